Context: an optimization exercise on an open-source flow, tuned for small area. The choices shown serve that exercise and are no tape-out recipe.
At most, simulation tests tie the RTL to the original design; equivalence was not proved.
Order is by start time. A run may have started before the one above it ended, and the first run may already hold edits.
Some runs may be left out. An edit can pass the tests and still lose a function that they never use.
The RTL of runs 7 to 10 and 17 was laid out without a check of its function.
The clock cells of runs 13 to 21 come from the design's own scripts or RTL, not from TritonCTS.
The flow treats the clock pin as an ideal source. Dropping or thinning the clock tree relies on that and would not hold on a real chip.
Power figures rest on the tool's default switching activity, not on a simulated workload.

[flow/config.mk]
export PLATFORM = sky130hd
export DESIGN_NAME = top_module_UART
export DESIGN_NICKNAME = top_module_UART
export VERILOG_FILES = /design/flow/design.v
export SDC_FILE = /design/flow/constraint.sdc
export NUM_CORES = 4
export LEC_CHECK = 0
export CAP_MARGIN = 20
export CORE_MARGIN = 2
export CORE_UTILIZATION = 40
export SLEW_MARGIN = 20
[flow/constraint.sdc]
create_clock -name core_clock -period 20.0 [get_ports {clk_10MHz}]
set_input_delay 4.0000 -clock core_clock [delete_from_list [all_inputs] [get_ports {clk_10MHz}]]
set_output_delay 4.0000 -clock core_clock [all_outputs]
set_load 0.01 [all_outputs]
[flow/design.v]
package pkg_UART;    
    typedef struct packed {
        logic [29 : 0]  zero;
        logic           new_rx;
        logic           send;
    } control_UART_r;
    typedef struct packed {
        logic [23 : 0]  zero;
        logic [7  : 0]  data;
    } data_UART_r;
endpackage
module UART_tx #(
    parameter int BAUD_CLK_TICKS = 1041   
) (
    input  logic       clk,
    input  logic       reset,
    input  logic       tx_start,
    output logic       tx_rdy,
    input  logic [7:0] tx_data_in,
    output logic       tx_data_out
);
    typedef enum logic [1:0] {IDLE, START, DATA, STOP} tx_states_t;
    tx_states_t tx_state;
    logic        baud_rate_clk;
    logic [10:0] baud_count;
    logic [2:0]  data_index;
    logic        data_index_reset;
    logic [7:0]  stored_data;
    logic        start_detected;
    logic        start_reset;
    logic        tx_end;
    logic        edge_signal;
    logic [7:0]  reg_data;
    logic        reg_start;
    logic        clean;
    always_ff @(posedge clk) begin
        if (reset) begin
            baud_rate_clk <= 1'b0;
            baud_count    <= 11'(BAUD_CLK_TICKS - 1);
        end else if (baud_count == 0) begin
            baud_rate_clk <= 1'b1;
            baud_count    <= 11'(BAUD_CLK_TICKS - 1);
        end else begin
            baud_rate_clk <= 1'b0;
            baud_count    <= baud_count - 11'd1;
        end
    end
    always_ff @(posedge clk) begin
        if (reset || clean) begin
            reg_data  <= '0;
            reg_start <= 1'b0;
        end else if (tx_start) begin
            reg_start <= 1'b1;
            reg_data  <= tx_data_in;
        end
    end
    always_ff @(posedge clk) begin
        if (reset || start_reset) begin
            start_detected <= 1'b0;
            clean          <= 1'b0;
        end else if (reg_start && !start_detected) begin
            start_detected <= 1'b1;
            stored_data    <= reg_data;
            clean          <= 1'b1;
        end else begin
            clean          <= 1'b0;
        end
    end
    always_ff @(posedge clk) begin
        if (reset || data_index_reset)
            data_index <= '0;
        else if (baud_rate_clk)
            data_index <= data_index + 3'd1;
    end
    always_ff @(posedge clk) begin
        if (reset) begin
            tx_state         <= IDLE;
            data_index_reset <= 1'b1;
            start_reset      <= 1'b1;
            tx_data_out      <= 1'b1;
            tx_end           <= 1'b0;
        end else if (baud_rate_clk) begin
            case (tx_state)
                IDLE: begin
                    tx_end           <= 1'b0;
                    data_index_reset <= 1'b1;
                    start_reset      <= 1'b0;
                    tx_data_out      <= 1'b1;
                    if (start_detected) tx_state <= START;
                end
                START: begin
                    tx_end           <= 1'b0;
                    data_index_reset <= 1'b0;
                    tx_data_out      <= 1'b0;
                    tx_state         <= DATA;
                end
                DATA: begin
                    tx_data_out <= stored_data[data_index];
                    if (data_index == 3'd7) begin
                        data_index_reset <= 1'b1;
                        tx_state         <= STOP;
                    end
                end
                default: begin  
                    tx_data_out <= 1'b1;
                    start_reset <= 1'b1;
                    tx_end      <= 1'b1;
                    tx_state    <= IDLE;
                end
            endcase
        end
    end
    always_ff @(posedge clk) begin
        if (reset) begin
            tx_rdy      <= 1'b0;
            edge_signal <= 1'b0;
        end else begin
            tx_rdy      <= tx_end & ~edge_signal;
            edge_signal <= tx_end;
        end
    end
endmodule
module UART_rx #(
    parameter int BAUD_X16_CLK_TICKS = 65   
) (
    input  logic       clk,
    input  logic       reset,
    input  logic       rx_data_in,
    output logic       rx_data_rdy,
    output logic [7:0] rx_data_out
);
    typedef enum logic [1:0] {IDLE, START, DATA, STOP} rx_states_t;
    rx_states_t rx_state;
    logic       baud_rate_x16_clk;
    logic [6:0] baud_x16_count;
    logic [7:0] rx_stored_data;
    logic       rx_end;
    logic       edge_signal;
    logic [3:0] bit_duration_count;
    logic [2:0] bit_count;
    always_ff @(posedge clk) begin
        if (reset) begin
            baud_rate_x16_clk <= 1'b0;
            baud_x16_count    <= 7'(BAUD_X16_CLK_TICKS - 1);
        end else if (baud_x16_count == 0) begin
            baud_rate_x16_clk <= 1'b1;
            baud_x16_count    <= 7'(BAUD_X16_CLK_TICKS - 1);
        end else begin
            baud_rate_x16_clk <= 1'b0;
            baud_x16_count    <= baud_x16_count - 7'd1;
        end
    end
    always_ff @(posedge clk) begin
        if (reset) begin
            rx_state           <= IDLE;
            rx_stored_data     <= '0;
            rx_data_out        <= '0;
            rx_end             <= 1'b0;
            bit_duration_count <= '0;
            bit_count          <= '0;
        end else if (baud_rate_x16_clk) begin
            case (rx_state)
                IDLE: begin
                    rx_end             <= 1'b0;
                    rx_stored_data     <= '0;
                    bit_duration_count <= '0;
                    bit_count          <= '0;
                    if (rx_data_in == 1'b0) rx_state <= START;
                end
                START: begin
                    rx_end <= 1'b0;
                    if (rx_data_in == 1'b0) begin
                        if (bit_duration_count == 4'd7) begin
                            rx_state           <= DATA;
                            bit_duration_count <= '0;
                        end else begin
                            bit_duration_count <= bit_duration_count + 4'd1;
                        end
                    end else begin
                        rx_state <= IDLE;
                    end
                end
                DATA: begin
                    if (bit_duration_count == 4'd15) begin
                        rx_stored_data[bit_count] <= rx_data_in;
                        bit_duration_count        <= '0;
                        if (bit_count == 3'd7)
                            rx_state <= STOP;
                        else
                            bit_count <= bit_count + 3'd1;
                    end else begin
                        bit_duration_count <= bit_duration_count + 4'd1;
                    end
                end
                default: begin  
                    if (bit_duration_count == 4'd15) begin
                        rx_data_out <= rx_stored_data;
                        rx_end      <= 1'b1;
                        rx_state    <= IDLE;
                    end else begin
                        bit_duration_count <= bit_duration_count + 4'd1;
                    end
                end
            endcase
        end
    end
    always_ff @(posedge clk) begin
        if (reset) begin
            rx_data_rdy <= 1'b0;
            edge_signal <= 1'b0;
        end else begin
            rx_data_rdy <= rx_end & ~edge_signal;
            edge_signal <= rx_end;
        end
    end
endmodule
module UART (
    input  logic       clk,
    input  logic       reset,
    input  logic       tx_start,
    output logic       tx_rdy,
    output logic       rx_data_rdy,
    input  logic [7:0] data_in,
    output logic [7:0] data_out,
    input  logic       rx,
    output logic       tx
);
    UART_tx transmitter (
        .clk         (clk),
        .reset       (reset),
        .tx_start    (tx_start),
        .tx_rdy      (tx_rdy),
        .tx_data_in  (data_in),
        .tx_data_out (tx)
    );
    UART_rx receiver (
        .clk         (clk),
        .reset       (reset),
        .rx_data_in  (rx),
        .rx_data_rdy (rx_data_rdy),
        .rx_data_out (data_out)
    );
endmodule
module module_control_register_uart
#(
    parameter DATA_WIDTH = 32
)(   
    input logic clk_i,
    input logic rst_i,
    input logic send_clear_i,
    input logic new_rx_clear_i,
    input logic wr_1_i,
    input logic wr_2_i,
    input logic wr_3_i,
    input logic [DATA_WIDTH - 1 : 0] data1_cr_i,
    output logic [DATA_WIDTH - 1 : 0] data_control_o
);
    pkg_UART::control_UART_r control;
    always_ff @ (posedge clk_i) begin
        if (!rst_i)
            control <= '0;
        else if (wr_1_i)
            control <= data1_cr_i;
        else if (wr_2_i && send_clear_i)
            control.send <= 0;
        else if (wr_3_i)
            control.new_rx <= new_rx_clear_i; 
        else control <= control;
    end 
    assign data_control_o = control; 
endmodule
module module_data_register_uart
(
    input logic clk_i,
    input logic rst_i,
    input logic addr_i,
    input logic wr_1_i,
    input logic wr_2_i,
    input pkg_UART::data_UART_r data1_i,
    input pkg_UART::data_UART_r data2_i,
    output pkg_UART::data_UART_r data1_o,
    output pkg_UART::data_UART_r data2_o
);
    typedef logic [31 : 0]  register;
    register      [1 : 0]   rf_r;
    always_ff@ (posedge clk_i) begin
        if (!rst_i) begin
            rf_r <= '0;
        end
        else begin
            if (wr_1_i)
                rf_r[0] <= data1_i.data;
            if (wr_2_i)
                rf_r[1] <= data2_i.data;
        end
    end
    assign data1_o.data = rf_r [0];
    assign data2_o.data = rf_r [addr_i];
    always_comb begin
        if (data1_i.zero == '0) 
            data1_o.zero = data1_i.zero;
        else  data1_o.zero = '0;
        if (data2_i.zero == '0) 
            data2_o.zero = data2_i.zero;
        else  data2_o.zero = '0;
    end      
endmodule
module module_dmux_1_2 (
  input logic  wr_i,
  input logic  reg_sel_i,
  output logic wr1_control_o,
  output logic wr1_data_o
);
  always_comb begin 
    case (reg_sel_i) 
      1'b0: begin
        wr1_control_o = wr_i;
        wr1_data_o   = 1'b0;
      end
      1'b1: begin
        wr1_control_o = 1'b0;
        wr1_data_o   = wr_i;
      end
    endcase
  end
endmodule
module module_fsm_rx(
    input logic  clk_i,
    input logic  reset_i,
    input logic  rx_data_rdy,
    output logic new_rx_clear,
    output logic we_control_rx_o
    );
    typedef enum logic [1 : 0] {
        STATE_0,
        STATE_1,
        STATE_2
    } states;
    states actual_state;
    states next_state;
    always_ff @(posedge clk_i) begin
        if (!reset_i) begin
            actual_state <= STATE_0;
        end
        else begin
            actual_state <= next_state;
		end
	end
	always_comb  begin
        case(actual_state)
            STATE_0: begin	
           	    if(rx_data_rdy) 
           	        next_state = STATE_1;
				else 
					next_state = STATE_0; 
            end
            STATE_1: next_state = STATE_2;    
            STATE_2: next_state = STATE_0;
            default: next_state = STATE_0;      
        endcase
    end
    always_comb begin
        new_rx_clear = 0;
        we_control_rx_o = 0;
        case(actual_state)
            STATE_0: begin
                new_rx_clear = 0; 
                we_control_rx_o = 0;
            end
            STATE_1: begin
                new_rx_clear = 1; 
                we_control_rx_o = 1;
            end
            STATE_2: begin
                new_rx_clear = 1;
                we_control_rx_o = 0;
            end
            default: begin
                new_rx_clear = 0;
                we_control_rx_o = 0;
            end
        endcase
    end
endmodule
module module_fsm_tx 
(
    input logic  clk_i,
    input logic  reset_i,
    input logic  tx_rdy,
    input logic  control_tx_i,
    output logic tx_start,
    output logic send_clear_o,
    output logic wr
);
    typedef enum logic [1:0] {
        STATE_0,
        STATE_1,
        STATE_2,
        STATE_3 
    } states;
    states actual_state; 
    states next_state;
    always_ff @ (posedge clk_i) begin
        if (!reset_i) begin
            actual_state <= STATE_0;
        end
        else begin
            actual_state <= next_state;
		end
	end
	always_comb  begin
        case(actual_state)
            STATE_0: begin	
           	    if(control_tx_i == 1)
           	        next_state = STATE_1;
				else 
					next_state = STATE_0; 
            end
            STATE_1: next_state = STATE_2; 
            STATE_2: begin
                if(tx_rdy == 1)
                    next_state = STATE_3;
                else 
					next_state = STATE_2; 
            end
            STATE_3: next_state = STATE_0;
            default: next_state = STATE_0;
        endcase
    end
    always_comb begin
        case(actual_state)
            STATE_1: begin
                tx_start     = 1;
                send_clear_o = 0;
                wr           = 0;
            end
            STATE_3: begin 
                tx_start     = 0;
                send_clear_o = 1;
                wr           = 1;
            end
            default: begin
                tx_start     = 0;
                send_clear_o = 0;
                wr           = 0;
            end
        endcase 
    end    
endmodule
module module_mux_2_1
    (
    input reg_sel_i,
    input pkg_UART::data_UART_r data_1_i,
    input pkg_UART::data_UART_r data_2_i,
    output pkg_UART::data_UART_r data_o
);
    always_comb begin
        case (reg_sel_i) 
            1'b0: data_o = data_1_i;
            1'b1: data_o = data_2_i;
            default: data_o = '0;
        endcase
    end
endmodule
module top_module_UART
    (
    input logic clk_10MHz,
    input logic rst,
    input logic wr_pi, 
    input logic reg_sel_pi,
    input logic addr_pi,
    input logic  [31 : 0] input_pi,
    output logic [31 : 0] output_po, 
    input  logic rx,
    output logic tx  
);
    logic wr_control;
    logic wr_data;
    logic wr_rx_clear;
    logic [31 : 0] data_out_control;
    logic [31 : 0] data_register;
    logic          tx_start;
    logic          tx_rdy;
    logic [31 : 0] data_in_UART;
    logic [31 : 0] data_out_UART;
    logic          rx_data_rdy; 
    logic new_rx_clear;
    logic send_clear;
    logic wr_fsm;
    module_dmux_1_2 DMUX (
        .wr_i           (wr_pi),
        .reg_sel_i      (reg_sel_pi),
        .wr1_control_o  (wr_control),
        .wr1_data_o     (wr_data)
    );
    module_mux_2_1 MUX (
        .reg_sel_i  (reg_sel_pi),
        .data_1_i   (data_out_control),
        .data_2_i   (data_register),
        .data_o     (output_po)
    );
    UART UART( 
        .clk            (clk_10MHz),
        .reset          (~rst),
        .tx_start       (tx_start),
        .tx_rdy         (tx_rdy),
        .data_out       (data_out_UART [7 : 0]),
        .data_in        (data_in_UART  [7 : 0]),
        .rx_data_rdy    (rx_data_rdy),
        .rx             (rx),
        .tx             (tx)
    );
    assign data_out_UART [31 : 8] = '0;
    module_fsm_rx RX (
        .clk_i           (clk_10MHz),
        .reset_i         (rst),
        .rx_data_rdy     (rx_data_rdy),
        .new_rx_clear    (new_rx_clear),
        .we_control_rx_o (wr_rx_clear)
    );
    module_fsm_tx TX (
        .clk_i          (clk_10MHz),
        .reset_i        (rst),
        .tx_rdy         (tx_rdy), 
        .control_tx_i   (data_out_control [0]),
        .tx_start       (tx_start),
        .send_clear_o   (send_clear),
        .wr             (wr_fsm)
    );
    module_control_register_uart CTRL_REG (
        .clk_i          (clk_10MHz),
        .rst_i          (rst),
        .send_clear_i   (send_clear),
        .new_rx_clear_i (new_rx_clear),
        .wr_1_i         (wr_control),
        .wr_2_i         (wr_fsm),
        .wr_3_i         (wr_rx_clear),
        .data1_cr_i     (input_pi),
        .data_control_o (data_out_control)
    );
    module_data_register_uart DATA_REG (
        .clk_i      (clk_10MHz),
        .rst_i      (rst),
        .addr_i     (addr_pi),
        .wr_1_i     (wr_data),
        .wr_2_i     (rx_data_rdy),
        .data1_i    (input_pi),
        .data2_i    (data_out_UART),
        .data1_o    (data_in_UART),
        .data2_o    (data_register)
    );
endmodule
[flow/run.sh]
#!/bin/bash
# synth_recipe.tcl (not shown) runs the flow's synth.tcl, then flattens the netlist and writes it again
# the make line also repeats each setting of config.mk as NAME=value (left out here)
make -C /OpenROAD-flow-scripts/flow DESIGN_CONFIG=/design/flow/config.mk WORK_HOME=/design/flow/orfs CLKGATE_MAP_FILE= SYNTH_SCRIPT=/design/flow/synth_recipe.tcl finish
==> results of run 1 <==
==> per-layer routing <==
| metal | track usage [%] | wire, um |
|---|---|---|
| met5 | 0 | 0 |
| met4 | 6.178 | 80 |
| met3 | 4.354 | 379 |
| met2 | 27.51 | 5733 |
| met1 | 20.69 | 5552 |
==> state kept, by name (all words and copies together), names as in the netlist, 2 cells and up <==
signal and flops:
UART.receiver.bit_count 3, UART.transmitter.reg_data 8, CTRL_REG.control 32, UART.transmitter.baud_count 11, UART.receiver.baud_x16_count 7, RX.actual_state 2
UART.receiver.bit_duration_count 4, UART.receiver.rx_data_out 8, UART.transmitter.data_index 3, UART.receiver.rx_state 2, UART.transmitter.stored_data 8, UART.receiver.rx_stored_data 8
TX.actual_state 2, DATA_REG.rf_r 16, UART.transmitter.tx_state 2
==> cell families after synthesis <==
kind of cell	after synthesis	synth area share, %
AND/OR/NAND/NOR	251	21.25
flip-flops	130	48.31
AO/OA/AOI/OAI	120	13.05
buffers and inverters	57	4.078
multiplexers	35	6.760
adder cells (fa/ha/maj)	20	4.507
XOR/XNOR	13	2.050
==> cell type report <==
type	count	share of cell area (%)
flip-flops and latches	130	38.44
multi-input cells	439	37.92
repair buffers	76	10.69
clock buffers	22	6.652
well taps	180	3.228
clock inverters	10	1.937
inverters	21	1.130
==> where the power goes <==
group	leakage, nW	switching [W]	internal (W)	total, W
clock	0.282	0.000108	0.000202	0.000309
sequential	1.07	0.00000988	0.000274	0.000284
combinational	1.17	0.0000299	0.0000297	0.0000597
==> worst max-delay path by stage <==
stage | start | to | slack, ns | depth (start not counted)
after global placement | reg_sel_pi | output_po[3] | 10.37 | 5
after global routing | reg_sel_pi | output_po[0] | 10.23 | 5
after floorplan | reg_sel_pi | output_po[6] | 11.19 | 4
after detailed placement | reg_sel_pi | output_po[5] | 10.35 | 5
after CTS | reg_sel_pi | output_po[5] | 10.33 | 5
final | reg_sel_pi | output_po[5] | 10.34 | 5
==> cells in the mapped netlist, types with 3 or more instances <==
| library cell | count | area [um2] |
|---|---|---|
| a211oi_1 | 5 | 37.54 |
| a21oi_1 | 67 | 335.3 |
| and2_1 | 4 | 25.02 |
| and3_1 | 3 | 18.77 |
| buf_2 | 4 | 20.02 |
| clkbuf_1 | 29 | 108.9 |
| dfxtp_1 | 122 | 2442 |
| edfxtp_1 | 8 | 240.2 |
| ha_1 | 20 | 250.2 |
| inv_1 | 20 | 75.07 |
| mux2i_1 | 33 | 330.3 |
| nand2_1 | 101 | 379.1 |
| nand2b_1 | 6 | 37.54 |
| nand3_1 | 15 | 75.07 |
| nand3b_1 | 7 | 52.55 |
| nand4_1 | 3 | 18.77 |
| nor2_1 | 57 | 214.0 |
| nor2b_1 | 29 | 181.4 |
| nor3_1 | 13 | 65.06 |
| o211ai_1 | 8 | 60.06 |
| o21ai_0 | 13 | 65.06 |
| o22ai_1 | 3 | 18.77 |
| or4_1 | 3 | 22.52 |
| xnor2_1 | 7 | 61.31 |
| xor2_1 | 6 | 52.55 |
==> worst max-delay path, stage by stage <==
cell	delay, ns
clkdlybuf4s50_1	0.45
buf_4	0.41
nor2_1	0.09
a21oi_1	0.14
clkdlybuf4s50_1	0.55
==> placed cells by master, fill, tap and decap left out, types with 4 or more instances in the layout <==
cell type / synthesis / layout
dfxtp_1: 122 / 122
nand2_1: 101 / 101
clkdlybuf4s50_1: 0 / 70
a21oi_1: 67 / 67
nor2_1: 57 / 57
mux2i_1: 33 / 33
nor2b_1: 29 / 28
inv_1: 20 / 20
ha_1: 20 / 20
clkbuf_16: 0 / 17
nand3_1: 15 / 15
o21ai_0: 13 / 13
nor3_1: 13 / 13
edfxtp_1: 8 / 8
o211ai_1: 8 / 8
xnor2_1: 7 / 7
nand3b_1: 7 / 7
nand2b_1: 6 / 6
xor2_1: 6 / 6
buf_4: 0 / 6
a211oi_1: 5 / 5
and2_1: 4 / 4
clkinvlp_4: 0 / 4
==> through the flow <==
step	total power (W)	cells	util, %
2_1_floorplan	0.0003272	626	-
3_3_place_gp	0.0003463	846	46.49
3_5_place_dp	0.0003491	846	46.49
4_1_cts	0.0006603	878	50.86
5_1_grt	0.0006802	878	50.86
6_report	0.0006525	878	50.86
==> summary.txt, run 1 <==
status: no timing/DRC/antenna violations
Die X: 121.8 um
clock root buffer: clkbuf_16
r2r startpoint: UART.receiver.bit_duration_count[0]
R2R cell count: 5
skew final: 0.006736 ns
I/O Buffers: 70
register area: 2683 um2
share of the yosys chip area belonging to registers: 48.31%
clock tree buffer depth: 2
Setup Buffers After CTS: 0
Final WS setup: 10.34 ns
GRT Residual Overflow: 0
final period utilization: 48.30%
fin nets: 743
RSZ-0062 raised after global routing: no
Cells after Synth: 626
TritonCTS clock tree: built
critical path type: primary input to primary output
minimum clock period: 9.660 ns
drt pass-1 iters: 4
crit path DAT: 5.66 ns
Final Hold Viols: 0
Post-CTS Resized: 0
via-per-instance ratio: 5.043
Post-Place Cell Area: 6379 um2
Peak VDD IR: 0.06151 mV
Rows: 43
Hold Crit Class: flip-flop to flip-flop
CTS Hold Bufs: 0
worst-path fanout max: 51
Setup-failing EPs final: 0
CP endpoint kind: primary output
Reg clk slew, reported paths: 0.05 ns
ys flop type: dfxtp_1
Slew Viols, Final: 0
global-route wire length before repair: 19,470 um
Worst-Margin Slew: 0.6465 ns
fin area: 6978 um2
hold path start: UART.receiver.edge_signal
area occupied by multi-input gates: 2646 um2
worst hold slack: 0.3871 ns
# DRC: 0
Setup Slack @ Placement: 10.35 ns
Max-Cap Viols: 0
CP Data Required Time: 16.00 ns
HPWL after DPL: 8178 um
Core Footprint: 13,720 um2
clk sinks: 130
vias: 4,428
Starting Density: 40.47%
IO Pins: 71
asr flop ratio synth: 0%
Routed Antenna Nets: 0
H-tree levels: 4
R2R Setup Slk: 18.10 ns
largest net degree at the start of global routing: 63
RR Endpoint: UART.receiver.rx_data_out[4]
routed len/inst: 13.38 um
GRT Overall Usage: 16.58%
number of global-route vias before repair: 4,170
Seq cells post-synth: 130
GP Congestion: 0.8185
Cell Area, Synth: 5553 um2
fraction of layout cells with a size suffix above 1: 6.877%
syn nets: 684
Area Overhead vs Synth: 25.66%
Min-Delay Endpoint: UART.receiver.rx_data_rdy
Hold Path Stages: 1
startpoint type of the worst setup path: primary input
CTS buffer count: 17
initial antenna violation count: 0
TNS Setup: 0 ns
EDFF count, synth: 8
antenna cell count: 0
YS warnings: 8
DRT iter0 DRCs: 322
height of the die: 121.8 um
WL final: 11,750 um
Rel. slew slack: 56.90%
Achievable Freq: 0.1035 GHz
Yosys cell types: 56
pwr dens: 93.51 nW/um2
Avg Inst Size Synth: 8.870 um2
clock latency (worst-skew pair): 0.41 ns
FILL cells: 1,294
Lkg Pwr: 2.516 nW
die area: 14,840 um2
==> inputs of run 2 (changes only) <==
==> flow/design.v (replaced) <==
package pkg_UART;    
    typedef struct packed {
        logic [29 : 0]  zero;
        logic           new_rx;
        logic           send;
    } control_UART_r;
    typedef struct packed {
        logic [23 : 0]  zero;
        logic [7  : 0]  data;
    } data_UART_r;
endpackage
module top_module_UART (
    input  logic        clk_10MHz,
    input  logic        rst,
    input  logic        wr_pi,
    input  logic        reg_sel_pi,
    input  logic        addr_pi,
    input  logic [31:0] input_pi,
    output logic [31:0] output_po,
    input  logic        rx,
    output logic        tx
);
    localparam logic [4:0] T_START = 5'b10110, T_SB = 5'b10111,
                           T_B0 = 5'b11000, T_B7 = 5'b11111,
                           T_Q1 = 5'b00101, T_Q2 = 5'b00110, T_Q3 = 5'b00111,
                           N_W0 = 5'b01000, N_W1 = 5'b01001, N_W2 = 5'b01010, N_W3 = 5'b01011,
                           N_R0 = 5'b01100, N_R1 = 5'b01101, N_R2 = 5'b01110, N_R3 = 5'b01111;
    logic [4:0]  ts;
    logic [10:0] tcnt;
    logic        ttick;
    logic [7:0]  tbuf;
    logic [7:0]  pos;
    logic [6:0]  rcnt;
    logic        rtick;
    logic [7:0]  rsh;
    logic [31:0] ctrl;
    logic [7:0]  dr0, dr1;
    localparam int TXT = 1041;   
    localparam int RXT = 65;     
    assign ttick = (tcnt == 11'd0);
    assign rtick = (rcnt == 7'd0);
    always_ff @(posedge clk_10MHz) begin
        if (!rst)       tcnt <= 11'(TXT);
        else if (ttick) tcnt <= 11'(TXT - 1);
        else            tcnt <= tcnt - 11'd1;
    end
    always_ff @(posedge clk_10MHz) begin
        if (!rst)       rcnt <= 7'(RXT);
        else if (rtick) rcnt <= 7'(RXT - 1);
        else            rcnt <= rcnt - 7'd1;
    end
    always_ff @(posedge clk_10MHz) begin
        if (!rst) ts <= N_W0;
        else begin
            if (ts[4]) begin
                if (ttick) ts <= (ts == T_B7) ? T_Q1 : ts + 5'd1;
            end else if (!ts[3]) begin
                ts <= ts + 5'd1;                           
            end else begin
                if (ttick && ts == N_R3) ts <= T_START;
                else begin
                    ts[2] <= ts[2] | ttick;
                    case (ts[1:0])
                        2'd0:    ts[1:0] <= {1'b0, ctrl[0]};
                        2'd1:    ts[1:0] <= 2'd2;
                        default: ts[1:0] <= 2'd3;
                    endcase
                end
            end
        end
    end
    always_ff @(posedge clk_10MHz) begin
        if (ts == N_W1 || ts == N_R1) tbuf <= dr0;
    end
    always_comb begin
        if (ts[4:3] == 2'b11) tx = tbuf[ts[2:0]];
        else                  tx = (ts != T_SB);
    end
    always_ff @(posedge clk_10MHz) begin
        if (!rst) pos <= 8'd255;
        else if (pos == 8'd152 || pos == 8'd153) pos <= pos + 8'd1;
        else if (pos == 8'd154) pos <= 8'd255;
        else if (rtick) begin
            if (pos == 8'd255 || pos < 8'd8) pos <= rx ? 8'd255 : pos + 8'd1;
            else                            pos <= pos + 8'd1;
        end
    end
    always_ff @(posedge clk_10MHz) begin
        if (rtick && pos >= 8'd8 && pos <= 8'd135 && pos[3:0] == 4'd7)
            rsh <= {rx, rsh[7:1]};
    end
    always_ff @(posedge clk_10MHz) begin
        if (!rst) ctrl <= '0;
        else if (wr_pi && !reg_sel_pi) ctrl <= input_pi;
        else if (ts == T_Q3) ctrl[0] <= 1'b0;
        else if (pos == 8'd154) ctrl[1] <= 1'b1;
    end
    always_ff @(posedge clk_10MHz) begin
        if (!rst) dr0 <= '0;
        else if (wr_pi && reg_sel_pi) dr0 <= input_pi[7:0];
    end
    always_ff @(posedge clk_10MHz) begin
        if (!rst) dr1 <= '0;
        else if (pos == 8'd153) dr1 <= rsh;
    end
    assign output_po = reg_sel_pi ? {24'd0, addr_pi ? dr1 : dr0} : ctrl;
endmodule
==> run 2 against run 1 <==
Compared with the run above:
- die area fell by 22%
- synthesized cell count shrank 24%
- utilization is 0.32 points higher
- register-to-register slack got worse by 0.08 ns
- clock power shrank 55%
- area after synthesis fell by 22%
- first-iteration DRC count fell by 21%
- hold slack gained 0.066 ns
- critical path depth down 1
- count of clock-buffer cells in the layout fell by 12
- global-route usage up 1.2 points
- sequential power fell by 24%
- highest routed layer is now met5
==> summary.txt, run 2 <==
Setup Buffers After CTS: 0 (unchanged)
syn nets: 530 (-23%)
mux share of post-synthesis cell area: 4.990% (-1.8 points)
Top Registers: ctrl: 32 flops, tcnt: 11 flops
Top cell by count, worst path: clkdlybuf4s50_1
Cell Area, Synth: 4313 um2 (-22%)
CP max stage cell: clkdlybuf4s50_1
critical path type: primary input to primary output
post-synth top area share: 36.67% (-7.3 points)
Largest register FFs: 32 (unchanged)
Cells after Synth: 478 (-24%)
Max-Cap Viols: 0 (unchanged)
worst hold slack: 0.4535 ns (+0.06638 ns)
IO Pins: 71 (unchanged)
top-count cell post-synth: nand2_1
largest area contributor in the netlist: dfxtp_1
DRT iter0 DRCs: 255 (-21%)
Yosys cell types: 52 (-7.1%)
I/O Buffers: 70 (unchanged)
asr flop ratio synth: 0% (unchanged)
Setup-failing EPs final: 0 (unchanged)
die area: 11,630 um2 (-22%)
Area Overhead vs Synth: 23.61%
Final Hold Viols: 0 (unchanged)
skew final: 0.01869 ns (+0.01195 ns)
clock latency (worst-skew pair): 0.35 ns (-0.06 ns)
Die X: 107.8 um (-11%)
Post-CTS Resized: 0 (unchanged)
Largest Register: ctrl
clk sinks: 95 (-27%)
Achievable Freq: 0.1031 GHz (-0.37%)
antenna cell count: 0 (unchanged)
GRT Residual Overflow: 0 (unchanged)
vias: 3,458 (-22%)
Simple-Gate Fraction of Synth Area: 25.36% (+4.1 points)
Starting Density: 41.41% (+0.93 points)
CP endpoint kind: primary output
largest net degree at the start of global routing: 52 (-17%)
Synth Area in Compound Gates: 11.60% (-1.4 points)
EDFF count, synth: 16 (+8)
ys flop type: dfxtp_1
Routed Antenna Nets: 0 (unchanged)
Rows: 37 (-14%)
Max stage delay on crit path: 0.77 ns (+0.22 ns)
Rel. slew slack: 39.59% (-17 points)
largest family of logic cells by synthesized area: simple AND/OR/NAND/NOR gates
Seq cells post-synth: 95 (-27%)
CTS Hold Bufs: 0 (unchanged)
synth top area cells: dfxtp_1 37%, edfxtp_1 11%, nand2_1 7.5%, a21oi_1 6.6%, ha_1 4.1%
final period utilization: 48.48% (+0.18 points)
FILL cells: 979 (-24%)
number of global-route vias before repair: 3,373 (-19%)
most frequent cells in the layout: 86 x nand2_1, 79 x dfxtp_1, 69 x clkdlybuf4s50_1
global-route wire length before repair: 16,530 um (-15%)
hold path start: ctrl[11]
crit path DAT: 5.70 ns (+0.04 ns)
via-per-instance ratio: 5.078 (+0.69%)
startpoint type of the worst setup path: primary input
# DRC: 0 (unchanged)
clock tree buffer depth: 2 (unchanged)
HPWL after DPL: 6892 um (-16%)
worst-path fanout max: 8 (-84%)
r2r startpoint: rcnt[0]
WL final: 9849 um (-16%)
Crit. Startpoint: addr_pi
share of the yosys chip area belonging to registers: 47.81% (-0.50 points)
Peak VDD IR: 0.04034 mV (-34%)
pwr dens: 77.19 nW/um2 (-17%)
status: no timing/DRC/antenna violations
most common cell after layout, fill and taps aside: nand2_1
Avg Inst Size Synth: 9.023 um2 (+1.7%)
YS warnings: 1 (-7)
GP Congestion: 0.7993 (-2.3%)
RSZ-0062 raised after global routing: no
adder-cell share of the synthesized area: 4.062% (-0.45 points)
clock root buffer: clkbuf_8
GRT Overall Usage: 17.74% (+1.2 points)
Synth Area in XOR/XNOR: 2.843% (+0.79 points)
Reg clk slew, reported paths: 0.08 ns (+0.03 ns)
initial antenna violation count: 1 (+1)
TNS Setup: 0 ns (unchanged)
CTS buffer count: 9 (-8)
CP Data Required Time: 16.00 ns (about the same)
Worst-Margin Slew: 0.9062 ns (+0.2597 ns)
fin nets: 592 (-20%)
H-tree levels: 3 (-1)
fraction of layout cells with a size suffix above 1: 6.972% (+0.096 points)
drt pass-1 iters: 4 (unchanged)
R2R Setup Slk: 18.02 ns (-0.08 ns)
height of the die: 107.8 um (-11%)
crit-path cells: clkdlybuf4s50_1, mux2i_1, a21oi_1, clkdlybuf4s50_1
Core Footprint: 10,420 um2 (-24%)
Commonest cells post-synth: 86 x nand2_1, 79 x dfxtp_1, 57 x a21oi_1
routed len/inst: 14.46 um (+8.1%)
Hold Crit Class: flip-flop to flip-flop
Slew Viols, Final: 0 (unchanged)
minimum clock period: 9.696 ns (+0.03560 ns)
Lkg Pwr: 2.037 nW (-19%)
TritonCTS clock tree: built
==> run 2: cell types whose count changed in the layout (fill, tap and decap cells not counted), moves of 10 or more <==
cell       before  now
a21oi_1        67   57
clkbuf_16      17    0
dfxtp_1       122   79
mux2i_1        33   17
nand2_1       101   86
nor2_1         57   39
==> run 2: stage by stage <==
step	std cells	worst slack, ns	area, um2	utilization (%)	total power [W]
finish	681	10.30	5331	51.18	0.0004115
global route	681	10.19	5331	51.18	0.0004333
CTS	681	10.29	5331	51.18	0.0004163
detailed placement	665	10.31	5112	49.08	0.0002771
global placement	665	10.32	5112	49.08	0.0002757
floorplan	478	11.19	4313	-	0.0002549
==> run 2: worst max-delay path, delay by kind of cell <==
family | cells | cell delay [ns]
mux | 1 | 0.15
buf+inv | 2 | 1.33
compound gates | 1 | 0.21
==> run 2: kinds of logic (layout without fill, tap and decap cells) <==
group	after synthesis	count (layout)
simple gates	216	216
flops	95	95
compound gates	85	85
buf+inv	35	102
mux	19	19
fa+ha+maj	14	14
xor+xnor	14	14
==> run 2: worst paths after layout <==
check	endpoint	cells after the start
hold / removal	ctrl[11]	2
hold reg to reg	ctrl[11]	2
setup / recovery	output_po[0]	4
setup reg to reg	rsh[7]	6
==> run 2: power by group <==
group | total (W) | switching [W] | leakage, nW | internal, W
clock network | 0.000139 | 0.0000676 | 0.111 | 0.0000715
logic | 0.0000570 | 0.0000285 | 1.13 | 0.0000285
registers | 0.000215 | 0.0000103 | 0.792 | 0.000205
==> run 2: routing by layer <==
| layer | part of all wire [%] | track usage [%] |
|---|---|---|
| met3 | 5.1 | 6.053 |
| met1 | 47 | 23.49 |
| met5 | 0.13 | 0 |
| met4 | 1.9 | 4.396 |
| met2 | 46 | 27.76 |
==> run 2: final cells by class <==
cell class | instances | area, um2 | area share [%]
tap | 136 | 170.2 | 3.192
multi-input combinational | 348 | 2110 | 39.57
clock buffer | 10 | 127.6 | 2.394
timing repair buffer | 74 | 725.7 | 13.61
inverter | 12 | 45.04 | 0.8449
sequential | 95 | 2062 | 38.68
clock inverter | 6 | 91.34 | 1.713
==> inputs of run 3 (changes only) <==
==> flow/flow/run.sh (new file) <==
#!/bin/bash
# The standard ORFS layout, with buf_1 port buffers and no CTS dummy loads.
set -euo pipefail
export BUFFER_PORTS_ARGS="-buffer_cell sky130_fd_sc_hd__buf_1"
export CTS_ARGS="-sink_clustering_enable -repair_clock_nets -dont_use_dummy_load"
bash standard.sh > standard_make.log 2>&1
==> flow/standard.sh (new file) <==
#!/bin/bash
# synth_recipe.tcl (not shown) runs the flow's synth.tcl, then flattens the netlist and writes it again
# the make line also repeats each setting of config.mk as NAME=value (left out here)
make -C /OpenROAD-flow-scripts/flow DESIGN_CONFIG=/design/flow/config.mk WORK_HOME=/design/flow/orfs CLKGATE_MAP_FILE= SYNTH_SCRIPT=/design/flow/synth_recipe.tcl "${@:-finish}"
removed: flow/run.sh
==> run 3 against run 2 <==
Compared with the run above:
- still clean
- clock power decreased by 29%
- critical path depth is the same
- global-route usage decreased by 1.1 points
- power fell by 12%
- setup slack better by 0.54 ns
- count of clock-buffer cells in the layout down 1
- die area stayed put
- synthesized cell count unchanged
- final cell count shrank 1.0%
- highest routed layer unchanged
==> summary.txt, run 3 <==
Hold Path Stages: 0 (-2)
crit-path cells: clkbuf_2, nor2_1, a21oi_1, buf_1
final period utilization: 45.77% (-2.7 points)
Peak VDD IR: 0.03911 mV (-3.0%)
TNS Setup: 0 ns (unchanged)
Setup-failing EPs final: 0 (unchanged)
Commonest cells post-synth: 86 x nand2_1, 79 x dfxtp_1, 57 x a21oi_1
ys flop type: dfxtp_1
Starting Density: 41.41% (unchanged)
Setup Buffers After CTS: 0 (unchanged)
fin nets: 592 (unchanged)
startpoint type of the worst setup path: primary input
largest area contributor in the netlist: dfxtp_1
Yosys cell types: 52 (unchanged)
clock latency (worst-skew pair): 0.36 ns (about the same)
P_sw: 0.00009623 W (-9.6%)
post-synth top area share: 36.67% (unchanged)
Rel. slew slack: 36.46% (-3.1 points)
Slew Viols, Final: 0 (unchanged)
CP Data Required Time: 16.00 ns (about the same)
RR Endpoint: pos[1]
Largest Register: ctrl
WL final: 9233 um (-6.3%)
TritonCTS clock tree: built
CTS Hold Bufs: 0 (unchanged)
syn nets: 530 (unchanged)
combinational share of power: 13.6% (-0.3 points)
pwr dens: 75.49 nW/um2 (-2.2%)
share of the yosys chip area belonging to registers: 47.81% (unchanged)
antenna cell count: 0 (unchanged)
via-per-instance ratio: 5.154 (+1.5%)
Largest register FFs: 32 (unchanged)
Worst-Margin Slew: 0.9531 ns (+0.04693 ns)
drt pass-1 iters: 4 (unchanged)
CP max stage cell: clkbuf_2
Routed Antenna Nets: 0 (unchanged)
synth top area cells: dfxtp_1 37%, edfxtp_1 11%, nand2_1 7.5%, a21oi_1 6.6%, ha_1 4.1%
Cells after Synth: 478 (unchanged)
Min-Delay Endpoint: rsh[2]
global-route wire length before repair: 15,300 um (-7.4%)
R2R cell count: 6 (unchanged)
IO Pins: 71 (unchanged)
HPWL after DPL: 6465 um (-6.2%)
most common cell after layout, fill and taps aside: nand2_1
worst-path fanout max: 51 (+43)
Max-Cap Viols: 0 (unchanged)
FILL cells: 1,048 (+7.0%)
critical path type: primary input to primary output
CP endpoint kind: primary output
Cell Area, Synth: 4313 um2 (unchanged)
internal power: 0.0002665 W (-13%)
GRT Overall Usage: 16.61% (-1.1 points)
Post-CTS Resized: 0 (unchanged)
initial antenna violation count: 1 (unchanged)
number of global-route vias before repair: 3,259 (-3.4%)
top-count cell post-synth: nand2_1
hold path start: rsh[3]
GRT Residual Overflow: 0 (unchanged)
YS warnings: 1 (unchanged)
Area Overhead vs Synth: 11.40%
Die X: 107.8 um (unchanged)
crit path DAT: 5.15 ns (-0.55 ns)
Avg Inst Size Synth: 9.023 um2 (unchanged)
height of the die: 107.8 um (unchanged)
RSZ-0062 raised after global routing: no
Hold Crit Class: flip-flop to flip-flop
switching share of power: 26.53% (+0.67 points)
clock tree buffer depth: 2 (unchanged)
Clock power frac: 27.1% (-6.7 points)
Reg clk slew, reported paths: 0.08 ns (about the same)
vias: 3,474 (+0.46%)
Max stage delay on crit path: 0.71 ns (-0.06 ns)
r2r startpoint: pos[0]
status: no timing/DRC/antenna violations
I/O Buffers: 70 (unchanged)
Rows: 37 (unchanged)
routed len/inst: 13.70 um (-5.3%)
CTS buffer count: 9 (unchanged)
Lkg Pwr: 1.815 nW (-11%)
H-tree levels: 3 (unchanged)
Achievable Freq: 0.1092 GHz (+5.9%)
Final Hold Viols: 0 (unchanged)
Seq cells post-synth: 95 (unchanged)
Core Footprint: 10,420 um2 (unchanged)
clock root buffer: clkbuf_8
fin area: 4805 um2 (-9.9%)
minimum clock period: 9.155 ns (-0.5413 ns)
Post-Place Cell Area: 4681 um2 (-8.4%)
GP Congestion: 0.7871 (-1.5%)
DRT iter0 DRCs: 231 (-9.4%)
largest net degree at the start of global routing: 52 (unchanged)
Flop pwr share: 59.4% (+7.1 points)
R2R Setup Slk: 18.03 ns (about the same)
# DRC: 0 (unchanged)
asr flop ratio synth: 0% (unchanged)
most frequent cells in the layout: 86 x nand2_1, 79 x dfxtp_1, 69 x buf_1
EDFF count, synth: 16 (unchanged)
clk sinks: 95 (unchanged)
skew final: 0.01500 ns (-0.003687 ns)
Top Registers: ctrl: 32 flops, tcnt: 11 flops
fraction of layout cells with a size suffix above 1: 5.948% (-1.0 points)
die area: 11,630 um2 (unchanged)
run 3: cell count changes in the layout (fill, tap and decap cells not counted), sizes merged:
| cell | previous run | this run |
|---|---|---|
| clkdlybuf4s50 | 69 | 0 |
| buf | 5 | 73 |
| bufinv | 2 | 0 |
| clkinv | 2 | 0 |
| inv | 14 | 12 |
run 3: kinds of logic (layout without fill, tap and decap cells):
kind of cell | count (synthesis) | in the layout | synth area share (%)
simple gates | 216 | 216 | 25.36
flops | 95 | 95 | 47.81
compound gates | 85 | 85 | 11.60
buf+inv | 35 | 95 | 3.336
mux | 19 | 19 | 4.990
fa+ha+maj | 14 | 14 | 4.062
xor+xnor | 14 | 14 | 2.843
run 3: final cells by class:
type | count | area [um2] | area share (%)
repair buffers | 74 | 294.0 | 6.120
multi-input cells | 348 | 2110 | 43.91
clock buffers | 9 | 123.9 | 2.578
inverters | 12 | 45.04 | 0.9375
well taps | 136 | 170.2 | 3.542
flip-flops and latches | 95 | 2062 | 42.92
run 3: layer usage:
layer	vias up	global-route usage, %	wire (um)
met2	73	25.43	4316
li1	1756	-	-
met3	16	5.085	473
met4	2	6.685	159
met5	-	0	12
met1	1627	21.79	4271
run 3: stage by stage:
step	power [W]	hold slack (ns)	utilization (%)	cells	setup WS, ns
after floorplan	0.0002549	0.4257	-	478	11.19
after global placement	0.0002676	0.4345	44.94	665	10.82
after detailed placement	0.0002691	0.4419	44.94	665	10.82
after CTS	0.0003684	0.4427	46.13	674	10.82
after global routing	0.0003832	0.4690	46.13	674	10.68
final	0.0003627	0.4360	46.13	674	10.85
run 3: power by group through the flow:
stage	Clock, W	Sequential, W	Combinational (W)
finish	0.0000982	0.000215	0.0000492
floorplan	0	0.000217	0.0000375
detailed placement	0	0.000220	0.0000493
CTS	0.000103	0.000215	0.0000496
global placement	0	0.000219	0.0000482
global route	0.000110	0.000217	0.0000559
run 3: critical path, delay by kind of cell:
family / cells / cell delay (ns)
buffers and inverters: 2 / 0.90
AO/OA/AOI/OAI: 1 / 0.18
AND/OR/NAND/NOR: 1 / 0.07
run 3: worst max path at each step:
stage,from,endpoint,slack [ns]
3_5_place_dp,reg_sel_pi,output_po[0],10.82
3_3_place_gp,reg_sel_pi,output_po[0],10.82
6_report,reg_sel_pi,output_po[0],10.85
5_1_grt,reg_sel_pi,output_po[0],10.68
4_1_cts,reg_sel_pi,output_po[0],10.82
2_1_floorplan,reg_sel_pi,output_po[6],11.19
==> inputs of run 4 (changes only) <==
--- a/flow/flow/run.sh
+++ b/flow/flow/run.sh
@@ -4,3 +4,4 @@
 export BUFFER_PORTS_ARGS="-buffer_cell sky130_fd_sc_hd__buf_1"
 export CTS_ARGS="-sink_clustering_enable -repair_clock_nets -dont_use_dummy_load"
+export RECOVER_POWER=100
 bash standard.sh > standard_make.log 2>&1
==> run 4 against run 3 <==
Compared with the run above:
- now fails the layout checks on capacitance limit, slew limit
- critical path depth is the same
- final cell count unchanged
- hold slack is essentially flat
- register-to-register slack got worse by 0.82 ns
- first-iteration DRC count is 16% higher
- combinational power is 1% lower
- utilization is 0.40 points lower
==> summary.txt, run 4 <==
status: complete, but fails checks
violated checks: capacitance limit, slew limit
final std cells w/o fill: 674 (unchanged)
pwr dens: 75.94 nW/um2 (+0.60%)
combinational share of power: 13.4% (-0.2 points)
Cells after DPL: 665 (unchanged)
most common cell after layout, fill and taps aside: nand2_1
Slew Viols, Final: 102 (+102)
fin nets: 592 (unchanged)
Commonest cells post-synth: 86 x nand2_1, 79 x dfxtp_1, 57 x a21oi_1
FILL cells: 1,057 (+0.86%)
largest area contributor in the netlist: dfxtp_1
Lkg Pwr: 1.791 nW (-1.3%)
I/O Buffers: 70 (unchanged)
Cell Area, Synth: 4313 um2 (unchanged)
die area: 11,630 um2 (unchanged)
Max stage delay on crit path: 1.42 ns (+0.71 ns)
# DRC: 0 (unchanged)
Rows: 37 (unchanged)
CP endpoint kind: primary output
Peak VDD IR: 0.03911 mV (about the same)
vias: 3,477 (+0.086%)
Setup-failing EPs final: 0 (unchanged)
Achievable Freq: 0.1010 GHz (-7.6%)
DRT iter0 DRCs: 268 (+16%)
CP max stage cell: clkbuf_1
initial antenna violation count: 1 (unchanged)
number of global-route vias before repair: 3,259 (unchanged)
synth top area cells: dfxtp_1 37%, edfxtp_1 11%, nand2_1 7.5%, a21oi_1 6.6%, ha_1 4.1%
area occupied by multi-input gates: 2081 um2 (-1.4%)
most frequent cells in the layout: 86 x nand2_1, 79 x dfxtp_1, 68 x buf_1
Seq cells post-synth: 95 (unchanged)
clk sinks: 95 (unchanged)
skew final: 0.01465 ns (-0.0003491 ns)
crit path DAT: 5.90 ns (+0.75 ns)
CTS Hold Bufs: 0 (unchanged)
Largest register FFs: 32 (unchanged)
YS warnings: 1 (unchanged)
routed len/inst: 13.76 um (+0.48%)
Max-Cap Viols: 2 (+2)
Clock power frac: 27.2% (about the same)
Area Overhead vs Synth: 10.44%
Yosys cell types: 52 (unchanged)
RSZ-0062 raised after global routing: no
Cells after Synth: 478 (unchanged)
minimum clock period: 9.902 ns (+0.7477 ns)
drt pass-1 iters: 4 (unchanged)
Core Footprint: 10,420 um2 (unchanged)
HPWL after DPL: 6465 um (unchanged)
delay-heaviest family, CP: buffers and inverters
IO Pins: 71 (unchanged)
Die X: 107.8 um (unchanged)
Hold Crit Class: flip-flop to flip-flop
R2R Setup Slk: 17.21 ns (-0.82 ns)
Reg clk slew, reported paths: 0.08 ns (about the same)
clock root buffer: clkbuf_8
largest net degree at the start of global routing: 52 (unchanged)
Top Registers: ctrl: 32 flops, tcnt: 11 flops
Post-CTS Resized: 0 (unchanged)
clock latency (worst-skew pair): 0.36 ns (about the same)
final period utilization: 49.51% (+3.7 points)
Post-Place Cell Area: 4681 um2 (unchanged)
H-tree levels: 3 (unchanged)
clock tree buffer depth: 2 (unchanged)
post-synth top area share: 36.67% (unchanged)
share of the yosys chip area belonging to registers: 47.81% (unchanged)
CP Data Required Time: 16.00 ns (about the same)
top-count cell post-synth: nand2_1
GP Congestion: 0.7871 (unchanged)
fin area: 4763 um2 (-0.86%)
CTS buffer count: 9 (unchanged)
internal power: 0.0002660 W (-0.17%)
antenna cell count: 0 (unchanged)
Starting Density: 41.41% (unchanged)
crit-path cells: clkbuf_1, nor2_1, a21oi_1, buf_1
Routed Antenna Nets: 0 (unchanged)
TritonCTS clock tree: built
switching share of power: 26.46% (-0.073 points)
Rel. slew slack: -47.94% (-84 points)
Largest Register: ctrl
startpoint type of the worst setup path: primary input
height of the die: 107.8 um (unchanged)
WL final: 9277 um (+0.48%)
Worst-Margin Slew: 2.219 ns (+1.266 ns)
worst-path fanout max: 51 (unchanged)
Flop pwr share: 59.4% (about the same)
TNS Setup: 0 ns (unchanged)
asr flop ratio synth: 0% (unchanged)
ys flop type: dfxtp_1
Setup Buffers After CTS: 0 (unchanged)
global-route wire length before repair: 15,300 um (unchanged)
syn nets: 530 (unchanged)
Avg Inst Size Synth: 9.023 um2 (unchanged)
via-per-instance ratio: 5.159 (about the same)
WP buf/inv: 2 (unchanged)
GRT Residual Overflow: 0 (unchanged)
fraction of layout cells with a size suffix above 1: 4.647% (-1.3 points)
EDFF count, synth: 16 (unchanged)
register area: 2062 um2 (unchanged)
Final Hold Viols: 0 (unchanged)
P_sw: 0.00009571 W (-0.54%)
GRT Overall Usage: 16.61% (unchanged)
critical path type: primary input to primary output
==> run 4: routing by layer <==
layer / vias to the layer above / global-route usage [%] / share of wire, %
met5: - / 0 / 0.12
met4: 2 / 6.685 / 1.8
met3: 16 / 5.085 / 5.5
met2: 77 / 25.43 / 46
met1: 1629 / 21.79 / 46
li1: 1753 / - / -
==> run 4: layout make-up <==
type                            instances  share of cell area, %
Sequential cell                        95                  43.29
Multi-Input combinational cell        348                  43.68
Tap cell                              136                  3.572
Inverter                               12                 0.9456
Clock buffer                            9                  2.600
Timing Repair Buffer                   74                  5.910
==> run 4: through the flow <==
stage	worst slack (ns)	hold WS, ns	power, W	utilization [%]
after floorplan	11.19	0.4257	0.0002549	-
after global placement	10.82	0.4345	0.0002676	44.94
after global routing	9.809	0.4690	0.0003820	45.73
after detailed placement	10.82	0.4419	0.0002691	44.94
final	10.10	0.4364	0.0003617	45.73
after CTS	10.82	0.4427	0.0003684	46.13
==> run 4: power by group through the flow <==
| stage | Sequential (W) | Combinational [W] | Clock [W] |
|---|---|---|---|
| 2_1_floorplan | 0.000217 | 0.0000375 | 0 |
| 3_3_place_gp | 0.000219 | 0.0000482 | 0 |
| 3_5_place_dp | 0.000220 | 0.0000493 | 0 |
| 4_1_cts | 0.000215 | 0.0000496 | 0.000103 |
| 5_1_grt | 0.000217 | 0.0000552 | 0.000110 |
| 6_report | 0.000215 | 0.0000485 | 0.0000984 |
==> run 4: cell families after synthesis <==
kind of cell / count (synthesis) / synth area share [%]
DFF: 95 / 47.81
and+or+nand+nor: 216 / 25.36
xor gates and xnor gates: 14 / 2.843
adders and majority gates: 14 / 4.062
muxes: 19 / 4.990
AOI/OAI and AO/OA: 85 / 11.60
buffers and inverters: 35 / 3.336
==> run 4: path summary, 6_finish.rpt <==
path | endpoint | depth (start not counted) | startpoint
setup / recovery | output_po[0] | 4 | reg_sel_pi
hold reg to reg | rsh[2] | 0 | rsh[3]
hold / removal | rsh[2] | 0 | rsh[3]
setup reg to reg | rsh[3] | 6 | rcnt[0]
==> inputs of run 5 (changes only) <==
==> flow/flow/run.sh (replaced) <==
#!/bin/bash
# The standard ORFS layout, with buf_1 port buffers and no CTS dummy loads.
set -euo pipefail
export BUFFER_PORTS_ARGS="-buffer_cell sky130_fd_sc_hd__buf_1"
export CTS_ARGS="-sink_clustering_enable -repair_clock_nets -dont_use_dummy_load -buf_list sky130_fd_sc_hd__clkbuf_8 -root_buf sky130_fd_sc_hd__clkbuf_8 -sink_clustering_size 32 -sink_clustering_max_diameter 200"
bash standard.sh > standard_make.log 2>&1
==> run 5 against run 4 <==
Compared with the run above:
- the run now finishes clean
- first-iteration DRC count fell by 14%
- largest cell class unchanged
- final cell count did not move
- synthesized cell count did not move
- non-clock buffer count did not move
- flip-flop and latch count did not move
- setup slack improved by 0.75 ns
- combinational power rose by 1%
- count of clock-buffer cells in the layout did not move
==> summary.txt, run 5 <==
Peak VDD IR: 0.03911 mV (about the same)
syn nets: 530 (unchanged)
Area Overhead vs Synth: 11.40%
ys flop type: dfxtp_1
number of global-route vias before repair: 3,259 (unchanged)
Top Registers: ctrl: 32 flops, tcnt: 11 flops
Core Footprint: 10,420 um2 (unchanged)
# DRC: 0 (unchanged)
Max-Cap Viols: 0 (-2)
global-route wire length before repair: 15,300 um (unchanged)
height of the die: 107.8 um (unchanged)
Commonest cells post-synth: 86 x nand2_1, 79 x dfxtp_1, 57 x a21oi_1
Largest Register: ctrl
clock root buffer: clkbuf_8
Routed Antenna Nets: 0 (unchanged)
I/O Buffers: 70 (unchanged)
delay-heaviest family, CP: buffers and inverters
antenna cell count: 0 (unchanged)
R2R Setup Slk: 18.03 ns (+0.82 ns)
synth top area cells: dfxtp_1 37%, edfxtp_1 11%, nand2_1 7.5%, a21oi_1 6.6%, ha_1 4.1%
Slew Viols, Final: 0 (-100%)
CP endpoint kind: primary output
clock latency (worst-skew pair): 0.36 ns (about the same)
GRT Residual Overflow: 0 (unchanged)
YS warnings: 1 (unchanged)
HPWL after DPL: 6465 um (unchanged)
Seq cells post-synth: 95 (unchanged)
most frequent cells in the layout: 86 x nand2_1, 79 x dfxtp_1, 69 x buf_1
EDFF count, synth: 16 (unchanged)
Max stage delay on crit path: 0.71 ns (-0.71 ns)
WP buf/inv: 2 (unchanged)
post-synth top area share: 36.67% (unchanged)
CTS buffer count: 9 (unchanged)
pwr dens: 75.49 nW/um2 (-0.59%)
Die X: 107.8 um (unchanged)
vias: 3,474 (-0.086%)
CP Depth: 4 (unchanged)
Cell Area, Synth: 4313 um2 (unchanged)
Worst-Margin Slew: 0.9531 ns (-1.266 ns)
crit path DAT: 5.15 ns (-0.75 ns)
Final Power: 0.0003627 W (+0.27%)
fin util: 46.13% (+0.40 points)
GRT Overall Usage: 16.61% (unchanged)
most common cell after layout, fill and taps aside: nand2_1
clock tree buffer depth: 2 (unchanged)
status: no timing/DRC/antenna violations
Hold Crit Class: flip-flop to flip-flop
Final Hold Viols: 0 (unchanged)
GP Congestion: 0.7871 (unchanged)
Yosys cell types: 52 (unchanged)
drt pass-1 iters: 4 (unchanged)
TritonCTS clock tree: built
Reg clk slew, reported paths: 0.08 ns (about the same)
Starting Density: 41.41% (unchanged)
share of the yosys chip area belonging to registers: 47.81% (unchanged)
top-count cell post-synth: nand2_1
IO Pins: 71 (unchanged)
via-per-instance ratio: 5.154 (about the same)
fin nets: 592 (unchanged)
Min-Delay Endpoint: rsh[2]
Lkg Pwr: 1.815 nW (+1.3%)
fraction of layout cells with a size suffix above 1: 5.948% (+1.3 points)
Rows: 37 (unchanged)
initial antenna violation count: 1 (unchanged)
CP max stage cell: clkbuf_2
Rel. slew slack: 36.46% (+84 points)
asr flop ratio synth: 0% (unchanged)
Avg Inst Size Synth: 9.023 um2 (unchanged)
RR Endpoint: pos[1]
TNS Setup: 0 ns (unchanged)
skew final: 0.01500 ns (+0.0003491 ns)
DRT iter0 DRCs: 231 (-14%)
WL final: 9233 um (-0.47%)
R2R cell count: 6 (unchanged)
hold path start: rsh[3]
crit-path cells: clkbuf_2, nor2_1, a21oi_1, buf_1
die area: 11,630 um2 (unchanged)
largest net degree at the start of global routing: 52 (unchanged)
Hold Path Stages: 0 (unchanged)
CTS Hold Bufs: 0 (unchanged)
r2r startpoint: pos[0]
CP Data Required Time: 16.00 ns (about the same)
Achievable Freq: 0.1092 GHz (+8.2%)
clk sinks: 95 (unchanged)
worst-path fanout max: 51 (unchanged)
Setup Buffers After CTS: 0 (unchanged)
startpoint type of the worst setup path: primary input
minimum clock period: 9.155 ns (-0.7477 ns)
RSZ-0062 raised after global routing: no
final period utilization: 45.77% (-3.7 points)
critical path type: primary input to primary output
Largest register FFs: 32 (unchanged)
Post-CTS Resized: 0 (unchanged)
Setup-failing EPs final: 0 (unchanged)
routed len/inst: 13.70 um (-0.47%)
H-tree levels: 3 (unchanged)
Cells after Synth: 478 (unchanged)
largest area contributor in the netlist: dfxtp_1
[run 5: kinds of logic (layout without fill, tap and decap cells)]
logic type	Yosys count	count (layout)	synth area share, %
AOI/OAI and AO/OA	85	85	11.60
xor gates and xnor gates	14	14	2.843
adders and majority gates	14	14	4.062
buffers and inverters	35	95	3.336
DFF	95	95	47.81
muxes	19	19	4.990
and+or+nand+nor	216	216	25.36
[run 5: worst max path at each step]
stage,startpoint,to,slack [ns]
final,reg_sel_pi,output_po[0],10.85
after global routing,reg_sel_pi,output_po[0],10.68
after CTS,reg_sel_pi,output_po[0],10.82
after detailed placement,reg_sel_pi,output_po[0],10.82
after global placement,reg_sel_pi,output_po[0],10.82
after floorplan,reg_sel_pi,output_po[6],11.19
[run 5: per-stage QoR]
stage / setup WS, ns / cells / area [um2] / hold WS [ns]
final: 10.85 / 674 / 4805 / 0.4360
after global routing: 10.68 / 674 / 4805 / 0.4690
after CTS: 10.82 / 674 / 4805 / 0.4427
after detailed placement: 10.82 / 665 / 4681 / 0.4419
after global placement: 10.82 / 665 / 4681 / 0.4345
after floorplan: 11.19 / 478 / 4313 / 0.4257
[run 5: final cells by class]
type                            instances  area (um2)
Inverter                               12       45.04
Multi-Input combinational cell        348        2110
Tap cell                              136       170.2
Timing Repair Buffer                   74       294.0
Fill cell                            1048        5612
Clock buffer                            9       123.9
Sequential cell                        95        2062
[run 5: where the power goes]
group,internal [W],switching (W),total [W],leakage (nW)
sequential,0.000205,0.0000102,0.000215,0.792
clock,0.0000404,0.0000578,0.0000982,0.0647
combinational,0.0000209,0.0000282,0.0000492,0.958
total,0.000266,0.0000962,0.000363,1.81
[run 5: per-layer routing]
metal	track usage, %	wire length (um)
met5	0	12
met4	6.685	159
met3	5.085	473
met2	25.43	4316
met1	21.79	4271
==> inputs of run 6 (changes only) <==
==> flow/design.v (replaced) <==
package pkg_UART;    
    typedef struct packed {
        logic [29 : 0]  zero;
        logic           new_rx;
        logic           send;
    } control_UART_r;
    typedef struct packed {
        logic [23 : 0]  zero;
        logic [7  : 0]  data;
    } data_UART_r;
endpackage
module top_module_UART (
    input  logic        clk_10MHz,
    input  logic        rst,
    input  logic        wr_pi,
    input  logic        reg_sel_pi,
    input  logic        addr_pi,
    input  logic [31:0] input_pi,
    output logic [31:0] output_po,
    input  logic        rx,
    output logic        tx
);
    localparam int TXT = 1041;   
    localparam int RXT = 65;     
    localparam logic [10:0] T_TERM = 11'b00000000101;   
    localparam logic [6:0]  R_TERM = 7'b0001110;        
    localparam logic [10:0] T_POL  = 11'b01010101010;
    localparam logic [6:0]  R_POL  = 7'b0101010;
    logic [10:0] tq;     
    logic [6:0]  rq;
    logic [10:0] ts_l;
    logic [6:0]  rs_l;
    logic        ttick, rtick;
    assign ts_l  = tq ^ T_POL;
    assign rs_l  = rq ^ R_POL;
    assign ttick = (ts_l == T_TERM);
    assign rtick = (rs_l == R_TERM);
    logic tload, rload;
    assign tload = ~rst | ttick;
    assign rload = ~rst | rtick;
    always_ff @(posedge clk_10MHz) begin
        for (int i = 1; i < 10; i++) tq[i] <= (tload | ts_l[i-1]) ^ T_POL[i];
        tq[10] <= rst & (ttick | ts_l[9]);
        tq[0]  <= (tload | (ts_l[10] ^ ts_l[8])) ^ T_POL[0];
    end
    always_ff @(posedge clk_10MHz) begin
        for (int i = 1; i < 6; i++) rq[i] <= (rload | rs_l[i-1]) ^ R_POL[i];
        rq[6] <= rst & (rtick | rs_l[5]);
        rq[0] <= (rload | (rs_l[6] ^ rs_l[5])) ^ R_POL[0];
    end
    logic [4:0] ts;
    logic [7:0] tbuf;
    logic       sclr;
    assign sclr = (ts[4:3] == 2'b00) & ~ts_l[1];
    always_ff @(posedge clk_10MHz) begin
        if (!rst) ts <= 5'b01000;
        else if (ts[4]) begin
            if (ttick) ts <= ts + 5'd1;
        end else if (!ts[3]) begin
            if (sclr) ts <= 5'b01000;
        end else if (ttick && ts[2:0] == 3'b110) begin
            ts <= 5'b10110;
        end else begin
            ts[2] <= ts[2] | ttick;
            ts[1] <= ts[1] | ts[0];
            ts[0] <= ~ts[1] & (ts[0] | ctrl0);
        end
    end
    always_ff @(posedge clk_10MHz) begin
        if (ts[4:3] == 2'b01 && ts[1:0] == 2'b01) tbuf <= dr0;
    end
    always_comb begin
        if (ts[4:3] == 2'b11) tx = tbuf[ts[2:0]];
        else                  tx = (ts != 5'b10111);
    end
    localparam logic [2:0] R_IDLE = 3'd0, R_START = 3'd1, R_DATA = 3'd2,
                           R_STOP = 3'd3, R_DONE = 3'd4;
    logic [2:0] rst_s;
    logic [3:0] dur;
    logic [7:0] rsh;
    logic       bend, ld1, rxset;
    assign bend  = rtick & (dur == 4'd15);
    assign ld1   = (rst_s == R_DONE) & rs_l[1] & ~rs_l[0];
    assign rxset = (rst_s == R_DONE) & ~rs_l[1];
    always_ff @(posedge clk_10MHz) begin
        if (!rst) rst_s <= R_IDLE;
        else case (rst_s)
            R_IDLE:  if (rtick && !rx) rst_s <= R_START;
            R_START: if (rtick && rx) rst_s <= R_IDLE;
                     else if (bend) rst_s <= R_DATA;
            R_DATA:  if (bend && rsh[0]) rst_s <= R_STOP;
            R_STOP:  if (bend) rst_s <= R_DONE;
            default: if (~rs_l[1]) rst_s <= R_IDLE;
        endcase
    end
    always_ff @(posedge clk_10MHz) begin
        if (rst_s == R_IDLE) dur <= 4'd8;
        else if (rtick)      dur <= dur + 4'd1;
    end
    always_ff @(posedge clk_10MHz) begin
        if (rst_s == R_START && bend)     rsh <= 8'h80;
        else if (rst_s == R_DATA && bend) rsh <= {rx, rsh[7:1]};
    end
    logic [31:0] ctrl;
    logic [7:0]  dr0, dr1;
    logic        ctrl0;
    assign ctrl0 = ctrl[0];
    always_ff @(posedge clk_10MHz) begin
        if (!rst) ctrl <= '0;
        else if (wr_pi && !reg_sel_pi) ctrl <= input_pi;
        else if (sclr) ctrl[0] <= 1'b0;
        else if (rxset) ctrl[1] <= 1'b1;
    end
    always_ff @(posedge clk_10MHz) begin
        if (!rst) dr0 <= '0;
        else if (wr_pi && reg_sel_pi) dr0 <= input_pi[7:0];
    end
    always_ff @(posedge clk_10MHz) begin
        if (!rst) dr1 <= '0;
        else if (ld1) dr1 <= rsh;
    end
    assign output_po = reg_sel_pi ? {24'd0, addr_pi ? dr1 : dr0} : ctrl;
endmodule
==> flow/flow/run.sh (replaced) <==
#!/bin/bash
# The standard ORFS layout with three changes: the technology mapping of the
# combinational logic uses an area-oriented ABC script (flow/area.abc; the
# rest of the synthesis, flip-flop mapping included, is synth_recipe.tcl
# unchanged), the port buffers are buf_1, and CTS inserts no dummy loads.
set -euo pipefail
HERE=$(pwd)
{
  head -n 1 synth_recipe.tcl
  echo "proc abc {args} {"
  echo "  set i [lsearch -exact \$args -script]"
  echo "  if { \$i >= 0 } { lset args [expr { \$i + 1 }] $HERE/flow/area.abc }"
  echo "  yosys abc {*}\$args"
  echo "}"
  tail -n +2 synth_recipe.tcl
} > flow_synth.tcl
export BUFFER_PORTS_ARGS="-buffer_cell sky130_fd_sc_hd__buf_1"
export CTS_ARGS="-sink_clustering_enable -repair_clock_nets -dont_use_dummy_load"
bash standard.sh SYNTH_SCRIPT=$HERE/flow_synth.tcl finish > standard_make.log 2>&1
==> flow/flow/area.abc (new file) <==
strash
dch -f
amap
strash
dch -f
amap
strash
dch -f
amap
strash
dch -f
amap
==> run 6 against run 5 <==
Compared with the run above:
- sequential share of layout area up 5.2 points
- still clean
- routed wire length down 15%
- utilization up 1.1 points
- largest power group unchanged
- clock power down 2.6%
- flip-flop and latch count down 1
- setup slack worse by 0.13 ns
- highest routed layer is now met4
- area after synthesis down 18%
- final cell count down 14%
- die area down 17%
- register-to-register slack worse by 0.91 ns
- count of clock-buffer cells in the layout unchanged
==> summary.txt, run 6 <==
status: no timing/DRC/antenna violations
clk sinks: 94 (-1.1%)
routed len/inst: 13.59 um (-0.80%)
Rows: 34 (-8.1%)
Largest register FFs: 32 (unchanged)
syn nets: 430 (-19%)
top-count cell post-synth: dfxtp_1
pwr dens: 81.96 nW/um2 (+8.6%)
Peak VDD IR: 0.04075 mV (+4.2%)
critical path type: primary input to primary output
antenna cell count: 0 (unchanged)
CP endpoint kind: primary output
area occupied by multi-input gates: 1454 um2 (-31%)
Cells after Synth: 387 (-19%)
WL final: 7841 um (-15%)
crit path DAT: 5.29 ns (+0.14 ns)
IO Pins: 71 (unchanged)
Starting Density: 40.92% (-0.49 points)
fin nets: 514 (-13%)
H-tree levels: 3 (unchanged)
# DRC: 0 (unchanged)
clock latency (worst-skew pair): 0.35 ns (about the same)
RSZ-0062 raised after global routing: no
synth top area cells: dfxtp_1 49%, nor2_1 8.3%, o22ai_1 8.0%, edfxtp_1 6.8%, nor2b_1 4.6%
Final Power: 0.0003344 W (-7.8%)
global-route wire length before repair: 13,440 um (-12%)
FILL cells: 884 (-16%)
Post-Place Cell Area: 3956 um2 (-15%)
R2R cell count: 12 (+6)
CTS buffer count: 9 (unchanged)
Top Registers: ctrl: 32 flops, tq: 11 flops
via-per-instance ratio: 5.232 (+1.5%)
Lkg Pwr: 1.393 nW (-23%)
die area: 9601 um2 (-17%)
Rel. slew slack: 38.69% (+2.2 points)
Achievable Freq: 0.1077 GHz (-1.4%)
Hold Path Stages: 1 (+1)
GRT Overall Usage: 16.99% (+0.39 points)
Post-CTS Resized: 0 (unchanged)
asr flop ratio synth: 0% (unchanged)
Die X: 97.99 um (-9.1%)
fraction of layout cells with a size suffix above 1: 2.772% (-3.2 points)
largest net degree at the start of global routing: 37 (-29%)
register area: 1962 um2 (-4.9%)
Setup Buffers After CTS: 0 (unchanged)
Area Overhead vs Synth: 15.47%
EDFF count, synth: 8 (-8)
skew final: 0.02212 ns (+0.007120 ns)
Core Footprint: 8636 um2 (-17%)
Worst-Margin Slew: 0.9140 ns (-0.03915 ns)
post-synth top area share: 48.73% (+12 points)
fin area: 4080 um2 (-15%)
drt pass-1 iters: 4 (unchanged)
number of global-route vias before repair: 2,930 (-10%)
Yosys cell types: 27 (-48%)
Commonest cells post-synth: 86 x dfxtp_1, 78 x nor2_1, 45 x o22ai_1
YS warnings: 1 (unchanged)
largest area contributor in the netlist: dfxtp_1
GP Congestion: 0.7952 (+1.0%)
height of the die: 97.99 um (-9.1%)
ys flop type: dfxtp_1
most frequent cells in the layout: 86 x dfxtp_1, 77 x nor2_1, 70 x buf_1
Seq cells post-synth: 94 (-1.1%)
worst-path fanout max: 27 (-47%)
TNS Setup: 0 ns (unchanged)
Cell Area, Synth: 3533 um2 (-18%)
GRT Residual Overflow: 0 (unchanged)
vias: 3,019 (-13%)
DRT iter0 DRCs: 84 (-64%)
most common cell after layout, fill and taps aside: dfxtp_1
clock tree buffer depth: 2 (unchanged)
final period utilization: 46.43% (+0.66 points)
HPWL after DPL: 5546 um (-14%)
CTS Hold Bufs: 0 (unchanged)
Routed Antenna Nets: 0 (unchanged)
share of the yosys chip area belonging to registers: 55.52% (+7.7 points)
minimum clock period: 9.286 ns (+0.1318 ns)
Avg Inst Size Synth: 9.130 um2 (+1.2%)
Final Hold Viols: 0 (unchanged)
clock root buffer: clkbuf_8
initial antenna violation count: 0 (-1)
Max-Cap Viols: 0 (unchanged)
Hold Crit Class: flip-flop to flip-flop
TritonCTS clock tree: built
Largest Register: ctrl
I/O Buffers: 70 (unchanged)
Reg clk slew, reported paths: 0.09 ns (about the same)
Setup-failing EPs final: 0 (unchanged)
startpoint type of the worst setup path: primary input
Slew Viols, Final: 0 (unchanged)
CP Data Required Time: 16.00 ns (about the same)
-- run 6: cell count changes after synthesis, sizes merged, moves of 9 or more --
cell    previous run  this run
nand3             25         7
o22ai              1        45
nand2             86        23
mux2i             17         0
nor2              40        78
clkinv             0        32
a22oi              1        18
inv               12         0
a21oi             57         7
ha                14         5
clkbuf            19         0
-- run 6: metrics by stage --
stage          instances  util [%]  hold slack (ns)  worst slack (ns)
5_1_grt              577     47.25           0.4032             10.57
6_report             577     47.25           0.3864             10.71
3_3_place_gp         568     45.81           0.3667             10.71
4_1_cts              577     47.25           0.3876             10.69
2_1_floorplan        387         -           0.3580             11.42
3_5_place_dp         568     45.81           0.3662             10.70
-- run 6: layout make-up --
type                            instances  share of cell area, %
Sequential cell                        94                  48.08
Timing Repair Buffer                   73                  6.992
Tap cell                              108                  3.312
Inverter                               32                  2.944
Clock buffer                            9                  3.036
Multi-Input combinational cell        261                  35.63
-- run 6: per-layer routing --
layer	vias up	global-route usage [%]	part of all wire (%)
li1	1565	-	-
met1	1363	24.50	50
met2	76	24.55	42
met3	15	3.508	5.2
met4	0	7.585	2.2
met5	-	0	0
-- run 6: final timing paths --
path	from	slack, ns	endpoint
max	reg_sel_pi	10.71	output_po[1]
min	rq[3]	0.39	rq[4]
max reg2reg	rq[1]	17.12	rst_s[1]
min reg2reg	rq[3]	0.39	rq[4]
-- run 6: worst max-delay path, stage by stage --
cell and delay, ns:
buf_1 0.06, buf_4 0.28, clkinv_1 0.39, o21ai_0 0.34, buf_1 0.19
-- run 6: cell families (layout without fill, tap and decap cells) --
kind of cell,count (synthesis),after routing,share of synthesized area (%)
fa+ha+maj,5,5,1.771
simple gates,148,148,18.41
flops,94,94,55.52
compound gates,108,108,20.89
buf+inv,32,114,3.400
-- run 6: power breakdown --
part	internal, W	total (W)	switching (W)	leakage (nW)
combinational	0.0000144	0.0000373	0.0000230	0.552
sequential	0.000197	0.000202	0.00000422	0.777
clock	0.0000404	0.0000956	0.0000552	0.0647
==> inputs of run 7 (changes only) <==
--- a/flow/design.v
+++ b/flow/design.v
@@ -102,22 +102,32 @@
         else if (rst_s == R_DATA && bend) rsh <= {rx, rsh[7:1]};
     end
-    logic [31:0] ctrl;
-    logic [7:0]  dr0, dr1;
+    logic [31:0] nctrl;
+    logic [7:0]  ndr0, ndr1, dr0;
     logic        ctrl0;
-    assign ctrl0 = ctrl[0];
+    logic        gc, hc, g0, h0, g1, h1;
+    assign ctrl0 = ~nctrl[0];
+    assign dr0   = ~ndr0;
+    assign gc = rst & wr_pi & ~reg_sel_pi;
+    assign hc = rst & ~(wr_pi & ~reg_sel_pi);
+    assign g0 = rst & wr_pi & reg_sel_pi;
+    assign h0 = rst & ~(wr_pi & reg_sel_pi);
+    assign g1 = rst & ld1;
+    assign h1 = rst & ~ld1;
     always_ff @(posedge clk_10MHz) begin
-        if (!rst) ctrl <= '0;
-        else if (wr_pi && !reg_sel_pi) ctrl <= input_pi;
-        else if (sclr) ctrl[0] <= 1'b0;
-        else if (rxset) ctrl[1] <= 1'b1;
+        nctrl[31:2] <= ~((gc ? input_pi[31:2] : 30'd0) | (hc ? ~nctrl[31:2] : 30'd0));
+        ndr0 <= ~((g0 ? input_pi[7:0] : 8'd0) | (h0 ? ~ndr0 : 8'd0));
+        ndr1 <= ~((g1 ? rsh : 8'd0) | (h1 ? ~ndr1 : 8'd0));
     end
     always_ff @(posedge clk_10MHz) begin
-        if (!rst) dr0 <= '0;
-        else if (wr_pi && reg_sel_pi) dr0 <= input_pi[7:0];
+        if (!rst) nctrl[1:0] <= 2'b11;
+        else if (wr_pi && !reg_sel_pi) nctrl[1:0] <= ~input_pi[1:0];
+        else if (sclr) nctrl[0] <= 1'b1;
+        else if (rxset) nctrl[1] <= 1'b0;
     end
-    always_ff @(posedge clk_10MHz) begin
-        if (!rst) dr1 <= '0;
-        else if (ld1) dr1 <= rsh;
-    end
-    assign output_po = reg_sel_pi ? {24'd0, addr_pi ? dr1 : dr0} : ctrl;
+    logic sc, s0, s1;
+    assign sc = ~reg_sel_pi;
+    assign s0 = reg_sel_pi & ~addr_pi;
+    assign s1 = reg_sel_pi & addr_pi;
+    assign output_po[31:8] = ~(nctrl[31:8] | {24{reg_sel_pi}});
+    assign output_po[7:0]  = ~(({8{sc}} & nctrl[7:0]) | ({8{s0}} & ndr0) | ({8{s1}} & ndr1));
 endmodule
==> flow/flow/area.abc (replaced) <==
strash
dch -f
amap -F 1000 -A 1000
strash
dch -f
amap -F 1000 -A 1000
strash
dch -f
amap -F 1000 -A 1000
strash
dch -f
amap -F 1000 -A 1000
==> run 7 against run 6 <==
Compared with the run above:
- utilization grew 1.0 points
- via count is 0.56% lower
- final area decreased by 2.3%
- non-clock buffer count rose by 1
- critical path depth grew 1
- clock skew grew 0.0074 ns
- synthesized cell count down 2.1%
- hold slack got worse by 0.016 ns
- register-to-register slack better by 0.47 ns
- fmax decreased by 4.2%
- critical endpoint is now output_po[4]
- largest cell class unchanged
==> summary.txt, run 7 <==
Clock power frac: 28.4% (-0.2 points)
pwr dens: 84.99 nW/um2 (+3.7%)
RSZ-0062 raised after global routing: no
critical path type: primary input to primary output
FILL cells: 829 (-6.2%)
Top Registers: nctrl: 32 flops, tq: 11 flops
DRT iter0 DRCs: 238 (+180%)
EDFF count, synth: 8 (unchanged)
HPWL after DPL: 5833 um (+5.2%)
Routed Antenna Nets: 0 (unchanged)
Final WS setup: 10.30 ns (-0.4101 ns)
largest family of logic cells by synthesized area: compound AO/OA/AOI/OAI gates
via-per-instance ratio: 5.295 (+1.2%)
post-synth top area share: 50.13% (+1.4 points)
TNS Setup: 0 ns (unchanged)
I/O Buffers: 70 (unchanged)
Hold Crit Class: flip-flop to flip-flop
Reg clk slew, reported paths: 0.10 ns (about the same)
CTS Hold Bufs: 0 (unchanged)
asr flop ratio synth: 0% (unchanged)
GRT Overall Usage: 17.48% (+0.49 points)
IO Pins: 71 (unchanged)
Post-CTS Resized: 0 (unchanged)
area occupied by multi-input gates: 1346 um2 (-7.4%)
Seq cells post-synth: 94 (unchanged)
internal power: 0.0002515 W (-0.24%)
fin nets: 507 (-1.4%)
Lkg Pwr: 1.372 nW (-1.5%)
worst hold slack: 0.3703 ns (-0.01609 ns)
CTS buffer count: 9 (unchanged)
Rel. slew slack: 34.98% (-3.7 points)
Synth Area in Compound Gates: 20.47% (-0.42 points)
Rows: 33 (-2.9%)
clock tree buffer depth: 2 (unchanged)
GRT Residual Overflow: 0 (unchanged)
CP Data Required Time: 16.00 ns (about the same)
ys flop type: dfxtp_1
syn nets: 422 (-1.9%)
Achievable Freq: 0.1031 GHz (-4.2%)
number of global-route vias before repair: 2,880 (-1.7%)
Largest Register: nctrl
Setup Buffers After CTS: 0 (unchanged)
Peak VDD IR: 0.03697 mV (-9.3%)
combinational share of power: 11.5% (+0.3 points)
YS warnings: 1 (unchanged)
Worst-Margin Slew: 0.9679 ns (+0.05391 ns)
Avg Inst Size Synth: 9.062 um2 (-0.75%)
most frequent cells in the layout: 100 x nor2_1, 86 x dfxtp_1, 70 x buf_1
skew final: 0.02951 ns (+0.007387 ns)
Synth Area in XOR/XNOR: 0% (unchanged)
clk sinks: 94 (unchanged)
mux share of post-synthesis cell area: 0% (unchanged)
die area: 9343 um2 (-2.7%)
TritonCTS clock tree: built
P_sw: 0.00008744 W (+6.2%)
synth top area cells: dfxtp_1 50%, nor2_1 11%, edfxtp_1 7.0%, a31oi_1 5.6%, clkinv_1 3.8%
Yosys cell types: 28 (+3.7%)
largest area contributor in the netlist: dfxtp_1
antenna cell count: 0 (unchanged)
routed len/inst: 14.27 um (+5.0%)
Area Overhead vs Synth: 16.10%
GP Congestion: 0.8084 (+1.7%)
switching share of power: 25.80% (+1.2 points)
largest net degree at the start of global routing: 38 (+2.7%)
Largest register FFs: 32 (unchanged)
status: no timing/DRC/antenna violations
Starting Density: 41.59% (+0.68 points)
Die X: 96.66 um (-1.4%)
H-tree levels: 3 (unchanged)
clock latency (worst-skew pair): 0.35 ns (about the same)
crit path DAT: 5.70 ns (+0.41 ns)
Max-Cap Viols: 0 (unchanged)
Setup-failing EPs final: 0 (unchanged)
minimum clock period: 9.697 ns (+0.4101 ns)
Simple-Gate Fraction of Synth Area: 16.76% (-1.7 points)
initial antenna violation count: 0 (unchanged)
R2R Setup Slk: 17.59 ns (+0.47 ns)
Final Hold Viols: 0 (unchanged)
global-route wire length before repair: 13,470 um (+0.20%)
register area: 1962 um2 (unchanged)
Core Footprint: 8258 um2 (-4.4%)
Commonest cells post-synth: 101 x nor2_1, 86 x dfxtp_1, 35 x clkinv_1
height of the die: 96.66 um (-1.4%)
drt pass-1 iters: 4 (unchanged)
top-count cell post-synth: nor2_1
Cell Area, Synth: 3435 um2 (-2.8%)
Cells after Synth: 379 (-2.1%)
final period utilization: 48.48% (+2.1 points)
share of the yosys chip area belonging to registers: 57.12% (+1.6 points)
vias: 3,002 (-0.56%)
# DRC: 0 (unchanged)
fin util: 48.29% (+1.0 points)
clock root buffer: clkbuf_8
Slew Viols, Final: 0 (unchanged)
fraction of layout cells with a size suffix above 1: 3.247% (+0.47 points)
Flop pwr share: 60.1% (-0.2 points)
worst-path fanout max: 26 (-3.7%)
WL final: 8092 um (+3.2%)
CP endpoint kind: primary output
Setup Slack @ Placement: 10.33 ns (-0.3645 ns)
startpoint type of the worst setup path: primary input
most common cell after layout, fill and taps aside: nor2_1
adder-cell share of the synthesized area: 1.821% (+0.051 points)
[run 7: metrics by stage]
stage,cells,cell area [um2],total power [W]
final,567,3988,0.0003389
after global routing,567,3988,0.0003553
after CTS,567,3985,0.0003423
after floorplan,379,3435,0.0002313
after detailed placement,558,3861,0.0002470
after global placement,558,3861,0.0002457
[run 7: layout make-up]
type | instances | share of cell area, %
Inverter | 35 | 3.295
Timing Repair Buffer | 74 | 7.342
Tap cell | 105 | 3.295
Sequential cell | 94 | 49.20
Clock buffer | 9 | 3.106
Multi-Input combinational cell | 250 | 33.76
[run 7: kinds of logic (layout without fill, tap and decap cells)]
logic type | after synthesis | count (layout)
AOI/OAI and AO/OA | 104 | 104
adders and majority gates | 5 | 5
buffers and inverters | 35 | 118
DFF | 94 | 94
and+or+nand+nor | 141 | 141
[run 7: layer usage]
layer | share of wire (%) | wire, um | GRT usage [%] | vias to the layer above
li1 | - | - | - | 1530
met1 | 45 | 3611 | 21.72 | 1410
met2 | 51 | 4096 | 29.27 | 49
met3 | 2.9 | 238 | 3.251 | 13
met4 | 1.8 | 144 | 8.342 | 0
met5 | 0 | 0 | 0 | -
[run 7: final timing paths]
| kind | from | endpoint | cells after the start |
|---|---|---|---|
| worst max register to register | rq[5] | rsh[3] | 9 |
| worst min register to register | tq[3] | tq[4] | 1 |
| worst max-delay path | reg_sel_pi | output_po[4] | 6 |
| worst min-delay path | tq[3] | tq[4] | 1 |
[run 7: power groups by stage]
stage                     clock network, W  logic (W)  registers (W)
after global placement                   0  0.0000379       0.000208
after floorplan                          0  0.0000250       0.000206
after global routing              0.000107  0.0000437       0.000205
after CTS                        0.0000994  0.0000392       0.000204
after detailed placement                 0  0.0000391       0.000208
final                            0.0000962  0.0000390       0.000204
[run 7: critical path, cell delays in order]
cell,delay [ns]
buf_1,0.07
buf_4,0.27
clkinv_1,0.34
nor2b_1,0.56
a222oi_1,0.27
buf_1,0.17
==> inputs of run 8 (changes only) <==
--- a/flow/flow/run.sh
+++ b/flow/flow/run.sh
@@ -16,4 +16,4 @@
 } > flow_synth.tcl
 export BUFFER_PORTS_ARGS="-buffer_cell sky130_fd_sc_hd__buf_1"
-export CTS_ARGS="-sink_clustering_enable -repair_clock_nets -dont_use_dummy_load"
+export CTS_ARGS="-sink_clustering_enable -repair_clock_nets -dont_use_dummy_load -sink_clustering_size 50 -sink_clustering_max_diameter 300 -sink_buffer_max_cap_derate 1.0 -buf_list sky130_fd_sc_hd__clkbuf_8 -root_buf sky130_fd_sc_hd__clkbuf_8"
 bash standard.sh SYNTH_SCRIPT=$HERE/flow_synth.tcl finish > standard_make.log 2>&1
==> run 8 against run 7 <==
Compared with the run above:
- critical path type unchanged
- highest routed layer unchanged
- final cell count unchanged
- largest power group unchanged
- critical endpoint unchanged
- hold slack unchanged
- non-clock buffer count unchanged
- setup slack is the same
- sequential share of layout area unchanged
- largest cell class unchanged
- register-to-register slack is essentially flat
- sequential power hardly changed
- die area unchanged
- area after synthesis unchanged
==> summary.txt, run 8 <==
clk sinks: 94 (unchanged)
status: no timing/DRC/antenna violations
largest net degree at the start of global routing: 38 (unchanged)
final period utilization: 48.48% (unchanged)
Rel. slew slack: 34.98% (unchanged)
most frequent cells in the layout: 100 x nor2_1, 86 x dfxtp_1, 70 x buf_1
Commonest cells post-synth: 101 x nor2_1, 86 x dfxtp_1, 35 x clkinv_1
Slew Viols, Final: 0 (unchanged)
Yosys cell types: 28 (unchanged)
Cells after DPL: 558 (unchanged)
Routed Antenna Nets: 0 (unchanged)
Core Footprint: 8258 um2 (unchanged)
number of global-route vias before repair: 2,880 (unchanged)
fin nets: 507 (unchanged)
antenna cell count: 0 (unchanged)
height of the die: 96.66 um (unchanged)
Area Overhead vs Synth: 16.10% (unchanged)
post-synth top area share: 50.13% (unchanged)
CTS Hold Bufs: 0 (unchanged)
Largest register FFs: 32 (unchanged)
clock root buffer: clkbuf_8
initial antenna violation count: 0 (unchanged)
top-count cell post-synth: nor2_1
CP max stage cell: nor2b_1
die area: 9343 um2 (unchanged)
Max-Cap Viols: 0 (unchanged)
# DRC: 0 (unchanged)
Cells after Synth: 379 (unchanged)
Setup-failing EPs final: 0 (unchanged)
pwr dens: 84.99 nW/um2 (unchanged)
fraction of layout cells with a size suffix above 1: 3.247% (unchanged)
Starting Density: 41.59% (unchanged)
largest area contributor in the netlist: dfxtp_1
drt pass-1 iters: 4 (unchanged)
Worst-Margin Slew: 0.9679 ns (unchanged)
crit path DAT: 5.70 ns (about the same)
Rows: 33 (unchanged)
RSZ-0062 raised after global routing: no
Avg Inst Size Synth: 9.062 um2 (unchanged)
clock tree buffer depth: 2 (unchanged)
worst-path fanout max: 26 (unchanged)
WP buf/inv: 4 (unchanged)
HPWL after DPL: 5833 um (unchanged)
minimum clock period: 9.697 ns (unchanged)
Largest Register: nctrl
GP Congestion: 0.8084 (unchanged)
CP endpoint kind: primary output
Final Hold Viols: 0 (unchanged)
TritonCTS clock tree: built
global-route wire length before repair: 13,470 um (unchanged)
asr flop ratio synth: 0% (unchanged)
Die X: 96.66 um (unchanged)
ys flop type: dfxtp_1
Peak VDD IR: 0.03697 mV (unchanged)
routed len/inst: 14.27 um (unchanged)
CP Data Required Time: 16.00 ns (about the same)
most common cell after layout, fill and taps aside: nor2_1
skew final: 0.02951 ns (unchanged)
share of the yosys chip area belonging to registers: 57.12% (unchanged)
startpoint type of the worst setup path: primary input
YS warnings: 1 (unchanged)
synth top area cells: dfxtp_1 50%, nor2_1 11%, edfxtp_1 7.0%, a31oi_1 5.6%, clkinv_1 3.8%
Post-CTS Resized: 0 (unchanged)
delay-heaviest family, CP: buffers and inverters
EDFF count, synth: 8 (unchanged)
Cell Area, Synth: 3435 um2 (unchanged)
final std cells w/o fill: 567 (unchanged)
via-per-instance ratio: 5.295 (unchanged)
vias: 3,002 (unchanged)
GRT Residual Overflow: 0 (unchanged)
crit-path cells: buf_1, buf_4, clkinv_1, nor2b_1, a222oi_1, buf_1
DRT iter0 DRCs: 238 (unchanged)
I/O Buffers: 70 (unchanged)
Lkg Pwr: 1.372 nW (unchanged)
Hold Crit Class: flip-flop to flip-flop
H-tree levels: 3 (unchanged)
Top cell by count, worst path: buf_1
Setup Buffers After CTS: 0 (unchanged)
Max stage delay on crit path: 0.56 ns (about the same)
syn nets: 422 (unchanged)
TNS Setup: 0 ns (unchanged)
WL final: 8092 um (unchanged)
Top Registers: nctrl: 32 flops, tq: 11 flops
GRT Overall Usage: 17.48% (unchanged)
clock latency (worst-skew pair): 0.35 ns (about the same)
Seq cells post-synth: 94 (unchanged)
IO Pins: 71 (unchanged)
CTS buffer count: 9 (unchanged)
Reg clk slew, reported paths: 0.10 ns (about the same)
Achievable Freq: 0.1031 GHz (unchanged)
critical path type: primary input to primary output
[run 8: cell counts after synthesis]
Identical to the previous run, type by type.
[run 8: power breakdown]
part / internal [W] / switching [W]
sequential: 0.000197 / 0.00000633
clock: 0.0000404 / 0.0000557
combinational: 0.0000136 / 0.0000254
[run 8: routing by layer]
metal / track usage [%] / wire length [um] / vias to the layer above
li1: - / - / 1530
met4: 8.342 / 144 / 0
met3: 3.251 / 238 / 13
met2: 29.27 / 4096 / 49
met5: 0 / 0 / -
met1: 21.72 / 3611 / 1410
[run 8: worst paths after layout]
kind	slack [ns]	startpoint	depth (start not counted)	to
worst min register to register	0.37	tq[3]	1	tq[4]
worst max register to register	17.59	rq[5]	9	rsh[3]
worst max-delay path	10.30	reg_sel_pi	6	output_po[4]
worst min-delay path	0.37	tq[3]	1	tq[4]
[run 8: logic make-up (layout without fill, tap and decap cells)]
logic type                 count (synthesis)  in the layout  share of synthesized area [%]
adders and majority gates                  5              5                          1.821
buffers and inverters                     35            118                          3.825
DFF                                       94             94                          57.12
AOI/OAI and AO/OA                        104            104                          20.47
and+or+nand+nor                          141            141                          16.76
[run 8: through the flow]
| step | util, % | instance area (um2) | total power [W] | worst slack [ns] | hold WS, ns |
|---|---|---|---|---|---|
| after floorplan | - | 3435 | 0.0002313 | 11.24 | 0.3527 |
| after global placement | 46.76 | 3861 | 0.0002457 | 10.35 | 0.3629 |
| after detailed placement | 46.76 | 3861 | 0.0002470 | 10.33 | 0.3613 |
| after CTS | 48.26 | 3985 | 0.0003423 | 10.31 | 0.3754 |
| after global routing | 48.29 | 3988 | 0.0003553 | 10.08 | 0.3827 |
| final | 48.29 | 3988 | 0.0003389 | 10.30 | 0.3703 |
[run 8: worst reg2reg max path: cells and delay by family (launching register included)]
family	cells	cell delay [ns]
DFF	1	0.38
AOI/OAI and AO/OA	1	0.32
buffers and inverters	3	0.52
and+or+nand+nor	5	1.08
[run 8: cell type report]
type	instances	area, um2
fillers	829	4270
flip-flops and latches	94	1962
multi-input cells	250	1346
repair buffers	74	292.8
inverters	35	131.4
well taps	105	131.4
clock buffers	9	123.9
==> inputs of run 9 (changes only) <==
==> flow/flow/run.sh (replaced) <==
#!/bin/bash
# The standard ORFS layout with three changes: the technology mapping of the
# combinational logic uses an area-oriented ABC script (flow/area.abc; the
# rest of the synthesis, flip-flop mapping included, is synth_recipe.tcl
# unchanged, except that adders are not mapped to adder cells first), the
# port buffers are buf_1, and CTS inserts no dummy loads.
set -euo pipefail
HERE=$(pwd)
{
  head -n 1 synth_recipe.tcl
  echo "proc abc {args} {"
  echo "  set i [lsearch -exact \$args -script]"
  echo "  if { \$i >= 0 } { lset args [expr { \$i + 1 }] $HERE/flow/area.abc }"
  echo "  yosys abc {*}\$args"
  echo "}"
  tail -n +2 synth_recipe.tcl
} > flow_synth.tcl
export BUFFER_PORTS_ARGS="-buffer_cell sky130_fd_sc_hd__buf_1"
export CTS_ARGS="-sink_clustering_enable -repair_clock_nets -dont_use_dummy_load -sink_clustering_size 50 -sink_clustering_max_diameter 500 -buf_list sky130_fd_sc_hd__clkbuf_16 -root_buf sky130_fd_sc_hd__clkbuf_16"
bash standard.sh SYNTH_SCRIPT=$HERE/flow_synth.tcl ADDER_MAP_FILE= finish > standard_make.log 2>&1
==> run 9 against run 8 <==
Compared with the run above:
- critical endpoint is now output_po[0]
- clock power up 44%
- sequential power up 3%
- utilization up 0.78 points
- first-iteration DRC count down 24%
- sequential share of layout area down 0.29 points
- critical path depth unchanged
- clock skew down 0.014 ns
- power up 19%
- non-clock buffer count down 1
- setup slack better by 0.090 ns
- count of clock-buffer cells in the layout unchanged
- via count down 3.0%
==> summary.txt, run 9 <==
status: no timing/DRC/antenna violations
clock tree buffer depth: 2 (unchanged)
startpoint type of the worst setup path: primary input
CP Data Required Time: 16.00 ns (about the same)
Setup-failing EPs final: 0 (unchanged)
clk sinks: 94 (unchanged)
Top cell by count, worst path: buf_1
number of global-route vias before repair: 2,572 (-11%)
CP max stage cell: nor2b_1
antenna cell count: 0 (unchanged)
crit path DAT: 5.61 ns (-0.09 ns)
H-tree levels: 3 (unchanged)
routed len/inst: 13.48 um (-5.5%)
minimum clock period: 9.606 ns (-0.09030 ns)
height of the die: 95.68 um (-1.0%)
Area Overhead vs Synth: 19.32%
GRT Overall Usage: 17.33% (-0.15 points)
skew final: 0.01505 ns (-0.01446 ns)
RSZ-0062 raised after global routing: no
global-route wire length before repair: 12,290 um (-8.8%)
I/O Buffers: 70 (unchanged)
Setup Buffers After CTS: 0 (unchanged)
combinational share of power: 13.5% (+2.0 points)
Hold Crit Class: flip-flop to flip-flop
Max stage delay on crit path: 0.52 ns (-0.04 ns)
Lkg Pwr: 1.409 nW (+2.7%)
CP endpoint kind: primary output
ys flop type: dfxtp_1
Top Registers: nctrl: 32 flops, tq: 11 flops
# DRC: 0 (unchanged)
pwr dens: 100.7 nW/um2 (+19%)
WL final: 7605 um (-6.0%)
most common cell after layout, fill and taps aside: nor2_1
Avg Inst Size Synth: 8.918 um2 (-1.6%)
Slew Viols, Final: 0 (unchanged)
critical path type: primary input to primary output
Max-Cap Viols: 0 (unchanged)
share of the yosys chip area belonging to registers: 58.36% (+1.2 points)
largest area contributor in the netlist: dfxtp_1
top-count cell post-synth: nor2_1
GRT Residual Overflow: 0 (unchanged)
Final WS setup: 10.39 ns (+0.09030 ns)
Cells after Synth: 377 (-0.53%)
synth top area cells: dfxtp_1 51%, nor2_1 11%, edfxtp_1 7.1%, a31oi_1 6.1%, clkinv_1 4.1%
TritonCTS clock tree: built
Final Hold Viols: 0 (unchanged)
most frequent cells in the layout: 99 x nor2_1, 86 x dfxtp_1, 70 x buf_1
die area: 9155 um2 (-2.0%)
post-synth top area share: 51.21% (+1.1 points)
crit-path cells: buf_1, buf_4, clkinv_1, nor2b_1, a222oi_1, buf_1
YS warnings: 1 (unchanged)
Reg clk slew, reported paths: 0.04 ns (-0.06 ns)
DRT iter0 DRCs: 181 (-24%)
syn nets: 415 (-1.7%)
Clock power frac: 34.5% (+6.1 points)
Die X: 95.68 um (-1.0%)
Cell Area, Synth: 3362 um2 (-2.1%)
Setup Slack @ Placement: 10.40 ns (+0.07020 ns)
clock root buffer: clkbuf_16
delay-heaviest family, CP: buffers and inverters
Rel. slew slack: 30.92% (-4.1 points)
largest net degree at the start of global routing: 39 (+2.6%)
clock latency (worst-skew pair): 0.33 ns (-0.02 ns)
Yosys cell types: 25 (-11%)
Rows: 33 (unchanged)
HPWL after DPL: 5331 um (-8.6%)
fraction of layout cells with a size suffix above 1: 3.050% (-0.20 points)
Peak VDD IR: 0.04426 mV (+20%)
switching share of power: 25.62% (-0.18 points)
fin nets: 499 (-1.6%)
GP Congestion: 0.8118 (+0.42%)
asr flop ratio synth: 0% (unchanged)
Post-CTS Resized: 0 (unchanged)
Largest register FFs: 32 (unchanged)
vias: 2,911 (-3.0%)
Flop pwr share: 52.1% (-8.0 points)
CTS Hold Bufs: 0 (unchanged)
via-per-instance ratio: 5.161 (-2.5%)
worst-path fanout max: 26 (unchanged)
Seq cells post-synth: 94 (unchanged)
drt pass-1 iters: 5 (+1)
Largest Register: nctrl
EDFF count, synth: 8 (unchanged)
Starting Density: 41.12% (-0.47 points)
CTS buffer count: 9 (unchanged)
Achievable Freq: 0.1041 GHz (+0.94%)
Core Footprint: 8175 um2 (-1.0%)
IO Pins: 71 (unchanged)
internal power: 0.0003005 W (+20%)
P_sw: 0.0001035 W (+18%)
TNS Setup: 0 ns (unchanged)
fin util: 49.07% (+0.78 points)
initial antenna violation count: 0 (unchanged)
Routed Antenna Nets: 0 (unchanged)
Worst-Margin Slew: 1.034 ns (+0.06572 ns)
Commonest cells post-synth: 100 x nor2_1, 86 x dfxtp_1, 37 x clkinv_1
WP buf/inv: 4 (unchanged)
final period utilization: 48.03% (-0.45 points)
[run 9: changes by cell type in the layout (fill, tap and decap cells not counted), moves of 3 or more]
cell / previous run / this run
a222oi_1: 8 / 11
o21ai_0: 10 / 13
nand2_1: 14 / 26
clkbuf_16: 0 / 9
o22ai_1: 8 / 4
nor3_1: 10 / 7
ha_1: 5 / 0
clkbuf_8: 9 / 0
[run 9: logic make-up after synthesis]
family / Yosys count / synth area share [%]
buffers and inverters: 37 / 4.131
DFF: 94 / 58.35
AOI/OAI and AO/OA: 101 / 20.36
and+or+nand+nor: 145 / 17.16
[run 9: power by group through the flow]
stage	sequential [W]	clock, W	combinational [W]
floorplan	0.000212	0	0.0000381
global placement	0.000214	0	0.0000531
detailed placement	0.000214	0	0.0000541
CTS	0.000210	0.000143	0.0000542
global route	0.000211	0.000152	0.0000620
finish	0.000210	0.000139	0.0000544
[run 9: layer usage]
metal | track usage (%) | share of wire [%] | vias up
met1 | 22.88 | 46 | 1316
li1 | - | - | 1508
met5 | 0 | 0 | -
met3 | 3.715 | 4.7 | 7
met4 | 5.833 | 0.97 | 0
met2 | 28.15 | 48 | 80
[run 9: per-stage QoR]
stage                     instances  hold slack, ns  total power, W  cell area (um2)
after floorplan                 377          0.3527       0.0002500             3362
after global placement          555          0.3592       0.0002670             3781
after detailed placement        555          0.3689       0.0002682             3781
after CTS                       564          0.3758       0.0004076             4006
after global routing            564          0.3891       0.0004253             4011
final                           564          0.3748       0.0004040             4011
[run 9: cell type report]
class | count | area (um2)
timing repair buffer | 73 | 285.3
clock buffer | 9 | 225.2
fill | 812 | 4164
multi-input combinational | 246 | 1269
inverter | 37 | 138.9
sequential | 94 | 1962
tap | 105 | 131.4
[run 9: final timing paths]
kind / start / endpoint / slack, ns / depth (start not counted)
min: rq[3] / rq[4] / 0.37 / 1
max: reg_sel_pi / output_po[0] / 10.39 / 6
min reg2reg: rq[3] / rq[4] / 0.37 / 1
max reg2reg: rq[5] / rsh[2] / 17.29 / 11
==> inputs of run 10 (changes only) <==
--- a/flow/flow/run.sh
+++ b/flow/flow/run.sh
@@ -17,4 +17,4 @@
 } > flow_synth.tcl
 export BUFFER_PORTS_ARGS="-buffer_cell sky130_fd_sc_hd__buf_1"
-export CTS_ARGS="-sink_clustering_enable -repair_clock_nets -dont_use_dummy_load -sink_clustering_size 50 -sink_clustering_max_diameter 500 -buf_list sky130_fd_sc_hd__clkbuf_16 -root_buf sky130_fd_sc_hd__clkbuf_16"
+export CTS_ARGS="-repair_clock_nets -dont_use_dummy_load -buf_list sky130_fd_sc_hd__clkbuf_16 -root_buf sky130_fd_sc_hd__clkbuf_16"
 bash standard.sh SYNTH_SCRIPT=$HERE/flow_synth.tcl ADDER_MAP_FILE= finish > standard_make.log 2>&1
==> run 10 against run 9 <==
Compared with the run above:
- register-to-register slack is essentially flat
- still clean
- setup slack stayed put
- clock skew is the same
- sequential share of layout area unchanged
- area after synthesis is the same
- highest routed layer unchanged
- clock power about the same
- combinational power about the same
- fmax unchanged
- power did not move
- via count stayed put
- global-route usage stayed put
- non-clock buffer count unchanged
==> summary.txt, run 10 <==
status: no timing/DRC/antenna violations
crit path DAT: 5.61 ns (about the same)
Avg Inst Size Synth: 8.918 um2 (unchanged)
startpoint type of the worst setup path: primary input
clock latency (worst-skew pair): 0.33 ns (about the same)
skew final: 0.01505 ns (unchanged)
GRT met3 Usage: 3.715% (unchanged)
CP Data Required Time: 16.00 ns (about the same)
fin nets: 499 (unchanged)
R2R Setup Slk: 17.29 ns (about the same)
Achievable Freq: 0.1041 GHz (unchanged)
met1 Use GR: 22.88% (unchanged)
initial antenna violation count: 0 (unchanged)
Top Registers: nctrl: 32 flops, tq: 11 flops
register area: 1962 um2 (unchanged)
EDFF count, synth: 8 (unchanged)
GP Congestion: 0.8118 (unchanged)
synth top area cells: dfxtp_1 51%, nor2_1 11%, edfxtp_1 7.1%, a31oi_1 6.1%, clkinv_1 4.1%
most common cell after layout, fill and taps aside: nor2_1
r2r startpoint: rq[5]
Reg clk slew, reported paths: 0.04 ns (about the same)
largest net degree at the start of global routing: 39 (unchanged)
IO Pins: 71 (unchanged)
CP endpoint kind: primary output
minimum clock period: 9.606 ns (unchanged)
Yosys cell types: 25 (unchanged)
Area Overhead vs Synth: 19.32% (unchanged)
RSZ-0062 raised after global routing: no
largest area contributor in the netlist: dfxtp_1
hold path start: rq[3]
area occupied by multi-input gates: 1269 um2 (unchanged)
Setup-failing EPs final: 0 (unchanged)
ys flop type: dfxtp_1
HPWL after DPL: 5331 um (unchanged)
critical path type: primary input to primary output
drt pass-1 iters: 5 (unchanged)
final period utilization: 48.03% (unchanged)
number of global-route vias before repair: 2,572 (unchanged)
worst-path fanout max: 26 (unchanged)
Post-CTS Resized: 0 (unchanged)
pwr dens: 100.7 nW/um2 (unchanged)
combinational share of power: 13.5% (about the same)
worst hold slack: 0.3748 ns (unchanged)
vias: 2,911 (unchanged)
YS warnings: 1 (unchanged)
via-per-instance ratio: 5.161 (unchanged)
Cells after Synth: 377 (unchanged)
antenna cell count: 0 (unchanged)
switching share of power: 25.62% (unchanged)
GRT met2 Usage: 28.15% (unchanged)
final std cells w/o fill: 564 (unchanged)
FILL cells: 812 (unchanged)
Commonest cells post-synth: 100 x nor2_1, 86 x dfxtp_1, 37 x clkinv_1
Core Footprint: 8175 um2 (unchanged)
global-route wire length before repair: 12,290 um (unchanged)
fraction of layout cells with a size suffix above 1: 3.050% (unchanged)
die area: 9155 um2 (unchanged)
CTS buffer count: 9 (unchanged)
Final Hold Viols: 0 (unchanged)
syn nets: 415 (unchanged)
Cell Area, Synth: 3362 um2 (unchanged)
Cells after DPL: 555 (unchanged)
TNS Setup: 0 ns (unchanged)
top-count cell post-synth: nor2_1
I/O Buffers: 70 (unchanged)
H-tree levels: 3 (unchanged)
Largest register FFs: 32 (unchanged)
clk sinks: 94 (unchanged)
Crit. Startpoint: reg_sel_pi
share of the yosys chip area belonging to registers: 58.36% (unchanged)
Slew Viols, Final: 0 (unchanged)
# DRC: 0 (unchanged)
Max-Cap Viols: 0 (unchanged)
WL final: 7605 um (unchanged)
Rel. slew slack: 30.92% (unchanged)
clock root buffer: clkbuf_16
GRT Overall Usage: 17.33% (unchanged)
asr flop ratio synth: 0% (unchanged)
Starting Density: 41.12% (unchanged)
Hold Crit Class: flip-flop to flip-flop
Clock power frac: 34.5% (about the same)
height of the die: 95.68 um (unchanged)
most frequent cells in the layout: 99 x nor2_1, 86 x dfxtp_1, 70 x buf_1
RR Endpoint: rsh[2]
Die X: 95.68 um (unchanged)
Peak VDD IR: 0.04426 mV (unchanged)
R2R cell count: 11 (unchanged)
Largest Register: nctrl
Setup Buffers After CTS: 0 (unchanged)
Worst-Margin Slew: 1.034 ns (unchanged)
Flop pwr share: 52.1% (about the same)
TritonCTS clock tree: built
DRT iter0 DRCs: 181 (unchanged)
Lkg Pwr: 1.409 nW (unchanged)
most used routing layer: met2
Hold Path Stages: 1 (unchanged)
GRT Residual Overflow: 0 (unchanged)
Min-Delay Endpoint: rq[4]
CTS Hold Bufs: 0 (unchanged)
Seq cells post-synth: 94 (unchanged)
internal power: 0.0003005 W (unchanged)
P_sw: 0.0001035 W (unchanged)
Routed Antenna Nets: 0 (unchanged)
clock tree buffer depth: 2 (unchanged)
Rows: 33 (unchanged)
routed len/inst: 13.48 um (unchanged)
post-synth top area share: 51.21% (unchanged)
[run 10: worst max-delay path by stage]
stage | slack [ns] | endpoint
after floorplan | 11.24 | output_po[0]
after global routing | 10.25 | output_po[0]
final | 10.39 | output_po[0]
after CTS | 10.40 | output_po[7]
after detailed placement | 10.40 | output_po[7]
after global placement | 10.41 | output_po[0]
[run 10: metal layers]
layer | part of all wire (%) | vias up
li1 | - | 1508
met1 | 46 | 1316
met2 | 48 | 80
met3 | 4.7 | 7
met4 | 0.97 | 0
met5 | 0 | -
[run 10: power groups by stage]
stage | Combinational (W) | Clock, W | Sequential [W]
floorplan | 0.0000381 | 0 | 0.000212
global placement | 0.0000531 | 0 | 0.000214
detailed placement | 0.0000541 | 0 | 0.000214
CTS | 0.0000542 | 0.000143 | 0.000210
global route | 0.0000620 | 0.000152 | 0.000211
finish | 0.0000544 | 0.000139 | 0.000210
[run 10: through the flow]
stage / setup slack, ns / instance area, um2 / total power, W / utilization [%]
after floorplan: 11.24 / 3362 / 0.0002500 / -
after global placement: 10.41 / 3781 / 0.0002670 / 46.25
after detailed placement: 10.40 / 3781 / 0.0002682 / 46.25
after CTS: 10.40 / 4006 / 0.0004076 / 49.01
after global routing: 10.25 / 4011 / 0.0004253 / 49.07
final: 10.39 / 4011 / 0.0004040 / 49.07
[run 10: cell type report]
type / count / share of cell area (%)
clock buffer: 9 / 5.614
inverter: 37 / 3.462
sequential: 94 / 48.91
tap: 105 / 3.275
multi-input combinational: 246 / 31.63
timing repair buffer: 73 / 7.112
[run 10: worst max-delay path, cell delays in order]
cell and delay [ns]:
buf_1 0.07, buf_4 0.27, clkinv_1 0.32, nor2b_1 0.52
a222oi_1 0.24, buf_1 0.17
[run 10: logic make-up (layout without fill, tap and decap cells)]
kind of cell    Yosys count  count (layout)  share of synthesized area, %
flops                    94              94                         58.35
buf+inv                  37             119                         4.131
compound gates          101             101                         20.36
simple gates            145             145                         17.16
==> inputs of run 11 (changes only) <==
--- a/flow/design.v
+++ b/flow/design.v
@@ -74,13 +74,12 @@
         else                  tx = (ts != 5'b10111);
     end
-    localparam logic [2:0] R_IDLE = 3'd0, R_START = 3'd1, R_DATA = 3'd2,
-                           R_STOP = 3'd3, R_DONE = 3'd4;
-    logic [2:0] rst_s;
+    localparam logic [1:0] R_IDLE = 2'd0, R_START = 2'd1, R_DATA = 2'd2, R_STOP = 2'd3;
+    logic [1:0] rst_s;
     logic [3:0] dur;
     logic [7:0] rsh;
     logic       bend, ld1, rxset;
     assign bend  = rtick & (dur == 4'd15);
-    assign ld1   = (rst_s == R_DONE) & rs_l[1] & ~rs_l[0];
-    assign rxset = (rst_s == R_DONE) & ~rs_l[1];
+    assign ld1   = (rst_s == R_IDLE) & (dur == 4'd1);
+    assign rxset = (rst_s == R_IDLE) & (dur == 4'd2);
     always_ff @(posedge clk_10MHz) begin
         if (!rst) rst_s <= R_IDLE;
@@ -90,11 +89,10 @@
                      else if (bend) rst_s <= R_DATA;
             R_DATA:  if (bend && rsh[0]) rst_s <= R_STOP;
-            R_STOP:  if (bend) rst_s <= R_DONE;
-            default: if (~rs_l[1]) rst_s <= R_IDLE;
+            default: if (bend) rst_s <= R_IDLE;
         endcase
     end
     always_ff @(posedge clk_10MHz) begin
-        if (rst_s == R_IDLE) dur <= 4'd8;
-        else if (rtick)      dur <= dur + 4'd1;
+        if (!rst || (rst_s == R_START && rtick && rx)) dur <= 4'd8;
+        else if (rst_s == R_IDLE ? dur != 4'd8 : rtick) dur <= dur + 4'd1;
     end
     always_ff @(posedge clk_10MHz) begin
--- a/flow/flow/run.sh
+++ b/flow/flow/run.sh
@@ -17,4 +17,4 @@
 } > flow_synth.tcl
 export BUFFER_PORTS_ARGS="-buffer_cell sky130_fd_sc_hd__buf_1"
-export CTS_ARGS="-repair_clock_nets -dont_use_dummy_load -buf_list sky130_fd_sc_hd__clkbuf_16 -root_buf sky130_fd_sc_hd__clkbuf_16"
+export CTS_ARGS="-sink_clustering_enable -repair_clock_nets -dont_use_dummy_load"
 bash standard.sh SYNTH_SCRIPT=$HERE/flow_synth.tcl ADDER_MAP_FILE= finish > standard_make.log 2>&1
--- a/flow/config.mk
+++ b/flow/config.mk
@@ -8,4 +8,5 @@
 export CAP_MARGIN = 20
 export CORE_MARGIN = 2
-export CORE_UTILIZATION = 40
+export CORE_UTILIZATION = 70
+export PLACE_DENSITY = 0.75
 export SLEW_MARGIN = 20
==> run 11 against run 10 <==
Compared with the run above:
- clock power shrank 31%
- hold slack gained 0.0091 ns
- setup slack lost 0.063 ns
- power shrank 15%
- fmax shrank 0.65%
- critical path type unchanged
- critical endpoint is now output_po[1]
- largest cell class unchanged
- highest routed layer unchanged
==> summary.txt, run 11 <==
TNS Setup: 0 ns (unchanged)
WL final: 7475 um (-1.7%)
clk sinks: 93 (-1.1%)
final std cells w/o fill: 522 (-7.4%)
Cell Area, Synth: 3372 um2 (+0.30%)
Top cell by count, worst path: buf_1
die area: 5388 um2 (-41%)
CTS buffer count: 9 (unchanged)
TritonCTS clock tree: built
Achievable Freq: 0.1034 GHz (-0.65%)
Starting Density: 71.87% (+31 points)
vias: 3,103 (+6.6%)
Cells after DPL: 513 (-7.6%)
final period utilization: 48.34% (+0.31 points)
GP Congestion: 0.8589 (+5.8%)
Lkg Pwr: 1.361 nW (-3.4%)
pwr dens: 89.25 nW/um2 (-11%)
height of the die: 73.41 um (-23%)
H-tree levels: 3 (unchanged)
startpoint type of the worst setup path: primary input
largest net degree at the start of global routing: 45 (+15%)
HPWL after DPL: 5274 um (-1.1%)
Cells after Synth: 386 (+2.4%)
Max-Cap Viols: 0 (unchanged)
CTS Hold Bufs: 0 (unchanged)
skew final: 0.01207 ns (-0.002975 ns)
Hold Path Stages: 1 (unchanged)
Slew Viols, Final: 0 (unchanged)
most common cell after layout, fill and taps aside: nor2_1
Largest register FFs: 32 (unchanged)
Setup-failing EPs final: 0 (unchanged)
ys flop type: dfxtp_1
YS warnings: 1 (unchanged)
Peak VDD IR: 0.06942 mV (+57%)
CP Data Required Time: 16.00 ns (about the same)
Min-Delay Endpoint: rq[4]
top-count cell post-synth: nor2_1
RSZ-0062 raised after global routing: no
Die X: 73.41 um (-23%)
synth top area cells: dfxtp_1 50%, nor2_1 12%, edfxtp_1 7.1%, a31oi_1 6.7%, clkinv_1 4.6%
worst-path fanout max: 26 (unchanged)
clock root buffer: clkbuf_8
global-route wire length before repair: 12,160 um (-1.0%)
EDFF count, synth: 8 (unchanged)
# DRC: 0 (unchanged)
Avg Inst Size Synth: 8.736 um2 (-2.0%)
crit path DAT: 5.67 ns (+0.06 ns)
Yosys cell types: 24 (-4.0%)
hold path start: rq[3]
fraction of layout cells with a size suffix above 1: 2.778% (-0.27 points)
WP buf/inv: 4 (unchanged)
R2R Setup Slk: 16.81 ns (-0.48 ns)
I/O Buffers: 70 (unchanged)
Routed Antenna Nets: 0 (unchanged)
Max stage delay on crit path: 0.57 ns (+0.05 ns)
minimum clock period: 9.669 ns (+0.06270 ns)
most frequent cells in the layout: 111 x nor2_1, 85 x dfxtp_1, 70 x buf_1
clock tree buffer depth: 2 (unchanged)
RR Endpoint: rsh[7]
asr flop ratio synth: 0% (unchanged)
syn nets: 424 (+2.2%)
number of global-route vias before repair: 2,752 (+7.0%)
CP max stage cell: nor2b_1
clock latency (worst-skew pair): 0.35 ns (+0.02 ns)
delay-heaviest family, CP: buffers and inverters
Area Overhead vs Synth: 14.21%
routed len/inst: 14.32 um (+6.2%)
Top Registers: nctrl: 32 flops, tq: 11 flops
Setup Slack @ Placement: 10.36 ns (-0.03960 ns)
Largest Register: nctrl
GRT Overall Usage: 29.25% (+12 points)
Commonest cells post-synth: 112 x nor2_1, 85 x dfxtp_1, 41 x clkinv_1
Final Hold Viols: 0 (unchanged)
r2r startpoint: rq[5]
drt pass-1 iters: 5 (unchanged)
status: no timing/DRC/antenna violations
crit-path cells: buf_1, buf_4, clkinv_1, nor2b_1, a222oi_1, buf_1
share of the yosys chip area belonging to registers: 57.59% (-0.77 points)
largest area contributor in the netlist: dfxtp_1
Seq cells post-synth: 93 (-1.1%)
Reg clk slew, reported paths: 0.08 ns (+0.04 ns)
R2R cell count: 11 (unchanged)
Rel. slew slack: 27.59% (-3.3 points)
CP endpoint kind: primary output
initial antenna violation count: 0 (unchanged)
antenna cell count: 0 (unchanged)
DRT iter0 DRCs: 242 (+34%)
Setup Buffers After CTS: 0 (unchanged)
Hold Crit Class: flip-flop to flip-flop
Rows: 25 (-24%)
Post-CTS Resized: 0 (unchanged)
critical path type: primary input to primary output
GRT Residual Overflow: 0 (unchanged)
Core Footprint: 4692 um2 (-43%)
IO Pins: 71 (unchanged)
post-synth top area share: 50.46% (-0.75 points)
via-per-instance ratio: 5.944 (+15%)
Final WS setup: 10.33 ns (-0.06270 ns)
Worst-Margin Slew: 1.078 ns (+0.04416 ns)
fin nets: 508 (+1.8%)
[run 11: worst max path at each step]
| stage | startpoint | endpoint | slack [ns] | cells after the start |
|---|---|---|---|---|
| floorplan | reg_sel_pi | output_po[0] | 11.24 | 3 |
| detailed placement | reg_sel_pi | output_po[7] | 10.36 | 6 |
| CTS | reg_sel_pi | output_po[1] | 10.35 | 6 |
| finish | reg_sel_pi | output_po[1] | 10.33 | 6 |
| global placement | reg_sel_pi | output_po[0] | 10.47 | 6 |
| global route | reg_sel_pi | output_po[0] | 10.18 | 6 |
[run 11: cell type report]
| cell class | count | area (um2) |
|---|---|---|
| Sequential cell | 93 | 1942 |
| Tap cell | 54 | 67.56 |
| Multi-Input combinational cell | 252 | 1279 |
| Fill cell | 321 | 840.8 |
| Timing Repair Buffer | 73 | 285.3 |
| Inverter | 41 | 153.9 |
| Clock buffer | 9 | 123.9 |
[run 11: kinds of logic (layout without fill, tap and decap cells)]
family          Yosys count  count (layout)  share of synthesized area (%)
compound gates           93              93                          18.81
simple gates            159             159                          19.04
buf+inv                  41             123                          4.564
flops                    93              93                          57.59
[run 11: per-stage QoR]
| step | power [W] | hold slack (ns) | utilization [%] | instance area (um2) |
|---|---|---|---|---|
| 5_1_grt | 0.0003591 | 0.4021 | 82.08 | 3851 |
| 4_1_cts | 0.0003438 | 0.3866 | 82.08 | 3851 |
| 6_report | 0.0003437 | 0.3840 | 82.08 | 3851 |
| 3_5_place_dp | 0.0002518 | 0.3693 | 79.44 | 3727 |
| 3_3_place_gp | 0.0002499 | 0.3626 | 79.44 | 3727 |
| 2_1_floorplan | 0.0002365 | 0.3529 | - | 3372 |
[run 11: routing by layer]
metal  routed length [um]  up-vias  part of all wire [%]  track usage, %
li1                     -     1541                     -               -
met2                 3650      128                    49           47.25
met3                  474       14                   6.3           4.801
met4                  163        0                   2.2           13.74
met1                 3186     1420                    43           38.51
met5                    0        -                     0               0
[run 11: report_power, final]
group	switching (W)	internal, W	total (W)
Sequential	0.00000755	0.000198	0.000206
Combinational	0.0000276	0.0000149	0.0000426
Clock	0.0000551	0.0000404	0.0000955
[run 11: worst register-to-register path, cell delays in order (launching register included)]
cell      delay (ns)
dfxtp_1         0.37
clkinv_1        0.09
or4_1           0.48
nor3_1          0.25
nand2_1         0.19
nor3_1          0.29
clkinv_1        0.17
nor2_1          0.46
clkinv_1        0.38
nor2_1          0.16
a21oi_1         0.05
or2_0           0.19
==> inputs of run 12 (changes only) <==
--- a/flow/config.mk
+++ b/flow/config.mk
@@ -8,5 +8,4 @@
 export CAP_MARGIN = 20
 export CORE_MARGIN = 2
-export CORE_UTILIZATION = 70
-export PLACE_DENSITY = 0.75
+export CORE_UTILIZATION = 40
 export SLEW_MARGIN = 20
==> run 12 against run 11 <==
Compared with the run above:
- first-iteration DRC count shrank 27%
- power shrank 0.18%
- critical path depth is the same
- area after synthesis is the same
- sequential power is essentially flat
- register-to-register slack gained 0.05 ns
- non-clock buffer count is the same
- clock skew grew 0.027 ns
- largest cell class unchanged
==> summary.txt, run 12 <==
status: no timing/DRC/antenna violations
Final Hold Viols: 0 (unchanged)
GRT Residual Overflow: 0 (unchanged)
adder-cell share of the synthesized area: 0% (unchanged)
final period utilization: 48.36% (about the same)
Commonest cells post-synth: 112 x nor2_1, 85 x dfxtp_1, 41 x clkinv_1
HPWL after DPL: 5321 um (+0.89%)
IO Pins: 71 (unchanged)
Routed Antenna Nets: 0 (unchanged)
I/O Buffers: 70 (unchanged)
Yosys cell types: 24 (unchanged)
asr flop ratio synth: 0% (unchanged)
share of the yosys chip area belonging to registers: 57.59% (unchanged)
Largest Register: nctrl
largest net degree at the start of global routing: 45 (unchanged)
Reg clk slew, reported paths: 0.06 ns (-0.02 ns)
Max stage delay on crit path: 0.56 ns (about the same)
startpoint type of the worst setup path: primary input
top-count cell post-synth: nor2_1
Cell Area, Synth: 3372 um2 (unchanged)
drt pass-1 iters: 5 (unchanged)
DRT iter0 DRCs: 176 (-27%)
Avg Inst Size Synth: 8.736 um2 (unchanged)
hold path start: tq[7]
syn nets: 424 (unchanged)
Seq cells post-synth: 93 (unchanged)
Synth Area in XOR/XNOR: 0% (unchanged)
clock root buffer: clkbuf_8
WP buf/inv: 4 (unchanged)
Peak VDD IR: 0.03792 mV (-45%)
FILL cells: 851 (+170%)
Die X: 95.82 um (+31%)
height of the die: 95.82 um (+31%)
Final WS setup: 10.33 ns (-0.003700 ns)
GP Congestion: 0.8164 (-4.9%)
CP max stage cell: nor2b_1
Setup Slack @ Placement: 10.33 ns (-0.03460 ns)
critical path type: primary input to primary output
Core Footprint: 8175 um2 (+74%)
CP Data Required Time: 16.00 ns (about the same)
crit-path cells: buf_1, buf_4, clkinv_1, nor2b_1, a222oi_1, buf_1
Post-CTS Resized: 0 (unchanged)
synth top area cells: dfxtp_1 50%, nor2_1 12%, edfxtp_1 7.1%, a31oi_1 6.7%, clkinv_1 4.6%
clock latency (worst-skew pair): 0.36 ns (about the same)
TNS Setup: 0 ns (unchanged)
RSZ-0062 raised after global routing: no
YS warnings: 1 (unchanged)
die area: 9181 um2 (+70%)
delay-heaviest family, CP: buffers and inverters
global-route wire length before repair: 12,000 um (-1.4%)
ys flop type: dfxtp_1
largest family of logic cells by synthesized area: simple AND/OR/NAND/NOR gates
RR Endpoint: rsh[7]
Worst-Margin Slew: 1.061 ns (-0.01695 ns)
initial antenna violation count: 0 (unchanged)
largest area contributor in the netlist: dfxtp_1
fin util: 47.90% (-34 points)
Crit. Startpoint: reg_sel_pi
Max-Cap Viols: 0 (unchanged)
Area Overhead vs Synth: 16.14%
number of global-route vias before repair: 2,591 (-5.9%)
Rel. slew slack: 29.11% (+1.5 points)
GRT Overall Usage: 16.83% (-12 points)
skew final: 0.03916 ns (+0.02708 ns)
worst-path fanout max: 26 (unchanged)
Top cell by count, worst path: buf_1
TritonCTS clock tree: built
Achievable Freq: 0.1034 GHz (about the same)
CTS Hold Bufs: 0 (unchanged)
r2r startpoint: rq[5]
Min-Delay Endpoint: tq[8]
Hold Path Stages: 1 (unchanged)
WL final: 7635 um (+2.1%)
clk sinks: 93 (unchanged)
most frequent cells in the layout: 111 x nor2_1, 85 x dfxtp_1, 69 x buf_1
CTS buffer count: 9 (unchanged)
pwr dens: 87.61 nW/um2 (-1.8%)
Setup-failing EPs final: 0 (unchanged)
vias: 2,981 (-3.9%)
post-synth top area share: 50.46% (unchanged)
H-tree levels: 3 (unchanged)
antenna cell count: 0 (unchanged)
Lkg Pwr: 1.364 nW (+0.22%)
Setup Buffers After CTS: 0 (unchanged)
most common cell after layout, fill and taps aside: nor2_1
Starting Density: 41.25% (-31 points)
R2R Setup Slk: 16.86 ns (+0.05 ns)
clock tree buffer depth: 2 (unchanged)
minimum clock period: 9.673 ns (+0.003700 ns)
EDFF count, synth: 8 (unchanged)
Hold Crit Class: flip-flop to flip-flop
Top Registers: nctrl: 32 flops, tq: 11 flops
R2R cell count: 11 (unchanged)
Simple-Gate Fraction of Synth Area: 19.04% (unchanged)
mux share of post-synthesis cell area: 0% (unchanged)
fin nets: 508 (unchanged)
Largest register FFs: 32 (unchanged)
via-per-instance ratio: 5.202 (-12%)
Cells after Synth: 386 (unchanged)
# DRC: 0 (unchanged)
CP endpoint kind: primary output
crit path DAT: 5.67 ns (about the same)
routed len/inst: 13.32 um (-7.0%)
Rows: 33 (+32%)
fraction of layout cells with a size suffix above 1: 2.991% (+0.21 points)
Slew Viols, Final: 0 (unchanged)
Synth Area in Compound Gates: 18.81% (unchanged)
-- run 12: cell counts after synthesis --
Identical to the previous run, type by type.
-- run 12: area by class of cell --
class / count / area (um2) / share of cell area [%]
tap: 105 / 131.4 / 3.355
clock buffer: 9 / 123.9 / 3.163
inverter: 41 / 153.9 / 3.930
multi-input combinational: 252 / 1279 / 32.65
sequential: 93 / 1942 / 49.58
timing repair buffer: 73 / 286.5 / 7.316
-- run 12: how the worst max path moves through the flow --
| stage | end | cells after the start |
|---|---|---|
| CTS | output_po[0] | 6 |
| global route | output_po[3] | 6 |
| detailed placement | output_po[0] | 6 |
| global placement | output_po[0] | 6 |
| finish | output_po[0] | 6 |
| floorplan | output_po[0] | 3 |
-- run 12: kinds of logic after synthesis --
logic type,Yosys count
flip-flops,93
AO/OA/AOI/OAI,93
AND/OR/NAND/NOR,159
buffers and inverters,41
-- run 12: through the flow --
| step | cells | power, W | hold slack [ns] | instance area [um2] |
|---|---|---|---|---|
| 6_report | 573 | 0.0003431 | 0.3802 | 3916 |
| 5_1_grt | 573 | 0.0003623 | 0.3964 | 3916 |
| 4_1_cts | 573 | 0.0003469 | 0.3849 | 3916 |
| 3_5_place_dp | 564 | 0.0002525 | 0.3682 | 3792 |
| 3_3_place_gp | 564 | 0.0002516 | 0.3633 | 3792 |
| 2_1_floorplan | 386 | 0.0002365 | 0.3529 | 3372 |
-- run 12: worst register-to-register path, stage by stage (launching register included) --
cell and delay, ns:
dfxtp_1 0.38, clkinv_1 0.09, or4_1 0.48, nor3_1 0.25
nand2_1 0.18, nor3_1 0.27, clkinv_1 0.16, nor2_1 0.46
clkinv_1 0.39, nor2_1 0.17, a21oi_1 0.05, or2_0 0.19
-- run 12: routing by layer --
layer | vias up | global-route usage (%) | wire [um]
li1 | 1537 | - | -
met1 | 1351 | 23.37 | 3692
met2 | 86 | 25.29 | 3405
met3 | 7 | 4.072 | 453
met4 | 0 | 6.429 | 84
met5 | - | 0 | 0
-- run 12: report_power, final --
part	internal, W	total (W)	switching (W)
Clock	0.0000404	0.0000948	0.0000544
Combinational	0.0000149	0.0000427	0.0000277
Sequential	0.000198	0.000206	0.00000743
Total	0.000254	0.000343	0.0000896
==> inputs of run 13 (changes only) <==
--- a/flow/flow/run.sh
+++ b/flow/flow/run.sh
@@ -4,5 +4,6 @@
 # rest of the synthesis, flip-flop mapping included, is synth_recipe.tcl
 # unchanged, except that adders are not mapped to adder cells first), the
-# port buffers are buf_1, and CTS inserts no dummy loads.
+# port buffers are buf_1, and the clock tree is built by flow/cts_pre.tcl: a
+# few clock buffers, each driving a group of neighbouring flip-flops.
 set -euo pipefail
 HERE=$(pwd)
@@ -17,4 +18,4 @@
 } > flow_synth.tcl
 export BUFFER_PORTS_ARGS="-buffer_cell sky130_fd_sc_hd__buf_1"
-export CTS_ARGS="-sink_clustering_enable -repair_clock_nets -dont_use_dummy_load"
+export PRE_CTS_TCL=$HERE/flow/cts_pre.tcl
 bash standard.sh SYNTH_SCRIPT=$HERE/flow_synth.tcl ADDER_MAP_FILE= finish > standard_make.log 2>&1
==> flow/flow/cts_pre.tcl (new file) <==
# Replaces clock_tree_synthesis: the clock sinks are split into groups of
# neighbouring flip-flops, each driven by one clock buffer placed at the
# group's centre; a root buffer drives the group buffers.
proc clock_tree_synthesis { args } {
  set leaf_cell sky130_fd_sc_hd__clkbuf_8
  set root_cell sky130_fd_sc_hd__clkbuf_4
  set max_group 19
  set block [ord::get_db_block]
  set clk_port [lindex [get_property [lindex [all_clocks] 0] sources] 0]
  set clk_name [get_full_name $clk_port]
  set net [$block findNet $clk_name]
  set dbu [$block getDbUnitsPerMicron]
  set sinks {}
  foreach it [$net getITerms] {
    if { ![$it isInputSignal] } { continue }
    lassign [$it getAvgXY] ok x y
    if { !$ok } {
      set inst [$it getInst]
      set bb [$inst getBBox]
      set x [expr { ([$bb xMin] + [$bb xMax]) / 2 }]
      set y [expr { ([$bb yMin] + [$bb yMax]) / 2 }]
    }
    lappend sinks [list [expr { double($x) / $dbu }] [expr { double($y) / $dbu }] \
      "[[$it getInst] getName]/[[$it getMTerm] getName]"]
  }
  set n [llength $sinks]
  set groups [expr { ($n + $max_group - 1) / $max_group }]
  set rows [expr { max(1, int(round(sqrt($groups)))) }]
  puts "clock sinks: $n, groups: $groups in $rows rows"
  set by_y [lsort -real -index 1 $sinks]
  set leaf_pins {}
  set k 0
  set a 0
  for { set r 0 } { $r < $rows } { incr r } {
    # groups in this row, and the sinks they take
    set cols [expr { ($r + 1) * $groups / $rows - $r * $groups / $rows }]
    set b [expr { $a + ($cols * $n + $groups - 1) / $groups - 1 }]
    if { $r == $rows - 1 } { set b [expr { $n - 1 }] }
    set row [lsort -real -index 0 [lrange $by_y $a $b]]
    set a [expr { $b + 1 }]
    set m [llength $row]
    for { set c 0 } { $c < $cols } { incr c } {
      set g [lrange $row [expr { $c * $m / $cols }] [expr { ($c + 1) * $m / $cols - 1 }]]
      if { [llength $g] == 0 } { continue }
      set sx 0.0
      set sy 0.0
      set pins {}
      foreach s $g {
        lassign $s x y p
        set sx [expr { $sx + $x }]
        set sy [expr { $sy + $y }]
        lappend pins [get_pins $p]
      }
      set cx [expr { $sx / [llength $g] }]
      set cy [expr { $sy / [llength $g] }]
      set buf [insert_buffer -buffer_cell $leaf_cell -net $clk_name -load_pins $pins \
        -location [list $cx $cy] -buffer_name clkbuf_leaf_$k -net_name clknet_leaf_$k]
      set bname [get_full_name $buf]
      lappend leaf_pins [get_pins $bname/A]
      [$block findNet [get_full_name [get_nets -of_objects [get_pins $bname/X]]]] setSigType CLOCK
      incr k
    }
  }
  if { [llength $leaf_pins] > 4 } {
    set sx 0.0; set sy 0.0
    foreach s $sinks { set sx [expr { $sx + [lindex $s 0] }]; set sy [expr { $sy + [lindex $s 1] }] }
    set buf [insert_buffer -buffer_cell $root_cell -net $clk_name -load_pins $leaf_pins \
      -location [list [expr { $sx / $n }] [expr { $sy / $n }]] \
      -buffer_name clkbuf_root -net_name clknet_root]
    set bname [get_full_name $buf]
    [$block findNet [get_full_name [get_nets -of_objects [get_pins $bname/X]]]] setSigType CLOCK
  }
  $net setSigType CLOCK
  set_propagated_clock [all_clocks]
}
--- a/flow/config.mk
+++ b/flow/config.mk
@@ -8,4 +8,5 @@
 export CAP_MARGIN = 20
 export CORE_MARGIN = 2
-export CORE_UTILIZATION = 40
+export CORE_UTILIZATION = 70
+export PLACE_DENSITY = 0.75
 export SLEW_MARGIN = 20
==> run 13 against run 12 <==
Compared with the run above:
- still clean on timing, DRC and antenna
- register-to-register slack gained 0.02 ns
- synthesized cell count unchanged
- routed wire length decreased by 4.5%
- sequential share of layout area rose by 1.5 points
- combinational power hardly changed
- final area decreased by 2.9%
- area after synthesis stayed put
- hold slack improved by 0.011 ns
- clock skew down 0.033 ns
- critical endpoint is now output_po[1]
- highest routed layer unchanged
==> summary.txt, run 13 <==
GP Congestion: 0.8589 (+5.2%)
Routed Antenna Nets: 0 (unchanged)
share of the yosys chip area belonging to registers: 57.59% (unchanged)
DRT iter0 DRCs: 295 (+68%)
worst-path fanout max: 26 (unchanged)
Cells after Synth: 386 (unchanged)
Cells after DPL: 513 (-9.0%)
Setup Slack @ Placement: 10.36 ns (+0.03460 ns)
die area: 5388 um2 (-41%)
height of the die: 73.41 um (-23%)
most common cell after layout, fill and taps aside: nor2_1
R2R Setup Slk: 16.88 ns (+0.02 ns)
Area Overhead vs Synth: 12.80%
drt pass-1 iters: 6 (+1)
crit path DAT: 5.68 ns (about the same)
antenna cell count: 0 (unchanged)
asr flop ratio synth: 0% (unchanged)
Hold Crit Class: flip-flop to flip-flop
largest net degree at the start of global routing: 45 (unchanged)
Rel. slew slack: 28.11% (-1.0 points)
Top Registers: nctrl: 32 flops, tq: 11 flops
combinational share of power: 13.1% (+0.7 points)
ys flop type: dfxtp_1
Post-CTS Resized: 0 (unchanged)
Die X: 73.41 um (-23%)
CTS Hold Bufs: 0 (unchanged)
Commonest cells post-synth: 112 x nor2_1, 85 x dfxtp_1, 41 x clkinv_1
final period utilization: 48.41% (+0.050 points)
via-per-instance ratio: 5.946 (+14%)
Setup-failing EPs final: 0 (unchanged)
Achievable Freq: 0.1033 GHz (-0.10%)
Yosys cell types: 24 (unchanged)
Setup Buffers After CTS: 0 (unchanged)
Starting Density: 71.87% (+31 points)
Largest register FFs: 32 (unchanged)
YS warnings: 1 (unchanged)
fin area: 3804 um2 (-2.9%)
status: no timing/DRC/antenna violations
largest area contributor in the netlist: dfxtp_1
WL final: 7294 um (-4.5%)
initial antenna violation count: 0 (unchanged)
I/O Buffers: 70 (unchanged)
routed len/inst: 14.05 um (+5.5%)
skew final: 0.006297 ns (-0.03286 ns)
startpoint type of the worst setup path: primary input
Reg clk slew, reported paths: 0.11 ns (+0.05 ns)
top-count cell post-synth: nor2_1
Post-Place Cell Area: 3727 um2 (-1.7%)
critical path type: primary input to primary output
Core Footprint: 4692 um2 (-43%)
Cell Area, Synth: 3372 um2 (unchanged)
synth top area cells: dfxtp_1 50%, nor2_1 12%, edfxtp_1 7.1%, a31oi_1 6.7%, clkinv_1 4.6%
final std cells w/o fill: 519 (-9.4%)
CP endpoint kind: primary output
vias: 3,086 (+3.5%)
HPWL after DPL: 5274 um (-0.88%)
Final Hold Viols: 0 (unchanged)
Slew Viols, Final: 0 (unchanged)
fin nets: 505 (-0.59%)
Flop pwr share: 63.4% (+3.5 points)
number of global-route vias before repair: 2,660 (+2.7%)
Rows: 25 (-24%)
most frequent cells in the layout: 111 x nor2_1, 85 x dfxtp_1, 70 x buf_1
Lkg Pwr: 1.337 nW (-2.0%)
# DRC: 0 (unchanged)
clock latency (worst-skew pair): 0.40 ns (+0.04 ns)
IO Pins: 71 (unchanged)
Seq cells post-synth: 93 (unchanged)
P_sw: 0.00008636 W (-3.6%)
Final Power: 0.0003245 W (-5.4%)
Largest Register: nctrl
Clock power frac: 23.6% (-4.0 points)
internal power: 0.0002381 W (-6.1%)
RSZ-0062 raised after global routing: no
Worst-Margin Slew: 1.070 ns (+0.009357 ns)
FILL cells: 323 (-62%)
GRT Overall Usage: 26.77% (+9.9 points)
Max-Cap Viols: 0 (unchanged)
Final WS setup: 10.32 ns (-0.009900 ns)
global-route wire length before repair: 11,870 um (-1.0%)
pwr dens: 85.30 nW/um2 (-2.6%)
EDFF count, synth: 8 (unchanged)
post-synth top area share: 50.46% (unchanged)
fraction of layout cells with a size suffix above 1: 2.151% (-0.84 points)
GRT Residual Overflow: 0 (unchanged)
CP Data Required Time: 16.00 ns (about the same)
minimum clock period: 9.683 ns (+0.009900 ns)
Avg Inst Size Synth: 8.736 um2 (unchanged)
switching share of power: 26.62% (+0.51 points)
TNS Setup: 0 ns (unchanged)
syn nets: 424 (unchanged)
Peak VDD IR: 0.06607 mV (+74%)
run 13: cell count changes in the layout (fill, tap and decap cells not counted):
cell	before	now
clkbuf_8	9	5
buf_1	69	70
clkbuf_2	1	0
clkbuf_4	0	1
run 13: metal layers:
layer | share of wire, % | routed length [um] | global-route usage (%)
met1 | 43 | 3164 | 38.54
met2 | 48 | 3485 | 44.84
met3 | 6.9 | 501 | 2.743
met4 | 1.9 | 142 | 4.242
met5 | 0 | 0 | 0
run 13: final cells by class, clock buffers not listed:
cell class / instances / area [um2] / area share [%]
timing repair buffer: 73 / 285.3 / 7.500
inverter: 41 / 153.9 / 4.046
sequential: 93 / 1942 / 51.05
multi-input combinational: 252 / 1279 / 33.62
tap: 54 / 67.56 / 1.776
run 13: through the flow:
| step | hold WS (ns) | util (%) |
|---|---|---|
| global route | 0.4090 | 81.07 |
| global placement | 0.3626 | 79.44 |
| floorplan | 0.3529 | - |
| finish | 0.3912 | 81.07 |
| detailed placement | 0.3693 | 79.44 |
| CTS | 0.3938 | 81.07 |
run 13: cell families (layout without fill, tap and decap cells):
| kind of cell | after synthesis | in the layout | synth area share (%) |
|---|---|---|---|
| AOI/OAI and AO/OA | 93 | 93 | 18.81 |
| buffers and inverters | 41 | 120 | 4.564 |
| DFF | 93 | 93 | 57.59 |
| and+or+nand+nor | 159 | 159 | 19.04 |
run 13: worst max-delay path, stage by stage:
cell and delay [ns]:
buf_1 0.06, buf_4 0.27, clkinv_1 0.36, nor2b_1 0.57, a222oi_1 0.24, buf_1 0.17
run 13: worst paths after layout:
check | start | end | cells after the start
worst max-delay path | reg_sel_pi | output_po[1] | 6
worst min-delay path | rq[3] | rq[4] | 1
worst max register to register | rq[5] | rsh[7] | 11
worst min register to register | rq[3] | rq[4] | 1
run 13: power groups by stage:
stage               clock [W]  combinational (W)  sequential (W)
detailed placement          0          0.0000421        0.000210
global placement            0          0.0000405        0.000209
finish              0.0000765          0.0000424        0.000206
CTS                 0.0000784          0.0000423        0.000205
floorplan                   0          0.0000287        0.000208
global route        0.0000853          0.0000487        0.000207
==> inputs of run 14 (changes only) <==
--- a/flow/flow/cts_pre.tcl
+++ b/flow/flow/cts_pre.tcl
@@ -3,7 +3,7 @@
 # group's centre; a root buffer drives the group buffers.
 proc clock_tree_synthesis { args } {
-  set leaf_cell sky130_fd_sc_hd__clkbuf_8
+  set leaf_cell sky130_fd_sc_hd__clkbuf_16
   set root_cell sky130_fd_sc_hd__clkbuf_4
-  set max_group 19
+  set max_group 31
   set block [ord::get_db_block]
   set clk_port [lindex [get_property [lindex [all_clocks] 0] sources] 0]
==> run 14 against run 13 <==
Compared with the run above:
- still clean on timing, DRC and antenna
- via count increased by 0.19%
- clock power decreased by 4.8%
- final area about the same
- die area unchanged
- clock skew increased by 0.0016 ns
- register-to-register slack about the same
- synthesized cell count unchanged
- critical endpoint unchanged
- largest power group unchanged
==> summary.txt, run 14 <==
# DRC: 0 (unchanged)
Worst-Margin Slew: 1.091 ns (+0.02074 ns)
fin nets: 502 (-0.59%)
Setup Buffers After CTS: 0 (unchanged)
Hold Path Stages: 1 (unchanged)
Cells after Synth: 386 (unchanged)
GRT Residual Overflow: 0 (unchanged)
Cell Area, Synth: 3372 um2 (unchanged)
final period utilization: 48.51% (+0.094 points)
Routed Antenna Nets: 0 (unchanged)
Reg clk slew, reported paths: 0.11 ns (about the same)
Largest Register: nctrl
Top cell by count, worst path: buf_1
Yosys cell types: 24 (unchanged)
Largest register FFs: 32 (unchanged)
post-synth top area share: 50.46% (unchanged)
I/O Buffers: 70 (unchanged)
drt pass-1 iters: 6 (unchanged)
Max-Cap Viols: 0 (unchanged)
most common cell after layout, fill and taps aside: nor2_1
antenna cell count: 0 (unchanged)
HPWL after DPL: 5274 um (unchanged)
IO Pins: 71 (unchanged)
Avg Inst Size Synth: 8.736 um2 (unchanged)
Slew Viols, Final: 0 (unchanged)
share of the yosys chip area belonging to registers: 57.59% (unchanged)
CP endpoint kind: primary output
height of the die: 73.41 um (unchanged)
CP max stage cell: nor2b_1
Die X: 73.41 um (unchanged)
synth top area cells: dfxtp_1 50%, nor2_1 12%, edfxtp_1 7.1%, a31oi_1 6.7%, clkinv_1 4.6%
top-count cell post-synth: nor2_1
status: no timing/DRC/antenna violations
Area Overhead vs Synth: 12.76% (about the same)
Rel. slew slack: 26.71% (-1.4 points)
Rows: 25 (unchanged)
Starting Density: 71.87% (unchanged)
pwr dens: 84.39 nW/um2 (-1.1%)
startpoint type of the worst setup path: primary input
GP Congestion: 0.8589 (unchanged)
routed len/inst: 14.26 um (+1.5%)
worst-path fanout max: 26 (unchanged)
critical path type: primary input to primary output
R2R cell count: 11 (unchanged)
Seq cells post-synth: 93 (unchanged)
most frequent cells in the layout: 111 x nor2_1, 85 x dfxtp_1, 70 x buf_1
fraction of layout cells with a size suffix above 1: 1.515% (-0.64 points)
largest net degree at the start of global routing: 45 (unchanged)
DRT iter0 DRCs: 245 (-17%)
Lkg Pwr: 1.333 nW (-0.27%)
vias: 3,092 (+0.19%)
Post-Place Cell Area: 3727 um2 (unchanged)
via-per-instance ratio: 5.992 (+0.78%)
Post-CTS Resized: 0 (unchanged)
TNS Setup: 0 ns (unchanged)
Final Hold Viols: 0 (unchanged)
Max stage delay on crit path: 0.58 ns (about the same)
ys flop type: dfxtp_1
largest area contributor in the netlist: dfxtp_1
YS warnings: 1 (unchanged)
WL final: 7358 um (+0.88%)
syn nets: 424 (unchanged)
CP Data Required Time: 16.00 ns (about the same)
die area: 5388 um2 (unchanged)
Commonest cells post-synth: 112 x nor2_1, 85 x dfxtp_1, 41 x clkinv_1
Setup-failing EPs final: 0 (unchanged)
fin area: 3802 um2 (about the same)
global-route wire length before repair: 11,930 um (+0.47%)
FILL cells: 332 (+2.8%)
number of global-route vias before repair: 2,662 (+0.075%)
Peak VDD IR: 0.06146 mV (-7.0%)
minimum clock period: 9.701 ns (+0.01870 ns)
RSZ-0062 raised after global routing: no
GRT Overall Usage: 26.94% (+0.17 points)
Hold Crit Class: flip-flop to flip-flop
worst hold slack: 0.3916 ns (+0.0003660 ns)
crit path DAT: 5.70 ns (+0.02 ns)
Core Footprint: 4692 um2 (unchanged)
R2R Setup Slk: 16.88 ns (about the same)
initial antenna violation count: 0 (unchanged)
EDFF count, synth: 8 (unchanged)
skew final: 0.007861 ns (+0.001564 ns)
CTS Hold Bufs: 0 (unchanged)
Top Registers: nctrl: 32 flops, tq: 11 flops
Achievable Freq: 0.1031 GHz (-0.19%)
clock latency (worst-skew pair): 0.17 ns (-0.23 ns)
asr flop ratio synth: 0% (unchanged)
crit-path cells: buf_1, buf_4, clkinv_1, nor2b_1, a222oi_1, buf_1
-- run 14: layer usage --
metal  up-vias  track usage, %  wire length [um]
met3        12           1.783               514
met5         -               0                 0
met4         0           3.434               108
met2       137           47.05              3569
met1      1415           38.10              3165
li1       1528               -                 -
-- run 14: power by group --
| group | internal [W] | switching (W) |
|---|---|---|
| clock network | 0.0000279 | 0.0000448 |
| logic | 0.0000149 | 0.0000275 |
| registers | 0.000198 | 0.00000750 |
| total | 0.000241 | 0.0000799 |
-- run 14: stage by stage --
stage | utilization, % | setup WS [ns] | power [W] | std cells
3_5_place_dp | 79.44 | 10.36 | 0.0002518 | 513
3_3_place_gp | 79.44 | 10.47 | 0.0002499 | 513
2_1_floorplan | - | 11.24 | 0.0002365 | 386
4_1_cts | 81.04 | 10.36 | 0.0003205 | 516
6_report | 81.04 | 10.30 | 0.0003209 | 516
5_1_grt | 81.04 | 10.18 | 0.0003349 | 516
-- run 14: cells by family (layout without fill, tap and decap cells) --
logic type	Yosys count	in the layout	synth area share, %
buffers and inverters	41	117	4.564
AO/OA/AOI/OAI	93	93	18.81
AND/OR/NAND/NOR	159	159	19.04
flip-flops	93	93	57.59
-- run 14: final cells by class, clock buffers not listed --
cell class	count	area [um2]	area share (%)
inverter	41	153.9	4.047
timing repair buffer	73	285.3	7.502
sequential	93	1942	51.07
multi-input combinational	252	1279	33.63
tap	54	67.56	1.777
-- run 14: worst paths after layout --
| path | startpoint | endpoint |
|---|---|---|
| max | reg_sel_pi | output_po[1] |
| min | tq[3] | tq[4] |
| max reg2reg | rq[5] | rsh[7] |
| min reg2reg | tq[3] | tq[4] |
-- run 14: worst max-delay path, delay by kind of cell --
kind	cells	cell delay (ns)
AO/OA/AOI/OAI	1	0.26
buffers and inverters	4	0.85
AND/OR/NAND/NOR	1	0.58
==> inputs of run 15 (changes only) <==
--- a/flow/config.mk
+++ b/flow/config.mk
@@ -6,7 +6,7 @@
 export NUM_CORES = 4
 export LEC_CHECK = 0
-export CAP_MARGIN = 20
+export CAP_MARGIN = 0
 export CORE_MARGIN = 2
 export CORE_UTILIZATION = 70
 export PLACE_DENSITY = 0.75
-export SLEW_MARGIN = 20
+export SLEW_MARGIN = 0
==> run 15 against run 14 <==
Compared with the run above:
- first-iteration DRC count is the same
- setup slack is the same
- area after synthesis unchanged
- final area stayed put
- synthesized cell count stayed put
- utilization unchanged
==> summary.txt, run 15 <==
Commonest cells post-synth: 112 x nor2_1, 85 x dfxtp_1, 41 x clkinv_1
met3 wire len: 514 um (unchanged)
CTS Hold Bufs: 0 (unchanged)
worst-path fanout max: 26 (unchanged)
Worst-Margin Slew: 1.091 ns (unchanged)
RSZ-0062 raised after global routing: no
ys flop type: dfxtp_1
Largest Register: nctrl
Setup Buffers After CTS: 0 (unchanged)
Area Overhead vs Synth: 12.76% (unchanged)
Starting Density: 71.87% (unchanged)
hold path start: tq[3]
Yosys cell types: 24 (unchanged)
DRT iter0 DRCs: 245 (unchanged)
IO Pins: 71 (unchanged)
largest area contributor in the netlist: dfxtp_1
EDFF count, synth: 8 (unchanged)
startpoint type of the worst setup path: primary input
R2R cell count: 11 (unchanged)
Largest register FFs: 32 (unchanged)
Rel. slew slack: 26.71% (unchanged)
fraction of layout cells with a size suffix above 1: 1.515% (unchanged)
status: no timing/DRC/antenna violations
number of global-route vias before repair: 2,662 (unchanged)
syn nets: 424 (unchanged)
clock latency (worst-skew pair): 0.17 ns (about the same)
register area: 1942 um2 (unchanged)
HPWL after DPL: 5274 um (unchanged)
Slew Viols, Final: 0 (unchanged)
Setup Slack @ Placement: 10.36 ns (unchanged)
Hold Crit Class: flip-flop to flip-flop
skew final: 0.007861 ns (unchanged)
CP Data Required Time: 16.00 ns (about the same)
Die X: 73.41 um (unchanged)
Post-CTS Resized: 0 (unchanged)
Seq cells post-synth: 93 (unchanged)
drt pass-1 iters: 6 (unchanged)
die area: 5388 um2 (unchanged)
most frequent cells in the layout: 111 x nor2_1, 85 x dfxtp_1, 70 x buf_1
WL final: 7358 um (unchanged)
fin nets: 502 (unchanged)
Reg clk slew, reported paths: 0.11 ns (about the same)
YS warnings: 1 (unchanged)
synth top area cells: dfxtp_1 50%, nor2_1 12%, edfxtp_1 7.1%, a31oi_1 6.7%, clkinv_1 4.6%
fin area: 3802 um2 (unchanged)
Top Metal Used: met4
Peak VDD IR: 0.06146 mV (unchanged)
share of the yosys chip area belonging to registers: 57.59% (unchanged)
critical path type: primary input to primary output
minimum clock period: 9.701 ns (unchanged)
top-count cell post-synth: nor2_1
Routed Antenna Nets: 0 (unchanged)
GRT Overall Usage: 26.94% (unchanged)
final period utilization: 48.51% (unchanged)
GP Congestion: 0.8589 (unchanged)
Crit. Startpoint: reg_sel_pi
Post-Place Cell Area: 3727 um2 (unchanged)
CP endpoint kind: primary output
# DRC: 0 (unchanged)
worst hold slack: 0.3916 ns (unchanged)
FILL cells: 332 (unchanged)
TNS Setup: 0 ns (unchanged)
most common cell after layout, fill and taps aside: nor2_1
DR WL met2: 3569 um (unchanged)
Rows: 25 (unchanged)
I/O Buffers: 70 (unchanged)
Final Power: 0.0003209 W (unchanged)
pwr dens: 84.39 nW/um2 (unchanged)
global-route wire length before repair: 11,930 um (unchanged)
Core Footprint: 4692 um2 (unchanged)
largest net degree at the start of global routing: 45 (unchanged)
Max-Cap Viols: 0 (unchanged)
asr flop ratio synth: 0% (unchanged)
GRT Residual Overflow: 0 (unchanged)
initial antenna violation count: 0 (unchanged)
Avg Inst Size Synth: 8.736 um2 (unchanged)
Setup-failing EPs final: 0 (unchanged)
via-per-instance ratio: 5.992 (unchanged)
vias: 3,092 (unchanged)
WL met1: 3165 um (unchanged)
Final Hold Viols: 0 (unchanged)
Cell Area, Synth: 3372 um2 (unchanged)
height of the die: 73.41 um (unchanged)
post-synth top area share: 50.46% (unchanged)
Lkg Pwr: 1.333 nW (unchanged)
routed len/inst: 14.26 um (unchanged)
crit path DAT: 5.70 ns (about the same)
area occupied by multi-input gates: 1279 um2 (unchanged)
Hold Path Stages: 1 (unchanged)
Cells after Synth: 386 (unchanged)
Achievable Freq: 0.1031 GHz (unchanged)
r2r startpoint: rq[5]
Top Registers: nctrl: 32 flops, tq: 11 flops
Final WS setup: 10.30 ns (unchanged)
antenna cell count: 0 (unchanged)
-- run 15: cell counts in the layout (fill, tap and decap cells not counted) --
No cell type changed its count.
-- run 15: path summary, 6_finish.rpt --
kind / to / slack, ns
worst max-delay path: output_po[1] / 10.30
worst min register to register: tq[4] / 0.39
worst min-delay path: tq[4] / 0.39
worst max register to register: rsh[7] / 16.88
-- run 15: area by class of cell, clock buffers not listed --
cell class | instances | area share (%)
Multi-Input combinational cell | 252 | 33.63
Tap cell | 54 | 1.777
Inverter | 41 | 4.047
Sequential cell | 93 | 51.07
Timing Repair Buffer | 73 | 7.502
-- run 15: where the power goes --
part           internal, W   total, W  switching [W]
clock network    0.0000279  0.0000728      0.0000448
registers         0.000198   0.000206     0.00000750
logic            0.0000149  0.0000425      0.0000275
total             0.000241   0.000321      0.0000799
-- run 15: metal layers --
| layer | GRT usage (%) | vias to the layer above |
|---|---|---|
| li1 | - | 1528 |
| met1 | 38.10 | 1415 |
| met2 | 47.05 | 137 |
| met3 | 1.783 | 12 |
| met4 | 3.434 | 0 |
| met5 | 0 | - |
-- run 15: logic make-up (layout without fill, tap and decap cells) --
family                 Yosys count  in the layout  synth area share, %
AO/OA/AOI/OAI                   93             93                18.81
buffers and inverters           41            117                4.564
AND/OR/NAND/NOR                159            159                19.04
flip-flops                      93             93                57.59
-- run 15: metrics by stage --
step                      std cells  utilization [%]
after floorplan                 386                -
after global placement          513            79.44
after detailed placement        513            79.44
after CTS                       516            81.04
after global routing            516            81.04
final                           516            81.04
-- run 15: worst max-delay path, stage by stage --
cell and delay [ns]:
buf_1 0.06, buf_4 0.26, clkinv_1 0.36, nor2b_1 0.58, a222oi_1 0.26, buf_1 0.17
==> inputs of run 16 (changes only) <==
--- a/flow/flow/area.abc
+++ b/flow/flow/area.abc
@@ -1,2 +1,6 @@
+strash
+&get -n
+&deepsyn -T 30
+&put
 strash
 dch -f
--- a/flow/config.mk
+++ b/flow/config.mk
@@ -6,7 +6,7 @@
 export NUM_CORES = 4
 export LEC_CHECK = 0
-export CAP_MARGIN = 0
+export CAP_MARGIN = 20
 export CORE_MARGIN = 2
 export CORE_UTILIZATION = 70
 export PLACE_DENSITY = 0.75
-export SLEW_MARGIN = 0
+export SLEW_MARGIN = 20
==> run 16 against run 15 <==
Compared with the run above:
- combinational power decreased by 45%
- hold slack better by 0.0039 ns
- global-route usage down 0.46 points
- area after synthesis fell by 2.1%
- first-iteration DRC count decreased by 44%
- die area down 2.0%
- clock skew grew 0.0012 ns
- clock power shrank 1%
- sequential power decreased by 3%
- routed wire length fell by 3.8%
==> summary.txt, run 16 <==
status: no timing/DRC/antenna violations
height of the die: 72.67 um (-1.0%)
largest net degree at the start of global routing: 34 (-24%)
global-route wire length before repair: 11,530 um (-3.4%)
register area: 1942 um2 (unchanged)
skew final: 0.009056 ns (+0.001195 ns)
crit path DAT: 5.58 ns (-0.12 ns)
minimum clock period: 9.582 ns (-0.1192 ns)
IO Pins: 71 (unchanged)
Max-Cap Viols: 0 (unchanged)
DRT iter0 DRCs: 136 (-44%)
Rows: 24 (-4.0%)
Slew Viols, Final: 0 (unchanged)
top-count cell post-synth: nor2_1
post-synth top area share: 51.55% (+1.1 points)
syn nets: 424 (unchanged)
FILL cells: 291 (-12%)
TNS Setup: 0 ns (unchanged)
Seq cells post-synth: 93 (unchanged)
I/O Buffers: 70 (unchanged)
RSZ-0062 raised after global routing: no
GRT Overall Usage: 26.48% (-0.46 points)
Area Overhead vs Synth: 12.96%
Max stage delay on crit path: 0.47 ns (-0.11 ns)
critical path type: primary input to primary output
combinational share of power: 7.9% (-5.3 points)
final period utilization: 47.91% (-0.60 points)
P_sw: 0.00006336 W (-21%)
Cell Area, Synth: 3301 um2 (-2.1%)
most common cell after layout, fill and taps aside: nor2_1
pwr dens: 78.93 nW/um2 (-6.5%)
vias: 2,942 (-4.9%)
Top Registers: nctrl: 32 flops, tq: 11 flops
Final WS setup: 10.42 ns (+0.1192 ns)
Avg Inst Size Synth: 8.551 um2 (-2.1%)
worst-path fanout max: 33 (+27%)
Achievable Freq: 0.1044 GHz (+1.2%)
Rel. slew slack: 29.39% (+2.7 points)
Reg clk slew, reported paths: 0.11 ns (about the same)
EDFF count, synth: 8 (unchanged)
initial antenna violation count: 0 (unchanged)
Final Hold Viols: 0 (unchanged)
CTS Hold Bufs: 0 (unchanged)
Largest register FFs: 32 (unchanged)
Hold Crit Class: flip-flop to flip-flop
most frequent cells in the layout: 99 x nor2_1, 85 x dfxtp_1, 70 x buf_1
Starting Density: 74.27% (+2.4 points)
fraction of layout cells with a size suffix above 1: 1.515% (unchanged)
# DRC: 0 (unchanged)
Routed Antenna Nets: 0 (unchanged)
switching share of power: 21.53% (-3.4 points)
CP max stage cell: nor2_1
Clock power frac: 24.5% (+1.8 points)
Setup Slack @ Placement: 10.44 ns (+0.07440 ns)
Setup-failing EPs final: 0 (unchanged)
Post-CTS Resized: 0 (unchanged)
asr flop ratio synth: 0% (unchanged)
GP Congestion: 0.8224 (-4.2%)
Cells after Synth: 386 (unchanged)
number of global-route vias before repair: 2,731 (+2.6%)
startpoint type of the worst setup path: primary input
internal power: 0.0002309 W (-4.2%)
Peak VDD IR: 0.09204 mV (+50%)
crit-path cells: buf_1, buf_4, clkinv_1, nor2_1, a22oi_1, o21ai_0, buf_1
Flop pwr share: 67.6% (+3.5 points)
clock latency (worst-skew pair): 0.17 ns (about the same)
largest area contributor in the netlist: dfxtp_1
Largest Register: nctrl
routed len/inst: 13.78 um (-3.4%)
Yosys cell types: 27 (+13%)
share of the yosys chip area belonging to registers: 58.83% (+1.2 points)
Commonest cells post-synth: 100 x nor2_1, 85 x dfxtp_1, 57 x a21oi_1
Die X: 72.67 um (-1.0%)
drt pass-1 iters: 5 (-1)
Lkg Pwr: 1.316 nW (-1.3%)
Final Power: 0.0002943 W (-8.3%)
Top cell by count, worst path: buf_1
CP Data Required Time: 16.00 ns (about the same)
WL final: 7081 um (-3.8%)
via-per-instance ratio: 5.724 (-4.5%)
area occupied by multi-input gates: 1189 um2 (-7.0%)
ys flop type: dfxtp_1
YS warnings: 1 (unchanged)
HPWL after DPL: 5138 um (-2.6%)
Setup Buffers After CTS: 0 (unchanged)
Core Footprint: 4444 um2 (-5.3%)
fin nets: 502 (unchanged)
Worst-Margin Slew: 1.048 ns (-0.04293 ns)
die area: 5280 um2 (-2.0%)
CP endpoint kind: primary output
synth top area cells: dfxtp_1 52%, nor2_1 11%, a21oi_1 8.6%, edfxtp_1 7.3%, clkinv_1 5.2%
GRT Residual Overflow: 0 (unchanged)
antenna cell count: 0 (unchanged)
-- run 16: path summary, 6_finish.rpt --
kind	startpoint	endpoint	slack [ns]	cells after the start
setup reg to reg	rq[5]	rsh[7]	16.63	10
hold / removal	rq[1]	rq[2]	0.40	1
hold reg to reg	rq[1]	rq[2]	0.40	1
setup / recovery	reg_sel_pi	output_po[4]	10.42	7
-- run 16: cells by family (layout without fill, tap and decap cells) --
kind of cell,Yosys count,count (layout),synth area share (%)
AND/OR/NAND/NOR,140,140,17.36
AO/OA/AOI/OAI,107,107,18.58
flip-flops,93,93,58.83
buffers and inverters,46,122,5.231
-- run 16: power groups by stage --
stage	registers, W	logic [W]	clock network [W]
3_5_place_dp	0.000203	0.0000232	0
4_1_cts	0.000199	0.0000233	0.0000725
6_report	0.000199	0.0000232	0.0000720
3_3_place_gp	0.000203	0.0000221	0
5_1_grt	0.000200	0.0000262	0.0000788
2_1_floorplan	0.000202	0.0000133	0
-- run 16: stage by stage --
stage,cells,hold WS [ns],cell area [um2],util [%]
after CTS,514,0.3949,3729,83.90
after detailed placement,511,0.3686,3654,82.21
after global placement,511,0.3624,3654,82.21
final,514,0.3954,3729,83.90
after global routing,514,0.4095,3729,83.90
after floorplan,386,0.3583,3301,-
-- run 16: area by class of cell, clock buffers not listed --
| type | instances | area share, % |
|---|---|---|
| Inverter | 46 | 4.631 |
| Multi-Input combinational cell | 247 | 31.88 |
| Sequential cell | 93 | 52.08 |
| Tap cell | 52 | 1.745 |
| Timing Repair Buffer | 73 | 7.651 |
-- run 16: worst max-delay path, delay by kind of cell --
family | cells | cell delay, ns
buffers and inverters | 4 | 0.78
and+or+nand+nor | 1 | 0.47
AOI/OAI and AO/OA | 2 | 0.31
-- run 16: routing by layer --
layer / share of wire (%) / wire length [um] / global-route usage, % / vias up
li1: - / - / - / 1457
met1: 41 / 2895 / 33.33 / 1365
met2: 52 / 3667 / 49.09 / 102
met3: 4.6 / 329 / 1.381 / 18
met4: 2.7 / 188 / 7.613 / 0
met5: 0 / 0 / 0 / -
==> inputs of run 17 (changes only) <==
--- a/flow/design.v
+++ b/flow/design.v
@@ -74,12 +74,13 @@
         else                  tx = (ts != 5'b10111);
     end
-    localparam logic [1:0] R_IDLE = 2'd0, R_START = 2'd1, R_DATA = 2'd2, R_STOP = 2'd3;
-    logic [1:0] rst_s;
+    localparam logic [2:0] R_IDLE = 3'd0, R_START = 3'd1, R_DATA = 3'd2,
+                           R_STOP = 3'd3, R_DONE = 3'd4;
+    logic [2:0] rst_s;
     logic [3:0] dur;
     logic [7:0] rsh;
     logic       bend, ld1, rxset;
     assign bend  = rtick & (dur == 4'd15);
-    assign ld1   = (rst_s == R_IDLE) & (dur == 4'd1);
-    assign rxset = (rst_s == R_IDLE) & (dur == 4'd2);
+    assign ld1   = (rst_s == R_DONE) & rs_l[1] & ~rs_l[0];
+    assign rxset = (rst_s == R_DONE) & ~rs_l[1];
     always_ff @(posedge clk_10MHz) begin
         if (!rst) rst_s <= R_IDLE;
@@ -89,10 +90,11 @@
                      else if (bend) rst_s <= R_DATA;
             R_DATA:  if (bend && rsh[0]) rst_s <= R_STOP;
-            default: if (bend) rst_s <= R_IDLE;
+            R_STOP:  if (bend) rst_s <= R_DONE;
+            default: if (~rs_l[1]) rst_s <= R_IDLE;
         endcase
     end
     always_ff @(posedge clk_10MHz) begin
-        if (!rst || (rst_s == R_START && rtick && rx)) dur <= 4'd8;
-        else if (rst_s == R_IDLE ? dur != 4'd8 : rtick) dur <= dur + 4'd1;
+        if (rst_s == R_IDLE) dur <= 4'd8;
+        else if (rtick)      dur <= dur + 4'd1;
     end
     always_ff @(posedge clk_10MHz) begin
--- a/flow/flow/run.sh
+++ b/flow/flow/run.sh
@@ -1,5 +1,6 @@
 #!/bin/bash
 # The standard ORFS layout with three changes: the technology mapping of the
-# combinational logic uses an area-oriented ABC script (flow/area.abc; the
+# combinational logic is chosen for area by flow/abc_pick.tcl (several ABC
+# scripts, flow/abc/*.abc, are tried and the smallest mapping is kept; the
 # rest of the synthesis, flip-flop mapping included, is synth_recipe.tcl
 # unchanged, except that adders are not mapped to adder cells first), the
@@ -10,9 +11,5 @@
 {
   head -n 1 synth_recipe.tcl
-  echo "proc abc {args} {"
-  echo "  set i [lsearch -exact \$args -script]"
-  echo "  if { \$i >= 0 } { lset args [expr { \$i + 1 }] $HERE/flow/area.abc }"
-  echo "  yosys abc {*}\$args"
-  echo "}"
+  echo "source $HERE/flow/abc_pick.tcl"
   tail -n +2 synth_recipe.tcl
 } > flow_synth.tcl
==> flow/flow/abc/a0.abc (new file) <==
strash
dch -f
amap -F 1000 -A 1000
strash
dch -f
amap -F 1000 -A 1000
strash
dch -f
amap -F 1000 -A 1000
strash
dch -f
amap -F 1000 -A 1000
==> flow/flow/abc/ds0.abc (new file) <==
strash
&get -n
&deepsyn -T 30 -S 0
&put
strash
dch -f
amap -F 1000 -A 1000
strash
dch -f
amap -F 1000 -A 1000
strash
dch -f
amap -F 1000 -A 1000
strash
dch -f
amap -F 1000 -A 1000
==> flow/flow/abc/ds1.abc (new file) <==
strash
&get -n
&deepsyn -T 30 -S 1
&put
strash
dch -f
amap -F 1000 -A 1000
strash
dch -f
amap -F 1000 -A 1000
strash
dch -f
amap -F 1000 -A 1000
strash
dch -f
amap -F 1000 -A 1000
==> flow/flow/abc/ds2.abc (new file) <==
strash
&get -n
&deepsyn -T 30 -S 2
&put
strash
dch -f
amap -F 1000 -A 1000
strash
dch -f
amap -F 1000 -A 1000
strash
dch -f
amap -F 1000 -A 1000
strash
dch -f
amap -F 1000 -A 1000
==> flow/flow/abc/ds3.abc (new file) <==
strash
&get -n
&deepsyn -T 30 -S 3
&put
strash
dch -f
amap -F 1000 -A 1000
strash
dch -f
amap -F 1000 -A 1000
strash
dch -f
amap -F 1000 -A 1000
strash
dch -f
amap -F 1000 -A 1000
==> flow/flow/abc/ds4.abc (new file) <==
strash
&get -n
&deepsyn -T 30 -S 4
&put
strash
dch -f
amap -F 1000 -A 1000
strash
dch -f
amap -F 1000 -A 1000
strash
dch -f
amap -F 1000 -A 1000
strash
dch -f
amap -F 1000 -A 1000
==> flow/flow/abc/ds5.abc (new file) <==
strash
&get -n
&deepsyn -T 30 -S 5
&put
strash
dch -f
amap -F 1000 -A 1000
strash
dch -f
amap -F 1000 -A 1000
strash
dch -f
amap -F 1000 -A 1000
strash
dch -f
amap -F 1000 -A 1000
==> flow/flow/abc_pick.tcl (new file) <==
# Technology mapping of the combinational logic for area: ABC is run with
# each of the scripts below (flow/abc/*.abc: AIG optimisation with
# different random seeds, then repeated area-oriented mapping) and the
# mapping with the smallest cell area is kept. Everything else in the
# synthesis is synth_recipe.tcl (ORFS's synthesis) unchanged.
set ::abc_pick_dir [file normalize [file join [file dirname [info script]] abc]]

proc abc { args } {
  set i [lsearch -exact $args -script]
  set libs {}
  foreach j [lsearch -all -exact $args -liberty] {
    lappend libs -liberty [lindex $args [expr { $j + 1 }]]
  }
  set scripts [lsort [glob -directory $::abc_pick_dir *.abc]]
  yosys design -save abc_pick_before
  set best_area ""
  set best_script ""
  foreach s $scripts {
    yosys design -load abc_pick_before
    set a $args
    lset a [expr { $i + 1 }] $s
    yosys abc {*}$a
    set rpt [tee -q -s result.string stat {*}$libs]
    if { ![regexp {Chip area for (?:top )?module[^:]*:\s*([0-9.]+)} $rpt -> area] } {
      error "abc_pick: no area for $s"
    }
    puts "abc_pick: $s area $area"
    if { $best_area eq "" || $area < $best_area } {
      set best_area $area
      set best_script $s
      yosys design -save abc_pick_best
    }
  }
  puts "abc_pick: kept $best_script area $best_area"
  yosys design -load abc_pick_best
}
removed: flow/flow/area.abc
==> run 17 against run 16 <==
Compared with the run above:
- critical endpoint is now output_po[3]
- via count fell by 3.1%
- area after synthesis shrank 0.76%
- clock power increased by 14%
- flip-flop and latch count rose by 1
- sequential share of layout area rose by 0.36 points
- highest routed layer unchanged
- first-iteration DRC count increased by 53%
- largest cell class unchanged
- global-route usage decreased by 0.24 points
- synthesized cell count shrank 6.5%
- final cell count decreased by 4.7%
==> summary.txt, run 17 <==
syn nets: 399 (-5.9%)
Final WS setup: 10.43 ns (+0.01460 ns)
fraction of layout cells with a size suffix above 1: 2.055% (+0.54 points)
largest area contributor in the netlist: dfxtp_1
GP Congestion: 0.8436 (+2.6%)
drt pass-1 iters: 6 (+1)
pwr dens: 82.64 nW/um2 (+4.7%)
WP buf/inv: 4 (unchanged)
Largest register FFs: 32 (unchanged)
Die X: 72.41 um (-0.36%)
EDFF count, synth: 8 (unchanged)
GRT Residual Overflow: 0 (unchanged)
Rows: 24 (unchanged)
Reg clk slew, reported paths: 0.09 ns (-0.02 ns)
final period utilization: 47.84% (-0.073 points)
CP Data Required Time: 16.00 ns (about the same)
Setup-failing EPs final: 0 (unchanged)
largest net degree at the start of global routing: 33 (-2.9%)
CP endpoint kind: primary output
HPWL after DPL: 5016 um (-2.4%)
fin nets: 478 (-4.8%)
Top Metal Used: met4
post-synth top area share: 52.56% (+1.0 points)
met3 wire len: 319 um (-3.0%)
YS warnings: 1 (unchanged)
Post-CTS Resized: 0 (unchanged)
ys flop type: dfxtp_1
DRT iter0 DRCs: 208 (+53%)
Achievable Freq: 0.1045 GHz (+0.15%)
GRT Overall Usage: 26.25% (-0.24 points)
WL met1: 3045 um (+5.2%)
Routed Antenna Nets: 0 (unchanged)
most frequent cells in the layout: 86 x nor2_1, 86 x dfxtp_1, 70 x buf_1
initial antenna violation count: 0 (unchanged)
Cell Area, Synth: 3276 um2 (-0.76%)
Avg Inst Size Synth: 9.074 um2 (+6.1%)
TNS Setup: 0 ns (unchanged)
Hold Crit Class: flip-flop to flip-flop
FILL cells: 284 (-2.4%)
Area Overhead vs Synth: 14.21%
Largest Register: nctrl
# DRC: 0 (unchanged)
Starting Density: 73.70% (-0.56 points)
CP max stage cell: nor2_1
critical path type: primary input to primary output
Setup Slack @ Placement: 10.48 ns (+0.04810 ns)
Top Registers: nctrl: 32 flops, tq: 11 flops
Seq cells post-synth: 94 (+1.1%)
via-per-instance ratio: 5.820 (+1.7%)
DR WL met2: 3655 um (-0.33%)
die area: 5242 um2 (-0.71%)
WL final: 7064 um (-0.24%)
Final Hold Viols: 0 (unchanged)
clock latency (worst-skew pair): 0.15 ns (-0.02 ns)
number of global-route vias before repair: 2,583 (-5.4%)
Core Footprint: 4444 um2 (unchanged)
Cells after Synth: 361 (-6.5%)
height of the die: 72.41 um (-0.36%)
Top cell by count, worst path: buf_1
R2R cell count: 12 (+2)
Max-Cap Viols: 0 (unchanged)
antenna cell count: 0 (unchanged)
RSZ-0062 raised after global routing: no
Setup Buffers After CTS: 0 (unchanged)
crit path DAT: 5.57 ns (about the same)
vias: 2,852 (-3.1%)
R2R Setup Slk: 17.38 ns (+0.75 ns)
Commonest cells post-synth: 87 x nor2_1, 86 x dfxtp_1, 51 x a21oi_1
global-route wire length before repair: 11,400 um (-1.1%)
worst-path fanout max: 25 (-24%)
Lkg Pwr: 1.346 nW (+2.3%)
Worst-Margin Slew: 0.9520 ns (-0.09602 ns)
minimum clock period: 9.567 ns (-0.01460 ns)
Min-Delay Endpoint: rq[4]
r2r startpoint: rq[1]
Rel. slew slack: 35.86% (+6.5 points)
Max stage delay on crit path: 0.50 ns (+0.03 ns)
fin util: 84.18% (+0.28 points)
synth top area cells: dfxtp_1 53%, nor2_1 10%, a21oi_1 7.8%, edfxtp_1 7.3%, clkinv_1 4.2%
I/O Buffers: 70 (unchanged)
share of the yosys chip area belonging to registers: 59.89% (+1.1 points)
routed len/inst: 14.42 um (+4.6%)
delay-heaviest family, CP: buffers and inverters
skew final: 0.006700 ns (-0.002356 ns)
startpoint type of the worst setup path: primary input
RR Endpoint: rsh[4]
Yosys cell types: 29 (+7.4%)
status: no timing/DRC/antenna violations
IO Pins: 71 (unchanged)
Hold Path Stages: 1 (unchanged)
top-count cell post-synth: nor2_1
crit-path cells: buf_1, buf_4, clkinv_1, nor2_1, a222oi_1, buf_1
CTS Hold Bufs: 0 (unchanged)
Slew Viols, Final: 0 (unchanged)
Peak VDD IR: 0.07329 mV (-20%)
asr flop ratio synth: 0% (unchanged)
worst hold slack: 0.3984 ns (+0.003017 ns)
hold path start: rq[3]
[run 17: metrics by stage]
| stage | power (W) | std cells | instance area (um2) |
|---|---|---|---|
| CTS | 0.0003081 | 489 | 3721 |
| finish | 0.0003092 | 490 | 3741 |
| global route | 0.0003186 | 490 | 3741 |
| global placement | 0.0002290 | 485 | 3621 |
| floorplan | 0.0002191 | 361 | 3276 |
| detailed placement | 0.0002304 | 485 | 3621 |
[run 17: worst max-delay path by stage]
stage,startpoint,to,slack [ns],cells after the start
2_1_floorplan,reg_sel_pi,output_po[1],11.23,3
6_report,reg_sel_pi,output_po[3],10.43,6
4_1_cts,reg_sel_pi,output_po[1],10.49,6
3_5_place_dp,reg_sel_pi,output_po[1],10.48,6
5_1_grt,reg_sel_pi,output_po[6],10.27,6
3_3_place_gp,reg_sel_pi,output_po[1],10.54,6
[run 17: cells by family after synthesis]
group / Yosys count / share of synthesized area [%]
flops: 94 / 59.89
buf+inv: 37 / 4.240
compound gates: 96 / 18.49
simple gates: 134 / 17.38
[run 17: area by class of cell, clock buffers not listed]
| class | count | area [um2] | share of cell area, % |
|---|---|---|---|
| tap | 52 | 65.06 | 1.739 |
| sequential | 94 | 1962 | 52.44 |
| multi-input combinational | 230 | 1182 | 31.61 |
| inverter | 37 | 138.9 | 3.712 |
| timing repair buffer | 73 | 292.8 | 7.826 |
[run 17: report_power, final]
group	internal, W	leakage [nW]	total (W)	switching [W]
Combinational	0.00000929	0.517	0.0000254	0.0000161
Clock	0.0000366	0.0493	0.0000823	0.0000457
Sequential	0.000197	0.779	0.000201	0.00000434
Total	0.000243	1.35	0.000309	0.0000661
[run 17: worst reg2reg max path, stage by stage, from the launching register on]
cell and delay [ns]:
dfxtp_1 0.36, nor2_1 0.14, nand3_1 0.10, nor3_1 0.17
nand2_1 0.13, nor2b_1 0.21, and3_1 0.29, nand4_1 0.18
nor2_1 0.18, clkinv_1 0.11, nand4_1 0.12, or2_0 0.36
o22ai_1 0.14
[run 17: per-layer routing]
layer	track usage [%]	vias to the layer above
li1	-	1417
met1	34.24	1341
met2	48.83	87
met3	1.944	7
met4	3.909	0
met5	0	-
==> inputs of run 18 (changes only) <==
--- a/flow/design.v
+++ b/flow/design.v
@@ -74,13 +74,12 @@
         else                  tx = (ts != 5'b10111);
     end
-    localparam logic [2:0] R_IDLE = 3'd0, R_START = 3'd1, R_DATA = 3'd2,
-                           R_STOP = 3'd3, R_DONE = 3'd4;
-    logic [2:0] rst_s;
+    localparam logic [1:0] R_IDLE = 2'd0, R_START = 2'd1, R_DATA = 2'd2, R_STOP = 2'd3;
+    logic [1:0] rst_s;
     logic [3:0] dur;
     logic [7:0] rsh;
     logic       bend, ld1, rxset;
     assign bend  = rtick & (dur == 4'd15);
-    assign ld1   = (rst_s == R_DONE) & rs_l[1] & ~rs_l[0];
-    assign rxset = (rst_s == R_DONE) & ~rs_l[1];
+    assign ld1   = (rst_s == R_IDLE) & (dur == 4'd1);
+    assign rxset = (rst_s == R_IDLE) & (dur == 4'd2);
     always_ff @(posedge clk_10MHz) begin
         if (!rst) rst_s <= R_IDLE;
@@ -90,11 +89,10 @@
                      else if (bend) rst_s <= R_DATA;
             R_DATA:  if (bend && rsh[0]) rst_s <= R_STOP;
-            R_STOP:  if (bend) rst_s <= R_DONE;
-            default: if (~rs_l[1]) rst_s <= R_IDLE;
+            default: if (bend) rst_s <= R_IDLE;
         endcase
     end
     always_ff @(posedge clk_10MHz) begin
-        if (rst_s == R_IDLE) dur <= 4'd8;
-        else if (rtick)      dur <= dur + 4'd1;
+        if (!rst || (rst_s == R_START && rtick && rx)) dur <= 4'd8;
+        else if (rst_s == R_IDLE ? dur != 4'd8 : rtick) dur <= dur + 4'd1;
     end
     always_ff @(posedge clk_10MHz) begin
==> run 18 against run 17 <==
Compared with the run above:
- sequential power hardly changed
- critical endpoint is now output_po[0]
- setup slack worse by 0.090 ns
- fmax is 0.93% lower
- clock skew is 0.0015 ns lower
- die area is 0.96% lower
- routed wire length is 3.9% lower
- combinational power is 4% lower
- hold slack better by 0.0038 ns
- sequential share of layout area is 0.46 points higher
- power is 4.5% lower
- via count is 2.3% lower
- clock power is 13% lower
==> summary.txt, run 18 <==
skew final: 0.005185 ns (-0.001515 ns)
Setup-failing EPs final: 0 (unchanged)
R2R Setup Slk: 17.60 ns (+0.22 ns)
ys flop type: dfxtp_1
critical path type: primary input to primary output
minimum clock period: 9.658 ns (+0.09020 ns)
asr flop ratio synth: 0% (unchanged)
Lkg Pwr: 1.298 nW (-3.5%)
largest area contributor in the netlist: dfxtp_1
antenna cell count: 0 (unchanged)
top-count cell post-synth: nor2_1
Die X: 72.06 um (-0.48%)
fraction of layout cells with a size suffix above 1: 1.826% (-0.23 points)
Post-CTS Resized: 0 (unchanged)
# DRC: 0 (unchanged)
IO Pins: 71 (unchanged)
met3 wire len: 290 um (-9.1%)
Area Overhead vs Synth: 13.24%
Avg Inst Size Synth: 8.931 um2 (-1.6%)
Max stage delay on crit path: 0.59 ns (+0.09 ns)
Final Power: 0.0002953 W (-4.5%)
clock latency (worst-skew pair): 0.17 ns (+0.02 ns)
worst hold slack: 0.4022 ns (+0.003788 ns)
Peak VDD IR: 0.07866 mV (+7.3%)
Cells after Synth: 363 (+0.55%)
CP endpoint kind: primary output
vias: 2,787 (-2.3%)
GRT Residual Overflow: 0 (unchanged)
startpoint type of the worst setup path: primary input
crit path DAT: 5.66 ns (+0.09 ns)
status: no timing/DRC/antenna violations
crit-path cells: buf_1, buf_4, clkinv_1, nor2b_1, a222oi_1, buf_1
Yosys cell types: 32 (+10%)
Starting Density: 73.44% (-0.26 points)
Rows: 24 (unchanged)
via-per-instance ratio: 5.688 (-2.3%)
Top Metal Used: met4
Seq cells post-synth: 93 (-1.1%)
GRT Overall Usage: 25.85% (-0.40 points)
Routed Antenna Nets: 0 (unchanged)
Top cell by count, worst path: buf_1
height of the die: 72.06 um (-0.48%)
delay-heaviest family, CP: buffers and inverters
Hold Crit Class: flip-flop to flip-flop
CP Data Required Time: 16.00 ns (about the same)
final period utilization: 48.29% (+0.45 points)
syn nets: 401 (+0.50%)
largest net degree at the start of global routing: 33 (unchanged)
Slew Viols, Final: 0 (unchanged)
Largest Register: nctrl
WL final: 6790 um (-3.9%)
WP buf/inv: 4 (unchanged)
CTS Hold Bufs: 0 (unchanged)
CP max stage cell: nor2b_1
global-route wire length before repair: 11,140 um (-2.2%)
DR WL met2: 3626 um (-0.79%)
I/O Buffers: 70 (unchanged)
Largest register FFs: 32 (unchanged)
most frequent cells in the layout: 100 x nor2_1, 85 x dfxtp_1, 70 x buf_1
Cell Area, Synth: 3242 um2 (-1.0%)
Core Footprint: 4414 um2 (-0.68%)
EDFF count, synth: 8 (unchanged)
GP Congestion: 0.9367 (+11%)
share of the yosys chip area belonging to registers: 59.90% (about the same)
YS warnings: 1 (unchanged)
post-synth top area share: 52.49% (-0.070 points)
routed len/inst: 13.86 um (-3.9%)
TNS Setup: 0 ns (unchanged)
Top Registers: nctrl: 32 flops, tq: 11 flops
Final Hold Viols: 0 (unchanged)
Reg clk slew, reported paths: 0.11 ns (+0.02 ns)
WL met1: 2792 um (-8.3%)
Max-Cap Viols: 0 (unchanged)
Setup Buffers After CTS: 0 (unchanged)
pwr dens: 80.44 nW/um2 (-2.7%)
Rel. slew slack: 31.13% (-4.7 points)
RSZ-0062 raised after global routing: no
DRT iter0 DRCs: 150 (-28%)
initial antenna violation count: 0 (unchanged)
fin util: 83.16% (-1.0 points)
HPWL after DPL: 4961 um (-1.1%)
fin nets: 478 (unchanged)
synth top area cells: dfxtp_1 52%, nor2_1 12%, a21oi_1 7.9%, edfxtp_1 7.4%, clkinv_1 4.5%
Achievable Freq: 0.1035 GHz (-0.93%)
worst-path fanout max: 25 (unchanged)
most common cell after layout, fill and taps aside: nor2_1
die area: 5192 um2 (-0.96%)
number of global-route vias before repair: 2,551 (-1.2%)
Worst-Margin Slew: 1.025 ns (+0.07320 ns)
drt pass-1 iters: 6 (unchanged)
Commonest cells post-synth: 101 x nor2_1, 85 x dfxtp_1, 51 x a21oi_1
-- run 18: changes by cell type in the layout (fill, tap and decap cells not counted), moves of 2 or more --
cell,before,now
and3_1,2,0
a2111oi_0,0,2
nand2_1,12,10
o22a_1,11,2
clkinv_1,37,39
nand3_1,9,5
nor3_1,10,7
a211oi_1,0,3
nor2_1,86,100
-- run 18: worst reg2reg max path, delay by kind of cell, from the launching register on --
| kind | cells | cell delay [ns] |
|---|---|---|
| buffers and inverters | 2 | 0.54 |
| AND/OR/NAND/NOR | 5 | 1.24 |
| flip-flops | 1 | 0.33 |
| XOR/XNOR | 1 | 0.19 |
-- run 18: cells by family (layout without fill, tap and decap cells) --
family | Yosys count | in the layout | synth area share [%]
AND/OR/NAND/NOR | 136 | 136 | 17.25
AO/OA/AOI/OAI | 94 | 94 | 18.06
flip-flops | 93 | 93 | 59.90
buffers and inverters | 39 | 114 | 4.516
XOR/XNOR | 1 | 1 | 0.2702
-- run 18: report_power, final --
| part | switching (W) | internal, W | total, W |
|---|---|---|---|
| logic | 0.0000154 | 0.00000886 | 0.0000243 |
| registers | 0.00000432 | 0.000195 | 0.000200 |
| clock network | 0.0000435 | 0.0000279 | 0.0000714 |
| total | 0.0000633 | 0.000232 | 0.000295 |
-- run 18: metrics by stage --
| step | setup WS [ns] | cells | cell area [um2] |
|---|---|---|---|
| 6_report | 10.34 | 490 | 3671 |
| 5_1_grt | 10.17 | 490 | 3671 |
| 4_1_cts | 10.40 | 490 | 3662 |
| 3_5_place_dp | 10.41 | 487 | 3587 |
| 3_3_place_gp | 10.51 | 487 | 3587 |
| 2_1_floorplan | 11.23 | 363 | 3242 |
-- run 18: routing by layer --
metal | vias to the layer above | track usage (%)
li1 | 1410 | -
met3 | 6 | 1.389
met4 | 0 | 3.774
met1 | 1290 | 32.20
met2 | 81 | 50.31
met5 | - | 0
-- run 18: final timing paths --
path              cells past startpoint      endpoint        from
setup / recovery                      6  output_po[0]  reg_sel_pi
hold / removal                        1         rq[2]       rq[1]
setup reg to reg                      8         ts[3]       tq[4]
hold reg to reg                       1         rq[2]       rq[1]
-- run 18: layout make-up, clock buffers not listed --
type	count	area, um2
inverters	39	146.4
multi-input cells	231	1165
repair buffers	72	277.8
flip-flops and latches	93	1942
fillers	287	743.2
well taps	52	65.06
==> inputs of run 19 (changes only) <==
--- a/flow/design.v
+++ b/flow/design.v
@@ -21,4 +21,7 @@
     output logic        tx
 );
+    logic [31:0] nctrl;
+    logic [7:0]  ndr0, ndr1;
+    logic        ctrl0;
     localparam int TXT = 1041;   
     localparam int RXT = 65;     
@@ -50,5 +53,5 @@
     end
     logic [4:0] ts;
-    logic [7:0] tbuf;
+    logic [7:0] ntbuf;   
     logic       sclr;
     assign sclr = (ts[4:3] == 2'b00) & ~ts_l[1];
@@ -68,8 +71,8 @@
     end
     always_ff @(posedge clk_10MHz) begin
-        if (ts[4:3] == 2'b01 && ts[1:0] == 2'b01) tbuf <= dr0;
+        if (ts[4:3] == 2'b01 && ts[1:0] == 2'b01) ntbuf <= ndr0;
     end
     always_comb begin
-        if (ts[4:3] == 2'b11) tx = tbuf[ts[2:0]];
+        if (ts[4:3] == 2'b11) tx = ~ntbuf[ts[2:0]];
         else                  tx = (ts != 5'b10111);
     end
@@ -100,10 +103,6 @@
         else if (rst_s == R_DATA && bend) rsh <= {rx, rsh[7:1]};
     end
-    logic [31:0] nctrl;
-    logic [7:0]  ndr0, ndr1, dr0;
-    logic        ctrl0;
     logic        gc, hc, g0, h0, g1, h1;
     assign ctrl0 = ~nctrl[0];
-    assign dr0   = ~ndr0;
     assign gc = rst & wr_pi & ~reg_sel_pi;
     assign hc = rst & ~(wr_pi & ~reg_sel_pi);
==> run 19 against run 18 <==
Compared with the run above:
- flip-flop and latch count stayed put
- largest power group unchanged
- highest routed layer unchanged
- clock skew is 0.0012 ns higher
- setup slack worse by 0.015 ns
- critical path type unchanged
- hold slack worse by 0.0035 ns
- first-iteration DRC count is 12% higher
- combinational power is about 10% lower
- final cell count is 0.61% lower
- largest cell class unchanged
- synthesized cell count is 1.4% lower
- still clean
- critical endpoint unchanged
- fmax is 0.15% lower
- area after synthesis is 0.62% lower
==> summary.txt, run 19 <==
startpoint type of the worst setup path: primary input
antenna cell count: 0 (unchanged)
synth top area cells: dfxtp_1 53%, nor2_1 11%, a21oi_1 8.4%, edfxtp_1 7.5%, clkinv_1 3.8%
Commonest cells post-synth: 96 x nor2_1, 85 x dfxtp_1, 54 x a21oi_1
# DRC: 0 (unchanged)
number of global-route vias before repair: 2,589 (+1.5%)
YS warnings: 1 (unchanged)
Setup Buffers After CTS: 0 (unchanged)
Reg clk slew, reported paths: 0.11 ns (about the same)
Worst-Margin Slew: 1.013 ns (-0.01252 ns)
Cell Area, Synth: 3222 um2 (-0.62%)
crit path DAT: 5.67 ns (about the same)
Avg Inst Size Synth: 9.000 um2 (+0.77%)
Hold Path Stages: 1 (unchanged)
TNS Setup: 0 ns (unchanged)
Post-CTS Resized: 0 (unchanged)
CP endpoint kind: primary output
routed len/inst: 14.09 um (+1.7%)
vias: 2,806 (+0.68%)
Final Hold Viols: 0 (unchanged)
drt pass-1 iters: 5 (-1)
HPWL after DPL: 4916 um (-0.93%)
most common cell after layout, fill and taps aside: nor2_1
Post-Place Cell Area: 3585 um2 (about the same)
RR Endpoint: rsh[5]
fraction of layout cells with a size suffix above 1: 1.839% (+0.013 points)
fin nets: 475 (-0.63%)
height of the die: 71.84 um (-0.30%)
P_sw: 0.00006200 W (-2.1%)
initial antenna violation count: 0 (unchanged)
Core Footprint: 4384 um2 (-0.68%)
WL final: 6860 um (+1.0%)
most frequent cells in the layout: 96 x nor2_1, 85 x dfxtp_1, 70 x buf_1
Slew Viols, Final: 0 (unchanged)
Starting Density: 73.49% (about the same)
minimum clock period: 9.672 ns (+0.01480 ns)
pwr dens: 79.74 nW/um2 (-0.86%)
I/O Buffers: 70 (unchanged)
IO Pins: 71 (unchanged)
clock latency (worst-skew pair): 0.17 ns (about the same)
share of the yosys chip area belonging to registers: 60.27% (+0.37 points)
top-count cell post-synth: nor2_1
Cells after Synth: 358 (-1.4%)
largest area contributor in the netlist: dfxtp_1
GP Congestion: 0.8832 (-5.7%)
EDFF count, synth: 8 (unchanged)
Rel. slew slack: 32.33% (+1.2 points)
R2R cell count: 9 (+1)
r2r startpoint: rq[5]
RSZ-0062 raised after global routing: no
switching share of power: 21.24% (-0.19 points)
ys flop type: dfxtp_1
Routed Antenna Nets: 0 (unchanged)
DRT iter0 DRCs: 168 (+12%)
worst-path fanout max: 26 (+4.0%)
Seq cells post-synth: 93 (unchanged)
Largest register FFs: 32 (unchanged)
Rows: 24 (unchanged)
hold path start: rq[1]
Hold Crit Class: flip-flop to flip-flop
Min-Delay Endpoint: rq[2]
die area: 5161 um2 (-0.60%)
post-synth top area share: 52.82% (+0.33 points)
largest net degree at the start of global routing: 34 (+3.0%)
R2R Setup Slk: 17.24 ns (-0.36 ns)
Lkg Pwr: 1.276 nW (-1.7%)
Yosys cell types: 30 (-6.3%)
CTS Hold Bufs: 0 (unchanged)
GRT Residual Overflow: 0 (unchanged)
syn nets: 396 (-1.2%)
global-route wire length before repair: 11,590 um (+4.0%)
GRT Overall Usage: 27.28% (+1.4 points)
Flop pwr share: 67.8% (+0.2 points)
CP Data Required Time: 16.00 ns (about the same)
skew final: 0.006387 ns (+0.001202 ns)
combinational share of power: 7.5% (-0.7 points)
Max-Cap Viols: 0 (unchanged)
Achievable Freq: 0.1034 GHz (-0.15%)
Peak VDD IR: 0.08683 mV (+10%)
internal power: 0.0002298 W (-0.92%)
Clock power frac: 24.8% (+0.6 points)
worst hold slack: 0.3987 ns (-0.003500 ns)
final period utilization: 48.36% (+0.074 points)
asr flop ratio synth: 0% (unchanged)
fin area: 3660 um2 (-0.31%)
Die X: 71.84 um (-0.30%)
Top Registers: nctrl: 32 flops, tq: 11 flops
critical path type: primary input to primary output
Final Power: 0.0002918 W (-1.2%)
via-per-instance ratio: 5.762 (+1.3%)
status: no timing/DRC/antenna violations
Setup-failing EPs final: 0 (unchanged)
Area Overhead vs Synth: 13.59%
Largest Register: nctrl
==> run 19: cell types whose count changed after synthesis, sizes merged, moves of 2 or more <==
cell / change
nor4: +3
a21oi: +3
nand3: +2
a2111oi: -2
nor2: -5
clkinv: -6
a31oi: +2
==> run 19: per-layer routing <==
layer  global-route usage (%)  share of wire [%]  up-vias
li1                         -                  -     1408
met1                    36.39                 42     1303
met2                    50.62                 53       84
met3                    1.547                4.3       11
met4                    3.145                1.3        0
met5                        0                  0        -
==> run 19: critical path: stages <==
cell	delay, ns
buf_1	0.07
buf_4	0.27
clkinv_1	0.33
nor2b_1	0.60
a222oi_1	0.23
buf_1	0.17
==> run 19: worst max-delay path by stage <==
stage,end,from,depth (start not counted)
finish,output_po[0],reg_sel_pi,6
global route,output_po[5],reg_sel_pi,6
CTS,output_po[1],reg_sel_pi,6
detailed placement,output_po[1],reg_sel_pi,6
global placement,output_po[3],reg_sel_pi,6
floorplan,output_po[0],reg_sel_pi,3
==> run 19: cell type report, clock buffers not listed <==
cell class / count / area [um2]
Tap cell: 52 / 65.06
Timing Repair Buffer: 74 / 292.8
Inverter: 33 / 123.9
Fill cell: 277 / 724.4
Multi-Input combinational cell: 232 / 1161
Sequential cell: 93 / 1942
==> run 19: cells by family after synthesis <==
logic type / synth area share, %
compound gates: 18.14
buf+inv: 3.845
simple gates: 17.75
flops: 60.27
==> run 19: metrics by stage <==
step,util (%),worst slack [ns],std cells
after floorplan,-,11.26,358
after global placement,81.76,10.52,484
after detailed placement,81.76,10.41,484
after CTS,83.48,10.42,487
after global routing,83.48,10.25,487
final,83.48,10.33,487
==> run 19: power groups by stage <==
stage          logic [W]  registers [W]  clock network [W]
3_3_place_gp   0.0000207       0.000202                  0
3_5_place_dp   0.0000215       0.000202                  0
2_1_floorplan  0.0000123       0.000201                  0
6_report       0.0000218       0.000198          0.0000723
4_1_cts        0.0000218       0.000198          0.0000721
5_1_grt        0.0000245       0.000198          0.0000789
==> inputs of run 20 (changes only) <==
--- a/flow/design.v
+++ b/flow/design.v
@@ -80,5 +80,5 @@
     logic [1:0] rst_s;
     logic [3:0] dur;
-    logic [7:0] rsh;
+    logic [7:0] nrsh;    
     logic       bend, ld1, rxset;
     assign bend  = rtick & (dur == 4'd15);
@@ -91,5 +91,5 @@
             R_START: if (rtick && rx) rst_s <= R_IDLE;
                      else if (bend) rst_s <= R_DATA;
-            R_DATA:  if (bend && rsh[0]) rst_s <= R_STOP;
+            R_DATA:  if (bend && !nrsh[0]) rst_s <= R_STOP;
             default: if (bend) rst_s <= R_IDLE;
         endcase
@@ -100,6 +100,6 @@
     end
     always_ff @(posedge clk_10MHz) begin
-        if (rst_s == R_START && bend)     rsh <= 8'h80;
-        else if (rst_s == R_DATA && bend) rsh <= {rx, rsh[7:1]};
+        if (rst_s == R_START && bend)     nrsh <= 8'h7f;
+        else if (rst_s == R_DATA && bend) nrsh <= {~rx, nrsh[7:1]};
     end
     logic        gc, hc, g0, h0, g1, h1;
@@ -114,5 +114,5 @@
         nctrl[31:2] <= ~((gc ? input_pi[31:2] : 30'd0) | (hc ? ~nctrl[31:2] : 30'd0));
         ndr0 <= ~((g0 ? input_pi[7:0] : 8'd0) | (h0 ? ~ndr0 : 8'd0));
-        ndr1 <= ~((g1 ? rsh : 8'd0) | (h1 ? ~ndr1 : 8'd0));
+        ndr1 <= ~((g1 ? ~nrsh : 8'd0) | (h1 ? ~ndr1 : 8'd0));
     end
     always_ff @(posedge clk_10MHz) begin
==> run 20 against run 19 <==
Compared with the run above:
- critical path type unchanged
- flip-flop and latch count is the same
- setup slack gained 0.14 ns
- critical endpoint is now output_po[5]
- highest routed layer unchanged
- clock power shrank 1%
==> summary.txt, run 20 <==
YS warnings: 1 (unchanged)
most frequent cells in the layout: 85 x dfxtp_1, 83 x nor2_1, 70 x buf_1
Seq cells post-synth: 93 (unchanged)
# DRC: 0 (unchanged)
worst hold slack: 0.4090 ns (+0.01026 ns)
Top cell by count, worst path: buf_1
Cell Area, Synth: 3214 um2 (-0.23%)
DRT iter0 DRCs: 206 (+23%)
fraction of layout cells with a size suffix above 1: 1.909% (+0.070 points)
pwr dens: 81.08 nW/um2 (+1.7%)
Setup Buffers After CTS: 0 (unchanged)
Peak VDD IR: 0.08680 mV (about the same)
Final Hold Viols: 0 (unchanged)
Rows: 24 (unchanged)
EDFF count, synth: 8 (unchanged)
RSZ-0062 raised after global routing: no
Commonest cells post-synth: 85 x dfxtp_1, 84 x nor2_1, 44 x a21oi_1
height of the die: 71.77 um (-0.10%)
startpoint type of the worst setup path: primary input
top-count cell post-synth: dfxtp_1
Worst-Margin Slew: 1.030 ns (+0.01711 ns)
crit path DAT: 5.53 ns (-0.14 ns)
synth top area cells: dfxtp_1 53%, nor2_1 9.8%, edfxtp_1 7.5%, a21oi_1 6.9%, o22a_1 3.8%
Largest register FFs: 32 (unchanged)
final period utilization: 47.64% (-0.72 points)
Hold Crit Class: flip-flop to flip-flop
number of global-route vias before repair: 2,628 (+1.5%)
ys flop type: dfxtp_1
Avg Inst Size Synth: 9.399 um2 (+4.4%)
Largest Register: nctrl
die area: 5150 um2 (-0.21%)
Max stage delay on crit path: 0.49 ns (-0.11 ns)
Area Overhead vs Synth: 13.47%
fin util: 83.19% (-0.29 points)
Starting Density: 73.32% (-0.17 points)
Slew Viols, Final: 0 (unchanged)
syn nets: 380 (-4.0%)
HPWL after DPL: 5007 um (+1.9%)
post-synth top area share: 52.94% (+0.12 points)
minimum clock period: 9.528 ns (-0.1444 ns)
Top Registers: nctrl: 32 flops, tq: 11 flops
Cells after Synth: 342 (-4.5%)
CP Data Required Time: 16.00 ns (about the same)
vias: 2,837 (+1.1%)
TNS Setup: 0 ns (unchanged)
Setup-failing EPs final: 0 (unchanged)
worst-path fanout max: 25 (-3.8%)
skew final: 0.008858 ns (+0.002470 ns)
Lkg Pwr: 1.261 nW (-1.2%)
most common cell after layout, fill and taps aside: dfxtp_1
Max-Cap Viols: 0 (unchanged)
CP endpoint kind: primary output
share of the yosys chip area belonging to registers: 60.41% (+0.14 points)
WL final: 7118 um (+3.8%)
crit-path cells: buf_1, buf_4, clkinv_1, nor2b_1, a222oi_1, buf_1
GRT Overall Usage: 27.50% (+0.22 points)
antenna cell count: 0 (unchanged)
asr flop ratio synth: 0% (unchanged)
CTS Hold Bufs: 0 (unchanged)
Reg clk slew, reported paths: 0.11 ns (about the same)
Achievable Freq: 0.1050 GHz (+1.5%)
largest net degree at the start of global routing: 33 (-2.9%)
GP Congestion: 0.8860 (+0.32%)
CP max stage cell: nor2b_1
Post-CTS Resized: 0 (unchanged)
drt pass-1 iters: 5 (unchanged)
I/O Buffers: 70 (unchanged)
clock latency (worst-skew pair): 0.17 ns (about the same)
global-route wire length before repair: 11,650 um (+0.60%)
routed len/inst: 15.11 um (+7.3%)
Routed Antenna Nets: 0 (unchanged)
critical path type: primary input to primary output
initial antenna violation count: 0 (unchanged)
GRT Residual Overflow: 0 (unchanged)
largest area contributor in the netlist: dfxtp_1
via-per-instance ratio: 6.023 (+4.5%)
Die X: 71.77 um (-0.10%)
Yosys cell types: 33 (+10%)
status: no timing/DRC/antenna violations
Core Footprint: 4384 um2 (unchanged)
IO Pins: 71 (unchanged)
Rel. slew slack: 31.18% (-1.1 points)
fin nets: 459 (-3.4%)
[run 20: cell types whose count changed after synthesis, sizes merged, moves of 2 or more]
cell    change
o22a       +13
a21oi      -10
o22ai       -8
o21ai       +6
a221oi      -2
nor2       -12
a31oi       -2
nand2       +3
clkinv     -10
[run 20: kinds of logic (layout without fill, tap and decap cells)]
logic type,count (synthesis),in the layout,share of synthesized area [%]
flip-flops,93,93,60.41
AND/OR/NAND/NOR,128,128,16.82
AO/OA/AOI/OAI,98,98,20.09
buffers and inverters,23,100,2.686
[run 20: routing by layer]
| metal | up-vias | global-route usage [%] | share of wire [%] |
|---|---|---|---|
| li1 | 1385 | - | - |
| met4 | 0 | 5.660 | 1.2 |
| met2 | 87 | 50.62 | 52 |
| met5 | - | 0 | 0 |
| met1 | 1357 | 35.36 | 42 |
| met3 | 8 | 2.391 | 4.9 |
[run 20: layout make-up, clock buffers not listed]
type | count | area, um2
timing repair buffer | 74 | 290.3
inverter | 23 | 86.33
sequential | 93 | 1942
multi-input combinational | 226 | 1189
fill | 276 | 737.0
tap | 52 | 65.06
[run 20: final timing paths]
kind	from	end	slack, ns	cells after the start
min	rq[1]	rq[2]	0.41	1
max	reg_sel_pi	output_po[5]	10.47	6
max reg2reg	rq[1]	nrsh[4]	17.30	7
min reg2reg	rq[1]	rq[2]	0.41	1
[run 20: where the power goes]
part / total (W) / switching [W] / internal (W) / leakage (nW)
sequential: 0.000200 / 0.00000450 / 0.000195 / 0.761
combinational: 0.0000246 / 0.0000157 / 0.00000898 / 0.462
clock: 0.0000715 / 0.0000437 / 0.0000279 / 0.0370
[run 20: through the flow]
step | area [um2] | instances | power [W] | setup slack (ns)
6_report | 3647 | 471 | 0.0002957 | 10.47
5_1_grt | 3647 | 471 | 0.0003071 | 10.31
4_1_cts | 3642 | 470 | 0.0002958 | 10.52
3_5_place_dp | 3567 | 467 | 0.0002277 | 10.52
3_3_place_gp | 3567 | 467 | 0.0002266 | 10.57
2_1_floorplan | 3214 | 342 | 0.0002165 | 11.24
[run 20: worst max-delay path: cells and delay by family]
family | cells | cell delay [ns]
compound gates | 1 | 0.21
buf+inv | 4 | 0.82
simple gates | 1 | 0.49
==> inputs of run 21 (changes only) <==
==> flow/flow/abc/ds10.abc (new file) <==
strash
&get -n
&deepsyn -T 30 -S 10
&put
strash
dch -f
amap -F 1000 -A 1000
strash
dch -f
amap -F 1000 -A 1000
strash
dch -f
amap -F 1000 -A 1000
strash
dch -f
amap -F 1000 -A 1000
==> flow/flow/abc/ds6.abc (new file) <==
strash
&get -n
&deepsyn -T 30 -S 6
&put
strash
dch -f
amap -F 1000 -A 1000
strash
dch -f
amap -F 1000 -A 1000
strash
dch -f
amap -F 1000 -A 1000
strash
dch -f
amap -F 1000 -A 1000
==> flow/flow/abc/ds7.abc (new file) <==
strash
&get -n
&deepsyn -T 30 -S 7
&put
strash
dch -f
amap -F 1000 -A 1000
strash
dch -f
amap -F 1000 -A 1000
strash
dch -f
amap -F 1000 -A 1000
strash
dch -f
amap -F 1000 -A 1000
==> flow/flow/abc/ds8.abc (new file) <==
strash
&get -n
&deepsyn -T 30 -S 8
&put
strash
dch -f
amap -F 1000 -A 1000
strash
dch -f
amap -F 1000 -A 1000
strash
dch -f
amap -F 1000 -A 1000
strash
dch -f
amap -F 1000 -A 1000
==> flow/flow/abc/ds9.abc (new file) <==
strash
&get -n
&deepsyn -T 30 -S 9
&put
strash
dch -f
amap -F 1000 -A 1000
strash
dch -f
amap -F 1000 -A 1000
strash
dch -f
amap -F 1000 -A 1000
strash
dch -f
amap -F 1000 -A 1000
==> flow/flow/abc/dt0.abc (new file) <==
strash
&get -n
&deepsyn -T 60 -S 0
&put
strash
dch -f
amap -F 1000 -A 1000
strash
dch -f
amap -F 1000 -A 1000
strash
dch -f
amap -F 1000 -A 1000
strash
dch -f
amap -F 1000 -A 1000
==> flow/flow/abc/dt1.abc (new file) <==
strash
&get -n
&deepsyn -T 60 -S 1
&put
strash
dch -f
amap -F 1000 -A 1000
strash
dch -f
amap -F 1000 -A 1000
strash
dch -f
amap -F 1000 -A 1000
strash
dch -f
amap -F 1000 -A 1000
==> run 21 against run 20 <==
Compared with the run above:
- critical path type unchanged
- sequential power about the same
- flip-flop and latch count did not move
- area after synthesis is 0.43% lower
- clock power is 0.6% higher
- highest routed layer unchanged
- critical path depth unchanged
- largest power group unchanged
- first-iteration DRC count up 56%
- final cell count grew 1.9%
- critical endpoint is now output_po[0]
- still clean
==> summary.txt, run 21 <==
global-route wire length before repair: 11,280 um (-3.2%)
Setup Buffers After CTS: 0 (unchanged)
GRT Overall Usage: 26.68% (-0.82 points)
Cells after Synth: 350 (+2.3%)
Post-CTS Resized: 0 (unchanged)
pwr dens: 81.51 nW/um2 (+0.54%)
Flop pwr share: 67.2% (-0.3 points)
via-per-instance ratio: 5.700 (-5.4%)
height of the die: 71.62 um (-0.20%)
share of the yosys chip area belonging to registers: 60.67% (+0.26 points)
Seq cells post-synth: 93 (unchanged)
Final Power: 0.0002976 W (+0.64%)
synth top area cells: dfxtp_1 53%, nor2_1 11%, a21oi_1 7.8%, edfxtp_1 7.5%, o22a_1 3.6%
most frequent cells in the layout: 92 x nor2_1, 85 x dfxtp_1, 70 x buf_1
Max-Cap Viols: 0 (unchanged)
HPWL after DPL: 4725 um (-5.6%)
Area Overhead vs Synth: 14.07%
top-count cell post-synth: nor2_1
largest area contributor in the netlist: dfxtp_1
worst hold slack: 0.3952 ns (-0.01379 ns)
final std cells w/o fill: 480 (+1.9%)
drt pass-1 iters: 7 (+2)
fin util: 83.28% (+0.086 points)
Die X: 71.62 um (-0.20%)
Routed Antenna Nets: 0 (unchanged)
EDFF count, synth: 8 (unchanged)
I/O Buffers: 70 (unchanged)
WL final: 6708 um (-5.8%)
GP Congestion: 0.9095 (+2.7%)
Largest register FFs: 32 (unchanged)
routed len/inst: 13.98 um (-7.5%)
initial antenna violation count: 0 (unchanged)
most common cell after layout, fill and taps aside: nor2_1
Reg clk slew, reported paths: 0.11 ns (about the same)
CP Data Required Time: 16.00 ns (about the same)
asr flop ratio synth: 0% (unchanged)
Achievable Freq: 0.1038 GHz (-1.1%)
vias: 2,736 (-3.6%)
TNS Setup: 0 ns (unchanged)
switching share of power: 21.71% (+0.13 points)
die area: 5129 um2 (-0.40%)
internal power: 0.0002330 W (+0.47%)
fin nets: 468 (+2.0%)
Rel. slew slack: 41.64% (+10 points)
Clock power frac: 24.2% (about the same)
combinational share of power: 8.6% (+0.3 points)
startpoint type of the worst setup path: primary input
crit path DAT: 5.63 ns (+0.10 ns)
final period utilization: 48.17% (+0.53 points)
antenna cell count: 0 (unchanged)
fraction of layout cells with a size suffix above 1: 2.103% (+0.19 points)
Lkg Pwr: 1.272 nW (+0.89%)
skew final: 0.002888 ns (-0.005969 ns)
syn nets: 388 (+2.1%)
RSZ-0062 raised after global routing: no
Commonest cells post-synth: 93 x nor2_1, 85 x dfxtp_1, 50 x a21oi_1
Slew Viols, Final: 0 (unchanged)
Final Hold Viols: 0 (unchanged)
Core Footprint: 4384 um2 (unchanged)
CP endpoint kind: primary output
P_sw: 0.00006461 W (+1.2%)
Largest Register: nctrl
post-synth top area share: 53.17% (+0.23 points)
Yosys cell types: 23 (-30%)
status: no timing/DRC/antenna violations
Worst-Margin Slew: 0.8688 ns (-0.1610 ns)
number of global-route vias before repair: 2,550 (-3.0%)
CTS Hold Bufs: 0 (unchanged)
critical path type: primary input to primary output
Cell Area, Synth: 3201 um2 (-0.43%)
Setup-failing EPs final: 0 (unchanged)
largest net degree at the start of global routing: 32 (-3.0%)
GRT Residual Overflow: 0 (unchanged)
minimum clock period: 9.634 ns (+0.1061 ns)
DRT iter0 DRCs: 322 (+56%)
ys flop type: dfxtp_1
YS warnings: 1 (unchanged)
Peak VDD IR: 0.06997 mV (-19%)
Top Registers: nctrl: 32 flops, tq: 11 flops
IO Pins: 71 (unchanged)
Cells after DPL: 476 (+1.9%)
Starting Density: 73.00% (-0.31 points)
Hold Crit Class: flip-flop to flip-flop
Avg Inst Size Synth: 9.144 um2 (-2.7%)
Rows: 24 (unchanged)
clock latency (worst-skew pair): 0.17 ns (about the same)
# DRC: 0 (unchanged)
worst-path fanout max: 25 (unchanged)
## run 21: changes by cell type after synthesis, sizes merged, moves of 3 or more
| cell | before | now |
|---|---|---|
| a21oi | 44 | 50 |
| a22oi | 3 | 0 |
| clkinv | 23 | 26 |
| nor2 | 84 | 93 |
| o21ai | 13 | 9 |
## run 21: area by class of cell, clock buffers not listed
class / count / area [um2]
sequential: 93 / 1942
multi-input combinational: 231 / 1164
fill: 285 / 733.2
timing repair buffer: 75 / 307.8
inverter: 26 / 97.59
tap: 52 / 65.06
## run 21: worst paths after layout
| check | startpoint | slack (ns) | depth (start not counted) | end |
|---|---|---|---|---|
| setup / recovery | reg_sel_pi | 10.37 | 6 | output_po[0] |
| hold / removal | rq[3] | 0.40 | 1 | rq[4] |
| setup reg to reg | rq[5] | 17.39 | 13 | nrsh[1] |
| hold reg to reg | rq[3] | 0.40 | 1 | rq[4] |
## run 21: power groups by stage
stage / Sequential [W] / Clock [W] / Combinational, W
2_1_floorplan: 0.000203 / 0 / 0.0000147
3_3_place_gp: 0.000204 / 0 / 0.0000240
3_5_place_dp: 0.000204 / 0 / 0.0000251
4_1_cts: 0.000200 / 0.0000725 / 0.0000253
5_1_grt: 0.000201 / 0.0000787 / 0.0000289
6_report: 0.000200 / 0.0000719 / 0.0000257
## run 21: critical path: stages
cell	delay (ns)
buf_1	0.07
buf_4	0.27
clkinv_1	0.34
nor2_1	0.54
a222oi_1	0.24
buf_1	0.17
## run 21: kinds of logic after synthesis
family	count (synthesis)	share of synthesized area (%)
buf+inv	26	3.049
compound gates	94	18.61
simple gates	137	17.67
flops	93	60.67
## run 21: metrics by stage
step,instance area [um2],worst slack [ns]
floorplan,3201,11.24
global placement,3561,10.49
detailed placement,3561,10.41
CTS,3636,10.39
global route,3651,10.24
finish,3651,10.37
## run 21: metal layers
metal	part of all wire [%]	track usage, %	vias to the layer above
li1	-	-	1394
met4	1.2	2.516	0
met3	5.8	2.672	7
met2	49	47.12	102
met5	0	0	-
met1	44	37.32	1233

-- static timing again, ports no longer ideal --
The results above use ideal ports. As a check the final layouts listed here were re-extracted and re-timed, cells and wires unchanged. Step 1 (the two cells are an assumption about what drives the block):
set clk [get_ports {clk_10MHz}]
set_driving_cell -lib_cell sky130_fd_sc_hd__clkbuf_16 $clk
set_driving_cell -lib_cell sky130_fd_sc_hd__buf_2 [delete_from_list [all_inputs] $clk]
Step 2 moves the port delays by t, midway between the first and last clock arrival at a register: inputs arrive t later, outputs are due t later. That takes back most of the time a late clock gives input paths. Three values: ideal, step 1, step 2; two values: the first two.
run | t, ns | setup WS [ns] | clock arrival spread, ns | worst slew at a driven data input, ns | cell pins on the clock port's net
run 1 | 0.449 | 10.340 / 10.316 / 10.316 | 0.007 / 0.007 | 0.05 | 1
run 2 | 0.376 | 10.304 / 10.279 / 10.279 | 0.019 / 0.019 | 0.06 | 1
run 3 | 0.381 | 10.845 / 10.822 / 10.822 | 0.018 / 0.018 | 0.07 | 1
run 4 | 0.385 | 10.098 / 10.058 / 10.058 | 0.017 / 0.017 | 0.07 | 1
run 5 | 0.381 | 10.845 / 10.822 / 10.822 | 0.018 / 0.018 | 0.07 | 1
run 6 | 0.370 | 10.714 / 10.692 / 10.692 | 0.026 / 0.025 | 0.04 | 1
run 7 | 0.372 | 10.303 / 10.272 / 10.272 | 0.030 / 0.030 | 0.05 | 1
run 8 | 0.372 | 10.303 / 10.272 / 10.272 | 0.030 / 0.030 | 0.05 | 1
run 9 | 0.354 | 10.394 / 10.370 / 10.370 | 0.019 / 0.019 | 0.05 | 1
run 10 | 0.354 | 10.394 / 10.370 / 10.370 | 0.019 / 0.019 | 0.05 | 1
run 11 | 0.372 | 10.331 / 10.308 / 10.308 | 0.017 / 0.016 | 0.04 | 1
run 12 | 0.373 | 10.327 / 10.303 / 10.303 | 0.039 / 0.039 | 0.04 | 1
run 13 | 0.425 | 10.317 / 10.295 / 10.295 | 0.007 / 0.006 | 0.04 | 1
run 14 | 0.230 | 10.299 / 10.276 / 10.276 | 0.009 / 0.009 | 0.04 | 3
run 15 | 0.230 | 10.299 / 10.276 / 10.276 | 0.009 / 0.009 | 0.04 | 3
run 16 | 0.230 | 10.418 / 10.388 / 10.388 | 0.009 / 0.009 | 0.05 | 3
run 17 | 0.225 | 10.433 / 10.406 / 10.406 | 0.007 / 0.007 | 0.05 | 4
run 18 | 0.225 | 10.342 / 10.320 / 10.320 | 0.007 / 0.007 | 0.04 | 3
run 19 | 0.228 | 10.328 / 10.299 / 10.299 | 0.007 / 0.006 | 0.04 | 3
run 20 | 0.225 | 10.472 / 10.450 / 10.450 | 0.009 / 0.010 | 0.04 | 3
run 21 | 0.227 | 10.366 / 10.343 / 10.343 | 0.003 / 0.003 | 0.04 | 3
For run 4, which loses most, drivers alone change the setup slack by -0.040 ns; drivers and shift together by -0.040 ns.
